From an optimization exercise on the open Yosys and OpenROAD flow, aimed at small area; shortcuts taken in it are not production practice.
In this exercise RTL edits were held to simulation tests only and were not proved equivalent to the original.
The runs stand in the order in which they began. Some may have run side by side, so a run need not build on the results above it, and the first need not be the original design.
Not every run is shown, and edits may drop behaviour that the tests do not exercise.
Power figures rest on the tool's default switching activity, not on a simulated workload.

[design/flow/run.sh]
#!/bin/bash
# synth_recipe.tcl (not shown) runs the flow's synth.tcl, then flattens the netlist and writes it again
# the make line also repeats each setting of config.mk as NAME=value (left out here)
make -C /OpenROAD-flow-scripts/flow DESIGN_CONFIG=/design/flow/config.mk WORK_HOME=/design/flow/orfs CLKGATE_MAP_FILE= SYNTH_SCRIPT=/design/flow/synth_recipe.tcl finish
[design/flow/config.mk]
export PLATFORM = sky130hd
export DESIGN_NAME = topModule
export DESIGN_NICKNAME = topModule
export VERILOG_FILES = /design/flow/design.v
export SDC_FILE = /design/flow/constraint.sdc
export NUM_CORES = 4
export LEC_CHECK = 0
export CAP_MARGIN = 20
export CORE_MARGIN = 2
export CORE_UTILIZATION = 40
export SLEW_MARGIN = 20
[design/flow/constraint.sdc]
create_clock -name core_clock -period 10.0 [get_ports {clk}]
set_input_delay 2.0000 -clock core_clock [delete_from_list [all_inputs] [get_ports {clk}]]
set_output_delay 2.0000 -clock core_clock [all_outputs]
set_load 0.01 [all_outputs]
[design/flow/design.v]
`timescale 1ns / 1ps
module clkDivider #(parameter integer N = 100_000_000) (
    input clk, 
    input rst, 
    output reg slw_clk,
    output tick      
);
    reg [$clog2(N/2)-1:0] cnt_tmp;
    assign tick = (cnt_tmp == (N/2)-1) && !slw_clk;
    always @(posedge clk or posedge rst) begin
        if (rst) begin
            cnt_tmp  <= 0;
            slw_clk  <= 0;
        end
        else if (cnt_tmp == (N/2)-1) begin
            slw_clk  <= ~slw_clk;
            cnt_tmp  <= 0;
        end
        else begin
            cnt_tmp  <= cnt_tmp + 1;
        end
    end
endmodule
`timescale 1ns / 1ps
module fsmClockCtrl(
    input clk, rst,
    input tick,        
    input S1, S2,       
    input S3,          
    input S4,          
    input S5,          
    input S6,          
    input S7,          
    input PB1,         
    output reg Buzzer,  
    output reg [5:0] minutes,
    output reg [4:0] hours,
    output reg [5:0] alarm_minutes,
    output reg [4:0] alarm_hours,
    output reg LED0, LED1
);
    localparam Time      = 2'b00,
               Set_time  = 2'b01,
               Set_alarm = 2'b10,
               Alarm     = 2'b11;
    reg [1:0] state;
    reg [5:0] seconds;
    reg time_led_counter;         
    reg [1:0] alarm_led_counter;  
    reg alarm_buzzer_counter;     
    reg prv_S5; 
    wire S5_edge;         
    assign S5_edge = S5 & ~prv_S5;
    always @ (posedge clk or posedge rst) begin
        if (rst) begin 
            prv_S5 <= 0;
        end 
        else if (tick) begin 
            prv_S5 <= S5;
        end 
    end   
    always @(posedge clk or posedge rst) begin
        if (rst) begin
            state               <= Time;
            minutes             <= 6'd0;
            seconds             <= 6'd0;
            hours               <= 5'd0;
            alarm_minutes       <= 6'd0;
            alarm_hours         <= 5'd0;
            time_led_counter    <= 1'b0;
            alarm_led_counter   <= 2'd0;
            alarm_buzzer_counter<= 1'b0;
            LED0                <= 1'b0;
            LED1                <= 1'b0;
            Buzzer              <= 1'b0;
        end 
        else if (!tick) begin
        end
        else if (S6) begin
            state         <= state;    
            minutes       <= minutes;
            seconds       <= seconds;
            hours         <= hours;
            alarm_minutes <= alarm_minutes;
            alarm_hours   <= alarm_hours;
            LED0          <= 1'b0;
            LED1          <= 1'b0;
            Buzzer        <= 1'b0;
        end
        else begin
            case (state)
                Time: begin
                    if (seconds == 6'd59) begin
                        seconds <= 6'd0;
                        if (minutes == 6'd59) begin
                            minutes <= 6'd0;
                            hours <= (hours == 5'd23) ? 5'd0 : hours + 1; 
                        end 
                        else 
                            minutes <= minutes + 1;
                    end 
                    else begin
                        seconds <= seconds + 1;
                    end
                    time_led_counter <= ~time_led_counter;
                    LED0 <= (time_led_counter == 1'b0) ? 1'b1 : 1'b0;
                    LED1 <= 1'b1;
                    Buzzer <= 1'b0;
                    if (S1)
                        state <= Set_time;
                    else if (S2)
                        state <= Set_alarm;
                    else if ((minutes == alarm_minutes) && (hours == alarm_hours) && S5_edge)
                        state <= Alarm;
                    else
                        state <= Time;
                end
                Set_time: begin
                    LED0   <= 1'b0;
                    LED1   <= 1'b1;
                    Buzzer <= 1'b0;
                    if (S3 && S4) begin
                        minutes <= (minutes == 6'd59) ? 6'd0 : minutes + 1;
                        hours <= (hours == 5'd23) ?  5'd0 : hours + 1; 
                    end 
                    else if (S3 && !S4) 
                        minutes <= (minutes == 6'd59) ? 6'd0 : minutes + 1;
                    else if (!S3 && S4) 
                        hours <= (hours == 5'd23) ?  5'd0 : hours + 1; 
                    if (!S1)
                        state <= Time;
                    else
                        state <= Set_time;
                end
                Set_alarm: begin
                    LED0   <= 1'b1;
                    LED1   <= 1'b1;
                    Buzzer <= 1'b0;
                    if (S3 && S4) begin
                        alarm_minutes <= (alarm_minutes == 6'd59) ? 6'd0 : alarm_minutes + 1;
                        alarm_hours   <= (alarm_hours == 5'd23) ? 5'd0: alarm_hours + 1;
                    end 
                    else if (S3 && !S4) 
                        alarm_minutes <= (alarm_minutes == 6'd59) ? 6'd0 : alarm_minutes + 1;
                    else if (!S3 && S4) 
                        alarm_hours   <= (alarm_hours == 5'd23) ? 5'd0: alarm_hours + 1;
                    if (!S2)
                        state <= Time;
                    else
                        state <= Set_alarm;
                end
                Alarm: begin
                    alarm_led_counter <= alarm_led_counter + 1;   
                    LED0 <= (alarm_led_counter < 2'd3) ? 1'b1 : 1'b0;
                    LED1 <= 1'b1;
                    if (!S7) begin
                        alarm_buzzer_counter <= ~alarm_buzzer_counter;
                        Buzzer <= (alarm_buzzer_counter == 1'b0) ? 1'b1 : 1'b0;
                    end else begin
                        Buzzer <= 1'b0;
                    end
                    if (PB1)
                        state <= Time;
                    else
                        state <= Alarm;
                end
                default: state <= Time;
            endcase
        end
    end
endmodule
`timescale 1ns / 1ps
module binaryBCD(
    input [5:0] minutes,
    input [4:0] hours,
    input [5:0] alarm_minutes,
    input [4:0] alarm_hours,
    output reg [7:0] bcd_minutes,   
    output reg [7:0] bcd_hours,     
    output reg [7:0] alarm_bcd_minutes,  
    output reg [7:0] alarm_bcd_hours     
);
    integer i;
    reg [13:0] shift_reg_minutes, shift_reg_alarm_minutes;   
    reg [12:0] shift_reg_hours, shift_reg_alarm_hours;     
    always @(*) begin
        shift_reg_minutes = 14'b0;
        shift_reg_minutes[5:0] = minutes;
        for (i = 0; i < 6; i = i + 1) begin
            if (shift_reg_minutes[9:6] >= 5)
                shift_reg_minutes[9:6] = shift_reg_minutes[9:6] + 3;
            if (shift_reg_minutes[13:10] >= 5)
                shift_reg_minutes[13:10] = shift_reg_minutes[13:10] + 3;
            shift_reg_minutes = shift_reg_minutes << 1;
        end
        bcd_minutes = {shift_reg_minutes[13:10], shift_reg_minutes[9:6]};
        shift_reg_hours = 13'b0;
        shift_reg_hours[4:0] = hours;
        for (i = 0; i < 5; i = i + 1) begin
            if (shift_reg_hours[8:5] >= 5)
                shift_reg_hours[8:5] = shift_reg_hours[8:5] + 3;
            if (shift_reg_hours[12:9] >= 5)
                shift_reg_hours[12:9] = shift_reg_hours[12:9] + 3;
            shift_reg_hours = shift_reg_hours << 1;
        end
        bcd_hours = {shift_reg_hours[12:9], shift_reg_hours[8:5]};
        shift_reg_alarm_minutes = 14'b0;
        shift_reg_alarm_minutes[5:0] = alarm_minutes;
        for (i = 0; i < 6; i = i + 1) begin
            if (shift_reg_alarm_minutes[9:6] >= 5)
                shift_reg_alarm_minutes[9:6] = shift_reg_alarm_minutes[9:6] + 3;
            if (shift_reg_alarm_minutes[13:10] >= 5)
                shift_reg_alarm_minutes[13:10] = shift_reg_alarm_minutes[13:10] + 3;
            shift_reg_alarm_minutes = shift_reg_alarm_minutes << 1;
        end
        alarm_bcd_minutes = {shift_reg_alarm_minutes[13:10], shift_reg_alarm_minutes[9:6]};
        shift_reg_alarm_hours = 13'b0;
        shift_reg_alarm_hours[4:0] = alarm_hours;
        for (i = 0; i < 5; i = i + 1) begin
            if (shift_reg_alarm_hours[8:5] >= 5)
                shift_reg_alarm_hours[8:5] = shift_reg_alarm_hours[8:5] + 3;
            if (shift_reg_alarm_hours[12:9] >= 5)
                shift_reg_alarm_hours[12:9] = shift_reg_alarm_hours[12:9] + 3;
            shift_reg_alarm_hours = shift_reg_alarm_hours << 1;
        end
        alarm_bcd_hours = {shift_reg_alarm_hours[12:9], shift_reg_alarm_hours[8:5]};
    end
endmodule
`timescale 1ns / 1ps
module sevenSegment #(parameter integer n = 100_000)(
    input clk, 
    input rst,
    input [7:0] display_minutes,
    input [7:0] display_hours,
    output reg [7:0] seg_7_display,
    output reg [7:0] active_low_anode
);
    reg [$clog2(n)-1:0] digit_count;
    reg [2:0] digit_for_display;
    reg [3:0] disp_val;  
    always @(posedge clk or posedge rst) begin
        if (rst) begin
            digit_count <= 0;
            digit_for_display <= 0;
        end else if (digit_count == n-1) begin
            digit_for_display <= digit_for_display + 1;
            digit_count <= 0;
        end else begin
            digit_count <= digit_count + 1;
        end
    end
    always @(*) begin
        case (digit_for_display)
            3'b000: active_low_anode = 8'b1111_1110;
            3'b001: active_low_anode = 8'b1111_1101;
            3'b010: active_low_anode = 8'b1111_1011;
            3'b011: active_low_anode = 8'b1111_0111;
            default: active_low_anode = 8'b1111_1111;  
        endcase
    end
    always @(*) begin
        case (digit_for_display)
            3'b000: disp_val = display_minutes[3:0];
            3'b001: disp_val = display_minutes[7:4];
            3'b010: disp_val = display_hours[3:0];
            3'b011: disp_val = display_hours[7:4];
            default: disp_val = 4'b0;
        endcase
    end
    always @(*) begin
        case (disp_val)
            4'b0000: seg_7_display = 8'b1100_0000;  
            4'b0001: seg_7_display = 8'b1111_1001;  
            4'b0010: seg_7_display = 8'b1010_0100;  
            4'b0011: seg_7_display = 8'b1011_0000;  
            4'b0100: seg_7_display = 8'b1001_1001;  
            4'b0101: seg_7_display = 8'b1001_0010;  
            4'b0110: seg_7_display = 8'b1000_0010;  
            4'b0111: seg_7_display = 8'b1111_1000;  
            4'b1000: seg_7_display = 8'b1000_0000;  
            4'b1001: seg_7_display = 8'b1001_0000;  
            default: seg_7_display = 8'b1100_0000;  
        endcase
    end
endmodule
`timescale 1ns / 1ps
module topModule (
    input clk, rst,
    input S1, S2,  
    input S3,  
    input S4,  
    input S5,  
    input S6,  
    input S7,  
    input PB1,  
    output Buzzer,  
    output LED0, LED1,
    output wire [7:0] seg_7_display,
    output wire [7:0] active_low_anode
);
    wire slw_clk;
    wire tick;
    wire [5:0] minutes;
    wire [4:0] hours;
    wire [5:0] alarm_minutes;
    wire [4:0] alarm_hours;
    wire [7:0] bcd_minutes;
    wire [7:0] bcd_hours;
    wire [7:0] alarm_bcd_minutes;
    wire [7:0] alarm_bcd_hours;
    wire [7:0] display_minutes;
    wire [7:0] display_hours;
    clkDivider #(.N(32768)) clock_divider (
        .clk(clk),
        .rst(rst),
        .slw_clk(slw_clk),
        .tick(tick)
    );
    fsmClockCtrl fsm_time_ctrl (
        .clk(clk),
        .rst(rst),
        .tick(tick),
        .S1(S1),
        .S2(S2),
        .S3(S3), 
        .S4(S4),
        .S5(S5), 
        .S6(S6), 
        .S7(S7), 
        .PB1(PB1), 
        .Buzzer(Buzzer),
        .minutes(minutes),
        .hours(hours),
        .alarm_minutes(alarm_minutes),
        .alarm_hours(alarm_hours),
        .LED0(LED0),
        .LED1(LED1)
    );
    binaryBCD binary_to_BCD (
         .minutes(minutes),
         .hours(hours),
         .alarm_minutes(alarm_minutes),
         .alarm_hours(alarm_hours),
         .bcd_minutes(bcd_minutes),
         .bcd_hours(bcd_hours),
         .alarm_bcd_minutes(alarm_bcd_minutes),
         .alarm_bcd_hours(alarm_bcd_hours)
         );
    assign display_minutes = (S2) ? alarm_bcd_minutes : bcd_minutes;
    assign display_hours = (S2) ? alarm_bcd_hours : bcd_hours;
    sevenSegment #(.n(32)) dsp_ctrl_unit (
        .clk(clk),
        .rst(rst),
        .display_minutes(display_minutes),
        .display_hours(display_hours),
        .seg_7_display(seg_7_display),
        .active_low_anode(active_low_anode)                   
    );
endmodule
==> flow_summary.toml, run 1 <==
[route]
antenna_viol_nets_final = 0
drtPass1Iterations = 4
route.detailed.drc = 0
post_drt_wl_per_cell_um = 14.7
dr.first_iter.drc_count = 134
finalWirelength_um = 10300
post_drt_via_cell_ratio = 5.47
vias = 3822

[layout]
design.final.nets = 602
area_growth_syn_to_layout_pct = 13.6
layout.core_utilization = 0.467
final_common_cell = "sky130_fd_sc_hd__dfrtp_1"
leading_cell_types_in_the_layout_fill_and_taps_excluded = "sky130_fd_sc_hd__dfrtp_1 (61), sky130_fd_sc_hd__nand2_1 (52), sky130_fd_sc_hd__ha_1 (41), sky130_fd_sc_hd__nor2_1 (38), sky130_fd_sc_hd__inv_1 (31)"
diodes = 0
layout.filler_cells = 1109
post_route_cells_drive_above_1_share = 0.0683

[synthesis]
yosysUniqueCellTypes = 72
synth_xor_xnor_area_share = 0.0654
postSynthCellCount = 536
synthSimpleGateAreaFrac = 0.205
synth-compound-area-share = 0.175
synth_sequential_area_ratio = 0.325
synth_adder_area_share = 0.109
post_synth.cell_area_avg_um2 = 8.75
mappedNetlistArea_um2 = 4690
synth-seq-cells = 61
main_combinational_cell_family_by_area_after_synthesis = "simple AND/OR/NAND/NOR gates"
muxShareOfSynthArea = 0.0678
synthArstFlopShare = 1.00
yosysWarningCount = 4
yosys_most_used_dff = "sky130_fd_sc_hd__dfrtp_1"
synth_enable_flop_cells = 0

[sta]
number_of_endpoints_failing_setup_at_the_final_stage = 0
final_hold_viol_count = 0
post-route-period-util = 0.735
finalClockSkew_ns = 0.00602
unrepaired_setup_endpoints_after_global_routing = "false"
clock.fmax_ghz = 0.136
timing.setup.tns_ns = 0
slew-limit-headroom = 0.437
final-max-slew-violation-count = 0
finalCriticalPeriod_ns = 7.35
tightest_slew_ns = 0.837

[worst_setup_path]
regToRegEndpoint = "fsm_time_ctrl.alarm_hours[2]"
critical_path_data_required_time_ns = 8.00
worst_path_max_delay_cell = "sky130_fd_sc_hd__dfrtp_1"
r2r_setup_slack_ns = 7.37
timing_worst_setup_path_type = "reg -> out"
worst_ep_arrival_time_ns = 5.35
crit_path_start = "fsm_time_ctrl.alarm_minutes[3]"
critical_path.endpoint_type = "output pin"
startpoint_type = "flip-flop"
path_cells = "inv_1 -> ha_1 -> inv_1 -> ha_1 -> a21oi_1 -> xnor2_1 -> ha_1 -> and2b_1 -> o21ai_0 -> a221o_1 -> nor2_1 -> mux2i_1 -> a221oi_1 -> o21a_1 -> inv_1 -> ha_1 -> inv_1 -> o211ai_1 -> o2bb2ai_1 -> clkdlybuf4s50_1"
cpPeakStageDelay_ns = 0.61
regToRegStartpoint = "clock_divider.cnt_tmp[0]"
crit_fanout = 11
reg2regPathDepth = 7

[place]
post-dp-hpwl_um = 7650
place.port_buffers = 23
routability_cong = 0.826

[min_path]
hold_start = "dsp_ctrl_unit.digit_count[0]"
hold_end = "dsp_ctrl_unit.digit_count[0]"
hold_class = "reg -> reg"
worstHoldPathCells = 1

[power_and_ir_drop]
netSwitchingFraction = 0.219
p_comb_frac = 0.042
cellInternalPower_mw = 0.479
switching_power_mw = 0.135
seq_power_share = 0.411
p_clk_frac = 0.548
pwr_density_cell_nw_per_um2 = 115
max-vdd-ir-drop_uv = 66.1
leakage_power_nw = 2.39

[clocking]
cts_root_buf = "sky130_fd_sc_hd__clkbuf_16"
cts.clk_slew.worst_paths_ns = 0.06
number_of_gates_given_a_new_drive_strength_after_cts = 0
clock_tree_from_tritoncts = "done"
cts_inserted_buffers = 9
number_of_post_cts_setup_repair_buffers = 0
worstSkewPairLatency_ns = 0.33
cts_max_level = 3
cts_sinks = 61
cts.path.max_buffers = 2
post_cts_hold_buffer_count = 0

[die]
placementRows = 39
boundaryPins = 29
die_area_um2 = 12600
placeableCoreArea_um2 = 11400
initial_utilization = 0.411
floorplan.die.height_um = 112
floorplan.die.width_um = 112

[global_routing]
grt_pass1_vias = 3813
grt_overflow_total = 0
globalRouteTotalUtil = 0.174
grt_pass1_wl_um = 18200
grt_start_max_net_pins = 62
antenna_violations_before_repair = 0

[outcome]
status = "no timing/DRC/antenna violations"

[run]
max_cap_violations = 0
[state kept, by name, summed over array words and instances (netlist names)]
register	cells
fsm_time_ctrl.minutes	6
clock_divider.cnt_tmp	14
fsm_time_ctrl.alarm_led_counter	2
fsm_time_ctrl.time_led_counter	1
fsm_time_ctrl.alarm_minutes	6
dsp_ctrl_unit.digit_for_display	3
fsm_time_ctrl.alarm_buzzer_counter	1
fsm_time_ctrl.alarm_hours	5
fsm_time_ctrl.prv_S5	1
clock_divider.slw_clk	1
fsm_time_ctrl.seconds	6
dsp_ctrl_unit.digit_count	5
fsm_time_ctrl.hours	5
fsm_time_ctrl.LED1	1
fsm_time_ctrl.Buzzer	1
fsm_time_ctrl.state	2
fsm_time_ctrl.LED0	1
[final cells by class]
cell class,instances,area (um^2),share of cell area
Clock buffer,9,225,0.0423
Sequential cell,61,1530,0.286
Clock inverter,7,98.8,0.0185
Multi-Input combinational cell,422,2940,0.551
Timing Repair Buffer,24,238,0.0446
Tap cell,143,179,0.0336
Inverter,33,124,0.0232
[routing by layer]
layer | share of wire | global-route usage
met5 | 0 | 0
met4 | 0.012 | 0.0504
met3 | 0.027 | 0.0265
met2 | 0.49 | 0.298
met1 | 0.47 | 0.229
[power groups by stage]
stage          clock network [mW]  logic (mW)  registers, mW
6_report                    0.336      0.0255          0.252
5_1_grt                     0.358      0.0289          0.252
4_1_cts                     0.344      0.0264          0.252
3_5_place_dp                    0      0.0263          0.256
3_3_place_gp                    0      0.0259          0.256
2_1_floorplan                   0      0.0187          0.254
[logic make-up (layout without fill, tap and decap cells)]
logic type / count (synthesis) / after routing
xor gates and xnor gates: 35 / 35
buffers and inverters: 57 / 73
DFF: 61 / 61
AOI/OAI and AO/OA: 123 / 123
other: 1 / 5
muxes: 29 / 29
and+or+nand+nor: 189 / 189
adders and majority gates: 41 / 41
[cells in the mapped netlist, drive strengths merged (3+ instances only)]
master	n	area [um^2]
inv	33	124
nand2b	6	37.5
mux2	9	105
o22ai	5	31.3
nor3b	5	47.5
a211oi	3	22.5
and2	4	27.5
buf	7	53.8
or4	4	33.8
o31ai	6	45.0
xnor2	26	228
dfrtp	61	1530
a21o	10	75.1
nor4	5	37.5
clkbuf	17	63.8
mux2i	20	213
o2111ai	3	26.3
nor2	39	149
nand3	27	135
xor2	9	78.8
nor2b	7	43.8
nor3	14	75.1
o211ai	7	52.6
o21ai	42	210
o221ai	3	26.3
and3	10	62.6
or3	3	23.8
a21oi	17	85.1
a21boi	3	22.5
nand4	7	43.8
nand2	52	195
ha	41	513
[stage by stage]
step	instance area, um^2	setup slack (ns)	hold WS, ns	cells	power (mW)
floorplan	4710	3.99	0.425	540	0.273
global placement	5000	2.81	0.444	683	0.282
detailed placement	5000	2.70	0.451	683	0.282
CTS	5330	2.69	0.459	699	0.622
global route	5330	2.14	0.486	699	0.639
finish	5330	2.65	0.453	699	0.613
[worst max-delay path: cells and delay by family, from the launching register on]
family / cells / cell delay (ns)
buffers and inverters: 5 / 0.94
DFF: 1 / 0.61
AOI/OAI and AO/OA: 7 / 1.43
and+or+nand+nor: 2 / 0.54
adders and majority gates: 4 / 1.04
xor gates and xnor gates: 1 / 0.31
muxes: 1 / 0.15
[worst max path at each step]
stage	endpoint	slack [ns]	cells past startpoint
final	seg_7_display[4]	2.65	20
after global routing	seg_7_display[6]	2.14	20
after CTS	seg_7_display[4]	2.69	13
after detailed placement	seg_7_display[4]	2.70	13
after global placement	seg_7_display[4]	2.81	13
after floorplan	seg_7_display[6]	3.99	20
==> run 2: changes to the inputs <==
==> design/flow/design.v (replaced) <==
module topModule (
    input clk, rst,
    input S1, S2,
    input S3,
    input S4,
    input S5,
    input S6,
    input S7,
    input PB1,
    output reg Buzzer,
    output reg LED0, LED1,
    output reg [7:0] seg_7_display,
    output reg [7:0] active_low_anode
);
    localparam Time = 2'b00, Set_time = 2'b01, Set_alarm = 2'b10, Alarm = 2'b11;
    reg [14:0] cnt;
    wire tick = (&cnt[13:0]) & ~cnt[14];
    wire [2:0] slot = cnt[7:5];
    always @(posedge clk or posedge rst)
        if (rst) cnt <= 15'd0;
        else     cnt <= cnt + 15'd1;
    reg [1:0] state;
    reg [5:0] seconds;               
    reg [5:0] minutes, alarm_minutes;
    reg [4:0] hours, alarm_hours;
    reg [1:0] alarm_led_counter;
    reg alarm_buzzer_counter;
    reg prv_S5;
    wire in_time  = state == Time;
    wire in_st    = state == Set_time;
    wire in_sa    = state == Set_alarm;
    wire sec59 = seconds == 6'd59;
    wire min59 = minutes == 6'd59;
    wire go    = tick & ~S6;
    wire inc_m  = go & ((in_time & sec59) | (in_st & S3));
    wire inc_h  = go & ((in_time & sec59 & min59) | (in_st & S4));
    wire inc_am = go & in_sa & S3;
    wire inc_ah = go & in_sa & S4;
    wire match = (minutes == alarm_minutes) && (hours == alarm_hours);
    always @(posedge clk or posedge rst)
        if (rst) prv_S5 <= 1'b0;
        else if (tick) prv_S5 <= S5;
    always @(posedge clk or posedge rst)
        if (rst) begin
            minutes <= 6'd0; hours <= 5'd0;
            alarm_minutes <= 6'd0; alarm_hours <= 5'd0;
        end else begin
            if (inc_m)  minutes <= min59 ? 6'd0 : minutes + 6'd1;
            if (inc_h)  hours <= (hours == 5'd23) ? 5'd0 : hours + 5'd1;
            if (inc_am) alarm_minutes <= (alarm_minutes == 6'd59) ? 6'd0 : alarm_minutes + 6'd1;
            if (inc_ah) alarm_hours <= (alarm_hours == 5'd23) ? 5'd0 : alarm_hours + 5'd1;
        end
    always @(posedge clk or posedge rst)
        if (rst) begin
            state <= Time;
            seconds <= 6'd0;
            alarm_led_counter <= 2'd0;
            alarm_buzzer_counter <= 1'b0;
            LED0 <= 1'b0;
            LED1 <= 1'b0;
            Buzzer <= 1'b0;
        end else if (tick) begin
            if (S6) begin
                LED0 <= 1'b0;
                LED1 <= 1'b0;
                Buzzer <= 1'b0;
            end else begin
                LED1 <= 1'b1;
                Buzzer <= 1'b0;
                case (state)
                    Time: begin
                        seconds <= sec59 ? 6'd0 : seconds + 6'd1;
                        LED0 <= ~seconds[0];
                        if (S1) state <= Set_time;
                        else if (S2) state <= Set_alarm;
                        else if (match & S5 & ~prv_S5) state <= Alarm;
                    end
                    Set_time: begin
                        LED0 <= 1'b0;
                        if (!S1) state <= Time;
                    end
                    Set_alarm: begin
                        LED0 <= 1'b1;
                        if (!S2) state <= Time;
                    end
                    default: begin
                        alarm_led_counter <= alarm_led_counter + 2'd1;
                        LED0 <= ~(&alarm_led_counter);
                        if (!S7) begin
                            alarm_buzzer_counter <= ~alarm_buzzer_counter;
                            Buzzer <= ~alarm_buzzer_counter;
                        end
                        if (PB1) state <= Time;
                    end
                endcase
            end
        end
    wire [5:0] v = slot[1] ? {1'b0, S2 ? alarm_hours : hours} : (S2 ? alarm_minutes : minutes);
    reg [2:0] tens;
    reg [3:0] units;
    always @(*) begin
        case (v)
            6'd0: {tens, units} = {3'd0, 4'd0};
            6'd1: {tens, units} = {3'd0, 4'd1};
            6'd2: {tens, units} = {3'd0, 4'd2};
            6'd3: {tens, units} = {3'd0, 4'd3};
            6'd4: {tens, units} = {3'd0, 4'd4};
            6'd5: {tens, units} = {3'd0, 4'd5};
            6'd6: {tens, units} = {3'd0, 4'd6};
            6'd7: {tens, units} = {3'd0, 4'd7};
            6'd8: {tens, units} = {3'd0, 4'd8};
            6'd9: {tens, units} = {3'd0, 4'd9};
            6'd10: {tens, units} = {3'd1, 4'd0};
            6'd11: {tens, units} = {3'd1, 4'd1};
            6'd12: {tens, units} = {3'd1, 4'd2};
            6'd13: {tens, units} = {3'd1, 4'd3};
            6'd14: {tens, units} = {3'd1, 4'd4};
            6'd15: {tens, units} = {3'd1, 4'd5};
            6'd16: {tens, units} = {3'd1, 4'd6};
            6'd17: {tens, units} = {3'd1, 4'd7};
            6'd18: {tens, units} = {3'd1, 4'd8};
            6'd19: {tens, units} = {3'd1, 4'd9};
            6'd20: {tens, units} = {3'd2, 4'd0};
            6'd21: {tens, units} = {3'd2, 4'd1};
            6'd22: {tens, units} = {3'd2, 4'd2};
            6'd23: {tens, units} = {3'd2, 4'd3};
            6'd24: {tens, units} = {3'd2, 4'd4};
            6'd25: {tens, units} = {3'd2, 4'd5};
            6'd26: {tens, units} = {3'd2, 4'd6};
            6'd27: {tens, units} = {3'd2, 4'd7};
            6'd28: {tens, units} = {3'd2, 4'd8};
            6'd29: {tens, units} = {3'd2, 4'd9};
            6'd30: {tens, units} = {3'd3, 4'd0};
            6'd31: {tens, units} = {3'd3, 4'd1};
            6'd32: {tens, units} = {3'd3, 4'd2};
            6'd33: {tens, units} = {3'd3, 4'd3};
            6'd34: {tens, units} = {3'd3, 4'd4};
            6'd35: {tens, units} = {3'd3, 4'd5};
            6'd36: {tens, units} = {3'd3, 4'd6};
            6'd37: {tens, units} = {3'd3, 4'd7};
            6'd38: {tens, units} = {3'd3, 4'd8};
            6'd39: {tens, units} = {3'd3, 4'd9};
            6'd40: {tens, units} = {3'd4, 4'd0};
            6'd41: {tens, units} = {3'd4, 4'd1};
            6'd42: {tens, units} = {3'd4, 4'd2};
            6'd43: {tens, units} = {3'd4, 4'd3};
            6'd44: {tens, units} = {3'd4, 4'd4};
            6'd45: {tens, units} = {3'd4, 4'd5};
            6'd46: {tens, units} = {3'd4, 4'd6};
            6'd47: {tens, units} = {3'd4, 4'd7};
            6'd48: {tens, units} = {3'd4, 4'd8};
            6'd49: {tens, units} = {3'd4, 4'd9};
            6'd50: {tens, units} = {3'd5, 4'd0};
            6'd51: {tens, units} = {3'd5, 4'd1};
            6'd52: {tens, units} = {3'd5, 4'd2};
            6'd53: {tens, units} = {3'd5, 4'd3};
            6'd54: {tens, units} = {3'd5, 4'd4};
            6'd55: {tens, units} = {3'd5, 4'd5};
            6'd56: {tens, units} = {3'd5, 4'd6};
            6'd57: {tens, units} = {3'd5, 4'd7};
            6'd58: {tens, units} = {3'd5, 4'd8};
            6'd59: {tens, units} = {3'd5, 4'd9};
            default: {tens, units} = 7'd0;
        endcase
    end
    wire [3:0] dv = slot[2] ? 4'd0 : (slot[0] ? {1'b0, tens} : units);
    always @(*) begin
        case (slot)
            3'd0: active_low_anode = 8'hFE;
            3'd1: active_low_anode = 8'hFD;
            3'd2: active_low_anode = 8'hFB;
            3'd3: active_low_anode = 8'hF7;
            default: active_low_anode = 8'hFF;
        endcase
        case (dv)
            4'd0: seg_7_display = 8'hC0;
            4'd1: seg_7_display = 8'hF9;
            4'd2: seg_7_display = 8'hA4;
            4'd3: seg_7_display = 8'hB0;
            4'd4: seg_7_display = 8'h99;
            4'd5: seg_7_display = 8'h92;
            4'd6: seg_7_display = 8'h82;
            4'd7: seg_7_display = 8'hF8;
            4'd8: seg_7_display = 8'h80;
            4'd9: seg_7_display = 8'h90;
            default: seg_7_display = 8'hC0;
        endcase
    end
endmodule
--- a/design/flow/config.mk
+++ b/design/flow/config.mk
@@ -8,4 +8,5 @@
 export CAP_MARGIN = 20
 export CORE_MARGIN = 2
 export CORE_UTILIZATION = 40
+export CTS_BUF_LIST = sky130_fd_sc_hd__clkbuf_8
 export SLEW_MARGIN = 20
==> flow_summary.toml, run 2 <==
[die]
floorplan.die.height_um = 97.4
die_area_um2 = 9490
boundaryPins = 29
initial_utilization = 0.406
floorplan.die.width_um = 97.4
placementRows = 34
placeableCoreArea_um2 = 8590

[layout]
diodes = 0
stdcell_count = 492
leading_cell_types_in_the_layout_fill_and_taps_excluded = "sky130_fd_sc_hd__dfrtp_1 (52), sky130_fd_sc_hd__nand2_1 (39), sky130_fd_sc_hd__nor2_1 (25), sky130_fd_sc_hd__xnor2_1 (23), sky130_fd_sc_hd__clkdlybuf4s50_1 (23)"
post_route_cells_drive_above_1_share = 0.0859
design.final.nets = 414
area_growth_syn_to_layout_pct = 10.7
layout.filler_cells = 835
largest_register = "cnt"
flip_flop_count_of_the_largest_register_all_copies_and_words_added = 15
final_common_cell = "sky130_fd_sc_hd__dfrtp_1"
final_area_um2 = 3860

[route]
antenna_viol_nets_final = 0
vias = 2677
finalWirelength_um = 7050
dr.first_iter.drc_count = 130
drt-met1-wl_um = 3570
drtPass1Iterations = 4
detailroute.wirelength.met2_um = 3150
post_drt_wl_per_cell_um = 14.3
route.detailed.drc = 0
met3RoutedLength_um = 253
highest-signal-layer = "met4"
post_drt_via_cell_ratio = 5.44

[sta]
unrepaired_setup_endpoints_after_global_routing = "false"
finalCriticalPeriod_ns = 7.63
final_hold_viol_count = 0
finalClockSkew_ns = 0.00798
tightest_slew_ns = 0.822
timing.setup.tns_ns = 0
number_of_endpoints_failing_setup_at_the_final_stage = 0
clock.fmax_ghz = 0.131
slew-limit-headroom = 0.447
final_critical_path_setup_slack_ns = 2.37
final-max-slew-violation-count = 0
post-route-period-util = 0.763

[clocking]
number_of_gates_given_a_new_drive_strength_after_cts = 0
number_of_post_cts_setup_repair_buffers = 0
cts_max_level = 2
cts_inserted_buffers = 5
worstSkewPairLatency_ns = 0.31
cts.clk_slew.worst_paths_ns = 0.10
post_cts_hold_buffer_count = 0
cts_root_buf = "sky130_fd_sc_hd__clkbuf_8"
cts.path.max_buffers = 2
clock_tree_from_tritoncts = "done"
cts_sinks = 52

[worst_setup_path]
worst_path_max_delay_cell = "sky130_fd_sc_hd__clkdlybuf4s50_1"
critical_path.endpoint_type = "output pin"
total_buffers_and_inverters_traversed_by_the_critical_path = 4
crit_fanout = 12
crit_path_start = "S2"
timing.critical_path.to = "seg_7_display[5]"
timing_worst_setup_path_type = "in -> out"
startpoint_type = "primary input"
critical_path_data_required_time_ns = 8.00
cpPeakStageDelay_ns = 0.80
path_depth = 13
path_delay_family = "buffers and inverters"
regToRegEndpoint = "hours[3]"
path_cells = "clkdlybuf4s50_1 -> mux4_2 -> inv_1 -> ha_1 -> nor2_1 -> a211oi_1 -> nor4_1 -> a32o_1 -> inv_1 -> ha_1 -> or2_1 -> a21oi_1 -> clkdlybuf4s50_1"
regToRegStartpoint = "cnt[6]"
reg2regPathDepth = 6
worst_ep_arrival_time_ns = 5.63
r2r_setup_slack_ns = 7.04

[synthesis]
synth_enable_flop_cells = 0
yosysWarningCount = 1
post_synth.cell_area_avg_um2 = 9.41
yosys_most_used_dff = "sky130_fd_sc_hd__dfrtp_1"
post-synth-top-area-fraction = 0.373
yosysUniqueCellTypes = 59
yosys-top-cells-count = "sky130_fd_sc_hd__dfrtp_1 (52), sky130_fd_sc_hd__nand2_1 (39), sky130_fd_sc_hd__nor2_1 (25)"
synthMostInstantiatedCell = "sky130_fd_sc_hd__dfrtp_1"
synth.top_cells.by_area = "sky130_fd_sc_hd__dfrtp_1 (37%), sky130_fd_sc_hd__ha_1 (7.5%), sky130_fd_sc_hd__xnor2_1 (5.8%)"
synth_sequential_area_ratio = 0.373
synth-seq-cells = 52
postSynthCellCount = 371
post-synth-top-area-cell = "sky130_fd_sc_hd__dfrtp_1"
mappedNetlistArea_um2 = 3490
synthArstFlopShare = 1.00

[global_routing]
grt_pass1_wl_um = 12200
globalRouteTotalUtil = 0.154
grt_overflow_total = 0
grt_start_max_net_pins = 53
grt_pass1_vias = 2524
antenna_violations_before_repair = 0

[power_and_ir_drop]
pwr_density_cell_nw_per_um2 = 96.3
leakage_power_nw = 1.68
max-vdd-ir-drop_uv = 81.8

[outcome]
status = "no timing/DRC/antenna violations"

[place]
dpl_worst_slack_ns = 2.38
post-dp-hpwl_um = 5060
routability_cong = 0.888
place.port_buffers = 23
place_area_um2 = 3760
place_inst = 484

[run]
max_cap_violations = 0

[min_path]
hold_class = "reg -> reg"
run 2: cell type report:
type / instances / area (um^2) / area share
clock buffer: 6 / 82.6 / 0.0214
clock inverter: 2 / 11.3 / 0.00291
inverter: 10 / 37.5 / 0.00971
multi-input combinational: 290 / 2060 / 0.533
sequential: 52 / 1300 / 0.337
tap: 108 / 135 / 0.0350
timing repair buffer: 24 / 238 / 0.0615
run 2: worst min path at each step:
stage,start,endpoint,slack (ns),cells past startpoint
6_report,cnt[13],cnt[13],0.47,1
5_1_grt,cnt[12],cnt[12],0.49,1
4_1_cts,cnt[12],cnt[12],0.48,1
3_5_place_dp,cnt[13],cnt[13],0.46,1
3_3_place_gp,cnt[12],cnt[12],0.45,1
2_1_floorplan,cnt[12],cnt[12],0.43,1
run 2: cell families (layout without fill, tap and decap cells):
logic type               after synthesis  after routing  synth area share
AND/OR/NAND/NOR                      151            151             0.227
AO/OA/AOI/OAI                         61             61             0.117
flip-flops                            52             52             0.373
buffers and inverters                 33             42            0.0459
XOR/XNOR                              29             29            0.0728
multiplexers                          23             23            0.0882
adder cells (fa/ha/maj)               21             21            0.0753
other                                  1              5           0.00107
run 2: per-layer routing:
layer / track usage / vias to the layer above
met5: 0 / -
li1: - / 1340
met4: 0.0491 / 0
met2: 0.233 / 59
met1: 0.223 / 1271
met3: 0.0273 / 7
run 2: through the flow:
stage          power [mW]   util  hold slack (ns)
4_1_cts             0.378  0.449            0.481
3_3_place_gp        0.251  0.438            0.450
6_report            0.372  0.450            0.474
3_5_place_dp        0.251  0.438            0.463
2_1_floorplan       0.240      -            0.435
5_1_grt             0.390  0.450            0.493
run 2: worst register-to-register path: cells and delay by family, from the launching register on:
| kind | cells | cell delay [ns] |
|---|---|---|
| simple gates | 5 | 1.85 |
| mux | 1 | 0.28 |
| flops | 1 | 0.72 |
run 2: power by group:
group	internal, mW	switching, mW	total [mW]
combinational	0.0148	0.0180	0.0328
sequential	0.212	0.00253	0.214
clock	0.0554	0.0699	0.125
==> run 3: changes to the inputs <==
==> design/flow/flow/run.sh (new file) <==
#!/bin/bash
# Own layout flow: the standard flow (standard.sh) with two changes:
#  - synthesis maps the logic with an area-oriented ABC script (flow/my_synth.tcl);
#    registers, their names and cell types are as in the standard synthesis;
#  - the port buffers that placement inserts are sky130_fd_sc_hd__buf_1.
# Each tool's output goes to its own log under orfs/logs; make's output to flow_make.log.
set -euo pipefail
HERE=$(pwd)
sed "s#SYNTH_SCRIPT=[^ ]*#SYNTH_SCRIPT=$HERE/flow/my_synth.tcl#" standard.sh > my_standard.sh
grep -q "SYNTH_SCRIPT=$HERE/flow/my_synth.tcl" my_standard.sh
export BUFFER_PORTS_ARGS="-buffer_cell sky130_fd_sc_hd__buf_1"
bash my_standard.sh > flow_make.log 2>&1
==> design/flow/flow/abc_area_deep.script (new file) <==
strash
&get -n
&st
&deepsyn -T 20
&put
dch -f
amap
topo
dnsize
==> design/flow/flow/my_synth.tcl (new file) <==
# synth_recipe.tcl with one change: ABC maps the logic with an area-oriented script
# (abc_area_deep.script beside this file) instead of ORFS's speed script.
set ::my_abc_script [file join [file dirname [file normalize [info script]]] abc_area_deep.script]
proc synth {args} { yosys synth -nofsm -noshare {*}$args }
proc abc {args} {
  set i [lsearch -exact $args -script]
  if {$i >= 0} { lset args [expr {$i + 1}] $::my_abc_script }
  yosys abc {*}$args
}
source $::env(SCRIPTS_DIR)/synth.tcl
# left out here: clear keep_hierarchy, flatten, clean up, hide names made inside functions, write 1_2_yosys.v
==> design/flow/standard.sh (new file) <==
#!/bin/bash
# synth_recipe.tcl (not shown) runs the flow's synth.tcl, then flattens the netlist and writes it again
# the make line also repeats each setting of config.mk as NAME=value (left out here)
make -C /OpenROAD-flow-scripts/flow DESIGN_CONFIG=/design/flow/config.mk WORK_HOME=/design/flow/orfs CLKGATE_MAP_FILE= SYNTH_SCRIPT=/design/flow/synth_recipe.tcl "${@:-finish}"
removed: design/flow/run.sh
==> flow_summary.toml, run 3 <==
[sta]
number_of_endpoints_failing_setup_at_the_final_stage = 0
finalCriticalPeriod_ns = 7.47
final_hold_viol_count = 0
timing.setup.tns_ns = 0
unrepaired_setup_endpoints_after_global_routing = "false"
slew-limit-headroom = 0.534
final-max-slew-violation-count = 0
finalClockSkew_ns = 0.00846
clock.fmax_ghz = 0.134
final_critical_path_setup_slack_ns = 2.53
post-route-period-util = 0.747
tightest_slew_ns = 0.699

[power_and_ir_drop]
leakage_power_nw = 1.40
max-vdd-ir-drop_uv = 76.9
pwr_density_cell_nw_per_um2 = 116

[route]
post_drt_via_cell_ratio = 5.42
drtPass1Iterations = 4
dr.first_iter.drc_count = 115
finalWirelength_um = 6800
antenna_viol_nets_final = 0
route.detailed.drc = 0
post_drt_wl_per_cell_um = 13.2
vias = 2796

[min_path]
hold_class = "reg -> reg"
hold_end = "cnt[9]"
worstHoldPathCells = 1
hold_start = "cnt[9]"

[layout]
diodes = 0
layout.core_utilization = 0.451
largest_register = "cnt"
leading_cell_types_in_the_layout_fill_and_taps_excluded = "sky130_fd_sc_hd__clkinv_1 (66), sky130_fd_sc_hd__dfrtp_1 (52), sky130_fd_sc_hd__nor2_1 (52), sky130_fd_sc_hd__nand2_1 (40), sky130_fd_sc_hd__a21oi_1 (24)"
design.final.nets = 444
flip_flop_count_of_the_largest_register_all_copies_and_words_added = 15
final_common_cell = "sky130_fd_sc_hd__clkinv_1"
post_route_cells_drive_above_1_share = 0.0242
final_area_um2 = 3450
area_growth_syn_to_layout_pct = 10.2
layout.filler_cells = 762

[clocking]
cts_inserted_buffers = 5
number_of_post_cts_setup_repair_buffers = 0
cts_root_buf = "sky130_fd_sc_hd__clkbuf_8"
clock_tree_from_tritoncts = "done"
worstSkewPairLatency_ns = 0.31
cts.clk_slew.worst_paths_ns = 0.10
cts.path.max_buffers = 2
number_of_gates_given_a_new_drive_strength_after_cts = 0
cts_sinks = 52
cts_max_level = 2
post_cts_hold_buffer_count = 0

[place]
place.port_buffers = 23
routability_cong = 0.865
post-dp-hpwl_um = 5200
dpl_worst_slack_ns = 2.62
place_area_um2 = 3330

[synthesis]
synth_sequential_area_ratio = 0.416
yosys_most_used_dff = "sky130_fd_sc_hd__dfrtp_1"
synth.top_cells.by_area = "sky130_fd_sc_hd__dfrtp_1 (42%), sky130_fd_sc_hd__ha_1 (8.4%), sky130_fd_sc_hd__clkinv_1 (8.0%)"
post-synth-top-area-cell = "sky130_fd_sc_hd__dfrtp_1"
synth-seq-cells = 52
synthMostInstantiatedCell = "sky130_fd_sc_hd__clkinv_1"
postSynthCellCount = 383
synthArstFlopShare = 1.00
synth_enable_flop_cells = 0
post-synth-top-area-fraction = 0.416
yosysUniqueCellTypes = 34
post_synth.cell_area_avg_um2 = 8.17
yosys-top-cells-count = "sky130_fd_sc_hd__clkinv_1 (67), sky130_fd_sc_hd__dfrtp_1 (52), sky130_fd_sc_hd__nor2_1 (52)"
yosysWarningCount = 1
mappedNetlistArea_um2 = 3130

[die]
floorplan.die.width_um = 92.4
boundaryPins = 29
floorplan.die.height_um = 92.4
initial_utilization = 0.409
placementRows = 32
die_area_um2 = 8540
placeableCoreArea_um2 = 7650

[global_routing]
grt_start_max_net_pins = 53
grt.met3_usage = 0.0260
grt_pass1_vias = 2644
grt_overflow_total = 0
global_route.usage.met1 = 0.222
global_route.usage.met2 = 0.290
antenna_violations_before_repair = 0
globalRouteTotalUtil = 0.170
grt_pass1_wl_um = 12000
gr-max-usage-layer = "met2"

[worst_setup_path]
worst_ep_arrival_time_ns = 5.47
startpoint_type = "primary input"
regToRegEndpoint = "hours[3]"
crit_fanout = 6
r2r_setup_slack_ns = 4.88
critical_path.endpoint_type = "output pin"
regToRegStartpoint = "cnt[0]"
timing_worst_setup_path_type = "in -> out"
critical_path_data_required_time_ns = 8.00
reg2regPathDepth = 23

[run]
max_cap_violations = 0

[outcome]
status = "no timing/DRC/antenna violations"
-- run 3: logic make-up after synthesis --
logic type | after synthesis | share of synthesized area
flops | 52 | 0.416
other cells | 1 | 0.00120
buf+inv | 72 | 0.0924
compound gates | 107 | 0.228
fa+ha+maj | 21 | 0.0840
simple gates | 130 | 0.178
-- run 3: worst max path at each step --
stage          slack (ns)  cells past startpoint               end  from
2_1_floorplan        3.45                     14  seg_7_display[3]    S2
3_3_place_gp         2.86                     16  seg_7_display[3]    S2
3_5_place_dp         2.62                     16  seg_7_display[3]    S2
4_1_cts              2.61                     16  seg_7_display[3]    S2
5_1_grt              2.11                     16  seg_7_display[3]    S2
6_report             2.53                     16  seg_7_display[5]    S2
-- run 3: final cells by class --
class / count / area [um^2] / share of cell area
multi-input cells: 263 / 1550 / 0.451
flip-flops and latches: 52 / 1300 / 0.378
inverters: 67 / 251 / 0.0730
well taps: 102 / 128 / 0.0370
repair buffers: 24 / 93.8 / 0.0272
clock buffers: 5 / 68.8 / 0.0200
clock inverters: 3 / 50.0 / 0.0145
-- run 3: routing by layer --
metal / share of wire / vias up
met3: 0.048 / 12
li1: - / 1411
met2: 0.46 / 82
met1: 0.48 / 1291
met5: 0 / -
met4: 0.014 / 0
-- run 3: critical path, cell delays in order --
cell and delay [ns]:
sky130_fd_sc_hd__buf_1 0.25, sky130_fd_sc_hd__clkinv_1 0.16, sky130_fd_sc_hd__nand2_1 0.18, sky130_fd_sc_hd__o22ai_1 0.11, sky130_fd_sc_hd__nor2_1 0.33, sky130_fd_sc_hd__clkinv_1 0.23, sky130_fd_sc_hd__ha_1 0.35, sky130_fd_sc_hd__a2111oi_0 0.47
sky130_fd_sc_hd__a21oi_1 0.08, sky130_fd_sc_hd__nor2_1 0.11, sky130_fd_sc_hd__a311oi_1 0.07, sky130_fd_sc_hd__nor2_1 0.31, sky130_fd_sc_hd__clkinv_1 0.16, sky130_fd_sc_hd__ha_1 0.24, sky130_fd_sc_hd__o32ai_1 0.23, sky130_fd_sc_hd__buf_1 0.18
-- run 3: report_power, final --
part           switching (mW)  internal (mW)
Clock                  0.0763         0.0773
Sequential            0.00100          0.211
Combinational          0.0240         0.0111
Total                   0.101          0.300
-- run 3: per-stage QoR --
step                      cells  power [mW]  hold WS, ns
after global routing        516       0.418        0.495
final                       516       0.401        0.460
after global placement      508       0.251        0.450
after CTS                   516       0.406        0.468
after floorplan             387       0.242        0.433
after detailed placement    508       0.251        0.453
==> run 4: changes to the inputs <==
==> design/flow/flow/run.sh (replaced) <==
#!/bin/bash
# Own layout flow: the standard flow (standard.sh) with two changes:
#  - synthesis maps the logic with an area-oriented ABC script (flow/my_synth.tcl);
#    registers, their names and cell types are as in the standard synthesis;
#  - the port buffers that placement inserts are sky130_fd_sc_hd__buf_1;
#  - clock tree synthesis takes its arguments from flow/cts_args.
# Each tool's output goes to its own log under orfs/logs; make's output to flow_make.log.
set -euo pipefail
HERE=$(pwd)
sed "s#SYNTH_SCRIPT=[^ ]*#SYNTH_SCRIPT=$HERE/flow/my_synth.tcl#" standard.sh > my_standard.sh
grep -q "SYNTH_SCRIPT=$HERE/flow/my_synth.tcl" my_standard.sh
export BUFFER_PORTS_ARGS="-buffer_cell sky130_fd_sc_hd__buf_1"
# clock tree options (ORFS's cts.tcl reads CTS_ARGS): no dummy loads
if [[ -f flow/cts_args ]]; then export CTS_ARGS="$(cat flow/cts_args)"; fi
bash my_standard.sh > flow_make.log 2>&1
==> design/flow/flow/cts_args (new file) <==
-sink_clustering_enable -repair_clock_nets -buf_list sky130_fd_sc_hd__clkbuf_8 -dont_use_dummy_load
==> flow_summary.toml, run 4 <==
[global_routing]
grt_start_max_net_pins = 53
grt_pass1_wl_um = 11800
grt_overflow_total = 0
antenna_violations_before_repair = 0
globalRouteTotalUtil = 0.167
grt_pass1_vias = 2605

[worst_setup_path]
path_cells = "buf_1 -> clkinv_1 -> nand2_1 -> o22ai_1 -> nor2_1 -> clkinv_1 -> ha_1 -> a2111oi_0 -> a21oi_1 -> nor2_1 -> a311oi_1 -> nor2_1 -> clkinv_1 -> ha_1 -> o32ai_1 -> buf_1"
crit_fanout = 6
path_depth = 16
path_delay_family = "buffers and inverters"
reg2regPathDepth = 23
r2r_setup_slack_ns = 4.87
total_buffers_and_inverters_traversed_by_the_critical_path = 5
worst_ep_arrival_time_ns = 5.45
worst_path_max_delay_cell = "sky130_fd_sc_hd__a2111oi_0"
critical_path_data_required_time_ns = 8.00
timing_worst_setup_path_type = "in -> out"
critical_path.endpoint_type = "output pin"
regToRegStartpoint = "cnt[0]"
cpPeakStageDelay_ns = 0.47
startpoint_type = "primary input"
regToRegEndpoint = "minutes[5]"

[layout]
layout.area.seq_um2 = 1300
final_common_cell = "sky130_fd_sc_hd__clkinv_1"
area_growth_syn_to_layout_pct = 8.56
diodes = 0
largest_register = "cnt"
leading_cell_types_in_the_layout_fill_and_taps_excluded = "sky130_fd_sc_hd__clkinv_1 (66), sky130_fd_sc_hd__dfrtp_1 (52), sky130_fd_sc_hd__nor2_1 (52), sky130_fd_sc_hd__nand2_1 (40), sky130_fd_sc_hd__a21oi_1 (24)"
design.final.nets = 444
multi_input_gate_area_in_the_final_layout_um2 = 1550
flip_flop_count_of_the_largest_register_all_copies_and_words_added = 15
layout.filler_cells = 762
post_route_cells_drive_above_1_share = 0.0170

[sta]
finalCriticalPeriod_ns = 7.45
slew-limit-headroom = 0.531
unrepaired_setup_endpoints_after_global_routing = "false"
post-route-period-util = 0.745
finalClockSkew_ns = 0.0299
final-max-slew-violation-count = 0
number_of_endpoints_failing_setup_at_the_final_stage = 0
timing.setup.tns_ns = 0
final_hold_viol_count = 0
tightest_slew_ns = 0.704
clock.fmax_ghz = 0.134

[route]
antenna_viol_nets_final = 0
highest-signal-layer = "met4"
route.detailed.drc = 0
drt-met1-wl_um = 3190
met3RoutedLength_um = 348
detailroute.wirelength.met2_um = 3090
post_drt_wl_per_cell_um = 13.0
dr.first_iter.drc_count = 135
finalWirelength_um = 6690
vias = 2784
drtPass1Iterations = 6
post_drt_via_cell_ratio = 5.43

[synthesis]
post_synth.cell_area_avg_um2 = 8.17
synth_sequential_area_ratio = 0.416
yosysWarningCount = 1
synth.top_cells.by_area = "sky130_fd_sc_hd__dfrtp_1 (42%), sky130_fd_sc_hd__ha_1 (8.4%), sky130_fd_sc_hd__clkinv_1 (8.0%)"
mappedNetlistArea_um2 = 3130
synthMostInstantiatedCell = "sky130_fd_sc_hd__clkinv_1"
post-synth-top-area-cell = "sky130_fd_sc_hd__dfrtp_1"
post-synth-top-area-fraction = 0.416
synth_enable_flop_cells = 0
yosys-top-cells-count = "sky130_fd_sc_hd__clkinv_1 (67), sky130_fd_sc_hd__dfrtp_1 (52), sky130_fd_sc_hd__nor2_1 (52)"
yosysUniqueCellTypes = 34
synth-seq-cells = 52
yosys_most_used_dff = "sky130_fd_sc_hd__dfrtp_1"
synthArstFlopShare = 1.00
postSynthCellCount = 383

[power_and_ir_drop]
leakage_power_nw = 1.37
power.total_mw = 0.355
max-vdd-ir-drop_uv = 74.3
pwr_density_cell_nw_per_um2 = 105

[clocking]
cts_root_buf = "sky130_fd_sc_hd__clkbuf_8"
number_of_post_cts_setup_repair_buffers = 0
cts_inserted_buffers = 5
number_of_gates_given_a_new_drive_strength_after_cts = 0
cts.path.max_buffers = 2
clock_tree_from_tritoncts = "done"
cts_sinks = 52
cts_max_level = 2
cts.clk_slew.worst_paths_ns = 0.10
post_cts_hold_buffer_count = 0
worstSkewPairLatency_ns = 0.31

[min_path]
hold_start = "cnt[9]"
worstHoldPathCells = 1
hold_class = "reg -> reg"
hold_end = "cnt[9]"

[place]
routability_cong = 0.865
place.port_buffers = 23
post-dp-hpwl_um = 5200

[die]
initial_utilization = 0.409
placementRows = 32
floorplan.die.width_um = 92.4
die_area_um2 = 8540
placeableCoreArea_um2 = 7650
boundaryPins = 29
floorplan.die.height_um = 92.4

[run]
max_cap_violations = 0

[outcome]
status = "no timing/DRC/antenna violations"
[run 4: power breakdown]
part	internal (mW)	switching [mW]	total, mW
Sequential	0.211	0.000974	0.212
Clock	0.0453	0.0624	0.108
Combinational	0.0111	0.0239	0.0351
[run 4: area by class of cell]
| class | instances | share of cell area |
|---|---|---|
| well taps | 102 | 0.0376 |
| inverters | 67 | 0.0741 |
| flip-flops and latches | 52 | 0.383 |
| multi-input cells | 263 | 0.457 |
| repair buffers | 24 | 0.0276 |
| clock buffers | 5 | 0.0203 |
[run 4: per-layer routing]
layer | global-route usage | vias up
met5 | 0 | -
met4 | 0.0423 | 0
met3 | 0.0228 | 9
met2 | 0.285 | 82
met1 | 0.223 | 1284
li1 | - | 1409
[run 4: worst max path at each step]
stage	slack (ns)	startpoint	end
floorplan	3.45	S2	seg_7_display[3]
global placement	2.86	S2	seg_7_display[3]
detailed placement	2.62	S2	seg_7_display[3]
CTS	2.61	S2	seg_7_display[3]
global route	2.11	S2	seg_7_display[3]
finish	2.55	S2	seg_7_display[5]
[run 4: cell families (layout without fill, tap and decap cells)]
kind of cell | count (synthesis) | after routing | synth area share
adder cells (fa/ha/maj) | 21 | 21 | 0.0840
other | 1 | 5 | 0.00120
flip-flops | 52 | 52 | 0.416
buffers and inverters | 72 | 96 | 0.0924
AO/OA/AOI/OAI | 107 | 107 | 0.228
AND/OR/NAND/NOR | 130 | 130 | 0.178
[run 4: per-stage QoR]
stage | util | setup slack (ns) | cells | hold slack (ns) | instance area, um^2
final | 0.444 | 2.55 | 513 | 0.460 | 3400
after global routing | 0.444 | 2.11 | 513 | 0.494 | 3400
after floorplan | - | 3.45 | 387 | 0.433 | 3140
after detailed placement | 0.435 | 2.62 | 508 | 0.453 | 3330
after global placement | 0.435 | 2.86 | 508 | 0.450 | 3330
after CTS | 0.444 | 2.61 | 513 | 0.468 | 3400
[run 4: worst reg2reg max path, stage by stage (launching register included)]
cell                       delay (ns)
sky130_fd_sc_hd__dfrtp_1         0.38
sky130_fd_sc_hd__ha_1            0.19
sky130_fd_sc_hd__clkinv_1        0.08
sky130_fd_sc_hd__nor3_1          0.27
sky130_fd_sc_hd__clkinv_1        0.14
sky130_fd_sc_hd__nor3_1          0.28
sky130_fd_sc_hd__clkinv_1        0.13
sky130_fd_sc_hd__nor3_1          0.31
sky130_fd_sc_hd__clkinv_1        0.14
sky130_fd_sc_hd__nor3_1          0.25
sky130_fd_sc_hd__and3_1          0.25
sky130_fd_sc_hd__and3_1          0.18
sky130_fd_sc_hd__nand2_1         0.15
sky130_fd_sc_hd__nor2_1          0.47
sky130_fd_sc_hd__clkinv_1        0.27
sky130_fd_sc_hd__nor2_1          0.28
sky130_fd_sc_hd__nand2_1         0.14
sky130_fd_sc_hd__nor2_1          0.20
sky130_fd_sc_hd__nand2_1         0.14
sky130_fd_sc_hd__nand2_1         0.16
sky130_fd_sc_hd__o21ai_0         0.14
sky130_fd_sc_hd__nor2_1          0.21
sky130_fd_sc_hd__and3_1          0.19
sky130_fd_sc_hd__o21ai_0         0.07
==> run 5: changes to the inputs <==
==> design/flow/flow/cts_args (replaced) <==
-sink_clustering_enable -repair_clock_nets -buf_list sky130_fd_sc_hd__clkbuf_8 -dont_use_dummy_load -sink_clustering_size 30 -sink_clustering_max_diameter 100
==> flow_summary.toml, run 5 <==
[outcome]
status = "no timing/DRC/antenna violations"

[route]
finalWirelength_um = 6690
antenna_viol_nets_final = 0
met3RoutedLength_um = 348
dr.first_iter.drc_count = 135
detailroute.wirelength.met2_um = 3090
post_drt_via_cell_ratio = 5.43
vias = 2784
post_drt_wl_per_cell_um = 13.0
drtPass1Iterations = 6
route.detailed.drc = 0
highest-signal-layer = "met4"
drt-met1-wl_um = 3190

[layout]
diodes = 0
largest_register = "cnt"
leading_cell_types_in_the_layout_fill_and_taps_excluded = "sky130_fd_sc_hd__clkinv_1 (66), sky130_fd_sc_hd__dfrtp_1 (52), sky130_fd_sc_hd__nor2_1 (52), sky130_fd_sc_hd__nand2_1 (40), sky130_fd_sc_hd__a21oi_1 (24)"
layout.core_utilization = 0.444
design.final.nets = 444
area_growth_syn_to_layout_pct = 8.56
flip_flop_count_of_the_largest_register_all_copies_and_words_added = 15
post_route_cells_drive_above_1_share = 0.0170
final_common_cell = "sky130_fd_sc_hd__clkinv_1"

[sta]
slew-limit-headroom = 0.531
unrepaired_setup_endpoints_after_global_routing = "false"
final_hold_viol_count = 0
clock.fmax_ghz = 0.134
tightest_slew_ns = 0.704
finalClockSkew_ns = 0.0299
number_of_endpoints_failing_setup_at_the_final_stage = 0
timing.setup.tns_ns = 0
post-route-period-util = 0.745
finalCriticalPeriod_ns = 7.45
final-max-slew-violation-count = 0

[clocking]
cts.clk_slew.worst_paths_ns = 0.10
cts_max_level = 2
cts_inserted_buffers = 5
worstSkewPairLatency_ns = 0.31
cts.path.max_buffers = 2
cts_root_buf = "sky130_fd_sc_hd__clkbuf_8"
post_cts_hold_buffer_count = 0
cts_sinks = 52
clock_tree_from_tritoncts = "done"
number_of_post_cts_setup_repair_buffers = 0
number_of_gates_given_a_new_drive_strength_after_cts = 0

[worst_setup_path]
startpoint_type = "primary input"
critical_path_data_required_time_ns = 8.00
r2r_setup_slack_ns = 4.87
critical_path.endpoint_type = "output pin"
crit_fanout = 6
timing_worst_setup_path_type = "in -> out"
worst_ep_arrival_time_ns = 5.45

[global_routing]
grt_overflow_total = 0
grt_start_max_net_pins = 53
antenna_violations_before_repair = 0
grt_pass1_vias = 2605
globalRouteTotalUtil = 0.167
grt_pass1_wl_um = 11800

[synthesis]
synthMostInstantiatedCell = "sky130_fd_sc_hd__clkinv_1"
postSynthCellCount = 383
synthArstFlopShare = 1.00
synth_enable_flop_cells = 0
synth-seq-cells = 52
synth_sequential_area_ratio = 0.416
yosysUniqueCellTypes = 34
mappedNetlistArea_um2 = 3130
post-synth-top-area-cell = "sky130_fd_sc_hd__dfrtp_1"
yosys_most_used_dff = "sky130_fd_sc_hd__dfrtp_1"
yosysWarningCount = 1
synth.top_cells.by_area = "sky130_fd_sc_hd__dfrtp_1 (42%), sky130_fd_sc_hd__ha_1 (8.4%), sky130_fd_sc_hd__clkinv_1 (8.0%)"
yosys-top-cells-count = "sky130_fd_sc_hd__clkinv_1 (67), sky130_fd_sc_hd__dfrtp_1 (52), sky130_fd_sc_hd__nor2_1 (52)"
post_synth.cell_area_avg_um2 = 8.17
post-synth-top-area-fraction = 0.416

[power_and_ir_drop]
leakage_power_nw = 1.37
netSwitchingFraction = 0.246
pwr_density_cell_nw_per_um2 = 105
p_comb_frac = 0.099
switching_power_mw = 0.0874
cellInternalPower_mw = 0.268
max-vdd-ir-drop_uv = 74.3
seq_power_share = 0.598
p_clk_frac = 0.304

[die]
boundaryPins = 29
initial_utilization = 0.409
floorplan.die.width_um = 92.4
placementRows = 32
floorplan.die.height_um = 92.4
die_area_um2 = 8540
placeableCoreArea_um2 = 7650

[min_path]
hold_class = "reg -> reg"

[place]
place.port_buffers = 23
routability_cong = 0.865
post-dp-hpwl_um = 5200

[run]
max_cap_violations = 0
## run 5: cell counts after synthesis
No cell type changed its count.
## run 5: power groups by stage
| stage | sequential (mW) | combinational (mW) | clock, mW |
|---|---|---|---|
| after floorplan | 0.216 | 0.0263 | 0 |
| after CTS | 0.212 | 0.0352 | 0.113 |
| after detailed placement | 0.216 | 0.0351 | 0 |
| final | 0.212 | 0.0351 | 0.108 |
| after global routing | 0.212 | 0.0408 | 0.119 |
| after global placement | 0.216 | 0.0348 | 0 |
## run 5: cells by family after synthesis
kind of cell / share of synthesized area
adder cells (fa/ha/maj): 0.0840
other: 0.00120
buffers and inverters: 0.0924
AO/OA/AOI/OAI: 0.228
AND/OR/NAND/NOR: 0.178
flip-flops: 0.416
## run 5: layout make-up
cell class / count / area (um^2)
fill: 762 / 4250
tap: 102 / 128
inverter: 67 / 251
timing repair buffer: 24 / 93.8
clock buffer: 5 / 68.8
multi-input combinational: 263 / 1550
sequential: 52 / 1300
## run 5: worst paths after layout
| path | end | startpoint | cells past startpoint |
|---|---|---|---|
| worst max register to register | minutes[5] | cnt[0] | 23 |
| worst max-delay path | seg_7_display[5] | S2 | 16 |
| max in group asynchronous | alarm_minutes[3] | rst | 3 |
| worst min register to register | cnt[9] | cnt[9] | 1 |
| min in group asynchronous | hours[2] | rst | 3 |
| worst min-delay path | cnt[9] | cnt[9] | 1 |
## run 5: critical path, stage by stage
cell and delay (ns):
sky130_fd_sc_hd__buf_1 0.25, sky130_fd_sc_hd__clkinv_1 0.16, sky130_fd_sc_hd__nand2_1 0.18, sky130_fd_sc_hd__o22ai_1 0.11
sky130_fd_sc_hd__nor2_1 0.32, sky130_fd_sc_hd__clkinv_1 0.23, sky130_fd_sc_hd__ha_1 0.35, sky130_fd_sc_hd__a2111oi_0 0.47
sky130_fd_sc_hd__a21oi_1 0.08, sky130_fd_sc_hd__nor2_1 0.11, sky130_fd_sc_hd__a311oi_1 0.06, sky130_fd_sc_hd__nor2_1 0.31
sky130_fd_sc_hd__clkinv_1 0.16, sky130_fd_sc_hd__ha_1 0.24, sky130_fd_sc_hd__o32ai_1 0.23, sky130_fd_sc_hd__buf_1 0.18
## run 5: per-layer routing
metal	vias up	GRT usage
li1	1409	-
met1	1284	0.223
met2	82	0.285
met3	9	0.0228
met4	0	0.0423
met5	-	0
## run 5: stage by stage
step / area, um^2 / cells / hold slack [ns] / setup WS (ns) / power [mW]
2_1_floorplan: 3140 / 387 / 0.433 / 3.45 / 0.242
3_3_place_gp: 3330 / 508 / 0.450 / 2.86 / 0.251
3_5_place_dp: 3330 / 508 / 0.453 / 2.62 / 0.251
4_1_cts: 3400 / 513 / 0.468 / 2.61 / 0.360
5_1_grt: 3400 / 513 / 0.494 / 2.11 / 0.372
6_report: 3400 / 513 / 0.460 / 2.55 / 0.355
==> run 6: changes to the inputs <==
==> design/flow/flow/cts_args (replaced) <==
-sink_clustering_enable -repair_clock_nets -buf_list sky130_fd_sc_hd__clkbuf_16 -dont_use_dummy_load -sink_clustering_size 60 -sink_clustering_max_diameter 300
==> flow_summary.toml, run 6 <==
[outcome]
status = "no timing/DRC/antenna violations"

[synthesis]
synthArstFlopShare = 1.00
yosysUniqueCellTypes = 34
synth_sequential_area_ratio = 0.416
mappedNetlistArea_um2 = 3130
synth.top_cells.by_area = "sky130_fd_sc_hd__dfrtp_1 (42%), sky130_fd_sc_hd__ha_1 (8.4%), sky130_fd_sc_hd__clkinv_1 (8.0%)"
postSynthCellCount = 383
post-synth-top-area-cell = "sky130_fd_sc_hd__dfrtp_1"
synth-seq-cells = 52
synth_enable_flop_cells = 0
yosysWarningCount = 1
post_synth.cell_area_avg_um2 = 8.17
post-synth-top-area-fraction = 0.416
synthMostInstantiatedCell = "sky130_fd_sc_hd__clkinv_1"
yosys_most_used_dff = "sky130_fd_sc_hd__dfrtp_1"
yosys-top-cells-count = "sky130_fd_sc_hd__clkinv_1 (67), sky130_fd_sc_hd__dfrtp_1 (52), sky130_fd_sc_hd__nor2_1 (52)"

[place]
place.port_buffers = 23
post-dp-hpwl_um = 5200
routability_cong = 0.865

[die]
initial_utilization = 0.409
floorplan.die.height_um = 92.4
placeableCoreArea_um2 = 7650
boundaryPins = 29
placementRows = 32
floorplan.die.width_um = 92.4
die_area_um2 = 8540

[clocking]
number_of_gates_given_a_new_drive_strength_after_cts = 0
number_of_post_cts_setup_repair_buffers = 0
clock_tree_from_tritoncts = "done"
cts_sinks = 52
cts.path.max_buffers = 2
cts.clk_slew.worst_paths_ns = 0.07
cts_root_buf = "sky130_fd_sc_hd__clkbuf_16"
cts_inserted_buffers = 5
cts_max_level = 2
post_cts_hold_buffer_count = 0
worstSkewPairLatency_ns = 0.29

[layout]
diodes = 0
area_growth_syn_to_layout_pct = 10.4
post_route_cells_drive_above_1_share = 0.0170
flip_flop_count_of_the_largest_register_all_copies_and_words_added = 15
design.final.nets = 444
final_common_cell = "sky130_fd_sc_hd__clkinv_1"
layout.core_utilization = 0.451
largest_register = "cnt"
leading_cell_types_in_the_layout_fill_and_taps_excluded = "sky130_fd_sc_hd__clkinv_1 (66), sky130_fd_sc_hd__dfrtp_1 (52), sky130_fd_sc_hd__nor2_1 (52), sky130_fd_sc_hd__nand2_1 (40), sky130_fd_sc_hd__a21oi_1 (24)"

[sta]
number_of_endpoints_failing_setup_at_the_final_stage = 0
slew-limit-headroom = 0.545
tightest_slew_ns = 0.683
clock.fmax_ghz = 0.134
final-max-slew-violation-count = 0
post-route-period-util = 0.749
finalCriticalPeriod_ns = 7.49
unrepaired_setup_endpoints_after_global_routing = "false"
timing.setup.tns_ns = 0
finalClockSkew_ns = 0.0181
final_hold_viol_count = 0

[route]
antenna_viol_nets_final = 0
post_drt_via_cell_ratio = 5.39
dr.first_iter.drc_count = 158
route.detailed.drc = 0
drtPass1Iterations = 5
finalWirelength_um = 6720
vias = 2763
post_drt_wl_per_cell_um = 13.1

[worst_setup_path]
worst_ep_arrival_time_ns = 5.49
startpoint_type = "primary input"
critical_path_data_required_time_ns = 8.00
critical_path.endpoint_type = "output pin"
timing_worst_setup_path_type = "in -> out"
crit_fanout = 6

[global_routing]
globalRouteTotalUtil = 0.168
antenna_violations_before_repair = 0
grt_pass1_vias = 2621
grt_pass1_wl_um = 11900
grt_start_max_net_pins = 53
grt_overflow_total = 0

[run]
max_cap_violations = 0

[power_and_ir_drop]
leakage_power_nw = 1.40
max-vdd-ir-drop_uv = 75.2
pwr_density_cell_nw_per_um2 = 117

[min_path]
hold_class = "reg -> reg"
## run 6: metrics by stage
stage                     cell area [um^2]  hold WS, ns  worst slack [ns]  std cells  power (mW)
final                                 3450        0.456              2.51        513       0.403
after global routing                  3450        0.489              2.12        513       0.421
after CTS                             3450        0.463              2.60        513       0.409
after detailed placement              3330        0.453              2.62        508       0.251
after global placement                3330        0.450              2.86        508       0.251
after floorplan                       3140        0.433              3.45        387       0.242
## run 6: worst paths after layout
kind,from,to,slack [ns],cells after the start
min,cnt[9],cnt[9],0.46,1
max in group asynchronous,rst,alarm_minutes[3],7.67,3
max,S2,seg_7_display[5],2.51,16
max reg2reg,cnt[0],hours[3],4.88,23
min reg2reg,cnt[9],cnt[9],0.46,1
min in group asynchronous,rst,cnt[9],1.87,3
## run 6: logic make-up after synthesis
kind of cell | count (synthesis) | share of synthesized area
flip-flops | 52 | 0.416
other | 1 | 0.00120
AND/OR/NAND/NOR | 130 | 0.178
adder cells (fa/ha/maj) | 21 | 0.0840
buffers and inverters | 72 | 0.0924
AO/OA/AOI/OAI | 107 | 0.228
## run 6: layout make-up
cell class	count	area, um^2
clock buffers	5	125
fillers	756	4200
inverters	67	251
multi-input cells	263	1550
flip-flops and latches	52	1300
well taps	102	128
repair buffers	24	93.8
## run 6: worst max-delay path, cell delays in order
cell and delay (ns):
sky130_fd_sc_hd__buf_1 0.25, sky130_fd_sc_hd__clkinv_1 0.16, sky130_fd_sc_hd__nand2_1 0.18, sky130_fd_sc_hd__o22ai_1 0.11, sky130_fd_sc_hd__nor2_1 0.33, sky130_fd_sc_hd__clkinv_1 0.23, sky130_fd_sc_hd__ha_1 0.35, sky130_fd_sc_hd__a2111oi_0 0.49
sky130_fd_sc_hd__a21oi_1 0.08, sky130_fd_sc_hd__nor2_1 0.10, sky130_fd_sc_hd__a311oi_1 0.06, sky130_fd_sc_hd__nor2_1 0.32, sky130_fd_sc_hd__clkinv_1 0.16, sky130_fd_sc_hd__ha_1 0.24, sky130_fd_sc_hd__o32ai_1 0.23, sky130_fd_sc_hd__buf_1 0.18
## run 6: power by group
group,leakage [nW],internal (mW),switching [mW]
logic,0.732,0.0111,0.0239
registers,0.604,0.211,0.000974
clock network,0.0616,0.0885,0.0675
## run 6: metal layers
metal,vias up,global-route usage,part of all wire
met3,12,0.0252,0.044
met4,0,0.0423,0.013
li1,1408,-,-
met5,-,0,0
met2,71,0.286,0.46
met1,1272,0.224,0.48
==> run 7: changes to the inputs <==
==> design/flow/flow/cts_args (replaced) <==
-repair_clock_nets -buf_list sky130_fd_sc_hd__clkbuf_16 -dont_use_dummy_load
==> flow_summary.toml, run 7 <==
[synthesis]
postSynthCellCount = 383
post-synth-top-area-cell = "sky130_fd_sc_hd__dfrtp_1"
post_synth.cell_area_avg_um2 = 8.17
yosysWarningCount = 1
synthArstFlopShare = 1.00
yosysUniqueCellTypes = 34
synth.top_cells.by_area = "sky130_fd_sc_hd__dfrtp_1 (42%), sky130_fd_sc_hd__ha_1 (8.4%), sky130_fd_sc_hd__clkinv_1 (8.0%)"
yosys-top-cells-count = "sky130_fd_sc_hd__clkinv_1 (67), sky130_fd_sc_hd__dfrtp_1 (52), sky130_fd_sc_hd__nor2_1 (52)"
mappedNetlistArea_um2 = 3130
yosys_most_used_dff = "sky130_fd_sc_hd__dfrtp_1"
synthMostInstantiatedCell = "sky130_fd_sc_hd__clkinv_1"
synth-seq-cells = 52
synth_sequential_area_ratio = 0.416
post-synth-top-area-fraction = 0.416
synth_enable_flop_cells = 0

[clocking]
number_of_gates_given_a_new_drive_strength_after_cts = 0
cts_inserted_buffers = 5
clock_tree_from_tritoncts = "done"
cts.clk_slew.worst_paths_ns = 0.07
post_cts_hold_buffer_count = 0
cts_root_buf = "sky130_fd_sc_hd__clkbuf_16"
cts_max_level = 2
worstSkewPairLatency_ns = 0.29
cts_sinks = 52
number_of_post_cts_setup_repair_buffers = 0
cts.path.max_buffers = 2

[min_path]
hold_start = "cnt[9]"
worstHoldPathCells = 1
hold_end = "cnt[9]"
hold_class = "reg -> reg"

[global_routing]
grt_pass1_wl_um = 11900
globalRouteTotalUtil = 0.168
grt_overflow_total = 0
grt_start_max_net_pins = 53
grt_pass1_vias = 2621
antenna_violations_before_repair = 0

[die]
floorplan.die.width_um = 92.4
die_area_um2 = 8540
placementRows = 32
initial_utilization = 0.409
placeableCoreArea_um2 = 7650
boundaryPins = 29
floorplan.die.height_um = 92.4

[place]
routability_cong = 0.865
place.port_buffers = 23
post-dp-hpwl_um = 5200

[sta]
tightest_slew_ns = 0.683
final_hold_viol_count = 0
timing.setup.tns_ns = 0
post-route-period-util = 0.749
slew-limit-headroom = 0.545
final-max-slew-violation-count = 0
finalClockSkew_ns = 0.0181
unrepaired_setup_endpoints_after_global_routing = "false"
finalCriticalPeriod_ns = 7.49
number_of_endpoints_failing_setup_at_the_final_stage = 0
fin_hold_ws_ns = 0.456
clock.fmax_ghz = 0.134

[power_and_ir_drop]
pwr_density_cell_nw_per_um2 = 117
max-vdd-ir-drop_uv = 75.2
power.total_mw = 0.403
leakage_power_nw = 1.40

[outcome]
status = "no timing/DRC/antenna violations"

[worst_setup_path]
crit_fanout = 6
regToRegEndpoint = "hours[3]"
r2r_setup_slack_ns = 4.88
regToRegStartpoint = "cnt[0]"
critical_path.endpoint_type = "output pin"
critical_path_data_required_time_ns = 8.00
startpoint_type = "primary input"
worst_ep_arrival_time_ns = 5.49
timing_worst_setup_path_type = "in -> out"
reg2regPathDepth = 23

[layout]
design.final.nets = 444
post_route_cells_drive_above_1_share = 0.0170
layout.core_utilization = 0.451
largest_register = "cnt"
area_growth_syn_to_layout_pct = 10.4
diodes = 0
layout.filler_cells = 756
final_common_cell = "sky130_fd_sc_hd__clkinv_1"
leading_cell_types_in_the_layout_fill_and_taps_excluded = "sky130_fd_sc_hd__clkinv_1 (66), sky130_fd_sc_hd__dfrtp_1 (52), sky130_fd_sc_hd__nor2_1 (52), sky130_fd_sc_hd__nand2_1 (40), sky130_fd_sc_hd__a21oi_1 (24)"
multi_input_gate_area_in_the_final_layout_um2 = 1550
flip_flop_count_of_the_largest_register_all_copies_and_words_added = 15
layout.area.seq_um2 = 1300

[route]
finalWirelength_um = 6720
antenna_viol_nets_final = 0
drtPass1Iterations = 5
post_drt_via_cell_ratio = 5.39
post_drt_wl_per_cell_um = 13.1
vias = 2763
dr.first_iter.drc_count = 158
route.detailed.drc = 0

[run]
max_cap_violations = 0
## run 7: cell counts in the layout (fill, tap and decap cells not counted)
Identical to the previous run, type by type.
## run 7: routing by layer
metal,vias up,share of wire,track usage
li1,1408,-,-
met1,1272,0.48,0.224
met2,71,0.46,0.286
met3,12,0.044,0.0252
met4,0,0.013,0.0423
met5,-,0,0
## run 7: cell families after synthesis
logic type | share of synthesized area
and+or+nand+nor | 0.178
AOI/OAI and AO/OA | 0.228
buffers and inverters | 0.0924
DFF | 0.416
adders and majority gates | 0.0840
other | 0.00120
## run 7: area by class of cell
cell class / count / share of cell area
Clock buffer: 5 / 0.0362
Inverter: 67 / 0.0729
Tap cell: 102 / 0.0370
Multi-Input combinational cell: 263 / 0.450
Timing Repair Buffer: 24 / 0.0272
Sequential cell: 52 / 0.377
## run 7: critical path: stages
cell and delay [ns]:
sky130_fd_sc_hd__buf_1 0.25, sky130_fd_sc_hd__clkinv_1 0.16, sky130_fd_sc_hd__nand2_1 0.18, sky130_fd_sc_hd__o22ai_1 0.11
sky130_fd_sc_hd__nor2_1 0.33, sky130_fd_sc_hd__clkinv_1 0.23, sky130_fd_sc_hd__ha_1 0.35, sky130_fd_sc_hd__a2111oi_0 0.49
sky130_fd_sc_hd__a21oi_1 0.08, sky130_fd_sc_hd__nor2_1 0.10, sky130_fd_sc_hd__a311oi_1 0.06, sky130_fd_sc_hd__nor2_1 0.32
sky130_fd_sc_hd__clkinv_1 0.16, sky130_fd_sc_hd__ha_1 0.24, sky130_fd_sc_hd__o32ai_1 0.23, sky130_fd_sc_hd__buf_1 0.18
## run 7: how the worst max path moves through the flow
stage,from,end,cells past startpoint
2_1_floorplan,S2,seg_7_display[3],14
3_3_place_gp,S2,seg_7_display[3],16
3_5_place_dp,S2,seg_7_display[3],16
4_1_cts,S2,seg_7_display[3],16
5_1_grt,S2,seg_7_display[3],16
6_report,S2,seg_7_display[5],16
## run 7: metrics by stage
stage | instances | worst slack (ns) | cell area (um^2)
floorplan | 387 | 3.45 | 3140
global placement | 508 | 2.86 | 3330
detailed placement | 508 | 2.62 | 3330
CTS | 513 | 2.60 | 3450
global route | 513 | 2.12 | 3450
finish | 513 | 2.51 | 3450
## run 7: power breakdown
part	total [mW]	leakage, nW	switching [mW]	internal [mW]
registers	0.212	0.604	0.000974	0.211
clock network	0.156	0.0616	0.0675	0.0885
logic	0.0350	0.732	0.0239	0.0111
==> run 8: changes to the inputs <==
==> design/flow/flow/cts_args (replaced) <==
-sink_clustering_enable -repair_clock_nets -buf_list {sky130_fd_sc_hd__clkbuf_2 sky130_fd_sc_hd__clkbuf_4 sky130_fd_sc_hd__clkbuf_8} -dont_use_dummy_load
==> flow_summary.toml, run 8 <==
[outcome]
status = "no timing/DRC/antenna violations"

[sta]
timing.setup.tns_ns = 0
fin_hold_ws_ns = 0.460
finalCriticalPeriod_ns = 7.45
post-route-period-util = 0.745
tightest_slew_ns = 0.704
unrepaired_setup_endpoints_after_global_routing = "false"
number_of_endpoints_failing_setup_at_the_final_stage = 0
final_critical_path_setup_slack_ns = 2.55
finalClockSkew_ns = 0.0299
clock.fmax_ghz = 0.134
slew-limit-headroom = 0.531
final_hold_viol_count = 0
final-max-slew-violation-count = 0

[layout]
stdcell_count = 513
design.final.nets = 444
final_common_cell = "sky130_fd_sc_hd__clkinv_1"
post_route_cells_drive_above_1_share = 0.0170
largest_register = "cnt"
layout.core_utilization = 0.444
flip_flop_count_of_the_largest_register_all_copies_and_words_added = 15
area_growth_syn_to_layout_pct = 8.56
final_area_um2 = 3400
leading_cell_types_in_the_layout_fill_and_taps_excluded = "sky130_fd_sc_hd__clkinv_1 (66), sky130_fd_sc_hd__dfrtp_1 (52), sky130_fd_sc_hd__nor2_1 (52), sky130_fd_sc_hd__nand2_1 (40), sky130_fd_sc_hd__a21oi_1 (24)"
diodes = 0

[route]
finalWirelength_um = 6690
post_drt_wl_per_cell_um = 13.0
antenna_viol_nets_final = 0
drtPass1Iterations = 6
post_drt_via_cell_ratio = 5.43
route.detailed.drc = 0
dr.first_iter.drc_count = 135
vias = 2784

[place]
post-dp-hpwl_um = 5200
place_inst = 508
place.port_buffers = 23
routability_cong = 0.865
dpl_worst_slack_ns = 2.62
place_area_um2 = 3330

[clocking]
post_cts_hold_buffer_count = 0
clock_tree_from_tritoncts = "done"
number_of_post_cts_setup_repair_buffers = 0
number_of_gates_given_a_new_drive_strength_after_cts = 0
cts_sinks = 52
cts_root_buf = "sky130_fd_sc_hd__clkbuf_8"
cts_max_level = 2
cts_inserted_buffers = 5
cts.path.max_buffers = 2
worstSkewPairLatency_ns = 0.31
cts.clk_slew.worst_paths_ns = 0.10

[power_and_ir_drop]
pwr_density_cell_nw_per_um2 = 105
power.total_mw = 0.355
max-vdd-ir-drop_uv = 74.3
leakage_power_nw = 1.37

[synthesis]
synthMostInstantiatedCell = "sky130_fd_sc_hd__clkinv_1"
post-synth-top-area-fraction = 0.416
mappedNetlistArea_um2 = 3130
synth-seq-cells = 52
postSynthCellCount = 383
synth.top_cells.by_area = "sky130_fd_sc_hd__dfrtp_1 (42%), sky130_fd_sc_hd__ha_1 (8.4%), sky130_fd_sc_hd__clkinv_1 (8.0%)"
post-synth-top-area-cell = "sky130_fd_sc_hd__dfrtp_1"
post_synth.cell_area_avg_um2 = 8.17
synth_enable_flop_cells = 0
yosys-top-cells-count = "sky130_fd_sc_hd__clkinv_1 (67), sky130_fd_sc_hd__dfrtp_1 (52), sky130_fd_sc_hd__nor2_1 (52)"
synth_sequential_area_ratio = 0.416
yosysUniqueCellTypes = 34
yosys_most_used_dff = "sky130_fd_sc_hd__dfrtp_1"
synthArstFlopShare = 1.00
yosysWarningCount = 1

[run]
max_cap_violations = 0

[global_routing]
grt_pass1_vias = 2605
antenna_violations_before_repair = 0
globalRouteTotalUtil = 0.167
grt_start_max_net_pins = 53
grt_overflow_total = 0
grt_pass1_wl_um = 11800

[worst_setup_path]
path_cells = "buf_1 -> clkinv_1 -> nand2_1 -> o22ai_1 -> nor2_1 -> clkinv_1 -> ha_1 -> a2111oi_0 -> a21oi_1 -> nor2_1 -> a311oi_1 -> nor2_1 -> clkinv_1 -> ha_1 -> o32ai_1 -> buf_1"
critical_path_data_required_time_ns = 8.00
cpPeakStageDelay_ns = 0.47
reg2regPathDepth = 23
critical_path.endpoint_type = "output pin"
worst_path_max_delay_cell = "sky130_fd_sc_hd__a2111oi_0"
worst_ep_arrival_time_ns = 5.45
timing_worst_setup_path_type = "in -> out"
startpoint_type = "primary input"
crit_fanout = 6

[die]
placeableCoreArea_um2 = 7650
boundaryPins = 29
floorplan.die.height_um = 92.4
die_area_um2 = 8540
floorplan.die.width_um = 92.4
placementRows = 32
initial_utilization = 0.409

[min_path]
worstHoldPathCells = 1
hold_class = "reg -> reg"
-- run 8: cell counts after synthesis --
No cell type changed its count.
-- run 8: layer usage --
metal / track usage / up-vias / routed length, um
met5: 0 / - / 0
met4: 0.0423 / 0 / 61
met3: 0.0228 / 9 / 348
met2: 0.285 / 82 / 3090
met1: 0.223 / 1284 / 3190
li1: - / 1409 / -
-- run 8: cell type report --
| cell class | instances | area [um^2] |
|---|---|---|
| Clock buffer | 5 | 68.8 |
| Timing Repair Buffer | 24 | 93.8 |
| Sequential cell | 52 | 1300 |
| Fill cell | 762 | 4250 |
| Inverter | 67 | 251 |
| Multi-Input combinational cell | 263 | 1550 |
| Tap cell | 102 | 128 |
-- run 8: critical path, delay by kind of cell --
family	cells	cell delay, ns
and+or+nand+nor	4	0.92
adders and majority gates	2	0.59
buffers and inverters	5	0.98
AOI/OAI and AO/OA	5	0.95
-- run 8: path summary, 6_finish.rpt --
path                       startpoint  slack [ns]          endpoint
max                                S2        2.55  seg_7_display[5]
min                            cnt[9]        0.46            cnt[9]
max reg2reg                    cnt[0]        4.87        minutes[5]
min reg2reg                    cnt[9]        0.46            cnt[9]
max in group asynchronous         rst        7.69  alarm_minutes[3]
min in group asynchronous         rst        1.84          hours[2]
-- run 8: report_power, final --
group / internal (mW) / switching [mW] / leakage [nW]
clock network: 0.0453 / 0.0624 / 0.0359
registers: 0.211 / 0.000974 / 0.604
logic: 0.0111 / 0.0239 / 0.732
total: 0.268 / 0.0874 / 1.37
-- run 8: logic make-up (layout without fill, tap and decap cells) --
logic type / Yosys count / in the layout / synth area share
and+or+nand+nor: 130 / 130 / 0.178
AOI/OAI and AO/OA: 107 / 107 / 0.228
buffers and inverters: 72 / 96 / 0.0924
DFF: 52 / 52 / 0.416
adders and majority gates: 21 / 21 / 0.0840
other: 1 / 5 / 0.00120
==> run 9: changes to the inputs <==
==> design/flow/flow/cts_args (replaced) <==
-sink_clustering_enable -repair_clock_nets -buf_list sky130_fd_sc_hd__clkbuf_8 -dont_use_dummy_load -sink_clustering_size 26 -sink_clustering_max_diameter 200 -sink_clustering_levels 1
==> flow_summary.toml, run 9 <==
[outcome]
status = "no timing/DRC/antenna violations"

[synthesis]
post_synth.cell_area_avg_um2 = 8.17
synth-seq-cells = 52
synthArstFlopShare = 1.00
synth_enable_flop_cells = 0
mappedNetlistArea_um2 = 3130
synthMostInstantiatedCell = "sky130_fd_sc_hd__clkinv_1"
yosys_most_used_dff = "sky130_fd_sc_hd__dfrtp_1"
yosysWarningCount = 1
post-synth-top-area-cell = "sky130_fd_sc_hd__dfrtp_1"
synth_sequential_area_ratio = 0.416
yosysUniqueCellTypes = 34
yosys-top-cells-count = "sky130_fd_sc_hd__clkinv_1 (67), sky130_fd_sc_hd__dfrtp_1 (52), sky130_fd_sc_hd__nor2_1 (52)"
post-synth-top-area-fraction = 0.416
postSynthCellCount = 383
synth.top_cells.by_area = "sky130_fd_sc_hd__dfrtp_1 (42%), sky130_fd_sc_hd__ha_1 (8.4%), sky130_fd_sc_hd__clkinv_1 (8.0%)"

[global_routing]
gr-max-usage-layer = "met2"
global_route.usage.met2 = 0.285
grt_overflow_total = 0
grt.met3_usage = 0.0228
globalRouteTotalUtil = 0.167
grt_pass1_vias = 2605
grt_start_max_net_pins = 53
global_route.usage.met1 = 0.223
antenna_violations_before_repair = 0
grt_pass1_wl_um = 11800

[worst_setup_path]
timing_worst_setup_path_type = "in -> out"
cpPeakStageDelay_ns = 0.47
worst_ep_arrival_time_ns = 5.45
startpoint_type = "primary input"
critical_path_data_required_time_ns = 8.00
critical_path.endpoint_type = "output pin"
crit_fanout = 6
worst_path_max_delay_cell = "sky130_fd_sc_hd__a2111oi_0"
path_cells = "buf_1 -> clkinv_1 -> nand2_1 -> o22ai_1 -> nor2_1 -> clkinv_1 -> ha_1 -> a2111oi_0 -> a21oi_1 -> nor2_1 -> a311oi_1 -> nor2_1 -> clkinv_1 -> ha_1 -> o32ai_1 -> buf_1"

[route]
drtPass1Iterations = 6
route.detailed.drc = 0
post_drt_wl_per_cell_um = 13.0
finalWirelength_um = 6690
post_drt_via_cell_ratio = 5.43
vias = 2784
dr.first_iter.drc_count = 135
antenna_viol_nets_final = 0

[clocking]
cts_sinks = 52
cts_root_buf = "sky130_fd_sc_hd__clkbuf_8"
cts.clk_slew.worst_paths_ns = 0.10
post_cts_hold_buffer_count = 0
cts_max_level = 2
number_of_gates_given_a_new_drive_strength_after_cts = 0
cts.path.max_buffers = 2
clock_tree_from_tritoncts = "done"
worstSkewPairLatency_ns = 0.31
number_of_post_cts_setup_repair_buffers = 0
cts_inserted_buffers = 5

[die]
placeableCoreArea_um2 = 7650
initial_utilization = 0.409
placementRows = 32
die_area_um2 = 8540
floorplan.die.height_um = 92.4
boundaryPins = 29
floorplan.die.width_um = 92.4

[layout]
final_common_cell = "sky130_fd_sc_hd__clkinv_1"
diodes = 0
design.final.nets = 444
layout.core_utilization = 0.444
post_route_cells_drive_above_1_share = 0.0170
leading_cell_types_in_the_layout_fill_and_taps_excluded = "sky130_fd_sc_hd__clkinv_1 (66), sky130_fd_sc_hd__dfrtp_1 (52), sky130_fd_sc_hd__nor2_1 (52), sky130_fd_sc_hd__nand2_1 (40), sky130_fd_sc_hd__a21oi_1 (24)"
area_growth_syn_to_layout_pct = 8.56
flip_flop_count_of_the_largest_register_all_copies_and_words_added = 15
largest_register = "cnt"
stdcell_count = 513
layout.filler_cells = 762

[sta]
slew-limit-headroom = 0.531
unrepaired_setup_endpoints_after_global_routing = "false"
number_of_endpoints_failing_setup_at_the_final_stage = 0
post-route-period-util = 0.745
final_hold_viol_count = 0
tightest_slew_ns = 0.704
clock.fmax_ghz = 0.134
timing.setup.tns_ns = 0
finalCriticalPeriod_ns = 7.45
finalClockSkew_ns = 0.0299
final-max-slew-violation-count = 0

[min_path]
hold_class = "reg -> reg"

[place]
place_inst = 508
routability_cong = 0.865
post-dp-hpwl_um = 5200
place.port_buffers = 23

[run]
max_cap_violations = 0

[power_and_ir_drop]
pwr_density_cell_nw_per_um2 = 105
leakage_power_nw = 1.37
max-vdd-ir-drop_uv = 74.3
==> run 9: area by class of cell <==
| cell class | count | area [um^2] | area share |
|---|---|---|---|
| multi-input combinational | 263 | 1550 | 0.457 |
| inverter | 67 | 251 | 0.0741 |
| tap | 102 | 128 | 0.0376 |
| timing repair buffer | 24 | 93.8 | 0.0276 |
| sequential | 52 | 1300 | 0.383 |
| clock buffer | 5 | 68.8 | 0.0203 |
==> run 9: cell families (layout without fill, tap and decap cells) <==
| family | count (synthesis) | after routing | share of synthesized area |
|---|---|---|---|
| compound gates | 107 | 107 | 0.228 |
| fa+ha+maj | 21 | 21 | 0.0840 |
| buf+inv | 72 | 96 | 0.0924 |
| flops | 52 | 52 | 0.416 |
| other cells | 1 | 5 | 0.00120 |
| simple gates | 130 | 130 | 0.178 |
==> run 9: final timing paths <==
| kind | end | slack (ns) | depth (start not counted) | start |
|---|---|---|---|---|
| hold / removal | cnt[9] | 0.46 | 1 | cnt[9] |
| setup / recovery | seg_7_display[5] | 2.55 | 16 | S2 |
| max in group asynchronous | alarm_minutes[3] | 7.69 | 3 | rst |
| hold reg to reg | cnt[9] | 0.46 | 1 | cnt[9] |
| min in group asynchronous | hours[2] | 1.84 | 3 | rst |
| setup reg to reg | minutes[5] | 4.87 | 23 | cnt[0] |
==> run 9: per-layer routing <==
| metal | routed length, um | part of all wire |
|---|---|---|
| met1 | 3190 | 0.48 |
| met2 | 3090 | 0.46 |
| met3 | 348 | 0.052 |
| met4 | 61 | 0.0091 |
| met5 | 0 | 0 |
==> run 9: per-stage QoR <==
stage	cell area [um^2]	total power [mW]	setup WS [ns]	hold slack (ns)
floorplan	3140	0.242	3.45	0.433
global placement	3330	0.251	2.86	0.450
detailed placement	3330	0.251	2.62	0.453
CTS	3400	0.360	2.61	0.468
global route	3400	0.372	2.11	0.494
finish	3400	0.355	2.55	0.460
==> run 9: worst max-delay path, delay by kind of cell <==
kind,cells,cell delay [ns]
buf+inv,5,0.98
compound gates,5,0.95
simple gates,4,0.92
fa+ha+maj,2,0.59
==> run 9: power by group <==
group          leakage [nW]  switching [mW]  internal [mW]
Combinational         0.732          0.0239         0.0111
Clock                0.0359          0.0624         0.0453
Sequential            0.604        0.000974          0.211
==> run 10: changes to the inputs <==
==> design/flow/flow/cts_args (replaced) <==
-repair_clock_nets -buf_list sky130_fd_sc_hd__clkbuf_8 -dont_use_dummy_load
==> flow_summary.toml, run 10 <==
[synthesis]
synthMostInstantiatedCell = "sky130_fd_sc_hd__clkinv_1"
synth_sequential_area_ratio = 0.416
mappedNetlistArea_um2 = 3130
synth-seq-cells = 52
postSynthCellCount = 383
post-synth-top-area-fraction = 0.416
synth_enable_flop_cells = 0
yosys_most_used_dff = "sky130_fd_sc_hd__dfrtp_1"
post_synth.cell_area_avg_um2 = 8.17
yosys-top-cells-count = "sky130_fd_sc_hd__clkinv_1 (67), sky130_fd_sc_hd__dfrtp_1 (52), sky130_fd_sc_hd__nor2_1 (52)"
yosysUniqueCellTypes = 34
synthArstFlopShare = 1.00
yosysWarningCount = 1
post-synth-top-area-cell = "sky130_fd_sc_hd__dfrtp_1"
synth.top_cells.by_area = "sky130_fd_sc_hd__dfrtp_1 (42%), sky130_fd_sc_hd__ha_1 (8.4%), sky130_fd_sc_hd__clkinv_1 (8.0%)"

[worst_setup_path]
startpoint_type = "primary input"
regToRegStartpoint = "cnt[0]"
timing_worst_setup_path_type = "in -> out"
r2r_setup_slack_ns = 4.87
crit_fanout = 6
worst_path_max_delay_cell = "sky130_fd_sc_hd__a2111oi_0"
cpPeakStageDelay_ns = 0.47
reg2regPathDepth = 23
worst_ep_arrival_time_ns = 5.45
critical_path_data_required_time_ns = 8.00
path_cells = "buf_1 -> clkinv_1 -> nand2_1 -> o22ai_1 -> nor2_1 -> clkinv_1 -> ha_1 -> a2111oi_0 -> a21oi_1 -> nor2_1 -> a311oi_1 -> nor2_1 -> clkinv_1 -> ha_1 -> o32ai_1 -> buf_1"
regToRegEndpoint = "minutes[5]"
critical_path.endpoint_type = "output pin"

[die]
floorplan.die.width_um = 92.4
placementRows = 32
floorplan.die.height_um = 92.4
boundaryPins = 29
placeableCoreArea_um2 = 7650
die_area_um2 = 8540
initial_utilization = 0.409

[layout]
design.final.nets = 444
leading_cell_types_in_the_layout_fill_and_taps_excluded = "sky130_fd_sc_hd__clkinv_1 (66), sky130_fd_sc_hd__dfrtp_1 (52), sky130_fd_sc_hd__nor2_1 (52), sky130_fd_sc_hd__nand2_1 (40), sky130_fd_sc_hd__a21oi_1 (24)"
post_route_cells_drive_above_1_share = 0.0170
largest_register = "cnt"
diodes = 0
stdcell_count = 513
final_common_cell = "sky130_fd_sc_hd__clkinv_1"
area_growth_syn_to_layout_pct = 8.56
flip_flop_count_of_the_largest_register_all_copies_and_words_added = 15

[sta]
post-route-period-util = 0.745
final_hold_viol_count = 0
clock.fmax_ghz = 0.134
finalCriticalPeriod_ns = 7.45
final-max-slew-violation-count = 0
timing.setup.tns_ns = 0
unrepaired_setup_endpoints_after_global_routing = "false"
number_of_endpoints_failing_setup_at_the_final_stage = 0
slew-limit-headroom = 0.531
finalClockSkew_ns = 0.0299
tightest_slew_ns = 0.704

[global_routing]
grt_pass1_vias = 2605
grt_pass1_wl_um = 11800
antenna_violations_before_repair = 0
grt_overflow_total = 0
grt_start_max_net_pins = 53
globalRouteTotalUtil = 0.167

[power_and_ir_drop]
netSwitchingFraction = 0.246
leakage_power_nw = 1.37
seq_power_share = 0.598
pwr_density_cell_nw_per_um2 = 105
p_clk_frac = 0.304
power.total_mw = 0.355
max-vdd-ir-drop_uv = 74.3
switching_power_mw = 0.0874
p_comb_frac = 0.099
cellInternalPower_mw = 0.268

[clocking]
cts_max_level = 2
cts.clk_slew.worst_paths_ns = 0.10
worstSkewPairLatency_ns = 0.31
cts_root_buf = "sky130_fd_sc_hd__clkbuf_8"
number_of_gates_given_a_new_drive_strength_after_cts = 0
cts_inserted_buffers = 5
cts.path.max_buffers = 2
cts_sinks = 52
number_of_post_cts_setup_repair_buffers = 0
clock_tree_from_tritoncts = "done"
post_cts_hold_buffer_count = 0

[min_path]
hold_end = "cnt[9]"
hold_class = "reg -> reg"
hold_start = "cnt[9]"
worstHoldPathCells = 1

[route]
post_drt_via_cell_ratio = 5.43
finalWirelength_um = 6690
post_drt_wl_per_cell_um = 13.0
antenna_viol_nets_final = 0
route.detailed.drc = 0
dr.first_iter.drc_count = 135
drtPass1Iterations = 6
vias = 2784

[outcome]
status = "no timing/DRC/antenna violations"

[place]
place_inst = 508
place.port_buffers = 23
routability_cong = 0.865
post-dp-hpwl_um = 5200

[run]
max_cap_violations = 0
-- run 10: cell counts in the layout (fill, tap and decap cells not counted) --
Identical to the previous run, type by type.
-- run 10: worst max path at each step --
stage | start | endpoint | cells past startpoint
2_1_floorplan | S2 | seg_7_display[3] | 14
3_5_place_dp | S2 | seg_7_display[3] | 16
6_report | S2 | seg_7_display[5] | 16
4_1_cts | S2 | seg_7_display[3] | 16
3_3_place_gp | S2 | seg_7_display[3] | 16
5_1_grt | S2 | seg_7_display[3] | 16
-- run 10: area by class of cell --
| cell class | count | area (um^2) |
|---|---|---|
| Tap cell | 102 | 128 |
| Timing Repair Buffer | 24 | 93.8 |
| Clock buffer | 5 | 68.8 |
| Fill cell | 762 | 4250 |
| Multi-Input combinational cell | 263 | 1550 |
| Inverter | 67 | 251 |
| Sequential cell | 52 | 1300 |
-- run 10: power groups by stage --
stage          logic, mW  clock network, mW  registers, mW
2_1_floorplan     0.0263                  0          0.216
3_3_place_gp      0.0348                  0          0.216
3_5_place_dp      0.0351                  0          0.216
4_1_cts           0.0352              0.113          0.212
5_1_grt           0.0408              0.119          0.212
6_report          0.0351              0.108          0.212
-- run 10: kinds of logic (layout without fill, tap and decap cells) --
family | after synthesis | in the layout | share of synthesized area
adders and majority gates | 21 | 21 | 0.0840
AOI/OAI and AO/OA | 107 | 107 | 0.228
and+or+nand+nor | 130 | 130 | 0.178
other | 1 | 5 | 0.00120
buffers and inverters | 72 | 96 | 0.0924
DFF | 52 | 52 | 0.416
-- run 10: routing by layer --
metal,vias up,wire [um],track usage
met1,1284,3190,0.223
met5,-,0,0
li1,1409,-,-
met3,9,348,0.0228
met4,0,61,0.0423
met2,82,3090,0.285
-- run 10: per-stage QoR --
| stage | setup WS, ns | cell area, um^2 | utilization | hold WS (ns) |
|---|---|---|---|---|
| global placement | 2.86 | 3330 | 0.435 | 0.450 |
| detailed placement | 2.62 | 3330 | 0.435 | 0.453 |
| CTS | 2.61 | 3400 | 0.444 | 0.468 |
| floorplan | 3.45 | 3140 | - | 0.433 |
| finish | 2.55 | 3400 | 0.444 | 0.460 |
| global route | 2.11 | 3400 | 0.444 | 0.494 |
-- run 10: worst max-delay path, delay by kind of cell --
kind	cells	cell delay, ns
buf+inv	5	0.98
compound gates	5	0.95
simple gates	4	0.92
fa+ha+maj	2	0.59
==> run 11: changes to the inputs <==
--- a/design/flow/design.v
+++ b/design/flow/design.v
@@ -13,12 +13,20 @@
     output reg [7:0] active_low_anode
 );
     localparam Time = 2'b00, Set_time = 2'b01, Set_alarm = 2'b10, Alarm = 2'b11;
-    reg [14:0] cnt;
-    wire tick = (&cnt[13:0]) & ~cnt[14];
-    wire [2:0] slot = cnt[7:5];
-    always @(posedge clk or posedge rst)
-        if (rst) cnt <= 15'd0;
-        else     cnt <= cnt + 15'd1;
+    reg [4:0] ph;
+    reg [9:0] hi;
+    wire ph_z = ~|ph[3:0];
+    wire ph_wrap = ph[4] & ph_z;
+    wire tick = ph_wrap & (&hi[8:0]) & ~hi[9];
+    wire [2:0] slot = hi[2:0];
+    always @(posedge clk or posedge rst)
+        if (rst) begin
+            ph <= 5'd0;
+            hi <= 10'd0;
+        end else begin
+            ph <= {ph[3:0], ph[4] ^ ph[2] ^ ph_z};
+            hi <= hi + {9'd0, ph_wrap};
+        end
     reg [1:0] state;
     reg [5:0] seconds;               
     reg [5:0] minutes, alarm_minutes;
@@ -29,8 +37,11 @@
     wire in_time  = state == Time;
     wire in_st    = state == Set_time;
     wire in_sa    = state == Set_alarm;
-    wire sec59 = seconds == 6'd59;
-    wire min59 = minutes == 6'd59;
+    wire sec59 = &{seconds[5:3], seconds[1:0]};
+    wire min59 = &{minutes[5:3], minutes[1:0]};
+    wire hr23  = &{hours[4], hours[2:0]};
+    wire amin59 = &{alarm_minutes[5:3], alarm_minutes[1:0]};
+    wire ahr23  = &{alarm_hours[4], alarm_hours[2:0]};
     wire go    = tick & ~S6;
     wire inc_m  = go & ((in_time & sec59) | (in_st & S3));
     wire inc_h  = go & ((in_time & sec59 & min59) | (in_st & S4));
@@ -46,9 +57,9 @@
             alarm_minutes <= 6'd0; alarm_hours <= 5'd0;
         end else begin
             if (inc_m)  minutes <= min59 ? 6'd0 : minutes + 6'd1;
-            if (inc_h)  hours <= (hours == 5'd23) ? 5'd0 : hours + 5'd1;
-            if (inc_am) alarm_minutes <= (alarm_minutes == 6'd59) ? 6'd0 : alarm_minutes + 6'd1;
-            if (inc_ah) alarm_hours <= (alarm_hours == 5'd23) ? 5'd0 : alarm_hours + 5'd1;
+            if (inc_h)  hours <= hr23 ? 5'd0 : hours + 5'd1;
+            if (inc_am) alarm_minutes <= amin59 ? 6'd0 : alarm_minutes + 6'd1;
+            if (inc_ah) alarm_hours <= ahr23 ? 5'd0 : alarm_hours + 5'd1;
         end
     always @(posedge clk or posedge rst)
         if (rst) begin
@@ -160,7 +171,10 @@
             6'd57: {tens, units} = {3'd5, 4'd7};
             6'd58: {tens, units} = {3'd5, 4'd8};
             6'd59: {tens, units} = {3'd5, 4'd9};
-            default: {tens, units} = 7'd0;
+            6'd60: {tens, units} = {3'd6, 4'd0};
+            6'd61: {tens, units} = {3'd6, 4'd1};
+            6'd62: {tens, units} = {3'd6, 4'd2};
+            6'd63: {tens, units} = {3'd6, 4'd3};
         endcase
     end
     wire [3:0] dv = slot[2] ? 4'd0 : (slot[0] ? {1'b0, tens} : units);
==> design/flow/flow/abc_a.script (new file) <==
strash
&get -n
&st
&deepsyn -T 20
&put
dch -f
amap
topo
dnsize
==> design/flow/flow/abc_b.script (new file) <==
strash
&get -n
&st
&deepsyn -T 40 -S 7
&put
dch -f
amap
topo
dnsize
==> design/flow/flow/abc_c.script (new file) <==
strash
&get -n
&st
&deepsyn -T 20
&dch
&nf -R 1000
&put
topo
dnsize
==> design/flow/flow/abc_d.script (new file) <==
strash
&get -n
&st
&deepsyn -T 20
&put
dch -f
amap -F 20 -A 30 -C 1000
topo
dnsize
==> design/flow/flow/abc_e.script (new file) <==
strash
&get -n
&st
&deepsyn -T 20
&put
dch -f
amap
strash
dch -f
amap
topo
dnsize
==> design/flow/flow/cts_args (replaced) <==
-sink_clustering_enable -repair_clock_nets -buf_list sky130_fd_sc_hd__clkbuf_8 -dont_use_dummy_load
==> design/flow/flow/my_synth.tcl (replaced) <==
# synth_recipe.tcl with one change: ABC maps the logic with area-oriented scripts
# (abc_*.script beside this file) instead of ORFS's speed script. Each script is
# tried on the same input and the mapping with the smallest cell area is kept.
set ::my_abc_scripts [lsort [glob [file join [file dirname [file normalize [info script]]] abc_*.script]]]
proc synth {args} { yosys synth -nofsm -noshare {*}$args }
proc abc {args} {
  set i [lsearch -exact $args -script]
  set lib $::env(LIB_FILES)
  design -save my_pre_abc
  set best 1e30
  set best_sc ""
  foreach sc $::my_abc_scripts {
    design -load my_pre_abc
    set a $args
    if {$i >= 0} { lset a [expr {$i + 1}] $sc }
    yosys abc {*}$a
    set s [tee -q -s result.string stat -liberty [lindex $lib 0]]
    if {[regexp {Chip area for module[^:]*:\s*([0-9.]+)} $s -> area]} {
      puts "MY_ABC $sc area $area"
      if {$area < $best} { set best $area; set best_sc $sc; design -save my_best_abc }
    }
  }
  puts "MY_ABC best $best_sc area $best"
  design -load my_best_abc
}
source $::env(SCRIPTS_DIR)/synth.tcl
# left out here: clear keep_hierarchy, flatten, clean up, hide names made inside functions, write 1_2_yosys.v
removed: design/flow/flow/abc_area_deep.script
==> flow_summary.toml, run 11 <==
[sta]
final_critical_path_setup_slack_ns = 2.58
slew-limit-headroom = 0.409
final_hold_viol_count = 0
final-max-slew-violation-count = 0
clock.fmax_ghz = 0.135
fin_hold_ws_ns = 0.384
finalClockSkew_ns = 0.0289
number_of_endpoints_failing_setup_at_the_final_stage = 0
finalCriticalPeriod_ns = 7.42
unrepaired_setup_endpoints_after_global_routing = "false"
timing.setup.tns_ns = 0
post-route-period-util = 0.742
tightest_slew_ns = 0.885

[layout]
leading_cell_types_in_the_layout_fill_and_taps_excluded = "sky130_fd_sc_hd__dfrtp_1 (52), sky130_fd_sc_hd__nand2_1 (32), sky130_fd_sc_hd__nor2_1 (32), sky130_fd_sc_hd__clkinv_1 (25), sky130_fd_sc_hd__buf_1 (23)"
final_common_cell = "sky130_fd_sc_hd__dfrtp_1"
design.final.nets = 390
diodes = 0
area_growth_syn_to_layout_pct = 8.67
largest_register = "hi"
post_route_cells_drive_above_1_share = 0.0225
stdcell_count = 455
flip_flop_count_of_the_largest_register_all_copies_and_words_added = 10

[clocking]
cts.clk_slew.worst_paths_ns = 0.11
clock_tree_from_tritoncts = "done"
number_of_post_cts_setup_repair_buffers = 0
number_of_gates_given_a_new_drive_strength_after_cts = 0
cts_inserted_buffers = 5
cts_max_level = 2
cts_sinks = 52
cts_root_buf = "sky130_fd_sc_hd__clkbuf_8"
worstSkewPairLatency_ns = 0.31
post_cts_hold_buffer_count = 0
cts.path.max_buffers = 2

[synthesis]
yosysUniqueCellTypes = 43
post-synth-top-area-fraction = 0.429
synth_sequential_area_ratio = 0.429
post-synth-top-area-cell = "sky130_fd_sc_hd__dfrtp_1"
synth_enable_flop_cells = 0
yosysWarningCount = 1
post_synth.cell_area_avg_um2 = 9.24
synth-seq-cells = 52
synthArstFlopShare = 1.00
yosys-top-cells-count = "sky130_fd_sc_hd__dfrtp_1 (52), sky130_fd_sc_hd__nand2_1 (32), sky130_fd_sc_hd__nor2_1 (32)"
yosys_most_used_dff = "sky130_fd_sc_hd__dfrtp_1"
mappedNetlistArea_um2 = 3030
synthMostInstantiatedCell = "sky130_fd_sc_hd__dfrtp_1"
synth.top_cells.by_area = "sky130_fd_sc_hd__dfrtp_1 (43%), sky130_fd_sc_hd__ha_1 (9.1%), sky130_fd_sc_hd__nand2_1 (4.0%)"
postSynthCellCount = 328

[global_routing]
grt_pass1_vias = 2371
grt_start_max_net_pins = 53
grt_pass1_wl_um = 10900
globalRouteTotalUtil = 0.161
grt_overflow_total = 0
antenna_violations_before_repair = 0

[route]
detailroute.wirelength.met2_um = 2860
vias = 2431
finalWirelength_um = 6160
drt-met1-wl_um = 3030
post_drt_wl_per_cell_um = 13.5
highest-signal-layer = "met4"
route.detailed.drc = 0
drtPass1Iterations = 4
met3RoutedLength_um = 237
antenna_viol_nets_final = 0
dr.first_iter.drc_count = 141
post_drt_via_cell_ratio = 5.34

[outcome]
status = "no timing/DRC/antenna violations"

[min_path]
hold_class = "reg -> reg"

[worst_setup_path]
critical_path.endpoint_type = "output pin"
worst_ep_arrival_time_ns = 5.42
crit_fanout = 10
critical_path_data_required_time_ns = 8.00
startpoint_type = "primary input"
timing_worst_setup_path_type = "in -> out"

[run]
max_cap_violations = 0

[die]
floorplan.die.height_um = 91.0
placementRows = 31
placeableCoreArea_um2 = 7290
initial_utilization = 0.416
floorplan.die.width_um = 91.0
die_area_um2 = 8290
boundaryPins = 29

[power_and_ir_drop]
pwr_density_cell_nw_per_um2 = 104
p_comb_frac = 0.071
power.total_mw = 0.343
leakage_power_nw = 1.46
cellInternalPower_mw = 0.263
p_clk_frac = 0.315
switching_power_mw = 0.0794
max-vdd-ir-drop_uv = 73.3
seq_power_share = 0.614
netSwitchingFraction = 0.232

[place]
dpl_worst_slack_ns = 2.59
place_inst = 449
post-dp-hpwl_um = 4660
place.port_buffers = 23
routability_cong = 0.939
==> run 11: critical path: stages <==
cell                       delay [ns]
sky130_fd_sc_hd__buf_1           0.35
sky130_fd_sc_hd__clkinv_1        0.20
sky130_fd_sc_hd__nand2_1         0.18
sky130_fd_sc_hd__o21ai_0         0.13
sky130_fd_sc_hd__a221oi_1        0.63
sky130_fd_sc_hd__ha_1            0.36
sky130_fd_sc_hd__mux2i_1         0.14
sky130_fd_sc_hd__o22ai_1         0.10
sky130_fd_sc_hd__nor2_1          0.10
sky130_fd_sc_hd__o21ai_0         0.11
sky130_fd_sc_hd__nor2_1          0.30
sky130_fd_sc_hd__clkinv_1        0.17
sky130_fd_sc_hd__ha_1            0.33
sky130_fd_sc_hd__o21ai_0         0.15
sky130_fd_sc_hd__buf_1           0.17
==> run 11: worst paths after layout <==
check                                        end   from  cells after the start  slack [ns]
worst max-delay path            seg_7_display[3]     S2                     15        2.58
worst min-delay path                       ph[1]  ph[0]                      0        0.38
worst max register to register          hours[0]  hi[5]                     11        6.53
worst min register to register             ph[1]  ph[0]                      0        0.38
max in group asynchronous             minutes[5]    rst                      2        7.63
min in group asynchronous                  ph[1]    rst                      2        1.81
==> run 11: cells by family (layout without fill, tap and decap cells) <==
| logic type | Yosys count | count (layout) | synth area share |
|---|---|---|---|
| flops | 52 | 52 | 0.429 |
| compound gates | 80 | 80 | 0.169 |
| fa+ha+maj | 22 | 22 | 0.0908 |
| buf+inv | 31 | 55 | 0.0446 |
| other cells | 1 | 5 | 0.00124 |
| xor+xnor | 21 | 21 | 0.0607 |
| mux | 6 | 6 | 0.0256 |
| simple gates | 115 | 115 | 0.178 |
==> run 11: metal layers <==
layer  track usage  vias up
met3        0.0249        4
met5             0        -
met4        0.0505        0
met2         0.264       50
li1              -     1224
met1         0.218     1153
==> run 11: area by class of cell <==
type                       count  area (um^2)
clock buffer                   5         68.8
fill                         772         4000
inverter                      26         98.8
multi-input combinational    249         1610
sequential                    52         1300
tap                           99          124
timing repair buffer          24         91.3
==> run 11: metrics by stage <==
stage	util	cell area, um^2
2_1_floorplan	-	3050
3_3_place_gp	0.441	3220
3_5_place_dp	0.441	3220
4_1_cts	0.451	3290
5_1_grt	0.452	3290
6_report	0.452	3290
==> run 11: power groups by stage <==
| stage | Sequential, mW | Clock [mW] | Combinational [mW] |
|---|---|---|---|
| 3_5_place_dp | 0.215 | 0 | 0.0245 |
| 5_1_grt | 0.211 | 0.120 | 0.0287 |
| 6_report | 0.211 | 0.108 | 0.0244 |
| 3_3_place_gp | 0.215 | 0 | 0.0241 |
| 2_1_floorplan | 0.215 | 0 | 0.0183 |
| 4_1_cts | 0.211 | 0.112 | 0.0246 |
==> run 12: changes to the inputs <==
--- a/design/flow/flow/my_synth.tcl
+++ b/design/flow/flow/my_synth.tcl
@@ -23,5 +23,9 @@
   puts "MY_ABC best $best_sc area $best"
   design -load my_best_abc
 }
+# no separate adder mapping: ABC maps the adders with the rest of the logic
+set ::env(ADDER_MAP_FILE) ""
+# and the adders are left to ABC as plain ripple logic (no Kogge-Stone carry map)
+set ::env(SYNTH_OPERATIONS_ARGS) "-nofsm"
 source $::env(SCRIPTS_DIR)/synth.tcl
 # left out here: clear keep_hierarchy, flatten, clean up, hide names made inside functions, write 1_2_yosys.v
==> flow_summary.toml, run 12 <==
[route]
post_drt_via_cell_ratio = 5.19
finalWirelength_um = 5390
drtPass1Iterations = 4
route.detailed.drc = 0
vias = 2201
dr.first_iter.drc_count = 129
post_drt_wl_per_cell_um = 12.7
antenna_viol_nets_final = 0

[worst_setup_path]
startpoint_type = "primary input"
worst_ep_arrival_time_ns = 5.11
worst_path_max_delay_cell = "sky130_fd_sc_hd__o21ai_0"
critical_path_data_required_time_ns = 8.00
crit_fanout = 6
path_common_cell = "sky130_fd_sc_hd__o21ai_0"
path_delay_family = "simple AND/OR/NAND/NOR gates"
path_cells = "buf_1 -> clkinv_1 -> nand2_1 -> o22ai_1 -> a31oi_1 -> o21ai_0 -> nor2b_1 -> nor3_1 -> nor2_1 -> nor2_1 -> o21ai_0 -> o21ai_0 -> a21oi_1 -> o21ai_0 -> or2_0 -> o21ai_0 -> o21a_1 -> nor2_1 -> nor3_1 -> buf_1"
timing_worst_setup_path_type = "in -> out"
r2r_setup_slack_ns = 5.39
total_buffers_and_inverters_traversed_by_the_critical_path = 3
cpPeakStageDelay_ns = 0.29
critical_path.endpoint_type = "output pin"

[sta]
clock.fmax_ghz = 0.141
finalClockSkew_ns = 0.0311
final_hold_viol_count = 0
timing.setup.tns_ns = 0
finalCriticalPeriod_ns = 7.11
final-max-slew-violation-count = 0
number_of_endpoints_failing_setup_at_the_final_stage = 0
unrepaired_setup_endpoints_after_global_routing = "false"
slew-limit-headroom = 0.526
fin_hold_ws_ns = 0.378
post-route-period-util = 0.711
tightest_slew_ns = 0.693

[layout]
stdcell_count = 424
largest_register = "hi"
final_common_cell = "sky130_fd_sc_hd__nor2_1"
post_route_cells_drive_above_1_share = 0.0173
flip_flop_count_of_the_largest_register_all_copies_and_words_added = 10
area_growth_syn_to_layout_pct = 8.88
multi_input_gate_area_in_the_final_layout_um2 = 1130
diodes = 0
leading_cell_types_in_the_layout_fill_and_taps_excluded = "sky130_fd_sc_hd__nor2_1 (84), sky130_fd_sc_hd__dfrtp_1 (52), sky130_fd_sc_hd__clkinv_1 (40), sky130_fd_sc_hd__nand2_1 (26), sky130_fd_sc_hd__buf_1 (23)"
design.final.nets = 359
layout.area.seq_um2 = 1300
layout.core_utilization = 0.449
layout.filler_cells = 664

[die]
initial_utilization = 0.413
floorplan.die.height_um = 84.7
floorplan.die.width_um = 84.7
die_area_um2 = 7180
boundaryPins = 29
placementRows = 29
placeableCoreArea_um2 = 6310

[global_routing]
globalRouteTotalUtil = 0.165
grt_pass1_vias = 2074
grt_overflow_total = 0
antenna_violations_before_repair = 0
grt_pass1_wl_um = 9580
grt_start_max_net_pins = 53

[power_and_ir_drop]
pwr_density_cell_nw_per_um2 = 124
leakage_power_nw = 1.23
power.total_mw = 0.353
max-vdd-ir-drop_uv = 80.5

[clocking]
cts.path.max_buffers = 2
cts_sinks = 52
cts_root_buf = "sky130_fd_sc_hd__clkbuf_8"
clock_tree_from_tritoncts = "done"
worstSkewPairLatency_ns = 0.30
number_of_gates_given_a_new_drive_strength_after_cts = 0
cts_inserted_buffers = 5
post_cts_hold_buffer_count = 0
cts.clk_slew.worst_paths_ns = 0.06
cts_max_level = 2
number_of_post_cts_setup_repair_buffers = 0

[synthesis]
post_synth.cell_area_avg_um2 = 8.14
synth-seq-cells = 52
mappedNetlistArea_um2 = 2610
synthMostInstantiatedCell = "sky130_fd_sc_hd__nor2_1"
synth_sequential_area_ratio = 0.499
yosysUniqueCellTypes = 33
synth.top_cells.by_area = "sky130_fd_sc_hd__dfrtp_1 (50%), sky130_fd_sc_hd__nor2_1 (12%), sky130_fd_sc_hd__clkinv_1 (5.9%)"
postSynthCellCount = 320
yosys-top-cells-count = "sky130_fd_sc_hd__nor2_1 (84), sky130_fd_sc_hd__dfrtp_1 (52), sky130_fd_sc_hd__clkinv_1 (41)"
synthArstFlopShare = 1.00
post-synth-top-area-fraction = 0.499
synth_enable_flop_cells = 0
yosys_most_used_dff = "sky130_fd_sc_hd__dfrtp_1"
post-synth-top-area-cell = "sky130_fd_sc_hd__dfrtp_1"
yosysWarningCount = 1

[place]
post-dp-hpwl_um = 4130
routability_cong = 0.855
place.port_buffers = 23
place_inst = 419

[outcome]
status = "no timing/DRC/antenna violations"

[min_path]
hold_class = "reg -> reg"

[run]
max_cap_violations = 0
==> run 12: changes by cell type after synthesis, sizes merged, moves of 10 or more <==
cell | before | now
xor2 | 10 | 0
ha | 22 | 0
nor2 | 32 | 84
clkinv | 26 | 41
xnor2 | 11 | 0
a21oi | 22 | 9
==> run 12: area by class of cell <==
cell class / instances / area share
flip-flops and latches: 52 / 0.459
multi-input cells: 226 / 0.398
inverters: 41 / 0.0551
well taps: 77 / 0.0340
repair buffers: 23 / 0.0304
clock buffers: 5 / 0.0243
==> run 12: metal layers <==
layer | wire [um] | up-vias | track usage
met1 | 2760 | 1000 | 0.243
met2 | 2300 | 50 | 0.254
met5 | 0 | - | 0
met4 | 47 | 0 | 0.0390
li1 | - | 1146 | -
met3 | 279 | 5 | 0.0295
==> run 12: power by group <==
group	switching [mW]	total (mW)	internal (mW)
clock network	0.0629	0.108	0.0453
registers	0.00345	0.216	0.213
logic	0.0190	0.0278	0.00876
==> run 12: cell families after synthesis <==
kind of cell / count (synthesis) / share of synthesized area
other cells: 1 / 0.00144
buf+inv: 46 / 0.0735
flops: 52 / 0.499
compound gates: 71 / 0.179
simple gates: 150 / 0.247
==> run 12: worst paths after layout <==
check	cells past startpoint	endpoint	start
worst max-delay path	20	seg_7_display[6]	S2
worst min-delay path	0	ph[2]	ph[1]
worst max register to register	23	minutes[5]	ph[1]
worst min register to register	0	ph[2]	ph[1]
max in group asynchronous	2	hours[3]	rst
min in group asynchronous	2	alarm_buzzer_counter	rst
==> run 12: per-stage QoR <==
step           worst slack (ns)  cell area [um^2]
2_1_floorplan              3.52              2620
3_3_place_gp               3.15              2770
3_5_place_dp               2.98              2770
4_1_cts                    2.96              2840
5_1_grt                    2.52              2840
6_report                   2.89              2840
==> run 13: changes to the inputs <==
--- a/design/flow/flow/my_synth.tcl
+++ b/design/flow/flow/my_synth.tcl
@@ -25,7 +25,5 @@
 }
 # no separate adder mapping: ABC maps the adders with the rest of the logic
 set ::env(ADDER_MAP_FILE) ""
-# and the adders are left to ABC as plain ripple logic (no Kogge-Stone carry map)
-set ::env(SYNTH_OPERATIONS_ARGS) "-nofsm"
 source $::env(SCRIPTS_DIR)/synth.tcl
 # left out here: clear keep_hierarchy, flatten, clean up, hide names made inside functions, write 1_2_yosys.v
==> flow_summary.toml, run 13 <==
[outcome]
status = "no timing/DRC/antenna violations"

[route]
drtPass1Iterations = 4
antenna_viol_nets_final = 0
finalWirelength_um = 5210
post_drt_wl_per_cell_um = 12.6
vias = 2135
route.detailed.drc = 0
post_drt_via_cell_ratio = 5.17
dr.first_iter.drc_count = 116

[sta]
tightest_slew_ns = 0.664
finalClockSkew_ns = 0.0212
post-route-period-util = 0.730
number_of_endpoints_failing_setup_at_the_final_stage = 0
slew-limit-headroom = 0.558
final_critical_path_setup_slack_ns = 2.70
clock.fmax_ghz = 0.137
unrepaired_setup_endpoints_after_global_routing = "false"
finalCriticalPeriod_ns = 7.30
timing.setup.tns_ns = 0
final_hold_viol_count = 0
final-max-slew-violation-count = 0

[layout]
multi_input_gate_area_in_the_final_layout_um2 = 1090
largest_register = "hi"
area_growth_syn_to_layout_pct = 9.22
layout.filler_cells = 640
layout.core_utilization = 0.446
post_route_cells_drive_above_1_share = 0.0208
leading_cell_types_in_the_layout_fill_and_taps_excluded = "sky130_fd_sc_hd__nor2_1 (64), sky130_fd_sc_hd__dfrtp_1 (52), sky130_fd_sc_hd__clkinv_1 (40), sky130_fd_sc_hd__nand2_1 (27), sky130_fd_sc_hd__buf_1 (23)"
design.final.nets = 348
layout.area.seq_um2 = 1300
flip_flop_count_of_the_largest_register_all_copies_and_words_added = 10
stdcell_count = 413
final_common_cell = "sky130_fd_sc_hd__nor2_1"
diodes = 0

[die]
placeableCoreArea_um2 = 6280
placementRows = 29
boundaryPins = 29
floorplan.die.width_um = 84.1
initial_utilization = 0.408
die_area_um2 = 7070
floorplan.die.height_um = 84.1

[place]
place_inst = 408
post-dp-hpwl_um = 3920
dpl_worst_slack_ns = 2.78
routability_cong = 0.874
place.port_buffers = 23

[clocking]
post_cts_hold_buffer_count = 0
cts_root_buf = "sky130_fd_sc_hd__clkbuf_8"
number_of_gates_given_a_new_drive_strength_after_cts = 0
worstSkewPairLatency_ns = 0.31
cts_max_level = 2
cts.path.max_buffers = 2
cts.clk_slew.worst_paths_ns = 0.08
number_of_post_cts_setup_repair_buffers = 0
cts_sinks = 52
cts_inserted_buffers = 5
clock_tree_from_tritoncts = "done"

[synthesis]
main_combinational_cell_family_by_area_after_synthesis = "simple AND/OR/NAND/NOR gates"
synth.top_cells.by_area = "sky130_fd_sc_hd__dfrtp_1 (51%), sky130_fd_sc_hd__nor2_1 (9.4%), sky130_fd_sc_hd__clkinv_1 (6.0%)"
muxShareOfSynthArea = 0
synth_enable_flop_cells = 0
post-synth-top-area-fraction = 0.508
synthSimpleGateAreaFrac = 0.215
post_synth.cell_area_avg_um2 = 8.32
mappedNetlistArea_um2 = 2560
postSynthCellCount = 308
synth-seq-cells = 52
post-synth-top-area-cell = "sky130_fd_sc_hd__dfrtp_1"
synth_sequential_area_ratio = 0.508
yosys-top-cells-count = "sky130_fd_sc_hd__nor2_1 (64), sky130_fd_sc_hd__dfrtp_1 (52), sky130_fd_sc_hd__clkinv_1 (41)"
synthArstFlopShare = 1.00
synthMostInstantiatedCell = "sky130_fd_sc_hd__nor2_1"
synth_xor_xnor_area_share = 0
yosys_most_used_dff = "sky130_fd_sc_hd__dfrtp_1"
synth-compound-area-share = 0.202
synth_adder_area_share = 0
yosysUniqueCellTypes = 32
yosysWarningCount = 1

[run]
max_cap_violations = 0

[worst_setup_path]
worst_ep_arrival_time_ns = 5.30
startpoint_type = "primary input"
critical_path_data_required_time_ns = 8.00
critical_path.endpoint_type = "output pin"
crit_fanout = 7
timing_worst_setup_path_type = "in -> out"

[global_routing]
globalRouteTotalUtil = 0.162
grt_pass1_wl_um = 9170
grt_pass1_vias = 2028
antenna_violations_before_repair = 0
grt_start_max_net_pins = 53
grt_overflow_total = 0

[power_and_ir_drop]
leakage_power_nw = 1.21
pwr_density_cell_nw_per_um2 = 125
max-vdd-ir-drop_uv = 47.7

[min_path]
hold_class = "reg -> reg"
-- run 13: cell count changes in the layout (fill, tap and decap cells not counted), moves of 3 or more --
cell                       previous run  this run
sky130_fd_sc_hd__or2_0                4         0
sky130_fd_sc_hd__o21ai_0             21        18
sky130_fd_sc_hd__nand3_1              4         8
sky130_fd_sc_hd__nor4_1               1         4
sky130_fd_sc_hd__o22ai_1              9        16
sky130_fd_sc_hd__o221ai_1             4         0
sky130_fd_sc_hd__a21oi_1              9        18
sky130_fd_sc_hd__and2_0               5         2
sky130_fd_sc_hd__nor3_1              13         8
sky130_fd_sc_hd__nor2_1              84        64
-- run 13: report_power, final --
part           switching [mW]  total, mW  internal (mW)
registers            0.000852      0.211          0.211
clock network          0.0640      0.109         0.0453
logic                  0.0204     0.0289        0.00852
total                  0.0852      0.350          0.264
-- run 13: path summary, 6_finish.rpt --
kind / from / end / slack (ns) / cells after the start
max reg2reg: hi[0] / minutes[5] / 5.24 / 26
min in group asynchronous: rst / hi[6] / 1.83 / 3
min: ph[1] / ph[2] / 0.38 / 0
min reg2reg: ph[1] / ph[2] / 0.38 / 0
max: S2 / seg_7_display[0] / 2.70 / 19
max in group asynchronous: rst / hours[2] / 7.70 / 3
-- run 13: cell families (layout without fill, tap and decap cells) --
| kind of cell | Yosys count | in the layout |
|---|---|---|
| AOI/OAI and AO/OA | 82 | 82 |
| buffers and inverters | 46 | 70 |
| DFF | 52 | 52 |
| other | 1 | 5 |
| and+or+nand+nor | 127 | 127 |
-- run 13: cell type report --
type / count / share of cell area
flip-flops and latches: 52 / 0.465
multi-input cells: 214 / 0.388
inverters: 41 / 0.0550
well taps: 77 / 0.0344
repair buffers: 24 / 0.0335
clock buffers: 5 / 0.0246
-- run 13: layer usage --
metal	wire length, um	GRT usage	share of wire
met1	2520	0.215	0.48
met3	240	0.0356	0.046
met5	0	0	0
met2	2340	0.261	0.45
met4	106	0.0543	0.020
-- run 13: metrics by stage --
stage	hold WS [ns]	power (mW)	instance area, um^2
floorplan	0.355	0.237	2580
global placement	0.358	0.244	2730
detailed placement	0.364	0.244	2730
CTS	0.384	0.354	2800
global route	0.393	0.365	2800
finish	0.382	0.350	2800
-- run 13: worst max-delay path: stages --
cell                       delay, ns
sky130_fd_sc_hd__buf_1          0.23
sky130_fd_sc_hd__clkinv_1       0.25
sky130_fd_sc_hd__nand2_1        0.21
sky130_fd_sc_hd__o22a_1         0.15
sky130_fd_sc_hd__o21ai_0        0.10
sky130_fd_sc_hd__a31oi_1        0.31
sky130_fd_sc_hd__nand2_1        0.19
sky130_fd_sc_hd__nand2_1        0.14
sky130_fd_sc_hd__nor2_1         0.07
sky130_fd_sc_hd__nor2_1         0.14
sky130_fd_sc_hd__nand3_1        0.10
sky130_fd_sc_hd__o31ai_1        0.11
sky130_fd_sc_hd__o31a_1         0.20
sky130_fd_sc_hd__nor2b_1        0.06
sky130_fd_sc_hd__o32a_1         0.33
sky130_fd_sc_hd__a21oi_1        0.27
sky130_fd_sc_hd__o21ai_0        0.17
sky130_fd_sc_hd__nor2_1         0.12
sky130_fd_sc_hd__buf_1          0.16
==> run 14: changes to the inputs <==
==> design/flow/flow/cts_args (replaced) <==
-sink_clustering_enable -repair_clock_nets -buf_list sky130_fd_sc_hd__clkbuf_16 -root_buf sky130_fd_sc_hd__clkbuf_16 -dont_use_dummy_load -sink_clustering_size 60 -sink_clustering_max_diameter 500
==> flow_summary.toml, run 14 <==
[outcome]
status = "no timing/DRC/antenna violations"

[route]
route.detailed.drc = 0
post_drt_wl_per_cell_um = 12.8
finalWirelength_um = 5300
vias = 2212
dr.first_iter.drc_count = 156
drtPass1Iterations = 4
antenna_viol_nets_final = 0
post_drt_via_cell_ratio = 5.36

[worst_setup_path]
cpPeakStageDelay_ns = 0.32
critical_path.endpoint_type = "output pin"
worst_path_max_delay_cell = "sky130_fd_sc_hd__nor2_1"
worst_ep_arrival_time_ns = 5.22
path_delay_family = "compound AO/OA/AOI/OAI gates"
timing_worst_setup_path_type = "in -> out"
crit_path_start = "S2"
total_buffers_and_inverters_traversed_by_the_critical_path = 5
crit_fanout = 6
critical_path_data_required_time_ns = 8.00
regToRegStartpoint = "ph[1]"
path_cells = "buf_1 -> clkinv_1 -> nor2_1 -> a222oi_1 -> o21ai_0 -> clkinv_1 -> nand3_1 -> nor2_1 -> a221oi_1 -> nand2_1 -> a22oi_1 -> nand2_1 -> o21ai_0 -> o32ai_1 -> nor2_1 -> clkinv_1 -> a211oi_1 -> nor2b_1 -> buf_1"
startpoint_type = "primary input"

[place]
routability_cong = 0.858
place_inst = 408
place_area_um2 = 2750
place.port_buffers = 23
post-dp-hpwl_um = 4020

[die]
placementRows = 29
placeableCoreArea_um2 = 6310
boundaryPins = 29
initial_utilization = 0.410
floorplan.die.width_um = 84.4
floorplan.die.height_um = 84.4
die_area_um2 = 7130

[clocking]
clock_tree_from_tritoncts = "done"
number_of_post_cts_setup_repair_buffers = 0
post_cts_hold_buffer_count = 0
cts_inserted_buffers = 5
cts_sinks = 52
number_of_gates_given_a_new_drive_strength_after_cts = 0
cts_root_buf = "sky130_fd_sc_hd__clkbuf_16"
worstSkewPairLatency_ns = 0.29
cts.clk_slew.worst_paths_ns = 0.05
cts.path.max_buffers = 2
cts_max_level = 2

[power_and_ir_drop]
pwr_density_cell_nw_per_um2 = 136
max-vdd-ir-drop_uv = 94.8
leakage_power_nw = 1.20

[synthesis]
synth-seq-cells = 52
post_synth.cell_area_avg_um2 = 8.37
synthArstFlopShare = 1.00
mappedNetlistArea_um2 = 2590
synth.top_cells.by_area = "sky130_fd_sc_hd__dfrtp_1 (50%), sky130_fd_sc_hd__nor2_1 (9.9%), sky130_fd_sc_hd__clkinv_1 (6.1%)"
synthMostInstantiatedCell = "sky130_fd_sc_hd__nor2_1"
yosys-top-cells-count = "sky130_fd_sc_hd__nor2_1 (68), sky130_fd_sc_hd__dfrtp_1 (52), sky130_fd_sc_hd__clkinv_1 (42)"
yosys_most_used_dff = "sky130_fd_sc_hd__dfrtp_1"
postSynthCellCount = 309
yosysWarningCount = 1
yosysUniqueCellTypes = 34
synth_enable_flop_cells = 0
post-synth-top-area-cell = "sky130_fd_sc_hd__dfrtp_1"
post-synth-top-area-fraction = 0.503
synth_sequential_area_ratio = 0.503

[global_routing]
grt_overflow_total = 0
grt_pass1_vias = 2165
antenna_violations_before_repair = 0
grt_pass1_wl_um = 9490
globalRouteTotalUtil = 0.163
grt_start_max_net_pins = 53

[min_path]
hold_class = "reg -> reg"
hold_start = "ph[1]"

[layout]
diodes = 0
largest_register = "hi"
multi_input_gate_area_in_the_final_layout_um2 = 1100
design.final.nets = 348
layout.filler_cells = 631
area_growth_syn_to_layout_pct = 11.1
final_common_cell = "sky130_fd_sc_hd__nor2_1"
final_area_um2 = 2870
stdcell_count = 413
post_route_cells_drive_above_1_share = 0.0179
layout.area.seq_um2 = 1300
flip_flop_count_of_the_largest_register_all_copies_and_words_added = 10
leading_cell_types_in_the_layout_fill_and_taps_excluded = "sky130_fd_sc_hd__nor2_1 (68), sky130_fd_sc_hd__dfrtp_1 (52), sky130_fd_sc_hd__clkinv_1 (41), sky130_fd_sc_hd__nand2_1 (31), sky130_fd_sc_hd__buf_1 (23)"

[sta]
final-max-slew-violation-count = 0
number_of_endpoints_failing_setup_at_the_final_stage = 0
finalCriticalPeriod_ns = 7.22
unrepaired_setup_endpoints_after_global_routing = "false"
post-route-period-util = 0.722
slew-limit-headroom = 0.575
final_hold_viol_count = 0
timing.setup.tns_ns = 0
clock.fmax_ghz = 0.139
finalClockSkew_ns = 0.0125
tightest_slew_ns = 0.630

[run]
max_cap_violations = 0
[run 14: logic make-up after synthesis]
logic type / count (synthesis) / share of synthesized area
flops: 52 / 0.503
compound gates: 81 / 0.210
simple gates: 128 / 0.210
other cells: 1 / 0.00145
buf+inv: 47 / 0.0755
[run 14: per-layer routing]
layer  routed length [um]  part of all wire  up-vias  GRT usage
li1                     -                 -     1114          -
met1                 2510              0.47     1027      0.212
met2                 2430              0.46       62      0.269
met3                  269             0.051        9     0.0305
met4                   88             0.017        0     0.0693
met5                    0                 0        -          0
[run 14: where the power goes]
part | total (mW) | internal [mW] | switching (mW)
Sequential | 0.211 | 0.211 | 0.000209
Combinational | 0.0202 | 0.00553 | 0.0147
Clock | 0.158 | 0.0886 | 0.0699
Total | 0.389 | 0.305 | 0.0848
[run 14: stage by stage]
step | utilization | power, mW | setup slack, ns | hold slack, ns
global placement | 0.435 | 0.235 | 3.01 | 0.359
detailed placement | 0.435 | 0.235 | 2.79 | 0.364
floorplan | - | 0.230 | 3.33 | 0.355
CTS | 0.455 | 0.395 | 2.81 | 0.379
global route | 0.455 | 0.406 | 2.29 | 0.393
finish | 0.455 | 0.389 | 2.78 | 0.375
[run 14: final cells by class]
| class | count | area share |
|---|---|---|
| Clock buffer | 5 | 0.0435 |
| Multi-Input combinational cell | 214 | 0.384 |
| Inverter | 42 | 0.0557 |
| Sequential cell | 52 | 0.453 |
| Timing Repair Buffer | 23 | 0.0300 |
| Tap cell | 77 | 0.0335 |
[run 14: final timing paths]
| kind | slack (ns) | end | depth (start not counted) |
|---|---|---|---|
| hold / removal | 0.37 | ph[2] | 0 |
| min in group asynchronous | 1.79 | LED1 | 2 |
| setup reg to reg | 5.16 | hours[4] | 21 |
| max in group asynchronous | 7.76 | ph[4] | 2 |
| hold reg to reg | 0.37 | ph[2] | 0 |
| setup / recovery | 2.78 | seg_7_display[0] | 19 |
==> run 15: changes to the inputs <==
==> design/flow/flow/cts_args (replaced) <==
-sink_clustering_enable -repair_clock_nets -buf_list sky130_fd_sc_hd__clkbuf_8 -dont_use_dummy_load -sink_clustering_size 30 -sink_clustering_max_diameter 500 -distance_between_buffers 500
==> flow_summary.toml, run 15 <==
[clocking]
post_cts_hold_buffer_count = 0
clock_tree_from_tritoncts = "done"
cts_root_buf = "sky130_fd_sc_hd__clkbuf_8"
cts_inserted_buffers = 5
cts.path.max_buffers = 2
number_of_post_cts_setup_repair_buffers = 0
cts_max_level = 2
worstSkewPairLatency_ns = 0.30
number_of_gates_given_a_new_drive_strength_after_cts = 0
cts_sinks = 52
cts.clk_slew.worst_paths_ns = 0.07

[min_path]
hold_end = "ph[2]"
worstHoldPathCells = 0
hold_class = "reg -> reg"
hold_start = "ph[1]"

[sta]
slew-limit-headroom = 0.573
fin_hold_ws_ns = 0.379
timing.setup.tns_ns = 0
final-max-slew-violation-count = 0
unrepaired_setup_endpoints_after_global_routing = "false"
clock.fmax_ghz = 0.139
tightest_slew_ns = 0.641
final_critical_path_setup_slack_ns = 2.78
post-route-period-util = 0.722
finalCriticalPeriod_ns = 7.22
finalClockSkew_ns = 0.0169
number_of_endpoints_failing_setup_at_the_final_stage = 0
final_hold_viol_count = 0

[layout]
layout.filler_cells = 640
diodes = 0
largest_register = "hi"
flip_flop_count_of_the_largest_register_all_copies_and_words_added = 10
final_common_cell = "sky130_fd_sc_hd__nor2_1"
final_area_um2 = 2820
area_growth_syn_to_layout_pct = 8.95
multi_input_gate_area_in_the_final_layout_um2 = 1100
design.final.nets = 348
post_route_cells_drive_above_1_share = 0.0179
layout.area.seq_um2 = 1300
layout.core_utilization = 0.446
leading_cell_types_in_the_layout_fill_and_taps_excluded = "sky130_fd_sc_hd__nor2_1 (68), sky130_fd_sc_hd__dfrtp_1 (52), sky130_fd_sc_hd__clkinv_1 (41), sky130_fd_sc_hd__nand2_1 (31), sky130_fd_sc_hd__buf_1 (23)"

[outcome]
status = "no timing/DRC/antenna violations"

[power_and_ir_drop]
netSwitchingFraction = 0.229
pwr_density_cell_nw_per_um2 = 120
seq_power_share = 0.621
switching_power_mw = 0.0778
cellInternalPower_mw = 0.261
p_clk_frac = 0.319
leakage_power_nw = 1.18
p_comb_frac = 0.059
max-vdd-ir-drop_uv = 69.3

[synthesis]
synth_adder_area_share = 0
post-synth-top-area-cell = "sky130_fd_sc_hd__dfrtp_1"
synth_xor_xnor_area_share = 0
synth_enable_flop_cells = 0
post-synth-top-area-fraction = 0.503
synth-seq-cells = 52
yosysWarningCount = 1
mappedNetlistArea_um2 = 2590
yosys-top-cells-count = "sky130_fd_sc_hd__nor2_1 (68), sky130_fd_sc_hd__dfrtp_1 (52), sky130_fd_sc_hd__clkinv_1 (42)"
synth_sequential_area_ratio = 0.503
postSynthCellCount = 309
synthSimpleGateAreaFrac = 0.210
main_combinational_cell_family_by_area_after_synthesis = "compound AO/OA/AOI/OAI gates"
synth-compound-area-share = 0.210
synth.top_cells.by_area = "sky130_fd_sc_hd__dfrtp_1 (50%), sky130_fd_sc_hd__nor2_1 (9.9%), sky130_fd_sc_hd__clkinv_1 (6.1%)"
synthArstFlopShare = 1.00
muxShareOfSynthArea = 0
synthMostInstantiatedCell = "sky130_fd_sc_hd__nor2_1"
yosys_most_used_dff = "sky130_fd_sc_hd__dfrtp_1"
post_synth.cell_area_avg_um2 = 8.37
yosysUniqueCellTypes = 34

[worst_setup_path]
worst_path_max_delay_cell = "sky130_fd_sc_hd__nor2_1"
reg2regPathDepth = 21
critical_path_data_required_time_ns = 8.00
path_cells = "buf_1 -> clkinv_1 -> nor2_1 -> a222oi_1 -> o21ai_0 -> clkinv_1 -> nand3_1 -> nor2_1 -> a221oi_1 -> nand2_1 -> a22oi_1 -> nand2_1 -> o21ai_0 -> o32ai_1 -> nor2_1 -> clkinv_1 -> a211oi_1 -> nor2b_1 -> buf_1"
timing_worst_setup_path_type = "in -> out"
regToRegStartpoint = "ph[1]"
worst_ep_arrival_time_ns = 5.22
regToRegEndpoint = "hours[4]"
cpPeakStageDelay_ns = 0.34
startpoint_type = "primary input"
r2r_setup_slack_ns = 5.19
crit_fanout = 6
critical_path.endpoint_type = "output pin"
crit_path_start = "S2"

[place]
place.port_buffers = 23
routability_cong = 0.858
dpl_worst_slack_ns = 2.79
place_area_um2 = 2750
post-dp-hpwl_um = 4020

[die]
floorplan.die.height_um = 84.4
placeableCoreArea_um2 = 6310
boundaryPins = 29
floorplan.die.width_um = 84.4
placementRows = 29
initial_utilization = 0.410
die_area_um2 = 7130

[route]
antenna_viol_nets_final = 0
drtPass1Iterations = 5
route.detailed.drc = 0
dr.first_iter.drc_count = 167
post_drt_wl_per_cell_um = 12.9
vias = 2209
post_drt_via_cell_ratio = 5.35
finalWirelength_um = 5330

[run]
max_cap_violations = 0

[global_routing]
grt_pass1_wl_um = 9530
grt_pass1_vias = 2179
grt_start_max_net_pins = 53
antenna_violations_before_repair = 0
globalRouteTotalUtil = 0.162
grt_overflow_total = 0
==> run 15: cell types whose count changed in the layout (fill, tap and decap cells not counted) <==
cell                        previous run  this run
sky130_fd_sc_hd__clkbuf_8              0         5
sky130_fd_sc_hd__clkbuf_16             5         0
==> run 15: how the worst max path moves through the flow <==
stage                             to  slack [ns]  cells after the start
finish              seg_7_display[0]        2.78                     19
global route        seg_7_display[0]        2.29                     19
CTS                 seg_7_display[0]        2.81                     19
detailed placement  seg_7_display[0]        2.79                     19
global placement    seg_7_display[0]        3.01                     19
floorplan           seg_7_display[0]        3.33                     17
==> run 15: stage by stage <==
stage / power (mW) / instances
after CTS: 0.345 / 413
after global routing: 0.356 / 413
after detailed placement: 0.235 / 408
after floorplan: 0.230 / 313
final: 0.339 / 413
after global placement: 0.235 / 408
==> run 15: layer usage <==
metal	track usage	wire length [um]	vias up
met4	0.0577	23	0
li1	-	-	1112
met5	0	0	-
met1	0.212	2500	1036
met2	0.272	2500	59
met3	0.0305	306	2
==> run 15: area by class of cell <==
cell class	count	share of cell area
tap	77	0.0342
multi-input combinational	214	0.392
timing repair buffer	23	0.0306
inverter	42	0.0568
clock buffer	5	0.0244
sequential	52	0.462
==> run 15: power by group through the flow <==
stage | clock network (mW) | logic [mW] | registers [mW]
finish | 0.108 | 0.0202 | 0.211
global route | 0.122 | 0.0234 | 0.211
CTS | 0.114 | 0.0205 | 0.211
detailed placement | 0 | 0.0205 | 0.215
global placement | 0 | 0.0200 | 0.215
floorplan | 0 | 0.0157 | 0.215
==> run 15: cell families after synthesis <==
family	count (synthesis)
compound gates	81
buf+inv	47
simple gates	128
flops	52
other cells	1
==> run 15: critical path: cells and delay by family <==
kind | cells | cell delay (ns)
and+or+nand+nor | 7 | 1.10
buffers and inverters | 5 | 0.76
AOI/OAI and AO/OA | 7 | 1.35
==> run 16: changes to the inputs <==
==> design/flow/flow/run.sh (replaced) <==
#!/bin/bash
# Own layout flow: the standard flow (standard.sh) with these changes:
#  - synthesis maps all the logic, adders included, with area-oriented ABC
#    scripts and keeps the smallest result (flow/my_synth.tcl);
#    registers, their names and cell types are as in the standard synthesis;
#  - the port buffers that placement inserts are sky130_fd_sc_hd__buf_1;
#  - clock tree synthesis takes its arguments from flow/cts_args;
#  - the constant outputs share one tie cell.
# Each tool's output goes to its own log under orfs/logs; make's output to flow_make.log.
set -euo pipefail
HERE=$(pwd)
sed "s#SYNTH_SCRIPT=[^ ]*#SYNTH_SCRIPT=$HERE/flow/my_synth.tcl#" standard.sh > my_standard.sh
grep -q "SYNTH_SCRIPT=$HERE/flow/my_synth.tcl" my_standard.sh
export BUFFER_PORTS_ARGS="-buffer_cell sky130_fd_sc_hd__buf_1"
# keep synthesis's single tie cell for the constant outputs (no tie per port)
export SKIP_REPAIR_TIE_FANOUT=1
# clock tree options (ORFS's cts.tcl reads CTS_ARGS): no dummy loads
if [[ -f flow/cts_args ]]; then export CTS_ARGS="$(cat flow/cts_args)"; fi
bash my_standard.sh > flow_make.log 2>&1
==> design/flow/flow/abc_f.script (new file) <==
strash
&get -n
&st
&deepsyn -T 30 -S 5
&put
dch -f
amap -F 20 -A 30 -C 1000
topo
dnsize
==> design/flow/flow/abc_g.script (new file) <==
strash
&get -n
&st
&deepsyn -T 30 -S 9
&put
dch -f
amap -F 20 -A 30 -C 1000
topo
dnsize
==> design/flow/flow/cts_args (replaced) <==
-sink_clustering_enable -repair_clock_nets -buf_list sky130_fd_sc_hd__clkbuf_8 -dont_use_dummy_load
==> flow_summary.toml, run 16 <==
[sta]
timing.setup.tns_ns = 0
tightest_slew_ns = 0.624
slew-limit-headroom = 0.580
fin_hold_ws_ns = 0.384
final_critical_path_setup_slack_ns = 2.75
final_hold_viol_count = 0
finalClockSkew_ns = 0.0203
number_of_endpoints_failing_setup_at_the_final_stage = 0
unrepaired_setup_endpoints_after_global_routing = "false"
post-route-period-util = 0.725
finalCriticalPeriod_ns = 7.25
final-max-slew-violation-count = 0
clock.fmax_ghz = 0.138

[layout]
largest_register = "hi"
final_common_cell = "sky130_fd_sc_hd__nor2_1"
design.final.nets = 344
flip_flop_count_of_the_largest_register_all_copies_and_words_added = 10
diodes = 0
area_growth_syn_to_layout_pct = 8.37
post_route_cells_drive_above_1_share = 0.0181
leading_cell_types_in_the_layout_fill_and_taps_excluded = "sky130_fd_sc_hd__nor2_1 (68), sky130_fd_sc_hd__dfrtp_1 (52), sky130_fd_sc_hd__clkinv_1 (41), sky130_fd_sc_hd__nand2_1 (31), sky130_fd_sc_hd__buf_1 (23)"

[clocking]
clock_tree_from_tritoncts = "done"
cts_max_level = 2
cts_root_buf = "sky130_fd_sc_hd__clkbuf_8"
worstSkewPairLatency_ns = 0.30
cts.path.max_buffers = 2
cts.clk_slew.worst_paths_ns = 0.07
number_of_post_cts_setup_repair_buffers = 0
cts_sinks = 52
number_of_gates_given_a_new_drive_strength_after_cts = 0
post_cts_hold_buffer_count = 0
cts_inserted_buffers = 5

[route]
route.detailed.drc = 0
post_drt_via_cell_ratio = 5.28
dr.first_iter.drc_count = 139
vias = 2158
drtPass1Iterations = 4
post_drt_wl_per_cell_um = 13.0
finalWirelength_um = 5320
antenna_viol_nets_final = 0

[place]
routability_cong = 0.855
dpl_worst_slack_ns = 2.82
place.port_buffers = 23
post-dp-hpwl_um = 4050

[global_routing]
globalRouteTotalUtil = 0.159
grt_overflow_total = 0
grt_start_max_net_pins = 53
grt_pass1_wl_um = 9320
antenna_violations_before_repair = 0
grt_pass1_vias = 2057

[worst_setup_path]
critical_path.endpoint_type = "output pin"
critical_path_data_required_time_ns = 8.00
crit_fanout = 6
worst_ep_arrival_time_ns = 5.25
timing_worst_setup_path_type = "in -> out"
startpoint_type = "primary input"

[die]
initial_utilization = 0.410
floorplan.die.height_um = 84.4
die_area_um2 = 7130
placementRows = 29
floorplan.die.width_um = 84.4
placeableCoreArea_um2 = 6310
boundaryPins = 29

[synthesis]
yosys-top-cells-count = "sky130_fd_sc_hd__nor2_1 (68), sky130_fd_sc_hd__dfrtp_1 (52), sky130_fd_sc_hd__clkinv_1 (42)"
yosys_most_used_dff = "sky130_fd_sc_hd__dfrtp_1"
post-synth-top-area-fraction = 0.503
post_synth.cell_area_avg_um2 = 8.37
synth_enable_flop_cells = 0
synth_sequential_area_ratio = 0.503
mappedNetlistArea_um2 = 2590
postSynthCellCount = 309
yosysUniqueCellTypes = 34
synthMostInstantiatedCell = "sky130_fd_sc_hd__nor2_1"
post-synth-top-area-cell = "sky130_fd_sc_hd__dfrtp_1"
synth.top_cells.by_area = "sky130_fd_sc_hd__dfrtp_1 (50%), sky130_fd_sc_hd__nor2_1 (9.9%), sky130_fd_sc_hd__clkinv_1 (6.1%)"
synth-seq-cells = 52
synthArstFlopShare = 1.00
yosysWarningCount = 1

[power_and_ir_drop]
leakage_power_nw = 1.16
max-vdd-ir-drop_uv = 71.6
pwr_density_cell_nw_per_um2 = 120

[min_path]
hold_class = "reg -> reg"

[run]
max_cap_violations = 0

[outcome]
status = "no timing/DRC/antenna violations"
[run 16: cell count changes in the layout (fill, tap and decap cells not counted)]
cell,change
sky130_fd_sc_hd__conb_1,-4
[run 16: report_power, final]
part	switching (mW)	internal, mW
clock network	0.0616	0.0453
registers	0.000228	0.210
logic	0.0146	0.00552
[run 16: metal layers]
metal	GRT usage	share of wire	up-vias
li1	-	-	1120
met1	0.218	0.49	989
met2	0.266	0.45	44
met3	0.0265	0.047	5
met4	0.0404	0.011	0
met5	0	0	-
[run 16: worst paths after layout]
| path | startpoint | end | slack, ns | cells after the start |
|---|---|---|---|---|
| worst max-delay path | S2 | seg_7_display[0] | 2.75 | 19 |
| worst min-delay path | ph[1] | ph[2] | 0.38 | 0 |
| worst max register to register | ph[1] | hours[4] | 5.17 | 21 |
| worst min register to register | ph[1] | ph[2] | 0.38 | 0 |
| max in group asynchronous | rst | minutes[1] | 7.78 | 2 |
| min in group asynchronous | rst | LED1 | 1.76 | 2 |
[run 16: kinds of logic (layout without fill, tap and decap cells)]
logic type,count (synthesis),after routing,share of synthesized area
compound gates,81,81,0.210
buf+inv,47,70,0.0755
flops,52,52,0.503
other cells,1,1,0.00145
simple gates,128,128,0.210
[run 16: final cells by class]
class                           instances  area (um^2)
Multi-Input combinational cell        210         1090
Timing Repair Buffer                   23         86.3
Clock buffer                            5         68.8
Fill cell                             644         3510
Tap cell                               77         96.3
Sequential cell                        52         1300
Inverter                               42          160
[run 16: per-stage QoR]
step           instances  area (um^2)  total power [mW]   util
2_1_floorplan        309         2590             0.230      -
3_3_place_gp         404         2730             0.235  0.433
3_5_place_dp         404         2730             0.235  0.433
4_1_cts              409         2800             0.342  0.444
5_1_grt              409         2800             0.354  0.444
6_report             409         2800             0.337  0.444
[run 16: critical path: stages]
cell,delay (ns)
sky130_fd_sc_hd__buf_1,0.15
sky130_fd_sc_hd__clkinv_1,0.15
sky130_fd_sc_hd__nor2_1,0.32
sky130_fd_sc_hd__a222oi_1,0.17
sky130_fd_sc_hd__o21ai_0,0.16
sky130_fd_sc_hd__clkinv_1,0.16
sky130_fd_sc_hd__nand3_1,0.12
sky130_fd_sc_hd__nor2_1,0.07
sky130_fd_sc_hd__a221oi_1,0.29
sky130_fd_sc_hd__nand2_1,0.13
sky130_fd_sc_hd__a22oi_1,0.25
sky130_fd_sc_hd__nand2_1,0.08
sky130_fd_sc_hd__o21ai_0,0.10
sky130_fd_sc_hd__o32ai_1,0.14
sky130_fd_sc_hd__nor2_1,0.21
sky130_fd_sc_hd__clkinv_1,0.15
sky130_fd_sc_hd__a211oi_1,0.29
sky130_fd_sc_hd__nor2b_1,0.16
sky130_fd_sc_hd__buf_1,0.15
==> run 17: changes to the inputs <==
==> design/flow/flow/abc_a.script (replaced) <==
strash
&get -n
&st
&deepsyn -J 800 -S 7
&put
dch -f
amap -F 20 -A 30 -C 1000
topo
dnsize
==> design/flow/flow/abc_b.script (replaced) <==
strash
&get -n
&st
&deepsyn -J 800 -S 7
&put
dch -f
amap
topo
dnsize
==> design/flow/flow/abc_c.script (replaced) <==
strash
&get -n
&st
&deepsyn -J 800 -S 7
&put
dch -f
amap
strash
dch -f
amap
topo
dnsize
==> design/flow/flow/abc_d.script (replaced) <==
strash
&get -n
&st
&deepsyn -J 800 -S 9
&put
dch -f
amap -F 20 -A 30 -C 1000
topo
dnsize
==> design/flow/flow/abc_e.script (replaced) <==
strash
&get -n
&st
&deepsyn -J 800 -S 5
&put
dch -f
amap -F 20 -A 30 -C 1000
topo
dnsize
--- a/design/flow/flow/my_synth.tcl
+++ b/design/flow/flow/my_synth.tcl
@@ -1,6 +1,8 @@
 # synth_recipe.tcl with one change: ABC maps the logic with area-oriented scripts
 # (abc_*.script beside this file) instead of ORFS's speed script. Each script is
 # tried on the same input and the mapping with the smallest cell area is kept.
+# The scripts stop on step counts, not on time, so the result does not depend
+# on the machine.
 set ::my_abc_scripts [lsort [glob [file join [file dirname [file normalize [info script]]] abc_*.script]]]
 proc synth {args} { yosys synth -nofsm -noshare {*}$args }
 proc abc {args} {
removed: design/flow/flow/abc_f.script
removed: design/flow/flow/abc_g.script
==> flow_summary.toml, run 17 <==
[outcome]
status = "no timing/DRC/antenna violations"

[die]
boundaryPins = 29
placeableCoreArea_um2 = 6280
floorplan.die.width_um = 84
floorplan.die.height_um = 84
placementRows = 29
die_area_um2 = 7060
initial_utilization = 0.408

[clocking]
cts_root_buf = "sky130_fd_sc_hd__clkbuf_8"
number_of_post_cts_setup_repair_buffers = 0
worstSkewPairLatency_ns = 0.31
cts_sinks = 52
clock_tree_from_tritoncts = "done"
cts_max_level = 2
cts.path.max_buffers = 2
post_cts_hold_buffer_count = 0
cts_inserted_buffers = 5
number_of_gates_given_a_new_drive_strength_after_cts = 0
cts.clk_slew.worst_paths_ns = 0.07

[synthesis]
synth_sequential_area_ratio = 0.508
post_synth.cell_area_avg_um2 = 8.48
synthMostInstantiatedCell = "sky130_fd_sc_hd__nor2_1"
yosysUniqueCellTypes = 32
post-synth-top-area-cell = "sky130_fd_sc_hd__dfrtp_1"
yosysWarningCount = 1
synth-seq-cells = 52
synth_enable_flop_cells = 0
synth_adder_area_share = 0
synth.top_cells.by_area = "sky130_fd_sc_hd__dfrtp_1 (51%), sky130_fd_sc_hd__nor2_1 (11%), sky130_fd_sc_hd__clkinv_1 (4.7%)"
postSynthCellCount = 302
yosys-top-cells-count = "sky130_fd_sc_hd__nor2_1 (73), sky130_fd_sc_hd__dfrtp_1 (52), sky130_fd_sc_hd__clkinv_1 (32)"
muxShareOfSynthArea = 0
synthSimpleGateAreaFrac = 0.227
mappedNetlistArea_um2 = 2560
yosys_most_used_dff = "sky130_fd_sc_hd__dfrtp_1"
synth_xor_xnor_area_share = 0.00342
synthArstFlopShare = 1.00
synth-compound-area-share = 0.198
post-synth-top-area-fraction = 0.508
main_combinational_cell_family_by_area_after_synthesis = "simple AND/OR/NAND/NOR gates"

[sta]
finalClockSkew_ns = 0.0261
finalCriticalPeriod_ns = 6.93
tightest_slew_ns = 0.648
post-route-period-util = 0.693
slew-limit-headroom = 0.568
clock.fmax_ghz = 0.144
final_hold_viol_count = 0
final-max-slew-violation-count = 0
timing.setup.tns_ns = 0
number_of_endpoints_failing_setup_at_the_final_stage = 0
unrepaired_setup_endpoints_after_global_routing = "false"

[route]
finalWirelength_um = 5020
vias = 2105
drtPass1Iterations = 4
post_drt_via_cell_ratio = 5.22
post_drt_wl_per_cell_um = 12.5
dr.first_iter.drc_count = 51
antenna_viol_nets_final = 0
route.detailed.drc = 0

[place]
routability_cong = 0.801
post-dp-hpwl_um = 3880
place.port_buffers = 23
place_area_um2 = 2710
place_inst = 398

[global_routing]
grt_pass1_vias = 2069
globalRouteTotalUtil = 0.158
grt_start_max_net_pins = 53
grt_pass1_wl_um = 9090
antenna_violations_before_repair = 0
grt_overflow_total = 0

[layout]
post_route_cells_drive_above_1_share = 0.0215
leading_cell_types_in_the_layout_fill_and_taps_excluded = "sky130_fd_sc_hd__nor2_1 (73), sky130_fd_sc_hd__dfrtp_1 (52), sky130_fd_sc_hd__clkinv_1 (31), sky130_fd_sc_hd__buf_1 (23), sky130_fd_sc_hd__nand2_1 (21)"
largest_register = "hi"
final_area_um2 = 2780
design.final.nets = 338
final_common_cell = "sky130_fd_sc_hd__nor2_1"
area_growth_syn_to_layout_pct = 8.65
stdcell_count = 403
flip_flop_count_of_the_largest_register_all_copies_and_words_added = 10
diodes = 0

[min_path]
hold_class = "reg -> reg"
worstHoldPathCells = 0

[worst_setup_path]
total_buffers_and_inverters_traversed_by_the_critical_path = 4
reg2regPathDepth = 25
critical_path_data_required_time_ns = 8.00
path_cells = "buf_1 -> clkinv_1 -> nor2_1 -> a22oi_1 -> o21ai_0 -> a21oi_1 -> nand2_1 -> nor3_1 -> a21oi_1 -> nand3_1 -> o21ai_0 -> clkinv_1 -> o21a_1 -> o21ai_0 -> o21ai_0 -> nor2_1 -> nor2_1 -> nor2_1 -> o21ai_0 -> nor2_1 -> buf_1"
startpoint_type = "primary input"
worst_ep_arrival_time_ns = 4.93
crit_fanout = 6
path_depth = 21
cpPeakStageDelay_ns = 0.28
timing_worst_setup_path_type = "in -> out"
worst_path_max_delay_cell = "sky130_fd_sc_hd__nor2_1"
critical_path.endpoint_type = "output pin"
path_delay_family = "compound AO/OA/AOI/OAI gates"

[power_and_ir_drop]
power.total_mw = 0.342
pwr_density_cell_nw_per_um2 = 123
max-vdd-ir-drop_uv = 74.3
leakage_power_nw = 1.23

[run]
max_cap_violations = 0
==> run 17: changes by cell type in the layout (fill, tap and decap cells not counted), moves of 4 or more <==
cell / previous run / this run
sky130_fd_sc_hd__a21oi_1: 14 / 18
sky130_fd_sc_hd__a222oi_1: 6 / 2
sky130_fd_sc_hd__and3_1: 4 / 9
sky130_fd_sc_hd__clkinv_1: 41 / 31
sky130_fd_sc_hd__nand2_1: 31 / 21
sky130_fd_sc_hd__nor2_1: 68 / 73
sky130_fd_sc_hd__or3_1: 1 / 5
==> run 17: worst paths after layout <==
| check | startpoint | slack [ns] | end |
|---|---|---|---|
| max | S2 | 3.07 | seg_7_display[0] |
| min | ph[3] | 0.38 | ph[4] |
| max reg2reg | ph[1] | 5.34 | minutes[5] |
| min reg2reg | ph[3] | 0.38 | ph[4] |
| max in group asynchronous | rst | 7.71 | hi[8] |
| min in group asynchronous | rst | 1.84 | LED0 |
==> run 17: kinds of logic (layout without fill, tap and decap cells) <==
family | count (synthesis) | in the layout
AOI/OAI and AO/OA | 79 | 79
xor gates and xnor gates | 1 | 1
and+or+nand+nor | 132 | 132
other | 1 | 1
buffers and inverters | 37 | 61
DFF | 52 | 52
==> run 17: cell type report <==
class | instances | area (um^2)
clock buffers | 5 | 68.8
well taps | 77 | 96.3
fillers | 654 | 3500
inverters | 32 | 120
repair buffers | 24 | 93.8
multi-input cells | 213 | 1100
flip-flops and latches | 52 | 1300
==> run 17: report_power, final <==
part / internal [mW] / switching [mW]
clock network: 0.0453 / 0.0611
registers: 0.211 / 0.000726
logic: 0.00736 / 0.0171
total: 0.263 / 0.0790
==> run 17: per-layer routing <==
metal | wire (um) | track usage
met5 | 0 | 0
met4 | 49 | 0.0587
met2 | 2430 | 0.256
met1 | 2400 | 0.211
met3 | 139 | 0.0317
==> run 17: through the flow <==
stage / utilization / worst slack, ns / hold WS [ns]
after CTS: 0.443 / 3.05 / 0.380
after floorplan: - / 3.48 / 0.355
after global routing: 0.443 / 2.60 / 0.397
final: 0.443 / 3.07 / 0.377
after global placement: 0.432 / 3.19 / 0.362
after detailed placement: 0.432 / 3.05 / 0.364
==> run 18: changes to the inputs <==
--- a/design/flow/design.v
+++ b/design/flow/design.v
@@ -12,7 +12,7 @@
     output reg [7:0] seg_7_display,
     output reg [7:0] active_low_anode
 );
-    localparam Time = 2'b00, Set_time = 2'b01, Set_alarm = 2'b10, Alarm = 2'b11;
+    localparam Time = 2'b00, Set_time = 2'b11, Set_alarm = 2'b01, Alarm = 2'b10;
     reg [4:0] ph;
     reg [9:0] hi;
     wire ph_z = ~|ph[3:0];
==> flow_summary.toml, run 18 <==
[place]
place.port_buffers = 23
routability_cong = 0.931
dpl_worst_slack_ns = 3.18
place_inst = 399
post-dp-hpwl_um = 3970
place_area_um2 = 2700

[layout]
layout.core_utilization = 0.443
diodes = 0
area_growth_syn_to_layout_pct = 8.70
leading_cell_types_in_the_layout_fill_and_taps_excluded = "sky130_fd_sc_hd__nor2_1 (64), sky130_fd_sc_hd__dfrtp_1 (52), sky130_fd_sc_hd__clkinv_1 (41), sky130_fd_sc_hd__buf_1 (23)"
flip_flop_count_of_the_largest_register_all_copies_and_words_added = 10
stdcell_count = 404
design.final.nets = 339
post_route_cells_drive_above_1_share = 0.0214
multi_input_gate_area_in_the_final_layout_um2 = 1050
layout.area.seq_um2 = 1300
final_area_um2 = 2770
layout.filler_cells = 629
final_common_cell = "sky130_fd_sc_hd__nor2_1"
largest_register = "hi"

[sta]
unrepaired_setup_endpoints_after_global_routing = "false"
final_critical_path_setup_slack_ns = 3.09
number_of_endpoints_failing_setup_at_the_final_stage = 0
clock.fmax_ghz = 0.145
post-route-period-util = 0.691
timing.setup.tns_ns = 0
finalClockSkew_ns = 0.0193
final_hold_viol_count = 0
final-max-slew-violation-count = 0
fin_hold_ws_ns = 0.386
finalCriticalPeriod_ns = 6.91

[global_routing]
antenna_violations_before_repair = 0
grt_pass1_wl_um = 8810
globalRouteTotalUtil = 0.154
grt_start_max_net_pins = 31
grt_overflow_total = 0
grt_pass1_vias = 1945

[synthesis]
synth_enable_flop_cells = 0
post-synth-top-area-cell = "sky130_fd_sc_hd__dfrtp_1"
synth-seq-cells = 52
post_synth.cell_area_avg_um2 = 8.40
synth.top_cells.by_area = "sky130_fd_sc_hd__dfrtp_1 (51%), sky130_fd_sc_hd__nor2_1 (9.4%), sky130_fd_sc_hd__clkinv_1 (6.2%)"
synthMostInstantiatedCell = "sky130_fd_sc_hd__nor2_1"
postSynthCellCount = 303
mappedNetlistArea_um2 = 2540
post-synth-top-area-fraction = 0.511
synth_sequential_area_ratio = 0.511
synthArstFlopShare = 1.00
yosysUniqueCellTypes = 31
yosysWarningCount = 1
yosys_most_used_dff = "sky130_fd_sc_hd__dfrtp_1"
yosys-top-cells-count = "sky130_fd_sc_hd__nor2_1 (64), sky130_fd_sc_hd__dfrtp_1 (52), sky130_fd_sc_hd__clkinv_1 (42)"

[die]
placementRows = 29
die_area_um2 = 7020
initial_utilization = 0.408
floorplan.die.height_um = 83.8
boundaryPins = 29
floorplan.die.width_um = 83.8
placeableCoreArea_um2 = 6240

[clocking]
cts.path.max_buffers = 2
cts_sinks = 52
clock_tree_from_tritoncts = "done"
worstSkewPairLatency_ns = 0.30
cts_inserted_buffers = 5
cts_root_buf = "sky130_fd_sc_hd__clkbuf_8"
cts.clk_slew.worst_paths_ns = 0.09
number_of_gates_given_a_new_drive_strength_after_cts = 0
cts_max_level = 2
number_of_post_cts_setup_repair_buffers = 0
post_cts_hold_buffer_count = 0

[route]
antenna_viol_nets_final = 0
vias = 2123
route.detailed.drc = 0
finalWirelength_um = 5160
post_drt_via_cell_ratio = 5.25
drtPass1Iterations = 4
post_drt_wl_per_cell_um = 12.8
dr.first_iter.drc_count = 144

[outcome]
status = "no timing/DRC/antenna violations"

[power_and_ir_drop]
max-vdd-ir-drop_uv = 56.9
pwr_density_cell_nw_per_um2 = 124
leakage_power_nw = 1.17
power.total_mw = 0.343

[worst_setup_path]
critical_path_data_required_time_ns = 8.00
crit_fanout = 5
timing_worst_setup_path_type = "in -> out"
critical_path.endpoint_type = "output pin"
startpoint_type = "primary input"
worst_ep_arrival_time_ns = 4.91

[min_path]
hold_class = "reg -> reg"

[run]
max_cap_violations = 0
-- run 18: cell types whose count changed in the layout (fill, tap and decap cells not counted), moves of 4 or more --
cell and delta:
sky130_fd_sc_hd__clkinv_1 +10, sky130_fd_sc_hd__nor2_1 -9, sky130_fd_sc_hd__o22ai_1 +7, sky130_fd_sc_hd__nand3_1 +6, sky130_fd_sc_hd__a21oi_1 +4, sky130_fd_sc_hd__and2_0 -4
sky130_fd_sc_hd__o21a_1 -4, sky130_fd_sc_hd__o21ai_0 -4
-- run 18: final cells by class --
class,count,share of cell area
multi-input combinational,204,0.379
timing repair buffer,24,0.0339
clock buffer,5,0.0249
inverter,42,0.0570
sequential,52,0.470
tap,77,0.0348
-- run 18: power breakdown --
part | internal, mW | leakage [nW] | switching, mW | total, mW
registers | 0.212 | 0.631 | 0.00229 | 0.215
logic | 0.00677 | 0.506 | 0.0156 | 0.0224
clock network | 0.0453 | 0.0359 | 0.0607 | 0.106
total | 0.264 | 1.17 | 0.0786 | 0.343
-- run 18: worst max-delay path: stages --
cell and delay [ns]:
sky130_fd_sc_hd__buf_1 0.16, sky130_fd_sc_hd__clkinv_1 0.17, sky130_fd_sc_hd__nand2_1 0.19, sky130_fd_sc_hd__o22a_1 0.16, sky130_fd_sc_hd__o221ai_1 0.12, sky130_fd_sc_hd__nor2b_1 0.19
sky130_fd_sc_hd__o21a_1 0.21, sky130_fd_sc_hd__nor2_1 0.24, sky130_fd_sc_hd__a21oi_1 0.07, sky130_fd_sc_hd__o22ai_1 0.30, sky130_fd_sc_hd__clkinv_1 0.17, sky130_fd_sc_hd__o21ai_0 0.29
sky130_fd_sc_hd__o22ai_1 0.16, sky130_fd_sc_hd__o21ai_0 0.25, sky130_fd_sc_hd__clkinv_1 0.09, sky130_fd_sc_hd__buf_1 0.13
-- run 18: metal layers --
layer,vias to the layer above,wire (um),global-route usage
met5,-,0,0
met3,7,237,0.0287
met1,979,2560,0.218
met4,0,53,0.0455
met2,45,2320,0.244
li1,1092,-,-
-- run 18: path summary, 6_finish.rpt --
path	slack, ns	startpoint	cells past startpoint	endpoint
hold reg to reg	0.39	ph[0]	0	ph[1]
setup reg to reg	5.05	hi[0]	22	minutes[5]
max in group asynchronous	7.56	rst	3	seconds[0]
setup / recovery	3.09	S2	16	seg_7_display[3]
hold / removal	0.39	ph[0]	0	ph[1]
min in group asynchronous	1.69	rst	2	alarm_hours[3]
-- run 18: logic make-up after synthesis --
group,Yosys count,synth area share
and+or+nand+nor,122,0.208
other,1,0.00147
DFF,52,0.511
buffers and inverters,47,0.0767
AOI/OAI and AO/OA,81,0.202

-- port drivers added, routing unchanged --
In the flow no input, the clock included, has a driving cell. The finished layouts below were timed again as built, in two steps.
Step 1 assumes that a clkbuf_16 drives the clock port and a buf_2 every other input.
Step 2 also shifts input and output timing later by t, the mid clock arrival at the registers, as if the neighbouring blocks saw the same clock.
a / b / c = ideal ports / drivers / drivers and shift; a / b = the first two.
run	shift t [ns]	setup slack, ns	worst register clock-pin slew, ns
run 1	0.364	2.645 / 2.607 / 2.640	0.06 / 0.06
run 2	0.331	2.367 / 2.336 / 2.336	0.10 / 0.10
run 3	0.339	2.530 / 2.509 / 2.509	0.10 / 0.10
run 4	0.323	2.550 / 2.529 / 2.529	0.10 / 0.10
run 5	0.323	2.550 / 2.529 / 2.529	0.10 / 0.10
run 6	0.315	2.514 / 2.493 / 2.493	0.07 / 0.07
run 7	0.315	2.514 / 2.493 / 2.493	0.07 / 0.07
run 8	0.323	2.550 / 2.529 / 2.529	0.10 / 0.10
run 9	0.323	2.550 / 2.529 / 2.529	0.10 / 0.10
run 10	0.323	2.550 / 2.529 / 2.529	0.10 / 0.10
run 11	0.328	2.585 / 2.561 / 2.561	0.11 / 0.11
run 12	0.318	2.886 / 2.855 / 2.855	0.10 / 0.10
run 13	0.330	2.704 / 2.668 / 2.668	0.09 / 0.09
run 14	0.315	2.782 / 2.748 / 2.748	0.07 / 0.07
run 15	0.323	2.780 / 2.746 / 2.746	0.09 / 0.09
run 16	0.321	2.752 / 2.720 / 2.720	0.10 / 0.10
run 17	0.325	3.071 / 3.049 / 3.049	0.10 / 0.10
run 18	0.319	3.085 / 3.060 / 3.060	0.09 / 0.09
After both steps every run listed still meets setup and hold. For run 13, which loses most, drivers alone change the setup slack by -0.036 ns; drivers and shift together by -0.036 ns.
